This is an optimization exercise on Yosys and OpenROAD, whose aim is small area, not a production implementation. RTL that was checked went through simulation tests only; none was proved equivalent to the original. The runs stand in the order in which they began. Some may have run side by side, so a run need not build on the results above it, and the first need not be the original design. The series may have gaps, and a smaller design here may also do less where the tests do not look. Function not checked in runs 6, 7 and 18: the RTL went through the layout flow alone. No driver is modelled on the clock port, so clocking that relies on it looks cheaper here than on a real chip.

### flow/config.mk
export PLATFORM = sky130hd
export DESIGN_NAME = polar_costas
export DESIGN_NICKNAME = polar_costas
export VERILOG_FILES = /design/flow/design.v
export SDC_FILE = /design/flow/constraint.sdc
export NUM_CORES = 4
export LEC_CHECK = 0
export CAP_MARGIN = 20
export CORE_MARGIN = 2
export CORE_UTILIZATION = 40
export SLEW_MARGIN = 20
### flow/run.sh
#!/bin/bash
# synth_recipe.tcl (not shown) runs the flow's synth.tcl, then flattens the netlist and writes it again
# the make line also repeats each setting of config.mk as NAME=value (left out here)
make -C /OpenROAD-flow-scripts/flow DESIGN_CONFIG=/design/flow/config.mk WORK_HOME=/design/flow/orfs CLKGATE_MAP_FILE= SYNTH_SCRIPT=/design/flow/synth_recipe.tcl finish
### flow/constraint.sdc
create_clock -name core_clock -period 10.0 [get_ports {aclk}]
set_input_delay 2.0000 -clock core_clock [delete_from_list [all_inputs] [get_ports {aclk}]]
set_output_delay 2.0000 -clock core_clock [all_outputs]
set_load 0.01 [all_outputs]
### flow/design.v
module nco_sin_rom (
  input      [7:0]  addr,
  output reg [14:0] data
);
always @(*) begin
  case (addr)
    8'd0: data = 15'd101;
    8'd1: data = 15'd302;
    8'd2: data = 15'd503;
    8'd3: data = 15'd704;
    8'd4: data = 15'd905;
    8'd5: data = 15'd1106;
    8'd6: data = 15'd1307;
    8'd7: data = 15'd1507;
    8'd8: data = 15'd1708;
    8'd9: data = 15'd1909;
    8'd10: data = 15'd2110;
    8'd11: data = 15'd2310;
    8'd12: data = 15'd2511;
    8'd13: data = 15'd2711;
    8'd14: data = 15'd2911;
    8'd15: data = 15'd3112;
    8'd16: data = 15'd3312;
    8'd17: data = 15'd3512;
    8'd18: data = 15'd3712;
    8'd19: data = 15'd3911;
    8'd20: data = 15'd4111;
    8'd21: data = 15'd4310;
    8'd22: data = 15'd4509;
    8'd23: data = 15'd4708;
    8'd24: data = 15'd4907;
    8'd25: data = 15'd5106;
    8'd26: data = 15'd5305;
    8'd27: data = 15'd5503;
    8'd28: data = 15'd5701;
    8'd29: data = 15'd5899;
    8'd30: data = 15'd6096;
    8'd31: data = 15'd6294;
    8'd32: data = 15'd6491;
    8'd33: data = 15'd6688;
    8'd34: data = 15'd6885;
    8'd35: data = 15'd7081;
    8'd36: data = 15'd7277;
    8'd37: data = 15'd7473;
    8'd38: data = 15'd7669;
    8'd39: data = 15'd7864;
    8'd40: data = 15'd8059;
    8'd41: data = 15'd8254;
    8'd42: data = 15'd8448;
    8'd43: data = 15'd8642;
    8'd44: data = 15'd8836;
    8'd45: data = 15'd9030;
    8'd46: data = 15'd9223;
    8'd47: data = 15'd9416;
    8'd48: data = 15'd9608;
    8'd49: data = 15'd9800;
    8'd50: data = 15'd9992;
    8'd51: data = 15'd10183;
    8'd52: data = 15'd10374;
    8'd53: data = 15'd10564;
    8'd54: data = 15'd10754;
    8'd55: data = 15'd10944;
    8'd56: data = 15'd11133;
    8'd57: data = 15'd11322;
    8'd58: data = 15'd11511;
    8'd59: data = 15'd11699;
    8'd60: data = 15'd11886;
    8'd61: data = 15'd12074;
    8'd62: data = 15'd12260;
    8'd63: data = 15'd12446;
    8'd64: data = 15'd12632;
    8'd65: data = 15'd12817;
    8'd66: data = 15'd13002;
    8'd67: data = 15'd13187;
    8'd68: data = 15'd13370;
    8'd69: data = 15'd13554;
    8'd70: data = 15'd13736;
    8'd71: data = 15'd13919;
    8'd72: data = 15'd14101;
    8'd73: data = 15'd14282;
    8'd74: data = 15'd14462;
    8'd75: data = 15'd14643;
    8'd76: data = 15'd14822;
    8'd77: data = 15'd15001;
    8'd78: data = 15'd15180;
    8'd79: data = 15'd15358;
    8'd80: data = 15'd15535;
    8'd81: data = 15'd15712;
    8'd82: data = 15'd15888;
    8'd83: data = 15'd16063;
    8'd84: data = 15'd16238;
    8'd85: data = 15'd16413;
    8'd86: data = 15'd16586;
    8'd87: data = 15'd16759;
    8'd88: data = 15'd16932;
    8'd89: data = 15'd17104;
    8'd90: data = 15'd17275;
    8'd91: data = 15'd17445;
    8'd92: data = 15'd17615;
    8'd93: data = 15'd17784;
    8'd94: data = 15'd17953;
    8'd95: data = 15'd18121;
    8'd96: data = 15'd18288;
    8'd97: data = 15'd18454;
    8'd98: data = 15'd18620;
    8'd99: data = 15'd18785;
    8'd100: data = 15'd18950;
    8'd101: data = 15'd19113;
    8'd102: data = 15'd19276;
    8'd103: data = 15'd19438;
    8'd104: data = 15'd19600;
    8'd105: data = 15'd19761;
    8'd106: data = 15'd19921;
    8'd107: data = 15'd20080;
    8'd108: data = 15'd20238;
    8'd109: data = 15'd20396;
    8'd110: data = 15'd20553;
    8'd111: data = 15'd20709;
    8'd112: data = 15'd20865;
    8'd113: data = 15'd21019;
    8'd114: data = 15'd21173;
    8'd115: data = 15'd21326;
    8'd116: data = 15'd21479;
    8'd117: data = 15'd21630;
    8'd118: data = 15'd21781;
    8'd119: data = 15'd21930;
    8'd120: data = 15'd22079;
    8'd121: data = 15'd22227;
    8'd122: data = 15'd22375;
    8'd123: data = 15'd22521;
    8'd124: data = 15'd22667;
    8'd125: data = 15'd22812;
    8'd126: data = 15'd22956;
    8'd127: data = 15'd23099;
    8'd128: data = 15'd23241;
    8'd129: data = 15'd23382;
    8'd130: data = 15'd23522;
    8'd131: data = 15'd23662;
    8'd132: data = 15'd23801;
    8'd133: data = 15'd23938;
    8'd134: data = 15'd24075;
    8'd135: data = 15'd24211;
    8'd136: data = 15'd24346;
    8'd137: data = 15'd24480;
    8'd138: data = 15'd24613;
    8'd139: data = 15'd24746;
    8'd140: data = 15'd24877;
    8'd141: data = 15'd25007;
    8'd142: data = 15'd25137;
    8'd143: data = 15'd25265;
    8'd144: data = 15'd25393;
    8'd145: data = 15'd25519;
    8'd146: data = 15'd25645;
    8'd147: data = 15'd25770;
    8'd148: data = 15'd25893;
    8'd149: data = 15'd26016;
    8'd150: data = 15'd26138;
    8'd151: data = 15'd26259;
    8'd152: data = 15'd26378;
    8'd153: data = 15'd26497;
    8'd154: data = 15'd26615;
    8'd155: data = 15'd26732;
    8'd156: data = 15'd26848;
    8'd157: data = 15'd26962;
    8'd158: data = 15'd27076;
    8'd159: data = 15'd27189;
    8'd160: data = 15'd27300;
    8'd161: data = 15'd27411;
    8'd162: data = 15'd27521;
    8'd163: data = 15'd27629;
    8'd164: data = 15'd27737;
    8'd165: data = 15'd27843;
    8'd166: data = 15'd27949;
    8'd167: data = 15'd28053;
    8'd168: data = 15'd28157;
    8'd169: data = 15'd28259;
    8'd170: data = 15'd28360;
    8'd171: data = 15'd28460;
    8'd172: data = 15'd28560;
    8'd173: data = 15'd28658;
    8'd174: data = 15'd28755;
    8'd175: data = 15'd28850;
    8'd176: data = 15'd28945;
    8'd177: data = 15'd29039;
    8'd178: data = 15'd29131;
    8'd179: data = 15'd29223;
    8'd180: data = 15'd29313;
    8'd181: data = 15'd29403;
    8'd182: data = 15'd29491;
    8'd183: data = 15'd29578;
    8'd184: data = 15'd29664;
    8'd185: data = 15'd29749;
    8'd186: data = 15'd29832;
    8'd187: data = 15'd29915;
    8'd188: data = 15'd29997;
    8'd189: data = 15'd30077;
    8'd190: data = 15'd30156;
    8'd191: data = 15'd30234;
    8'd192: data = 15'd30311;
    8'd193: data = 15'd30387;
    8'd194: data = 15'd30462;
    8'd195: data = 15'd30535;
    8'd196: data = 15'd30607;
    8'd197: data = 15'd30679;
    8'd198: data = 15'd30749;
    8'd199: data = 15'd30818;
    8'd200: data = 15'd30885;
    8'd201: data = 15'd30952;
    8'd202: data = 15'd31017;
    8'd203: data = 15'd31082;
    8'd204: data = 15'd31145;
    8'd205: data = 15'd31206;
    8'd206: data = 15'd31267;
    8'd207: data = 15'd31327;
    8'd208: data = 15'd31385;
    8'd209: data = 15'd31442;
    8'd210: data = 15'd31498;
    8'd211: data = 15'd31553;
    8'd212: data = 15'd31607;
    8'd213: data = 15'd31659;
    8'd214: data = 15'd31710;
    8'd215: data = 15'd31760;
    8'd216: data = 15'd31809;
    8'd217: data = 15'd31857;
    8'd218: data = 15'd31903;
    8'd219: data = 15'd31949;
    8'd220: data = 15'd31993;
    8'd221: data = 15'd32036;
    8'd222: data = 15'd32077;
    8'd223: data = 15'd32118;
    8'd224: data = 15'd32157;
    8'd225: data = 15'd32195;
    8'd226: data = 15'd32232;
    8'd227: data = 15'd32267;
    8'd228: data = 15'd32302;
    8'd229: data = 15'd32335;
    8'd230: data = 15'd32367;
    8'd231: data = 15'd32397;
    8'd232: data = 15'd32427;
    8'd233: data = 15'd32455;
    8'd234: data = 15'd32482;
    8'd235: data = 15'd32508;
    8'd236: data = 15'd32533;
    8'd237: data = 15'd32556;
    8'd238: data = 15'd32578;
    8'd239: data = 15'd32599;
    8'd240: data = 15'd32619;
    8'd241: data = 15'd32637;
    8'd242: data = 15'd32655;
    8'd243: data = 15'd32671;
    8'd244: data = 15'd32685;
    8'd245: data = 15'd32699;
    8'd246: data = 15'd32711;
    8'd247: data = 15'd32722;
    8'd248: data = 15'd32732;
    8'd249: data = 15'd32741;
    8'd250: data = 15'd32748;
    8'd251: data = 15'd32755;
    8'd252: data = 15'd32759;
    8'd253: data = 15'd32763;
    8'd254: data = 15'd32766;
    8'd255: data = 15'd32767;
    default: data = 15'd0;
  endcase
end
endmodule
module nco (
  input         aclk,
  input         aresetn,
  input         s_axis_phase_tvalid,
  input  [31:0] s_axis_phase_tdata,    
  output        m_axis_data_tvalid,
  output [31:0] m_axis_data_tdata      
);
reg [29:0] acc;
reg [7:0]  vld;
reg [31:0] dly0, dly1, dly2, dly3, dly4, dly5, dly6;
wire [9:0] ang   = acc[29:20];
wire [1:0] quad  = ang[9:8];
wire [7:0] idx   = ang[7:0];
wire [14:0] t_i, t_ni;
nco_sin_rom rom_a (.addr(idx),  .data(t_i));
nco_sin_rom rom_b (.addr(~idx), .data(t_ni));
reg signed [15:0] sin_v, cos_v;
always @(*) begin
  case (quad)
    2'd0: begin sin_v =  {1'b0, t_i};  cos_v =  {1'b0, t_ni}; end
    2'd1: begin sin_v =  {1'b0, t_ni}; cos_v = -{1'b0, t_i};  end
    2'd2: begin sin_v = -{1'b0, t_i};  cos_v = -{1'b0, t_ni}; end
    default: begin sin_v = -{1'b0, t_ni}; cos_v = {1'b0, t_i}; end
  endcase
end
always @(posedge aclk or negedge aresetn) begin
  if (!aresetn) begin
    acc  <= 30'd0;
    vld  <= 8'd0;
    dly0 <= 32'd0;
    dly1 <= 32'd0;
    dly2 <= 32'd0;
    dly3 <= 32'd0;
    dly4 <= 32'd0;
    dly5 <= 32'd0;
    dly6 <= 32'd0;
  end
  else begin
    vld <= {vld[6:0], s_axis_phase_tvalid};
    if (s_axis_phase_tvalid)
      acc <= acc + s_axis_phase_tdata[29:0];
    dly0 <= {sin_v, cos_v};
    dly1 <= dly0;
    dly2 <= dly1;
    dly3 <= dly2;
    dly4 <= dly3;
    dly5 <= dly4;
    dly6 <= dly5;
  end
end
assign m_axis_data_tvalid = vld[7];
assign m_axis_data_tdata  = dly6;
endmodule
module cmpy_0 (
  input         aclk,
  input         aresetn,
  input         s_axis_a_tvalid,
  input  [31:0] s_axis_a_tdata,      
  input         s_axis_b_tvalid,
  input  [31:0] s_axis_b_tdata,      
  output        m_axis_dout_tvalid,
  output [79:0] m_axis_dout_tdata    
);
reg v1, v2, v3, v4;
reg signed [15:0] ar, ai, br, bi;
reg signed [31:0] p_rr, p_ii, p_ri, p_ir;
reg signed [32:0] re_s, im_s;
reg signed [32:0] re_o, im_o;
wire both = s_axis_a_tvalid & s_axis_b_tvalid;
always @(posedge aclk or negedge aresetn) begin
  if (!aresetn) begin
    v1 <= 1'b0; v2 <= 1'b0; v3 <= 1'b0; v4 <= 1'b0;
    ar <= 16'd0; ai <= 16'd0; br <= 16'd0; bi <= 16'd0;
    p_rr <= 32'd0; p_ii <= 32'd0; p_ri <= 32'd0; p_ir <= 32'd0;
    re_s <= 33'd0; im_s <= 33'd0;
    re_o <= 33'd0; im_o <= 33'd0;
  end
  else begin
    v1 <= both;
    v2 <= v1;
    v3 <= v2;
    v4 <= v3;
    if (both) begin
      ar <= s_axis_a_tdata[15:0];
      ai <= s_axis_a_tdata[31:16];
      br <= s_axis_b_tdata[15:0];
      bi <= s_axis_b_tdata[31:16];
    end
    if (v1) begin
      p_rr <= ar * br;
      p_ii <= ai * bi;
      p_ri <= ar * bi;
      p_ir <= ai * br;
    end
    if (v2) begin
      re_s <= {p_rr[31], p_rr} - {p_ii[31], p_ii};
      im_s <= {p_ri[31], p_ri} + {p_ir[31], p_ir};
    end
    if (v3) begin
      re_o <= re_s;
      im_o <= im_s;
    end
  end
end
assign m_axis_dout_tvalid = v4;
assign m_axis_dout_tdata  = {{7{im_o[32]}}, im_o, {7{re_o[32]}}, re_o};
endmodule
module loop_filter
#(
	parameter AVE_DATA_NUM = 64,
	parameter AVE_DATA_BIT = 6
)
(
   input rst_n,
   input clk,
   input signed [33:0] pd,                 
   input               pd_valid,
   output signed [34:0] dout,      
   output reg           dout_valid
);
reg [33:0] data_reg [AVE_DATA_NUM-1:0];
reg [7:0]temp_i;
always @ (posedge clk or negedge rst_n)
if(!rst_n)
	for (temp_i=0; temp_i<AVE_DATA_NUM; temp_i=temp_i+1)
		data_reg[temp_i] <= 'd0;
else
begin
	if (pd_valid)
		data_reg[0] <= pd;
	else
		data_reg[0] <= data_reg[0];
	for (temp_i=0; temp_i<AVE_DATA_NUM-1; temp_i=temp_i+1) begin
		if (pd_valid)
			data_reg[temp_i+1] <= data_reg[temp_i];
		else
			data_reg[temp_i+1] <= data_reg[temp_i+1];
	end
end
reg signed [40:0] sum;    
always @ (posedge clk or negedge rst_n)
if (!rst_n) begin
	sum <= 'd0;
	dout_valid <= 1'b0;
end
else
	if (pd_valid) begin
		sum <= sum + {{7{pd[33]}}, pd} - {{7{data_reg[AVE_DATA_NUM-1][33]}}, data_reg[AVE_DATA_NUM-1]};  
		dout_valid <= 1;
	end
	else begin
		sum <= sum;
		dout_valid <= 0;
	end
assign dout = sum[40:6];  
endmodule
module polar_costas (
  input aclk,
  input aresetn,
  input signed [15:0] s_axis_i_tdata,
  input               s_axis_i_tvalid,
  output              s_axis_i_tready,
  input signed [15:0] s_axis_q_tdata,
  input               s_axis_q_tvalid,
  output              s_axis_q_tready,
  output signed [15:0] m_axis_i_sync_tdata,
  output 		  m_axis_i_sync_tvalid,
  input		  m_axis_i_sync_tready,
  output signed [15:0] m_axis_q_sync_tdata,
  output 		  m_axis_q_sync_tvalid,
  input		  m_axis_q_sync_tready
);
wire [31:0] nco_out_tdata;
wire        nco_out_tvalid;
wire [79:0] mixer_out_tdata; 
wire        mixer_out_tvalid;
wire signed [33:0] phase_detect;
wire [31:0] phase_offset_tdata;
wire        phase_offset_tvalid;
wire [15:0] nco_out_i, nco_out_q;
assign nco_out_q = nco_out_tdata[31:16];
assign nco_out_i = nco_out_tdata[15:0];
nco nco (
  .aclk(aclk),                                 
  .aresetn(aresetn),                           
  .s_axis_phase_tvalid(s_axis_i_tvalid),   
  .s_axis_phase_tdata(phase_offset_tdata),     
  .m_axis_data_tvalid(nco_out_tvalid),     
  .m_axis_data_tdata(nco_out_tdata)       
);
cmpy_0 cmpy (
  .aclk(aclk),                               
  .aresetn(aresetn),                         
  .s_axis_a_tvalid(nco_out_tvalid),         
  .s_axis_a_tdata(nco_out_tdata),           
  .s_axis_b_tvalid(s_axis_i_tvalid && s_axis_q_tvalid),         
  .s_axis_b_tdata({s_axis_q_tdata, s_axis_i_tdata}),           
  .m_axis_dout_tvalid(mixer_out_tvalid),   
  .m_axis_dout_tdata(mixer_out_tdata)      
);
reg signed [32:0] before_LF_plus;
reg signed [32:0] before_LF_minus;
reg               phase_detect_valid;
wire signed [32:0] mixer_out_i;
wire signed [32:0] mixer_out_q;
assign mixer_out_i = mixer_out_tdata[32:0];
assign mixer_out_q = mixer_out_tdata[72:40];
assign m_axis_i_sync_tdata = mixer_out_i[32:17];
assign m_axis_q_sync_tdata = mixer_out_q[32:17];
assign m_axis_i_sync_tvalid = mixer_out_tvalid;
assign m_axis_q_sync_tvalid = mixer_out_tvalid;
always @(posedge aclk or negedge aresetn) begin
  if(!aresetn) begin
    before_LF_plus <= 0;
    before_LF_minus <= 0;
    phase_detect_valid <= 0;
  end
  else begin
    phase_detect_valid <= mixer_out_tvalid;    
    if (mixer_out_i[32]) begin
      before_LF_plus <= -mixer_out_q;
    end
    else begin
      before_LF_plus <= mixer_out_q;
    end
    if (mixer_out_q[32]) begin
      before_LF_minus <= -mixer_out_i;
    end
    else begin
      before_LF_minus <= mixer_out_i;
    end
  end
end
assign phase_detect = {before_LF_plus[32], before_LF_plus} - {before_LF_minus[32], before_LF_minus};   
wire signed [34:0] loop_filter_out;
wire               loop_filter_out_valid;
loop_filter lp
(
   .rst_n(aresetn),
   .clk(aclk),
   .pd(phase_detect),                 
   .pd_valid(phase_detect_valid),
   .dout(loop_filter_out),  
   .dout_valid(loop_filter_out_valid)
);
wire signed [34:0] K_loop_filter;
assign K_loop_filter = { {8{loop_filter_out[34]}}, loop_filter_out[34:8] };   
reg signed [38:0] pacc;    
always @(posedge aclk or negedge aresetn) begin
  if(!aresetn) pacc <= 39'h1;
  else begin
    if(loop_filter_out_valid) pacc <= pacc + {{4{K_loop_filter[34]}}, K_loop_filter};
    else pacc <= pacc;
  end
end
reg signed [38:0] pacc_abs;   
always @(*) begin
  if (pacc[38]) pacc_abs = +pacc;
  else pacc_abs = -pacc;
end
assign phase_offset_tdata = { {2'b0}, pacc_abs[29:0] };   
assign phase_offset_tvalid = loop_filter_out_valid;
assign s_axis_i_tready = 1'b1;
assign s_axis_q_tready = 1'b1;
endmodule
==> results of run 1 <==
[how the worst max path moves through the flow]
stage | start | end | slack [ns] | depth (start not counted)
2_1_floorplan | cmpy.ai[15] | cmpy.p_ii[31] | 3.50 | 23
3_3_place_gp | cmpy.br[9] | cmpy.p_rr[30] | 2.48 | 21
3_5_place_dp | cmpy.br[9] | cmpy.p_rr[30] | 2.53 | 21
4_1_cts | cmpy.br[9] | cmpy.p_rr[30] | 2.45 | 21
5_1_grt | cmpy.br[9] | cmpy.p_rr[30] | 2.12 | 21
6_report | cmpy.br[9] | cmpy.p_rr[30] | 2.29 | 21
[cells in the final DEF (no fill, tap or decap), types with 55 or more instances in the layout]
| cell type | n |
|---|---|
| a211oi_1 | 60 |
| a21o_1 | 148 |
| a21oi_1 | 381 |
| a31oi_1 | 76 |
| and2_1 | 507 |
| buf_4 | 142 |
| clkbuf_16 | 312 |
| clkbuf_8 | 56 |
| clkdlybuf4s50_1 | 67 |
| clkinv_2 | 55 |
| dfrtp_1 | 2884 |
| fa_1 | 1096 |
| ha_1 | 575 |
| inv_1 | 1479 |
| mux2_2 | 2464 |
| mux2i_1 | 68 |
| mux4_2 | 56 |
| nand2_1 | 788 |
| nand2b_1 | 101 |
| nand3_1 | 96 |
| nor2_1 | 413 |
| nor2b_1 | 61 |
| nor3_1 | 112 |
| o21a_1 | 62 |
| o21ai_0 | 307 |
| xnor2_1 | 300 |
| xor2_1 | 119 |
[routing by layer]
metal | global-route usage | vias up
met5 | 0 | -
met1 | 0.240 | 50300
li1 | - | 45100
met3 | 0.0210 | 633
met2 | 0.274 | 2049
met4 | 0.0662 | 4
[area by class of cell]
| class | instances | share of cell area |
|---|---|---|
| Clock inverter | 136 | 0.00971 |
| Sequential cell | 2914 | 0.402 |
| Clock buffer | 420 | 0.0483 |
| Timing Repair Buffer | 235 | 0.0123 |
| Inverter | 1482 | 0.0306 |
| Tap cell | 5451 | 0.0375 |
| Antenna cell | 10 | 0.000138 |
| Multi-Input combinational cell | 8465 | 0.460 |
[per-stage QoR]
step                worst slack [ns]  cell area (um^2)
floorplan                       3.50            165000
global placement                2.48            171000
detailed placement              2.53            171000
CTS                             2.45            182000
global route                    2.12            182000
finish                          2.29            182000
[cells in the mapped netlist (32+ instances only)]
| cell | count |
|---|---|
| o31ai_1 | 53 |
| o21bai_1 | 49 |
| o21ai_0 | 309 |
| a211oi_1 | 60 |
| a21oi_1 | 381 |
| fa_1 | 1096 |
| clkbuf_1 | 582 |
| nand2_1 | 788 |
| or2_2 | 32 |
| mux2_2 | 2464 |
| o21a_1 | 62 |
| dfrtp_1 | 2913 |
| o211ai_1 | 53 |
| xnor2_1 | 300 |
| and3_1 | 34 |
| a31oi_1 | 76 |
| buf_1 | 43 |
| nand2b_1 | 101 |
| or3_1 | 35 |
| inv_1 | 1480 |
| mux2i_1 | 68 |
| ha_1 | 576 |
| buf_2 | 63 |
| a21o_1 | 148 |
| nand3_1 | 96 |
| nor2_1 | 413 |
| mux4_2 | 56 |
| nor3_1 | 112 |
| xor2_1 | 119 |
| and2_1 | 507 |
| nor2b_1 | 61 |
| buf_4 | 38 |
[cells by family after synthesis]
logic type	after synthesis	share of synthesized area
DFF	2914	0.442
and+or+nand+nor	2298	0.0683
AOI/OAI and AO/OA	1483	0.0588
buffers and inverters	2214	0.0520
adders and majority gates	1672	0.177
xor gates and xnor gates	420	0.0224
other	1	0.0000227
muxes	2590	0.180
==> summary.md, run 1 <==
| Metric | Value |
|---|---|
| Status | `no timing/DRC/antenna violations` |
| Wire per inst | `18.4 um` |
| Pre-antenna DRT Iters | `6` |
| Top-area cell type share of the netlist area | `0.442` |
| Hold Violations, Final | `0` |
| GRT overflow | `0` |
| Multi-input logic area | `83600 um^2` |
| Post-route ant nets | `0` |
| Area grow syn2layout | `10.1%` |
| Initial DRC count | `7044` |
| DR vias | `98000` |
| Worst path top cell family by delay | `adder cells` |
| Reg2reg end | `cmpy.p_rr[30]` |
| Async SR Flop Fraction | `1.00` |
| Nets | `15100` |
| Yosys warns | `6` |
| Setup violators final | `0` |
| CTS root buffer | `clkbuf_16` |
| Crit share post-route | `0.771` |
| R2R depth | `21` |
| Hold EP | `nco.dly1[15]` |
| Hold crit path type | `reg2reg` |
| Reg clk slew, reported paths | `0.07 ns` |
| Total GRT Usage | `0.172` |
| Post-synth EDFFs | `0` |
| Cells on Worst Hold Path | `0` |
| CP Cell Sequence | `buf_4 -> nand2_1 -> fa_1 -> inv_1 -> fa_1 -> inv_1 -> fa_1 -> inv_1 -> fa_1 -> fa_1 -> fa_1 -> ha_1 -> a2111o_1 -> nor3b_1 -> o211ai_1 -> nand2_1 -> o21ai_0 -> o41ai_1 -> o21ai_0 -> xor2_1 -> mux2_2` |
| Syn_area_per_cell | `12.1 um^2` |
| Worst slew margin | `0.259` |
| CTS tree | `built` |
| Top layer in use | `met5` |
| Share of cells above drive strength 1 | `0.242` |
| Critical path's most frequent cell | `fa_1` |
| Rows | `235` |
| Layout Utilization | `0.443` |
| WL final | `352000 um` |
| Initial antenna violation count | `13` |
| Final hold slack | `0.320 ns` |
| RSZ-0062 raised after global routing | `false` |
| MaxCap Viol Count | `0` |
| Placed Instances | `18500` |
| Synth area leaders | `dfrtp_1, mux2_2, fa_1, ha_1, inv_1` |
| Cell count after synthesis | `13600` |
| Clock Sinks | `2914` |
| Top_reg_cell synth | `dfrtp_1` |
| Starting Density | `0.402` |
| Count of different cell masters after synthesis | `102` |
| Sequential cell area | `73000 um^2` |
| DPL Wire Length | `244000 um` |
| Max reg flops | `2176` |
| CP Launch Type | `flip-flop` |
| Hold path startpoint | `nco.dly0[15]` |
| Mapped cell area | `165000 um^2` |
| Slew @ Worst Pin | `1.10 ns` |
| Die Area | `418000 um^2` |
| Die width | `646 um` |
| Final Slew Violations | `0` |
| Number of global-route vias before repair | `101000` |
| CTS Buf Count | `310` |
| Worst path buffer plus inverter count | `4` |
| CTS H-tree depth | `5` |
| First-pass GRT wire length | `578000 um` |
| Reg2reg setup slack | `2.29 ns` |
| Largest net degree at the start of global routing | `190` |
| CP max-delay cell | `dfrtp_1` |
| Met2 WL | `161000 um` |
| Max clock buf depth | `4` |
| Fill cells | `37700` |
| Critical path required time | `10.78 ns` |
| Clock Skew | `0.0696 ns` |
| Post_cts resized | `0` |
| # IOs | `74` |
| Post-CTS Setup Bufs | `0` |
| Total Negative Setup Slacks | `0 ns` |
| Critical Path AT | `8.49 ns` |
| M1 wire length | `159000 um` |
| Max Freq | `0.130 GHz` |
| Hold bufs inserted after CTS | `0` |
| Crit Reg-Reg Startpoint | `cmpy.br[9]` |
| CP endpoint kind | `flip-flop` |
| Final Critical Period | `7.71 ns` |
| Fin cells | `19100` |
| Die height | `646 um` |
| #FFs+latches synth | `2914` |
| Clk latency of the worst-skew pair | `0.92 ns` |
| CP peak stage delay | `0.97 ns` |
| Worst setup path category | `reg2reg` |
| Metal3 WL | `16200 um` |
| Sequential fraction of the synthesis area | `0.442` |
| PortBufs | `69` |
| Critical Path Fanout Max | `20` |
| DRC errors left | `0` |
| Vias per cell | `5.13` |
| Total core area | `410000 um^2` |
| GP Congestion | `0.939` |
| Largest area contributor in the netlist | `dfrtp_1` |
Power of run 1 is not shown: default switching activity piles up to over one toggle a cycle in this logic, so the estimate is an artifact.
==> run 2: changes to the inputs <==
==> flow/design.v (replaced) <==
module nco_sin_rom (
  input      [6:0]  addr,
  output reg [29:0] data
);
always @(*) begin
  case (addr)
    7'd0: data = {15'd32767, 15'd101};
    7'd1: data = {15'd32766, 15'd302};
    7'd2: data = {15'd32763, 15'd503};
    7'd3: data = {15'd32759, 15'd704};
    7'd4: data = {15'd32755, 15'd905};
    7'd5: data = {15'd32748, 15'd1106};
    7'd6: data = {15'd32741, 15'd1307};
    7'd7: data = {15'd32732, 15'd1507};
    7'd8: data = {15'd32722, 15'd1708};
    7'd9: data = {15'd32711, 15'd1909};
    7'd10: data = {15'd32699, 15'd2110};
    7'd11: data = {15'd32685, 15'd2310};
    7'd12: data = {15'd32671, 15'd2511};
    7'd13: data = {15'd32655, 15'd2711};
    7'd14: data = {15'd32637, 15'd2911};
    7'd15: data = {15'd32619, 15'd3112};
    7'd16: data = {15'd32599, 15'd3312};
    7'd17: data = {15'd32578, 15'd3512};
    7'd18: data = {15'd32556, 15'd3712};
    7'd19: data = {15'd32533, 15'd3911};
    7'd20: data = {15'd32508, 15'd4111};
    7'd21: data = {15'd32482, 15'd4310};
    7'd22: data = {15'd32455, 15'd4509};
    7'd23: data = {15'd32427, 15'd4708};
    7'd24: data = {15'd32397, 15'd4907};
    7'd25: data = {15'd32367, 15'd5106};
    7'd26: data = {15'd32335, 15'd5305};
    7'd27: data = {15'd32302, 15'd5503};
    7'd28: data = {15'd32267, 15'd5701};
    7'd29: data = {15'd32232, 15'd5899};
    7'd30: data = {15'd32195, 15'd6096};
    7'd31: data = {15'd32157, 15'd6294};
    7'd32: data = {15'd32118, 15'd6491};
    7'd33: data = {15'd32077, 15'd6688};
    7'd34: data = {15'd32036, 15'd6885};
    7'd35: data = {15'd31993, 15'd7081};
    7'd36: data = {15'd31949, 15'd7277};
    7'd37: data = {15'd31903, 15'd7473};
    7'd38: data = {15'd31857, 15'd7669};
    7'd39: data = {15'd31809, 15'd7864};
    7'd40: data = {15'd31760, 15'd8059};
    7'd41: data = {15'd31710, 15'd8254};
    7'd42: data = {15'd31659, 15'd8448};
    7'd43: data = {15'd31607, 15'd8642};
    7'd44: data = {15'd31553, 15'd8836};
    7'd45: data = {15'd31498, 15'd9030};
    7'd46: data = {15'd31442, 15'd9223};
    7'd47: data = {15'd31385, 15'd9416};
    7'd48: data = {15'd31327, 15'd9608};
    7'd49: data = {15'd31267, 15'd9800};
    7'd50: data = {15'd31206, 15'd9992};
    7'd51: data = {15'd31145, 15'd10183};
    7'd52: data = {15'd31082, 15'd10374};
    7'd53: data = {15'd31017, 15'd10564};
    7'd54: data = {15'd30952, 15'd10754};
    7'd55: data = {15'd30885, 15'd10944};
    7'd56: data = {15'd30818, 15'd11133};
    7'd57: data = {15'd30749, 15'd11322};
    7'd58: data = {15'd30679, 15'd11511};
    7'd59: data = {15'd30607, 15'd11699};
    7'd60: data = {15'd30535, 15'd11886};
    7'd61: data = {15'd30462, 15'd12074};
    7'd62: data = {15'd30387, 15'd12260};
    7'd63: data = {15'd30311, 15'd12446};
    7'd64: data = {15'd30234, 15'd12632};
    7'd65: data = {15'd30156, 15'd12817};
    7'd66: data = {15'd30077, 15'd13002};
    7'd67: data = {15'd29997, 15'd13187};
    7'd68: data = {15'd29915, 15'd13370};
    7'd69: data = {15'd29832, 15'd13554};
    7'd70: data = {15'd29749, 15'd13736};
    7'd71: data = {15'd29664, 15'd13919};
    7'd72: data = {15'd29578, 15'd14101};
    7'd73: data = {15'd29491, 15'd14282};
    7'd74: data = {15'd29403, 15'd14462};
    7'd75: data = {15'd29313, 15'd14643};
    7'd76: data = {15'd29223, 15'd14822};
    7'd77: data = {15'd29131, 15'd15001};
    7'd78: data = {15'd29039, 15'd15180};
    7'd79: data = {15'd28945, 15'd15358};
    7'd80: data = {15'd28850, 15'd15535};
    7'd81: data = {15'd28755, 15'd15712};
    7'd82: data = {15'd28658, 15'd15888};
    7'd83: data = {15'd28560, 15'd16063};
    7'd84: data = {15'd28460, 15'd16238};
    7'd85: data = {15'd28360, 15'd16413};
    7'd86: data = {15'd28259, 15'd16586};
    7'd87: data = {15'd28157, 15'd16759};
    7'd88: data = {15'd28053, 15'd16932};
    7'd89: data = {15'd27949, 15'd17104};
    7'd90: data = {15'd27843, 15'd17275};
    7'd91: data = {15'd27737, 15'd17445};
    7'd92: data = {15'd27629, 15'd17615};
    7'd93: data = {15'd27521, 15'd17784};
    7'd94: data = {15'd27411, 15'd17953};
    7'd95: data = {15'd27300, 15'd18121};
    7'd96: data = {15'd27189, 15'd18288};
    7'd97: data = {15'd27076, 15'd18454};
    7'd98: data = {15'd26962, 15'd18620};
    7'd99: data = {15'd26848, 15'd18785};
    7'd100: data = {15'd26732, 15'd18950};
    7'd101: data = {15'd26615, 15'd19113};
    7'd102: data = {15'd26497, 15'd19276};
    7'd103: data = {15'd26378, 15'd19438};
    7'd104: data = {15'd26259, 15'd19600};
    7'd105: data = {15'd26138, 15'd19761};
    7'd106: data = {15'd26016, 15'd19921};
    7'd107: data = {15'd25893, 15'd20080};
    7'd108: data = {15'd25770, 15'd20238};
    7'd109: data = {15'd25645, 15'd20396};
    7'd110: data = {15'd25519, 15'd20553};
    7'd111: data = {15'd25393, 15'd20709};
    7'd112: data = {15'd25265, 15'd20865};
    7'd113: data = {15'd25137, 15'd21019};
    7'd114: data = {15'd25007, 15'd21173};
    7'd115: data = {15'd24877, 15'd21326};
    7'd116: data = {15'd24746, 15'd21479};
    7'd117: data = {15'd24613, 15'd21630};
    7'd118: data = {15'd24480, 15'd21781};
    7'd119: data = {15'd24346, 15'd21930};
    7'd120: data = {15'd24211, 15'd22079};
    7'd121: data = {15'd24075, 15'd22227};
    7'd122: data = {15'd23938, 15'd22375};
    7'd123: data = {15'd23801, 15'd22521};
    7'd124: data = {15'd23662, 15'd22667};
    7'd125: data = {15'd23522, 15'd22812};
    7'd126: data = {15'd23382, 15'd22956};
    7'd127: data = {15'd23241, 15'd23099};
    default: data = 30'd0;
  endcase
end
endmodule
module nco (
  input         aclk,
  input         aresetn,
  input         s_axis_phase_tvalid,
  input  [38:0] pacc,
  output [9:0]  phase,                  
  output        m_axis_data_tvalid      
);
reg [29:0] acc;
reg [7:0]  vld;
reg [69:0] phd;
wire        inv  = ~pacc[38];
wire [29:0] incx = (pacc[29:0] ^ {30{inv}}) & {30{s_axis_phase_tvalid}};
wire        cin  = inv & s_axis_phase_tvalid;
wire [30:0] accs = {acc, 1'b1} + {incx, cin};
always @(posedge aclk or negedge aresetn) begin
  if (!aresetn) begin
    acc <= 30'd0;
    vld <= 8'd0;
  end
  else begin
    acc <= accs[30:1];
    vld <= {vld[6:0], s_axis_phase_tvalid};
  end
end
always @(posedge aclk)
  phd <= {phd[59:0], acc[29:20]};
assign phase = phd[69:60];
assign m_axis_data_tvalid = vld[7];
endmodule
module cmpy_0 (
  input         aclk,
  input  [9:0]  phase,
  input  [31:0] s_axis_b_tdata,      
  output reg signed [31:0] re_o,
  output reg signed [31:0] im_o
);
reg [41:0] s1, s2, s3;
always @(posedge aclk) begin
  s1 <= {s_axis_b_tdata, phase};
  s2 <= s1;
  s3 <= s2;
end
wire [1:0] quad = s3[9:8];
wire [7:0] idx  = s3[7:0];
wire signed [15:0] br = s3[25:10];
wire signed [15:0] bi = s3[41:26];
wire [29:0] tp;
nco_sin_rom rom (.addr(idx[7] ? ~idx[6:0] : idx[6:0]), .data(tp));
wire [14:0] tb_ = idx[7] ? tp[29:15] : tp[14:0];
wire [14:0] ta_ = idx[7] ? tp[14:0] : tp[29:15];
reg signed [15:0] sin_v, cos_v;
always @(*) begin
  case (quad)
    2'd0: begin sin_v =  {1'b0, tb_}; cos_v =  {1'b0, ta_}; end
    2'd1: begin sin_v =  {1'b0, ta_}; cos_v = -{1'b0, tb_}; end
    2'd2: begin sin_v = -{1'b0, tb_}; cos_v = -{1'b0, ta_}; end
    default: begin sin_v = -{1'b0, ta_}; cos_v = {1'b0, tb_}; end
  endcase
end
always @(posedge aclk) begin
  re_o <= cos_v * br - sin_v * bi;
  im_o <= cos_v * bi + sin_v * br;
end
endmodule
module loop_filter (
  input               rst_n,
  input               clk,
  input signed [31:0] pd,
  input               pd_valid,
  output reg signed [37:0] sum,
  output reg          dout_valid
);
reg [2047:0] dl;
reg [6:0]    cnt;
wire         full = cnt[6];
wire signed [31:0] old = full ? dl[2047:2016] : 32'd0;
always @(posedge clk)
  if (pd_valid) dl <= {dl[2015:0], pd};
always @(posedge clk or negedge rst_n)
  if (!rst_n) begin
    cnt <= 7'd0;
    sum <= 38'd0;
    dout_valid <= 1'b0;
  end
  else begin
    dout_valid <= pd_valid;
    if (pd_valid) begin
      if (!full) cnt <= cnt + 7'd1;
      sum <= sum + pd - old;
    end
  end
endmodule
module polar_costas (
  input aclk,
  input aresetn,
  input signed [15:0] s_axis_i_tdata,
  input               s_axis_i_tvalid,
  output              s_axis_i_tready,
  input signed [15:0] s_axis_q_tdata,
  input               s_axis_q_tvalid,
  output              s_axis_q_tready,
  output signed [15:0] m_axis_i_sync_tdata,
  output               m_axis_i_sync_tvalid,
  input                m_axis_i_sync_tready,
  output signed [15:0] m_axis_q_sync_tdata,
  output               m_axis_q_sync_tvalid,
  input                m_axis_q_sync_tready
);
reg signed [38:0] pacc;
wire [9:0] phase;
wire       nco_valid;
nco nco (
  .aclk(aclk),
  .aresetn(aresetn),
  .s_axis_phase_tvalid(s_axis_i_tvalid),
  .pacc(pacc),
  .phase(phase),
  .m_axis_data_tvalid(nco_valid)
);
reg v1, v2, v3, v4, pd_valid;
wire both = nco_valid & s_axis_i_tvalid & s_axis_q_tvalid;
always @(posedge aclk or negedge aresetn)
  if (!aresetn) begin
    v1 <= 1'b0; v2 <= 1'b0; v3 <= 1'b0; v4 <= 1'b0; pd_valid <= 1'b0;
  end
  else begin
    v1 <= both; v2 <= v1; v3 <= v2; v4 <= v3; pd_valid <= v4;
  end
wire signed [31:0] re, im;
cmpy_0 cmpy (
  .aclk(aclk),
  .phase(phase),
  .s_axis_b_tdata({s_axis_q_tdata, s_axis_i_tdata}),
  .re_o(re),
  .im_o(im)
);
assign m_axis_i_sync_tdata = {re[31], re[31:17]};
assign m_axis_q_sync_tdata = {im[31], im[31:17]};
assign m_axis_i_sync_tvalid = v4;
assign m_axis_q_sync_tvalid = v4;
reg signed [31:0] pd;
wire signed [31:0] pd_plus  = re[31] ? -im : im;
wire signed [31:0] pd_minus = im[31] ? -re : re;
always @(posedge aclk)
  pd <= pd_plus - pd_minus;
wire signed [37:0] sum;
wire               lf_valid;
loop_filter lp (
  .rst_n(aresetn),
  .clk(aclk),
  .pd(pd),
  .pd_valid(pd_valid),
  .sum(sum),
  .dout_valid(lf_valid)
);
always @(posedge aclk or negedge aresetn)
  if (!aresetn) pacc <= 39'h1;
  else if (lf_valid) pacc <= pacc + {{15{sum[37]}}, sum[37:14]};
assign s_axis_i_tready = 1'b1;
assign s_axis_q_tready = 1'b1;
endmodule
--- a/flow/config.mk
+++ b/flow/config.mk
@@ -6,4 +6,5 @@
 export NUM_CORES = 4
 export LEC_CHECK = 0
+export ABC_AREA = 1
 export CAP_MARGIN = 20
 export CORE_MARGIN = 2
==> summary.md, run 2 <==
| Metric | Value |
|---|---|
| Status | `no timing/DRC/antenna violations` |
| Total core area | `314000 um^2` |
| Count of different cell masters after synthesis | `59` |
| Max reg flops | `2048` |
| Top_reg_cell synth | `edfxtp_1` |
| Clock Sinks | `2468` |
| Hold Violations, Final | `0` |
| CTS Buf Count | `240` |
| # IOs | `74` |
| Total Negative Setup Slacks | `0 ns` |
| DRC errors left | `0` |
| Final Critical Period | `9.66 ns` |
| CTS H-tree depth | `4` |
| Hold EP | `nco.phd[59]` |
| Async SR Flop Fraction | `0.0519` |
| CP Launch Type | `flip-flop` |
| Die Area | `320000 um^2` |
| Most common cell after layout, fill and taps aside | `edfxtp_1` |
| CP endpoint kind | `flip-flop` |
| Worst setup path category | `reg2reg` |
| CTS tree | `built` |
| CP peak stage delay | `0.64 ns` |
| Final hold slack | `0.280 ns` |
| Setup violators final | `0` |
| Number of global-route vias before repair | `78400` |
| Die width | `566 um` |
| Placed Instances | `14600` |
| Max Freq | `0.104 GHz` |
| Critical Path AT | `10.40 ns` |
| Largest net degree at the start of global routing | `201` |
| Final worst slack | `0.341 ns` |
| Hold bufs inserted after CTS | `0` |
| Reg clk slew, reported paths | `0.06 ns` |
| Starting Density | `0.402` |
| Share of cells above drive strength 1 | `0.129` |
| Syn_area_per_cell | `12.7 um^2` |
| PortBufs | `69` |
| Critical path required time | `10.74 ns` |
| M1 wire length | `138000 um` |
| R2R depth | `47` |
| Critical Path Fanout Max | `10` |
| Top-area cell type share of the netlist area | `0.487` |
| Initial DRC count | `6004` |
| Reg2reg setup slack | `0.34 ns` |
| #FFs+latches synth | `2468` |
| Vias per cell | `4.89` |
| Cell count after synthesis | `9958` |
| Final Slew Violations | `0` |
| Worst slew margin | `0.250` |
| DR vias | `73900` |
| Hold path startpoint | `nco.phd[49]` |
| Synth area leaders | `edfxtp_1, fa_1, inv_1, dfxtp_1, ha_1` |
| Rows | `206` |
| Reg2reg end | `cmpy.im_o[31]` |
| Sequential fraction of the synthesis area | `0.559` |
| GRT overflow | `0` |
| Nets | `12400` |
| Yosys warns | `5` |
| Hold crit path type | `reg2reg` |
| Fin cells | `15100` |
| Largest area contributor in the netlist | `edfxtp_1` |
| Metal3 WL | `17000 um` |
| Die height | `566 um` |
| Post-synth EDFFs | `2048` |
| Area grow syn2layout | `15.3%` |
| Top-count cell post-synth | `edfxtp_1` |
| Wire per inst | `21.3 um` |
| Initial antenna violation count | `7` |
| Cells on Worst Hold Path | `0` |
| Max clock buf depth | `4` |
| Clk latency of the worst-skew pair | `0.91 ns` |
| First-pass GRT wire length | `486000 um` |
| Met2 WL | `150000 um` |
| Top cells by count, synth | `edfxtp_1, inv_1, nand2_1` |
| Commonest non-fill, non-tap cells in the layout | `edfxtp_1, inv_1, nand2_1, fa_1, nor2_1` |
| CP max-delay cell | `fa_2` |
| DPL Wire Length | `241000 um` |
| GP Congestion | `0.952` |
| Total GRT Usage | `0.202` |
| Top layer in use | `met5` |
| Clock Skew | `0.0975 ns` |
| Pre-CTS setup slack | `-0.187 ns` |
| MaxCap Viol Count | `0` |
| CTS root buffer | `clkbuf_16` |
| Crit share post-route | `0.966` |
| Mapped cell area | `126000 um^2` |
| Crit Reg-Reg Startpoint | `cmpy.s3[7]` |
| Pre-antenna DRT Iters | `6` |
| Post-route ant nets | `0` |
| Slew @ Worst Pin | `1.12 ns` |
| WL final | `322000 um` |
## run 2: cell type report
cell class                      instances  area [um^2]
Multi-Input combinational cell       5364        48000
Clock buffer                          329         6560
Tap cell                             4160         5200
Timing Repair Buffer                  843         7150
Fill cell                           28100       169000
Inverter                             1832         6900
Sequential cell                      2468        70600
Clock inverter                        120         1180
Antenna cell                            9         22.5
## run 2: how the worst max path moves through the flow
stage / startpoint / end / slack [ns] / depth (start not counted)
after floorplan: pd_valid / lp.dout_valid / -5.05 / 0
after global placement: cmpy.s3[7] / cmpy.im_o[31] / -0.19 / 51
after detailed placement: cmpy.s3[7] / cmpy.im_o[31] / -0.19 / 50
after CTS: cmpy.s3[7] / cmpy.im_o[31] / 0.0008 / 51
after global routing: cmpy.s3[1] / cmpy.re_o[30] / -0.03 / 46
final: cmpy.s3[7] / cmpy.im_o[31] / 0.34 / 47
## run 2: metal layers
| metal | vias to the layer above | GRT usage |
|---|---|---|
| li1 | 33700 | - |
| met1 | 37500 | 0.270 |
| met3 | 653 | 0.0292 |
| met2 | 2060 | 0.327 |
| met5 | - | 0 |
| met4 | 2 | 0.0891 |
## run 2: timing repair
action / in CTS / in global routing
buffers inserted: 0 / 32
setup endpoints to repair: 10 / 35
pin swaps: 0 / 51
cloned: 0 / 7
endpoints found under the hold margin: 0 / 0
resized for setup: 11 / 194
## run 2: logic make-up (layout without fill, tap and decap cells)
logic type,count (synthesis),count (layout),share of synthesized area
DFF,2468,2468,0.559
buffers and inverters,2130,3124,0.0664
AOI/OAI and AO/OA,697,697,0.0311
xor gates and xnor gates,293,293,0.0204
adders and majority gates,1646,1646,0.234
other,1,11,0.0000297
and+or+nand+nor,2723,2726,0.0897
## run 2: stage by stage
stage	area, um^2	util
after global placement	137000	0.435
after floorplan	126000	-
after global routing	146000	0.463
after CTS	144000	0.459
final	146000	0.463
after detailed placement	137000	0.435
## run 2: critical path: cells and delay by family (launching register included)
kind	cells	cell delay, ns
simple gates	20	2.34
compound gates	4	0.79
buf+inv	13	1.40
xor+xnor	1	0.18
flops	1	0.39
fa+ha+maj	9	4.43
Power of run 2 is left out for the same reason.
==> run 3: too many edits to list; what changed since run 2 <==
flow/design.v: 300 -> 2359 lines; modules unchanged: 4
  cmpy_0: edited, 35 -> 15 lines
  cmpy_mix: new, 2079 lines, shown in part
==> module cmpy_0 as of run 3 <==
module cmpy_0 (
  input         aclk,
  input  [9:0]  phase,
  input  [31:0] s_axis_b_tdata,      
  output signed [31:0] re_o,
  output signed [31:0] im_o
);
reg [41:0] s1, s2, s3;
always @(posedge aclk) begin
  s1 <= {s_axis_b_tdata, phase};
  s2 <= s1;
  s3 <= s2;
end
cmpy_mix mix (.clk(aclk), .ph(s3[9:0]), .br(s3[25:10]), .bi(s3[41:26]), .re(re_o), .im(im_o));
endmodule
==> module cmpy_mix as of run 3, first 41 of 2079 lines <==
module cmpy_mix(input clk, input [9:0] ph, input signed [15:0] br, bi, output reg signed [31:0] re, im);
wire [1:0] quad = ph[9:8]; wire [7:0] idx = ph[7:0];
wire [29:0] tp;
nco_sin_rom rom (.addr(idx[7] ? ~idx[6:0] : idx[6:0]), .data(tp));
wire swp = idx[7] ^ quad[0];
wire [14:0] cm = swp ? tp[14:0] : tp[29:15];    
wire [14:0] sm = swp ? tp[29:15] : tp[14:0];    
wire nc = quad[1] ^ quad[0];                      
wire ns = quad[1];                                
wire cm_one0 = cm[0] ^ 1'b0;
wire cm_two0 = (cm[1] & ~cm[0] & ~1'b0) | (~cm[1] & cm[0] & 1'b0);
wire cm_neg0 = cm[1];
wire cm_one1 = cm[2] ^ cm[1];
wire cm_two1 = (cm[3] & ~cm[2] & ~cm[1]) | (~cm[3] & cm[2] & cm[1]);
wire cm_neg1 = cm[3];
wire cm_one2 = cm[4] ^ cm[3];
wire cm_two2 = (cm[5] & ~cm[4] & ~cm[3]) | (~cm[5] & cm[4] & cm[3]);
wire cm_neg2 = cm[5];
wire cm_one3 = cm[6] ^ cm[5];
wire cm_two3 = (cm[7] & ~cm[6] & ~cm[5]) | (~cm[7] & cm[6] & cm[5]);
wire cm_neg3 = cm[7];
wire cm_one4 = cm[8] ^ cm[7];
wire cm_two4 = (cm[9] & ~cm[8] & ~cm[7]) | (~cm[9] & cm[8] & cm[7]);
wire cm_neg4 = cm[9];
wire cm_one5 = cm[10] ^ cm[9];
wire cm_two5 = (cm[11] & ~cm[10] & ~cm[9]) | (~cm[11] & cm[10] & cm[9]);
wire cm_neg5 = cm[11];
wire cm_one6 = cm[12] ^ cm[11];
wire cm_two6 = (cm[13] & ~cm[12] & ~cm[11]) | (~cm[13] & cm[12] & cm[11]);
wire cm_neg6 = cm[13];
wire cm_one7 = cm[14] ^ cm[13];
wire cm_two7 = (1'b0 & ~cm[14] & ~cm[13]) | (~1'b0 & cm[14] & cm[13]);
wire cm_neg7 = 1'b0;
wire sm_one0 = sm[0] ^ 1'b0;
wire sm_two0 = (sm[1] & ~sm[0] & ~1'b0) | (~sm[1] & sm[0] & 1'b0);
wire sm_neg0 = sm[1];
wire sm_one1 = sm[2] ^ sm[1];
wire sm_two1 = (sm[3] & ~sm[2] & ~sm[1]) | (~sm[3] & sm[2] & sm[1]);
wire sm_neg1 = sm[3];
wire sm_one2 = sm[4] ^ sm[3];
wire sm_two2 = (sm[5] & ~sm[4] & ~sm[3]) | (~sm[5] & sm[4] & sm[3]);
==> summary.md, run 3 <==
| Metric | Value |
|---|---|
| Fill cells | `24900` |
| Critical path required time | `10.78 ns` |
| Max clock buf depth | `4` |
| Critical path's most frequent cell | `nand2_1` |
| Post-route ant nets | `0` |
| Slew @ Worst Pin | `1.20 ns` |
| Final Slew Violations | `0` |
| CTS H-tree depth | `4` |
| Total GRT Usage | `0.215` |
| Top cells by count, synth | `edfxtp_1, nand2_1, inv_1` |
| Max reg flops | `2048` |
| Worst slew margin | `0.195` |
| # IOs | `74` |
| Max Freq | `0.105 GHz` |
| Vias per cell | `5.12` |
| Initial DRC count | `6716` |
| GP Congestion | `1.01` |
| CP peak stage delay | `0.59 ns` |
| Die height | `534 um` |
| Most common cell after layout, fill and taps aside | `edfxtp_1` |
| CP endpoint kind | `flip-flop` |
| Wire per inst | `22.6 um` |
| Share of cells above drive strength 1 | `0.127` |
| Hold Violations, Final | `0` |
| Final Critical Period | `9.51 ns` |
| Total core area | `279000 um^2` |
| Critical Path Fanout Max | `5` |
| CTS tree | `built` |
| Mapped cell area | `112000 um^2` |
| Top_reg_cell synth | `edfxtp_1` |
| Placed standard-cell area | `122000 um^2` |
| GRT overflow | `0` |
| Count of different cell masters after synthesis | `57` |
| Post-synth EDFFs | `2048` |
| Setup violators final | `0` |
| Area grow syn2layout | `16.2%` |
| Yosys warns | `6` |
| Nets | `10500` |
| CTS root buffer | `clkbuf_16` |
| Synth area leaders | `edfxtp_1, fa_1, nand2_1, dfxtp_1, xor2_1` |
| Hold crit path type | `reg2reg` |
| Clock Sinks | `2468` |
| Die Area | `285000 um^2` |
| Pre-antenna DRT Iters | `6` |
| CP max-delay cell | `fa_1` |
| CP Launch Type | `flip-flop` |
| RSZ-0062 raised after global routing | `false` |
| Hold bufs inserted after CTS | `0` |
| Number of global-route vias before repair | `70600` |
| Largest net degree at the start of global routing | `205` |
| Commonest non-fill, non-tap cells in the layout | `edfxtp_1, nand2_1, inv_1` |
| Clk latency of the worst-skew pair | `0.90 ns` |
| Clock Skew | `0.100 ns` |
| Starting Density | `0.402` |
| Syn_area_per_cell | `12.4 um^2` |
| Worst setup path category | `reg2reg` |
| Top-count cell post-synth | `edfxtp_1` |
| Crit share post-route | `0.951` |
| CTS Buf Count | `238` |
| Die width | `534 um` |
| Reg clk slew, reported paths | `0.06 ns` |
| Status | `no timing/DRC/antenna violations` |
| First-pass GRT wire length | `456000 um` |
| Post_cts resized | `0` |
| #FFs+latches synth | `2468` |
| Critical Path AT | `10.29 ns` |
| DPL Wire Length | `222000 um` |
| DRC errors left | `0` |
| DR vias | `69900` |
| Initial antenna violation count | `7` |
| Reg2reg setup slack | `0.49 ns` |
| Async SR Flop Fraction | `0.0519` |
| Largest area contributor in the netlist | `edfxtp_1` |
| Post-CTS Setup Bufs | `0` |
| PortBufs | `69` |
| WL final | `309000 um` |
| Total Negative Setup Slacks | `0 ns` |
| Sequential fraction of the synthesis area | `0.629` |
| Rows | `194` |
| Top-area cell type share of the netlist area | `0.548` |
| Cell count after synthesis | `9032` |
| Final instance area | `130000 um^2` |
| MaxCap Viol Count | `0` |
-- run 3: worst max-delay path: cells and delay by family, from the launching register on --
family | cells | cell delay [ns]
adder cells (fa/ha/maj) | 9 | 3.97
AND/OR/NAND/NOR | 23 | 2.73
buffers and inverters | 10 | 1.24
AO/OA/AOI/OAI | 4 | 0.82
XOR/XNOR | 2 | 0.35
flip-flops | 1 | 0.33
-- run 3: stage by stage --
step           utilization  std cells  hold slack (ns)  setup slack (ns)
2_1_floorplan            -       9033            0.310             -5.36
3_3_place_gp         0.438      13200            0.310             0.224
3_5_place_dp         0.438      13200            0.312             0.240
4_1_cts              0.467      13600            0.267             0.192
5_1_grt              0.467      13600            0.293            0.0199
6_report             0.467      13700            0.274             0.493
-- run 3: layout make-up --
cell class | count | area, um^2 | share of cell area
antenna | 1 | 2.50 | 0.0000192
clock buffer | 327 | 6730 | 0.0517
clock inverter | 108 | 1200 | 0.00921
inverter | 932 | 3500 | 0.0269
multi-input combinational | 5235 | 36400 | 0.279
sequential | 2468 | 70600 | 0.541
tap | 3724 | 4660 | 0.0357
timing repair buffer | 855 | 7340 | 0.0563
-- run 3: cell families after synthesis --
family | share of synthesized area
AND/OR/NAND/NOR | 0.107
flip-flops | 0.629
adder cells (fa/ha/maj) | 0.121
AO/OA/AOI/OAI | 0.0532
XOR/XNOR | 0.0425
other | 0.0000334
buffers and inverters | 0.0481
-- run 3: path summary, 6_finish.rpt --
check                           start               to  cells after the start
setup / recovery           cmpy.s3[1]  cmpy.mix.re[31]                     48
hold / removal             nco.phd[0]      nco.phd[10]                      0
setup reg to reg           cmpy.s3[1]  cmpy.mix.re[31]                     48
max in group asynchronous     aresetn         pacc[32]                      2
min in group asynchronous     aresetn               v3                      1
hold reg to reg            nco.phd[0]      nco.phd[10]                      0
-- run 3: routing by layer --
metal / vias to the layer above / share of wire / GRT usage
met2: 2456 / 0.47 / 0.347
li1: 32100 / - / -
met1: 34600 / 0.43 / 0.290
met4: 4 / 0.049 / 0.0949
met5: - / 0.000074 / 0
met3: 720 / 0.060 / 0.0301
Power of run 3 is left out for the same reason.
==> run 4: changes to the inputs <==
--- a/flow/config.mk
+++ b/flow/config.mk
@@ -9,4 +9,6 @@
 export CAP_MARGIN = 20
 export CORE_MARGIN = 2
-export CORE_UTILIZATION = 40
+export CORE_UTILIZATION = 60
+export CTS_BUF_LIST = sky130_fd_sc_hd__clkbuf_4 sky130_fd_sc_hd__clkbuf_8
+export GPL_TIMING_DRIVEN = 0
 export SLEW_MARGIN = 20
==> summary.md, run 4 <==
| Metric | Value |
|---|---|
| DPL Wire Length | `341000 um` |
| Mapped cell area | `112000 um^2` |
| GP Congestion | `1.09` |
| CTS H-tree depth | `5` |
| Async SR Flop Fraction | `0.0519` |
| Placed Instances | `11600` |
| Syn_area_per_cell | `12.4 um^2` |
| Rows | `158` |
| Hold bufs inserted after CTS | `0` |
| Yosys warns | `6` |
| Stopped at | `global routing` |
| Count of different cell masters after synthesis | `57` |
| # IOs | `74` |
| Die height | `436 um` |
| Max clock buf depth | `4` |
| Largest area contributor in the netlist | `edfxtp_1` |
| CTS root buffer | `clkbuf_8` |
| Top-count cell post-synth | `edfxtp_1` |
| Die width | `436 um` |
| PortBufs | `69` |
| #FFs+latches synth | `2468` |
| Sequential fraction of the synthesis area | `0.629` |
| Cell count after synthesis | `9032` |
| Post-synth EDFFs | `2048` |
| Log Error | `[ERROR GRT-0116] Global routing finished with congestion. Check the congestion regions in the DRC Viewer.` |
| Largest net degree at the start of global routing | `90` |
| Top-area cell type share of the netlist area | `0.548` |
| CTS Buf Count | `372` |
| Top cells by count, synth | `edfxtp_1, nand2_1, inv_1` |
| Clock Sinks | `2468` |
| Starting Density | `0.604` |
| Status | `did not finish` |
| Top_reg_cell synth | `edfxtp_1` |
| Synth area leaders | `edfxtp_1, fa_1, nand2_1, dfxtp_1, xor2_1` |
[run 4: how the worst max path moves through the flow]
stage,startpoint,to,cells past startpoint
floorplan,pd_valid,lp.cnt[5],7
global placement,pd_valid,lp.cnt[5],7
CTS,cmpy.s3[2],cmpy.mix.im[31],40
detailed placement,cmpy.s3[7],cmpy.mix.re[31],40
[run 4: logic make-up after synthesis]
family                   after synthesis  share of synthesized area
AND/OR/NAND/NOR                     2887                      0.107
flip-flops                          2468                      0.629
buffers and inverters               1330                     0.0481
AO/OA/AOI/OAI                       1040                     0.0532
adder cells (fa/ha/maj)              780                      0.121
XOR/XNOR                             526                     0.0425
other                                  1                  0.0000334
[run 4: through the flow]
step / worst slack (ns) / utilization / hold slack, ns / setup TNS (ns) / instance area [um^2]
2_1_floorplan: -5.36 / - / 0.310 / -9537.04 / 112000
3_3_place_gp: -8.95 / 0.625 / 0.312 / - / 116000
3_5_place_dp: -1.78 / 0.631 / 0.312 / -42.69 / 117000
4_1_cts: 0.00720 / 0.673 / 0.301 / 0 / 125000
[run 4: what timing repair did]
item	4_1_cts
pin swaps	6
endpoints found under the setup margin	42
buffers inserted	9
gates resized for setup	94
gates cloned	0
==> run 5: changes to the inputs <==
--- a/flow/design.v
+++ b/flow/design.v
@@ -174,21 +174,26 @@
   output signed [31:0] im_o
 );
-reg [41:0] s1, s2, s3;
+reg [41:0] s1, s2;
+reg [31:0] s3;
+reg [14:0] cm3, sm3;
+reg        nc3, ns3;
+wire [1:0]  quad = s2[9:8];
+wire [7:0]  idx  = s2[7:0];
+wire [29:0] tp;
+nco_sin_rom rom (.addr(idx[7] ? ~idx[6:0] : idx[6:0]), .data(tp));
+wire        swp = idx[7] ^ quad[0];
 always @(posedge aclk) begin
-  s1 <= {s_axis_b_tdata, phase};
-  s2 <= s1;
-  s3 <= s2;
+  s1  <= {s_axis_b_tdata, phase};
+  s2  <= s1;
+  s3  <= s2[41:10];
+  cm3 <= swp ? tp[14:0] : tp[29:15];    
+  sm3 <= swp ? tp[29:15] : tp[14:0];    
+  nc3 <= quad[1] ^ quad[0];             
+  ns3 <= quad[1];                       
 end
-cmpy_mix mix (.clk(aclk), .ph(s3[9:0]), .br(s3[25:10]), .bi(s3[41:26]), .re(re_o), .im(im_o));
+cmpy_mix mix (.clk(aclk), .cm(cm3), .sm(sm3), .nc(nc3), .ns(ns3),
+              .br(s3[15:0]), .bi(s3[31:16]), .re(re_o), .im(im_o));
 endmodule
-module cmpy_mix(input clk, input [9:0] ph, input signed [15:0] br, bi, output reg signed [31:0] re, im);
-wire [1:0] quad = ph[9:8]; wire [7:0] idx = ph[7:0];
-wire [29:0] tp;
-nco_sin_rom rom (.addr(idx[7] ? ~idx[6:0] : idx[6:0]), .data(tp));
-wire swp = idx[7] ^ quad[0];
-wire [14:0] cm = swp ? tp[14:0] : tp[29:15];    
-wire [14:0] sm = swp ? tp[29:15] : tp[14:0];    
-wire nc = quad[1] ^ quad[0];                      
-wire ns = quad[1];                                
+module cmpy_mix(input clk, input [14:0] cm, input [14:0] sm, input nc, input ns, input signed [15:0] br, bi, output reg signed [31:0] re, im);
 wire cm_one0 = cm[0] ^ 1'b0;
 wire cm_two0 = (cm[1] & ~cm[0] & ~1'b0) | (~cm[1] & cm[0] & 1'b0);
--- a/flow/config.mk
+++ b/flow/config.mk
@@ -9,6 +9,4 @@
 export CAP_MARGIN = 20
 export CORE_MARGIN = 2
-export CORE_UTILIZATION = 60
-export CTS_BUF_LIST = sky130_fd_sc_hd__clkbuf_4 sky130_fd_sc_hd__clkbuf_8
-export GPL_TIMING_DRIVEN = 0
+export CORE_UTILIZATION = 40
 export SLEW_MARGIN = 20
==> summary.md, run 5 <==
| Metric | Value |
|---|---|
| Status | `no timing/DRC/antenna violations` |
| Share of cells above drive strength 1 | `0.0711` |
| DPL Wire Length | `182000 um` |
| CTS H-tree depth | `4` |
| Syn_area_per_cell | `13.0 um^2` |
| Pre-CTS setup slack | `2.83 ns` |
| Clock Sinks | `2490` |
| Initial antenna violation count | `6` |
| Clock Skew | `0.0950 ns` |
| RSZ-0062 raised after global routing | `false` |
| Crit Reg-Reg Startpoint | `cmpy.nc3` |
| Die width | `533 um` |
| Sequential fraction of the synthesis area | `0.635` |
| PortBufs | `69` |
| Top-count cell post-synth | `edfxtp_1` |
| Cell count after synthesis | `8568` |
| CTS Buf Count | `246` |
| Critical Path AT | `8.01 ns` |
| Top-area cell type share of the netlist area | `0.550` |
| Fin cells | `12600` |
| # IOs | `74` |
| Commonest non-fill, non-tap cells in the layout | `edfxtp_1, nand2_1, inv_1` |
| Multi-input logic area | `35700 um^2` |
| CP Launch Type | `flip-flop` |
| WL final | `277000 um` |
| Final worst slack | `2.76 ns` |
| CP Launch Point | `cmpy.nc3` |
| Count of different cell masters after synthesis | `61` |
| Mapped cell area | `112000 um^2` |
| Nets | `9461` |
| Hold Violations, Final | `0` |
| #FFs+latches synth | `2490` |
| Area grow syn2layout | `11.8%` |
| Worst setup path category | `reg2reg` |
| Sequential cell area | `71000 um^2` |
| Max Freq | `0.138 GHz` |
| Max clock buf depth | `4` |
| Die Area | `284000 um^2` |
| Post-CTS Setup Bufs | `0` |
| Post-route ant nets | `0` |
| DR vias | `65000` |
| Fill cells | `25100` |
| Yosys warns | `6` |
| Starting Density | `0.401` |
| MaxCap Viol Count | `0` |
| Worst slew margin | `0.173` |
| Largest net degree at the start of global routing | `207` |
| Post-synth EDFFs | `2048` |
| Hold path startpoint | `nco.phd[0]` |
| GRT overflow | `0` |
| Critical Path Fanout Max | `22` |
| Synth area leaders | `edfxtp_1, fa_1, dfxtp_1, xor2_1, nand2_1` |
| GP Congestion | `0.892` |
| Vias per cell | `5.17` |
| Slew @ Worst Pin | `1.24 ns` |
| Critical path required time | `10.77 ns` |
| Layout Utilization | `0.448` |
| Top_reg_cell synth | `edfxtp_1` |
| Most common cell after layout, fill and taps aside | `edfxtp_1` |
| CTS root buffer | `clkbuf_16` |
| Setup violators final | `0` |
| Final Slew Violations | `0` |
| Top cells by count, synth | `edfxtp_1, nand2_1, inv_1` |
| Initial DRC count | `5890` |
| Die height | `533 um` |
| Number of global-route vias before repair | `67200` |
| Largest area contributor in the netlist | `edfxtp_1` |
| Max reg flops | `2048` |
| Pre-antenna DRT Iters | `8` |
| Final Critical Period | `7.24 ns` |
| Placed Instances | `12100` |
| Total Negative Setup Slacks | `0 ns` |
| Wire per inst | `22.1 um` |
| Total GRT Usage | `0.193` |
| Diodes inserted | `0` |
| Hold bufs inserted after CTS | `0` |
| DRC errors left | `0` |
| Async SR Flop Fraction | `0.0514` |
| First-pass GRT wire length | `419000 um` |
| CP endpoint kind | `flip-flop` |
| Post_cts resized | `0` |
| Total core area | `279000 um^2` |
| Rows | `194` |
| Hold crit path type | `reg2reg` |
| CTS tree | `built` |
| Crit share post-route | `0.724` |
| Clk latency of the worst-skew pair | `0.91 ns` |
| Reg clk slew, reported paths | `0.06 ns` |
[run 5: path summary, 6_finish.rpt]
kind | end | cells after the start | slack, ns
min | nco.phd[10] | 0 | 0.28
max | cmpy.mix.re[31] | 25 | 2.76
min reg2reg | nco.phd[10] | 0 | 0.28
max in group asynchronous | nco.acc[9] | 3 | 7.10
max reg2reg | cmpy.mix.re[31] | 25 | 2.76
min in group asynchronous | v3 | 1 | 1.00
[run 5: layout make-up]
type / instances / share of cell area
repair buffers: 189 / 0.0137
well taps: 3724 / 0.0373
multi-input cells: 4764 / 0.286
clock buffers: 302 / 0.0523
clock inverters: 146 / 0.0139
flip-flops and latches: 2490 / 0.568
inverters: 954 / 0.0287
[run 5: kinds of logic after synthesis]
logic type	count (synthesis)	share of synthesized area
flops	2490	0.635
simple gates	2156	0.0800
buf+inv	1315	0.0477
compound gates	1080	0.0557
fa+ha+maj	778	0.121
xor+xnor	746	0.0601
mux	2	0.000179
other cells	1	0.0000336
[run 5: worst max-delay path, stage by stage, from the launching register on]
cell and delay (ns):
dfxtp_2 0.49, buf_4 0.52, xor2_4 0.12, buf_4 0.25, inv_2 0.20, buf_4 0.52
xor2_1 0.25, fa_1 0.47, fa_1 0.51, fa_1 0.43, fa_1 0.40, fa_1 0.49
fa_1 0.51, inv_1 0.06, ha_1 0.32, a21oi_1 0.13, o21ai_0 0.13, a21oi_1 0.15
nand2_1 0.11, nand2_1 0.08, nand2_1 0.11, nand2_1 0.10, nand2_1 0.07, fa_1 0.38
xnor2_1 0.17, xor2_1 0.18
[run 5: metal layers]
| layer | vias to the layer above | global-route usage | wire [um] |
|---|---|---|---|
| li1 | 29400 | - | - |
| met1 | 32400 | 0.260 | 118000 |
| met2 | 2438 | 0.307 | 128000 |
| met3 | 736 | 0.0343 | 18300 |
| met4 | 4 | 0.0872 | 13000 |
| met5 | - | 0 | 21 |
[run 5: stage by stage]
step                      area (um^2)  hold slack, ns
final                          125000           0.279
after CTS                      125000           0.278
after global routing           125000           0.277
after global placement         117000           0.315
after detailed placement       117000           0.312
after floorplan                112000           0.310
Power of run 5 is left out for the same reason.
==> run 6: changes to the inputs <==
--- a/flow/design.v
+++ b/flow/design.v
@@ -2271,11 +2271,10 @@
   input signed [31:0] pd,
   input               pd_valid,
-  output reg signed [37:0] sum,
-  output reg          dout_valid
+  output reg signed [37:0] sum
 );
 reg [2047:0] dl;
 reg [6:0]    cnt;
 wire         full = cnt[6];
-wire signed [31:0] old = full ? dl[2047:2016] : 32'd0;
+wire signed [31:0] old = (full & pd_valid) ? dl[2047:2016] : 32'd0;
 always @(posedge clk)
   if (pd_valid) dl <= {dl[2015:0], pd};
@@ -2284,12 +2283,8 @@
     cnt <= 7'd0;
     sum <= 38'd0;
-    dout_valid <= 1'b0;
   end
   else begin
-    dout_valid <= pd_valid;
-    if (pd_valid) begin
-      if (!full) cnt <= cnt + 7'd1;
-      sum <= sum + pd - old;
-    end
+    if (pd_valid & ~full) cnt <= cnt + 7'd1;
+    sum <= sum + pd - old;
   end
 endmodule
@@ -2342,22 +2337,26 @@
 assign m_axis_i_sync_tvalid = v4;
 assign m_axis_q_sync_tvalid = v4;
-reg signed [31:0] pd;
-wire signed [31:0] pd_plus  = re[31] ? -im : im;
-wire signed [31:0] pd_minus = im[31] ? -re : re;
-always @(posedge aclk)
-  pd <= pd_plus - pd_minus;
+wire        pr = re[31];
+wire        pm = im[31];
+wire [31:0] pd = (im ^ {32{pr}}) + (re ^ {32{~pm}}) + {31'd0, pr} + {31'd0, ~pm};
+wire [31:0] pd_in = pd & {32{v4}};
 wire signed [37:0] sum;
-wire               lf_valid;
 loop_filter lp (
   .rst_n(aresetn),
   .clk(aclk),
-  .pd(pd),
-  .pd_valid(pd_valid),
-  .sum(sum),
-  .dout_valid(lf_valid)
+  .pd(pd_in),
+  .pd_valid(v4),
+  .sum(sum)
 );
+reg signed [23:0] k_d;
 always @(posedge aclk or negedge aresetn)
-  if (!aresetn) pacc <= 39'h1;
-  else if (lf_valid) pacc <= pacc + {{15{sum[37]}}, sum[37:14]};
+  if (!aresetn) begin
+    k_d  <= 24'd0;
+    pacc <= 39'h1;
+  end
+  else begin
+    k_d  <= pd_valid ? sum[37:14] : 24'd0;
+    pacc <= pacc + {{15{k_d[23]}}, k_d};
+  end
 assign s_axis_i_tready = 1'b1;
 assign s_axis_q_tready = 1'b1;
--- a/flow/config.mk
+++ b/flow/config.mk
@@ -10,3 +10,4 @@
 export CORE_MARGIN = 2
 export CORE_UTILIZATION = 40
+export CTS_BUF_LIST = sky130_fd_sc_hd__clkbuf_4 sky130_fd_sc_hd__clkbuf_8
 export SLEW_MARGIN = 20
==> summary.md, run 6 <==
| Metric | Value |
|---|---|
| Area grow syn2layout | `11.4%` |
| Hold Violations, Final | `0` |
| Initial antenna violation count | `7` |
| Max clock buf depth | `4` |
| DPL Wire Length | `165000 um` |
| Placed Instances | `11400` |
| Critical path required time | `10.82 ns` |
| CTS H-tree depth | `5` |
| Max Freq | `0.136 GHz` |
| Hold path startpoint | `cmpy.s2[35]` |
| Largest net degree at the start of global routing | `187` |
| Total GRT Usage | `0.182` |
| Die height | `528 um` |
| Fin cells | `12100` |
| WL final | `256000 um` |
| Number of global-route vias before repair | `63900` |
| Reg clk slew, reported paths | `0.06 ns` |
| Worst setup path category | `reg2reg` |
| Final worst slack | `2.66 ns` |
| Share of cells above drive strength 1 | `0.100` |
| Initial DRC count | `5939` |
| Fill cells | `24300` |
| Sequential cell area | `70900 um^2` |
| #FFs+latches synth | `2481` |
| Synth area leaders | `edfxtp_1, fa_1, xor2_1, dfxtp_1, dfrtp_1` |
| Slew @ Worst Pin | `1.10 ns` |
| R2R depth | `25` |
| Sequential fraction of the synthesis area | `0.646` |
| Crit Reg-Reg Startpoint | `cmpy.sm3[7]` |
| Clk latency of the worst-skew pair | `0.94 ns` |
| Setup violators final | `0` |
| CTS root buffer | `clkbuf_8` |
| Cells on Worst Hold Path | `0` |
| MaxCap Viol Count | `0` |
| Post_cts resized | `0` |
| Total core area | `273000 um^2` |
| Vias per cell | `5.14` |
| RSZ-0062 raised after global routing | `false` |
| Count of different cell masters after synthesis | `61` |
| Pre-antenna DRT Iters | `6` |
| Hold crit path type | `reg2reg` |
| Commonest non-fill, non-tap cells in the layout | `edfxtp_1, nand2_1, inv_1` |
| Wire per inst | `21.2 um` |
| Post-route ant nets | `0` |
| Pre-CTS setup slack | `2.68 ns` |
| PortBufs | `69` |
| CTS Buf Count | `375` |
| Crit share post-route | `0.734` |
| GRT overflow | `0` |
| CP Launch Type | `flip-flop` |
| Hold bufs inserted after CTS | `0` |
| Multi-input logic area | `34300 um^2` |
| Status | `no timing/DRC/antenna violations` |
| Async SR Flop Fraction | `0.0609` |
| Top cells by count, synth | `edfxtp_1, nand2_1, inv_1` |
| DRC errors left | `0` |
| Layout Utilization | `0.447` |
| Nets | `9042` |
| Die width | `528 um` |
| Most common cell after layout, fill and taps aside | `edfxtp_1` |
| Post-synth EDFFs | `2048` |
| Worst slew margin | `0.262` |
| Hold EP | `cmpy.s3[25]` |
| GP Congestion | `0.895` |
| Reg2reg setup slack | `2.66 ns` |
| CTS tree | `built` |
| # IOs | `74` |
| Cell count after synthesis | `7961` |
| DR vias | `62100` |
| Critical Path AT | `8.16 ns` |
| Yosys warns | `6` |
| Die Area | `279000 um^2` |
| CP endpoint kind | `flip-flop` |
| Max reg flops | `2048` |
| Post-CTS Setup Bufs | `0` |
| Final Slew Violations | `0` |
| First-pass GRT wire length | `389000 um` |
| Top-count cell post-synth | `edfxtp_1` |
| Final Critical Period | `7.34 ns` |
| Reg2reg end | `cmpy.mix.im[31]` |
| Rows | `192` |
| Starting Density | `0.402` |
| Critical Path Fanout Max | `34` |
| Clock Sinks | `2481` |
| Clock Skew | `0.0839 ns` |
| Mapped cell area | `110000 um^2` |
| Largest area contributor in the netlist | `edfxtp_1` |
| Top-area cell type share of the netlist area | `0.560` |
| Top_reg_cell synth | `edfxtp_1` |
| Syn_area_per_cell | `13.8 um^2` |
run 6: cell types whose count changed after synthesis, sizes merged, moves of 15 or more:
cell / delta
a21oi: +33
dfrtp: +23
dfxtp: -32
ha: +27
inv: -109
nand2: -464
nand3: -130
nor2: +25
o211ai: +22
o21bai: +15
xnor2: +27
xor2: -18
run 6: layer usage:
metal	part of all wire	routed length, um	vias up	track usage
li1	-	-	28100	-
met1	0.45	115000	30900	0.259
met2	0.43	110000	2373	0.267
met3	0.076	19400	688	0.0417
met4	0.043	11100	2	0.0776
met5	0.000051	13	-	0
run 6: final cells by class:
| class | count | area share |
|---|---|---|
| Inverter | 842 | 0.0259 |
| Timing Repair Buffer | 202 | 0.0144 |
| Antenna cell | 3 | 0.0000614 |
| Tap cell | 3589 | 0.0367 |
| Clock inverter | 143 | 0.00857 |
| Clock buffer | 537 | 0.0535 |
| Sequential cell | 2481 | 0.580 |
| Multi-Input combinational cell | 4297 | 0.281 |
run 6: worst max-delay path: stages (launching register included):
cell and delay, ns:
dfxtp_1 0.48, nor2_1 0.14, inv_1 0.09, nand2_2 0.59, o22ai_1 0.47, xor2_1 0.23
fa_1 0.47, fa_1 0.60, fa_1 0.45, fa_1 0.41, fa_1 0.49, fa_1 0.57
inv_1 0.06, ha_1 0.35, a21oi_1 0.16, nand2_1 0.07, a21oi_1 0.11, nand2_1 0.28
nand2_1 0.14, nand2_1 0.12, nand2_1 0.10, nand2_1 0.15, nand2_1 0.10, nand2_1 0.07
fa_1 0.37, xor2_1 0.17
run 6: through the flow:
stage | hold WS, ns | area, um^2 | setup TNS, ns
6_report | 0.291 | 122000 | 0
5_1_grt | 0.288 | 122000 | 0
4_1_cts | 0.269 | 122000 | 0
3_5_place_dp | 0.312 | 115000 | 0
3_3_place_gp | 0.310 | 115000 | 0
2_1_floorplan | 0.310 | 110000 | -9845.41
run 6: worst max path at each step:
| stage | from | to | slack (ns) | cells past startpoint |
|---|---|---|---|---|
| after CTS | cmpy.cm3[9] | cmpy.mix.re[31] | 2.71 | 26 |
| final | cmpy.sm3[7] | cmpy.mix.im[31] | 2.66 | 25 |
| after global placement | cmpy.nc3 | cmpy.mix.im[31] | 2.66 | 24 |
| after floorplan | v4 | lp.sum[37] | -8.28 | 13 |
| after detailed placement | cmpy.nc3 | cmpy.mix.im[31] | 2.68 | 24 |
| after global routing | cmpy.cm3[9] | cmpy.mix.re[31] | 2.35 | 26 |
run 6: logic make-up (layout without fill, tap and decap cells):
kind of cell | after synthesis | count (layout) | synth area share
adders and majority gates | 805 | 805 | 0.126
other | 1 | 5 | 0.0000342
muxes | 5 | 5 | 0.000468
and+or+nand+nor | 1552 | 1552 | 0.0581
AOI/OAI and AO/OA | 1178 | 1178 | 0.0629
buffers and inverters | 1184 | 1724 | 0.0435
xor gates and xnor gates | 755 | 755 | 0.0622
DFF | 2481 | 2481 | 0.646
Power of run 6 is left out for the same reason.
==> run 7: changes to the inputs <==
--- a/flow/design.v
+++ b/flow/design.v
@@ -151,5 +151,6 @@
 wire [29:0] incx = (pacc[29:0] ^ {30{inv}}) & {30{s_axis_phase_tvalid}};
 wire        cin  = inv & s_axis_phase_tvalid;
-wire [30:0] accs = {acc, 1'b1} + {incx, cin};
+wire [29:0] accs;
+acc_add acc_adder (.a(acc), .b(incx), .ci(cin), .s(accs));
 always @(posedge aclk or negedge aresetn) begin
   if (!aresetn) begin
@@ -158,5 +159,5 @@
   end
   else begin
-    acc <= accs[30:1];
+    acc <= accs;
     vld <= {vld[6:0], s_axis_phase_tvalid};
   end
@@ -2266,4 +2267,1155 @@
 always @(posedge clk) begin re <= re_w; im <= im_w; end
 endmodule
+module acc_add(input [29:0] a, input [29:0] b, input ci, output [29:0] s);
+wire x_g0 = a[0] & b[0];
+wire x_p0 = a[0] ^ b[0];
+wire x_g1 = a[1] & b[1];
+wire x_p1 = a[1] ^ b[1];
+wire x_g2 = a[2] & b[2];
+wire x_p2 = a[2] ^ b[2];
+wire x_g3 = a[3] & b[3];
+wire x_p3 = a[3] ^ b[3];
+wire x_g4 = a[4] & b[4];
+wire x_p4 = a[4] ^ b[4];
+wire x_g5 = a[5] & b[5];
+wire x_p5 = a[5] ^ b[5];
+wire x_g6 = a[6] & b[6];
+wire x_p6 = a[6] ^ b[6];
+wire x_g7 = a[7] & b[7];
+wire x_p7 = a[7] ^ b[7];
+wire x_g8 = a[8] & b[8];
+wire x_p8 = a[8] ^ b[8];
+wire x_g9 = a[9] & b[9];
+wire x_p9 = a[9] ^ b[9];
+wire x_g10 = a[10] & b[10];
+wire x_p10 = a[10] ^ b[10];
+wire x_g11 = a[11] & b[11];
+wire x_p11 = a[11] ^ b[11];
+wire x_g12 = a[12] & b[12];
+wire x_p12 = a[12] ^ b[12];
+wire x_g13 = a[13] & b[13];
+wire x_p13 = a[13] ^ b[13];
+wire x_g14 = a[14] & b[14];
+wire x_p14 = a[14] ^ b[14];
+wire x_g15 = a[15] & b[15];
+wire x_p15 = a[15] ^ b[15];
+wire x_g16 = a[16] & b[16];
+wire x_p16 = a[16] ^ b[16];
+wire x_g17 = a[17] & b[17];
+wire x_p17 = a[17] ^ b[17];
+wire x_g18 = a[18] & b[18];
+wire x_p18 = a[18] ^ b[18];
+wire x_g19 = a[19] & b[19];
+wire x_p19 = a[19] ^ b[19];
+wire x_g20 = a[20] & b[20];
+wire x_p20 = a[20] ^ b[20];
+wire x_g21 = a[21] & b[21];
+wire x_p21 = a[21] ^ b[21];
+wire x_g22 = a[22] & b[22];
+wire x_p22 = a[22] ^ b[22];
+wire x_g23 = a[23] & b[23];
+wire x_p23 = a[23] ^ b[23];
+wire x_g24 = a[24] & b[24];
+wire x_p24 = a[24] ^ b[24];
+wire x_g25 = a[25] & b[25];
+wire x_p25 = a[25] ^ b[25];
+wire x_g26 = a[26] & b[26];
+wire x_p26 = a[26] ^ b[26];
+wire x_g27 = a[27] & b[27];
+wire x_p27 = a[27] ^ b[27];
+wire x_g28 = a[28] & b[28];
+wire x_p28 = a[28] ^ b[28];
+wire x_g29 = a[29] & b[29];
+wire x_p29 = a[29] ^ b[29];
+wire x_g0c = x_g0 | (x_p0 & ci);
+wire x_n1_G = x_g1 | (x_p1 & x_g0c);
+wire x_n1_P = x_p1 & x_p0;
+wire x_n2_G = x_g3 | (x_p3 & x_g2);
+wire x_n2_P = x_p3 & x_p2;
+wire x_n3_G = x_g5 | (x_p5 & x_g4);
+wire x_n3_P = x_p5 & x_p4;
+wire x_n4_G = x_g7 | (x_p7 & x_g6);
+wire x_n4_P = x_p7 & x_p6;
+wire x_n5_G = x_g9 | (x_p9 & x_g8);
+wire x_n5_P = x_p9 & x_p8;
+wire x_n6_G = x_g11 | (x_p11 & x_g10);
+wire x_n6_P = x_p11 & x_p10;
+wire x_n7_G = x_g13 | (x_p13 & x_g12);
+wire x_n7_P = x_p13 & x_p12;
+wire x_n8_G = x_g15 | (x_p15 & x_g14);
+wire x_n8_P = x_p15 & x_p14;
+wire x_n9_G = x_g17 | (x_p17 & x_g16);
+wire x_n9_P = x_p17 & x_p16;
+wire x_n10_G = x_g19 | (x_p19 & x_g18);
+wire x_n10_P = x_p19 & x_p18;
+wire x_n11_G = x_g21 | (x_p21 & x_g20);
+wire x_n11_P = x_p21 & x_p20;
+wire x_n12_G = x_g23 | (x_p23 & x_g22);
+wire x_n12_P = x_p23 & x_p22;
+wire x_n13_G = x_g25 | (x_p25 & x_g24);
+wire x_n13_P = x_p25 & x_p24;
+wire x_n14_G = x_g27 | (x_p27 & x_g26);
+wire x_n14_P = x_p27 & x_p26;
+wire x_n15_G = x_g29 | (x_p29 & x_g28);
+wire x_n15_P = x_p29 & x_p28;
+wire x_n16_G = x_n2_G | (x_n2_P & x_n1_G);
+wire x_n16_P = x_n2_P & x_n1_P;
+wire x_n17_G = x_n4_G | (x_n4_P & x_n3_G);
+wire x_n17_P = x_n4_P & x_n3_P;
+wire x_n18_G = x_n6_G | (x_n6_P & x_n5_G);
+wire x_n18_P = x_n6_P & x_n5_P;
+wire x_n19_G = x_n8_G | (x_n8_P & x_n7_G);
+wire x_n19_P = x_n8_P & x_n7_P;
+wire x_n20_G = x_n10_G | (x_n10_P & x_n9_G);
+wire x_n20_P = x_n10_P & x_n9_P;
+wire x_n21_G = x_n12_G | (x_n12_P & x_n11_G);
+wire x_n21_P = x_n12_P & x_n11_P;
+wire x_n22_G = x_n14_G | (x_n14_P & x_n13_G);
+wire x_n22_P = x_n14_P & x_n13_P;
+wire x_n23_G = x_n17_G | (x_n17_P & x_n16_G);
+wire x_n23_P = x_n17_P & x_n16_P;
+wire x_n24_G = x_n19_G | (x_n19_P & x_n18_G);
+wire x_n24_P = x_n19_P & x_n18_P;
+wire x_n25_G = x_n21_G | (x_n21_P & x_n20_G);
+wire x_n25_P = x_n21_P & x_n20_P;
+wire x_n26_G = x_n24_G | (x_n24_P & x_n23_G);
+wire x_n26_P = x_n24_P & x_n23_P;
+wire x_n27_G = x_n25_G | (x_n25_P & x_n26_G);
+wire x_n27_P = x_n25_P & x_n26_P;
+wire x_n28_G = x_n18_G | (x_n18_P & x_n23_G);
+wire x_n28_P = x_n18_P & x_n23_P;
+wire x_n29_G = x_n20_G | (x_n20_P & x_n26_G);
+wire x_n29_P = x_n20_P & x_n26_P;
+wire x_n30_G = x_n22_G | (x_n22_P & x_n27_G);
+wire x_n30_P = x_n22_P & x_n27_P;
+wire x_n31_G = x_n3_G | (x_n3_P & x_n16_G);
+wire x_n31_P = x_n3_P & x_n16_P;
+wire x_n32_G = x_n5_G | (x_n5_P & x_n23_G);
+wire x_n32_P = x_n5_P & x_n23_P;
+wire x_n33_G = x_n7_G | (x_n7_P & x_n28_G);
+wire x_n33_P = x_n7_P & x_n28_P;
+wire x_n34_G = x_n9_G | (x_n9_P & x_n26_G);
+wire x_n34_P = x_n9_P & x_n26_P;
+wire x_n35_G = x_n11_G | (x_n11_P & x_n29_G);
+wire x_n35_P = x_n11_P & x_n29_P;
+wire x_n36_G = x_n13_G | (x_n13_P & x_n27_G);
+wire x_n36_P = x_n13_P & x_n27_P;
+wire x_n37_G = x_n15_G | (x_n15_P & x_n30_G);
+wire x_n37_P = x_n15_P & x_n30_P;
+wire x_n38_G = x_g2 | (x_p2 & x_n1_G);
+wire x_n38_P = x_p2 & x_n1_P;
+wire x_n39_G = x_g4 | (x_p4 & x_n16_G);
+wire x_n39_P = x_p4 & x_n16_P;
+wire x_n40_G = x_g6 | (x_p6 & x_n31_G);
+wire x_n40_P = x_p6 & x_n31_P;
+wire x_n41_G = x_g8 | (x_p8 & x_n23_G);
+wire x_n41_P = x_p8 & x_n23_P;
+wire x_n42_G = x_g10 | (x_p10 & x_n32_G);
+wire x_n42_P = x_p10 & x_n32_P;
+wire x_n43_G = x_g12 | (x_p12 & x_n28_G);
+wire x_n43_P = x_p12 & x_n28_P;
+wire x_n44_G = x_g14 | (x_p14 & x_n33_G);
+wire x_n44_P = x_p14 & x_n33_P;
+wire x_n45_G = x_g16 | (x_p16 & x_n26_G);
+wire x_n45_P = x_p16 & x_n26_P;
+wire x_n46_G = x_g18 | (x_p18 & x_n34_G);
+wire x_n46_P = x_p18 & x_n34_P;
+wire x_n47_G = x_g20 | (x_p20 & x_n29_G);
+wire x_n47_P = x_p20 & x_n29_P;
+wire x_n48_G = x_g22 | (x_p22 & x_n35_G);
+wire x_n48_P = x_p22 & x_n35_P;
+wire x_n49_G = x_g24 | (x_p24 & x_n27_G);
+wire x_n49_P = x_p24 & x_n27_P;
+wire x_n50_G = x_g26 | (x_p26 & x_n36_G);
+wire x_n50_P = x_p26 & x_n36_P;
+wire x_n51_G = x_g28 | (x_p28 & x_n30_G);
+wire x_n51_P = x_p28 & x_n30_P;
+wire x_s0 = x_p0 ^ ci;
+wire x_s1 = x_p1 ^ x_g0c;
+wire x_s2 = x_p2 ^ x_n1_G;
+wire x_s3 = x_p3 ^ x_n38_G;
+wire x_s4 = x_p4 ^ x_n16_G;
+wire x_s5 = x_p5 ^ x_n39_G;
+wire x_s6 = x_p6 ^ x_n31_G;
+wire x_s7 = x_p7 ^ x_n40_G;
+wire x_s8 = x_p8 ^ x_n23_G;
+wire x_s9 = x_p9 ^ x_n41_G;
+wire x_s10 = x_p10 ^ x_n32_G;
+wire x_s11 = x_p11 ^ x_n42_G;
+wire x_s12 = x_p12 ^ x_n28_G;
+wire x_s13 = x_p13 ^ x_n43_G;
+wire x_s14 = x_p14 ^ x_n33_G;
+wire x_s15 = x_p15 ^ x_n44_G;
+wire x_s16 = x_p16 ^ x_n26_G;
+wire x_s17 = x_p17 ^ x_n45_G;
+wire x_s18 = x_p18 ^ x_n34_G;
+wire x_s19 = x_p19 ^ x_n46_G;
+wire x_s20 = x_p20 ^ x_n29_G;
+wire x_s21 = x_p21 ^ x_n47_G;
+wire x_s22 = x_p22 ^ x_n35_G;
+wire x_s23 = x_p23 ^ x_n48_G;
+wire x_s24 = x_p24 ^ x_n27_G;
+wire x_s25 = x_p25 ^ x_n49_G;
+wire x_s26 = x_p26 ^ x_n36_G;
+wire x_s27 = x_p27 ^ x_n50_G;
+wire x_s28 = x_p28 ^ x_n30_G;
+wire x_s29 = x_p29 ^ x_n51_G;
+assign s = {x_s29,x_s28,x_s27,x_s26,x_s25,x_s24,x_s23,x_s22,x_s21,x_s20,x_s19,x_s18,x_s17,x_s16,x_s15,x_s14,x_s13,x_s12,x_s11,x_s10,x_s9,x_s8,x_s7,x_s6,x_s5,x_s4,x_s3,x_s2,x_s1,x_s0};
+endmodule
+module pacc_add(input [38:0] a, input [23:0] k, output [38:0] s);
+wire h_1 = a[23] ^ ~k[23];
+wire h_2 = a[23] & ~k[23];
+wire h_3 = a[24] ^ 1'b1;
+wire h_4 = a[24] & 1'b1;
+wire h_5 = a[25] ^ 1'b1;
+wire h_6 = a[25] & 1'b1;
+wire h_7 = a[26] ^ 1'b1;
+wire h_8 = a[26] & 1'b1;
+wire h_9 = a[27] ^ 1'b1;
+wire h_10 = a[27] & 1'b1;
+wire h_11 = a[28] ^ 1'b1;
+wire h_12 = a[28] & 1'b1;
+wire h_13 = a[29] ^ 1'b1;
+wire h_14 = a[29] & 1'b1;
+wire h_15 = a[30] ^ 1'b1;
+wire h_16 = a[30] & 1'b1;
+wire h_17 = a[31] ^ 1'b1;
+wire h_18 = a[31] & 1'b1;
+wire h_19 = a[32] ^ 1'b1;
+wire h_20 = a[32] & 1'b1;
+wire h_21 = a[33] ^ 1'b1;
+wire h_22 = a[33] & 1'b1;
+wire h_23 = a[34] ^ 1'b1;
+wire h_24 = a[34] & 1'b1;
+wire h_25 = a[35] ^ 1'b1;
+wire h_26 = a[35] & 1'b1;
+wire h_27 = a[36] ^ 1'b1;
+wire h_28 = a[36] & 1'b1;
+wire h_29 = a[37] ^ 1'b1;
+wire h_30 = a[37] & 1'b1;
+wire h_31 = a[38] ^ 1'b1;
+wire h_32 = a[38] & 1'b1;
+wire x_g0 = a[0] & k[0];
+wire x_p0 = a[0] ^ k[0];
+wire x_g1 = a[1] & k[1];
+wire x_p1 = a[1] ^ k[1];
+wire x_g2 = a[2] & k[2];
+wire x_p2 = a[2] ^ k[2];
+wire x_g3 = a[3] & k[3];
+wire x_p3 = a[3] ^ k[3];
+wire x_g4 = a[4] & k[4];
+wire x_p4 = a[4] ^ k[4];
+wire x_g5 = a[5] & k[5];
+wire x_p5 = a[5] ^ k[5];
+wire x_g6 = a[6] & k[6];
+wire x_p6 = a[6] ^ k[6];
+wire x_g7 = a[7] & k[7];
+wire x_p7 = a[7] ^ k[7];
+wire x_g8 = a[8] & k[8];
+wire x_p8 = a[8] ^ k[8];
+wire x_g9 = a[9] & k[9];
+wire x_p9 = a[9] ^ k[9];
+wire x_g10 = a[10] & k[10];
+wire x_p10 = a[10] ^ k[10];
+wire x_g11 = a[11] & k[11];
+wire x_p11 = a[11] ^ k[11];
+wire x_g12 = a[12] & k[12];
+wire x_p12 = a[12] ^ k[12];
+wire x_g13 = a[13] & k[13];
+wire x_p13 = a[13] ^ k[13];
+wire x_g14 = a[14] & k[14];
+wire x_p14 = a[14] ^ k[14];
+wire x_g15 = a[15] & k[15];
+wire x_p15 = a[15] ^ k[15];
+wire x_g16 = a[16] & k[16];
+wire x_p16 = a[16] ^ k[16];
+wire x_g17 = a[17] & k[17];
+wire x_p17 = a[17] ^ k[17];
+wire x_g18 = a[18] & k[18];
+wire x_p18 = a[18] ^ k[18];
+wire x_g19 = a[19] & k[19];
+wire x_p19 = a[19] ^ k[19];
+wire x_g20 = a[20] & k[20];
+wire x_p20 = a[20] ^ k[20];
+wire x_g21 = a[21] & k[21];
+wire x_p21 = a[21] ^ k[21];
+wire x_g22 = a[22] & k[22];
+wire x_p22 = a[22] ^ k[22];
+wire x_g23 = 1'b1 & h_1;
+wire x_p23 = 1'b1 ^ h_1;
+wire x_g24 = h_2 & h_3;
+wire x_p24 = h_2 ^ h_3;
+wire x_g25 = h_4 & h_5;
+wire x_p25 = h_4 ^ h_5;
+wire x_g26 = h_6 & h_7;
+wire x_p26 = h_6 ^ h_7;
+wire x_g27 = h_8 & h_9;
+wire x_p27 = h_8 ^ h_9;
+wire x_g28 = h_10 & h_11;
+wire x_p28 = h_10 ^ h_11;
+wire x_g29 = h_12 & h_13;
+wire x_p29 = h_12 ^ h_13;
+wire x_g30 = h_14 & h_15;
+wire x_p30 = h_14 ^ h_15;
+wire x_g31 = h_16 & h_17;
+wire x_p31 = h_16 ^ h_17;
+wire x_g32 = h_18 & h_19;
+wire x_p32 = h_18 ^ h_19;
+wire x_g33 = h_20 & h_21;
+wire x_p33 = h_20 ^ h_21;
+wire x_g34 = h_22 & h_23;
+wire x_p34 = h_22 ^ h_23;
+wire x_g35 = h_24 & h_25;
+wire x_p35 = h_24 ^ h_25;
+wire x_g36 = h_26 & h_27;
+wire x_p36 = h_26 ^ h_27;
+wire x_g37 = h_28 & h_29;
+wire x_p37 = h_28 ^ h_29;
+wire x_g38 = h_30 & h_31;
+wire x_p38 = h_30 ^ h_31;
+wire x_n1_G = x_g1 | (x_p1 & x_g0);
+wire x_n1_P = x_p1 & x_p0;
+wire x_n2_G = x_g3 | (x_p3 & x_g2);
+wire x_n2_P = x_p3 & x_p2;
+wire x_n3_G = x_g5 | (x_p5 & x_g4);
+wire x_n3_P = x_p5 & x_p4;
+wire x_n4_G = x_g7 | (x_p7 & x_g6);
+wire x_n4_P = x_p7 & x_p6;
+wire x_n5_G = x_g9 | (x_p9 & x_g8);
+wire x_n5_P = x_p9 & x_p8;
+wire x_n6_G = x_g11 | (x_p11 & x_g10);
+wire x_n6_P = x_p11 & x_p10;
+wire x_n7_G = x_g13 | (x_p13 & x_g12);
+wire x_n7_P = x_p13 & x_p12;
+wire x_n8_G = x_g15 | (x_p15 & x_g14);
+wire x_n8_P = x_p15 & x_p14;
+wire x_n9_G = x_g17 | (x_p17 & x_g16);
+wire x_n9_P = x_p17 & x_p16;
+wire x_n10_G = x_g19 | (x_p19 & x_g18);
+wire x_n10_P = x_p19 & x_p18;
+wire x_n11_G = x_g21 | (x_p21 & x_g20);
+wire x_n11_P = x_p21 & x_p20;
+wire x_n12_G = x_g23 | (x_p23 & x_g22);
+wire x_n12_P = x_p23 & x_p22;
+wire x_n13_G = x_g25 | (x_p25 & x_g24);
+wire x_n13_P = x_p25 & x_p24;
+wire x_n14_G = x_g27 | (x_p27 & x_g26);
+wire x_n14_P = x_p27 & x_p26;
+wire x_n15_G = x_g29 | (x_p29 & x_g28);
+wire x_n15_P = x_p29 & x_p28;
+wire x_n16_G = x_g31 | (x_p31 & x_g30);
+wire x_n16_P = x_p31 & x_p30;
+wire x_n17_G = x_g33 | (x_p33 & x_g32);
+wire x_n17_P = x_p33 & x_p32;
+wire x_n18_G = x_g35 | (x_p35 & x_g34);
+wire x_n18_P = x_p35 & x_p34;
+wire x_n19_G = x_g37 | (x_p37 & x_g36);
+wire x_n19_P = x_p37 & x_p36;
+wire x_n20_G = x_n2_G | (x_n2_P & x_n1_G);
+wire x_n20_P = x_n2_P & x_n1_P;
+wire x_n21_G = x_n4_G | (x_n4_P & x_n3_G);
+wire x_n21_P = x_n4_P & x_n3_P;
+wire x_n22_G = x_n6_G | (x_n6_P & x_n5_G);
+wire x_n22_P = x_n6_P & x_n5_P;
+wire x_n23_G = x_n8_G | (x_n8_P & x_n7_G);
+wire x_n23_P = x_n8_P & x_n7_P;
+wire x_n24_G = x_n10_G | (x_n10_P & x_n9_G);
+wire x_n24_P = x_n10_P & x_n9_P;
+wire x_n25_G = x_n12_G | (x_n12_P & x_n11_G);
+wire x_n25_P = x_n12_P & x_n11_P;
+wire x_n26_G = x_n14_G | (x_n14_P & x_n13_G);
+wire x_n26_P = x_n14_P & x_n13_P;
+wire x_n27_G = x_n16_G | (x_n16_P & x_n15_G);
+wire x_n27_P = x_n16_P & x_n15_P;
+wire x_n28_G = x_n18_G | (x_n18_P & x_n17_G);
+wire x_n28_P = x_n18_P & x_n17_P;
+wire x_n29_G = x_n21_G | (x_n21_P & x_n20_G);
+wire x_n29_P = x_n21_P & x_n20_P;
+wire x_n30_G = x_n23_G | (x_n23_P & x_n22_G);
+wire x_n30_P = x_n23_P & x_n22_P;
+wire x_n31_G = x_n25_G | (x_n25_P & x_n24_G);
+wire x_n31_P = x_n25_P & x_n24_P;
+wire x_n32_G = x_n27_G | (x_n27_P & x_n26_G);
+wire x_n32_P = x_n27_P & x_n26_P;
+wire x_n33_G = x_n30_G | (x_n30_P & x_n29_G);
+wire x_n33_P = x_n30_P & x_n29_P;
+wire x_n34_G = x_n32_G | (x_n32_P & x_n31_G);
+wire x_n34_P = x_n32_P & x_n31_P;
+wire x_n35_G = x_n34_G | (x_n34_P & x_n33_G);
+wire x_n35_P = x_n34_P & x_n33_P;
+wire x_n36_G = x_n31_G | (x_n31_P & x_n33_G);
+wire x_n36_P = x_n31_P & x_n33_P;
+wire x_n37_G = x_n22_G | (x_n22_P & x_n29_G);
+wire x_n37_P = x_n22_P & x_n29_P;
+wire x_n38_G = x_n24_G | (x_n24_P & x_n33_G);
+wire x_n38_P = x_n24_P & x_n33_P;
+wire x_n39_G = x_n26_G | (x_n26_P & x_n36_G);
+wire x_n39_P = x_n26_P & x_n36_P;
+wire x_n40_G = x_n28_G | (x_n28_P & x_n35_G);
+wire x_n40_P = x_n28_P & x_n35_P;
+wire x_n41_G = x_n3_G | (x_n3_P & x_n20_G);
+wire x_n41_P = x_n3_P & x_n20_P;
+wire x_n42_G = x_n5_G | (x_n5_P & x_n29_G);
+wire x_n42_P = x_n5_P & x_n29_P;
+wire x_n43_G = x_n7_G | (x_n7_P & x_n37_G);
+wire x_n43_P = x_n7_P & x_n37_P;
+wire x_n44_G = x_n9_G | (x_n9_P & x_n33_G);
+wire x_n44_P = x_n9_P & x_n33_P;
+wire x_n45_G = x_n11_G | (x_n11_P & x_n38_G);
+wire x_n45_P = x_n11_P & x_n38_P;
+wire x_n46_G = x_n13_G | (x_n13_P & x_n36_G);
+wire x_n46_P = x_n13_P & x_n36_P;
+wire x_n47_G = x_n15_G | (x_n15_P & x_n39_G);
+wire x_n47_P = x_n15_P & x_n39_P;
+wire x_n48_G = x_n17_G | (x_n17_P & x_n35_G);
+wire x_n48_P = x_n17_P & x_n35_P;
+wire x_n49_G = x_n19_G | (x_n19_P & x_n40_G);
+wire x_n49_P = x_n19_P & x_n40_P;
+wire x_n50_G = x_g2 | (x_p2 & x_n1_G);
+wire x_n50_P = x_p2 & x_n1_P;
+wire x_n51_G = x_g4 | (x_p4 & x_n20_G);
+wire x_n51_P = x_p4 & x_n20_P;
+wire x_n52_G = x_g6 | (x_p6 & x_n41_G);
+wire x_n52_P = x_p6 & x_n41_P;
+wire x_n53_G = x_g8 | (x_p8 & x_n29_G);
+wire x_n53_P = x_p8 & x_n29_P;
+wire x_n54_G = x_g10 | (x_p10 & x_n42_G);
+wire x_n54_P = x_p10 & x_n42_P;
+wire x_n55_G = x_g12 | (x_p12 & x_n37_G);
+wire x_n55_P = x_p12 & x_n37_P;
+wire x_n56_G = x_g14 | (x_p14 & x_n43_G);
+wire x_n56_P = x_p14 & x_n43_P;
+wire x_n57_G = x_g16 | (x_p16 & x_n33_G);
+wire x_n57_P = x_p16 & x_n33_P;
+wire x_n58_G = x_g18 | (x_p18 & x_n44_G);
+wire x_n58_P = x_p18 & x_n44_P;
+wire x_n59_G = x_g20 | (x_p20 & x_n38_G);
+wire x_n59_P = x_p20 & x_n38_P;
+wire x_n60_G = x_g22 | (x_p22 & x_n45_G);
+wire x_n60_P = x_p22 & x_n45_P;
+wire x_n61_G = x_g24 | (x_p24 & x_n36_G);
+wire x_n61_P = x_p24 & x_n36_P;
+wire x_n62_G = x_g26 | (x_p26 & x_n46_G);
+wire x_n62_P = x_p26 & x_n46_P;
+wire x_n63_G = x_g28 | (x_p28 & x_n39_G);
+wire x_n63_P = x_p28 & x_n39_P;
+wire x_n64_G = x_g30 | (x_p30 & x_n47_G);
+wire x_n64_P = x_p30 & x_n47_P;
+wire x_n65_G = x_g32 | (x_p32 & x_n35_G);
+wire x_n65_P = x_p32 & x_n35_P;
+wire x_n66_G = x_g34 | (x_p34 & x_n48_G);
+wire x_n66_P = x_p34 & x_n48_P;
+wire x_n67_G = x_g36 | (x_p36 & x_n40_G);
+wire x_n67_P = x_p36 & x_n40_P;
+wire x_n68_G = x_g38 | (x_p38 & x_n49_G);
+wire x_n68_P = x_p38 & x_n49_P;
+wire x_s1 = x_p1 ^ x_g0;
+wire x_s2 = x_p2 ^ x_n1_G;
+wire x_s3 = x_p3 ^ x_n50_G;
+wire x_s4 = x_p4 ^ x_n20_G;
+wire x_s5 = x_p5 ^ x_n51_G;
+wire x_s6 = x_p6 ^ x_n41_G;
+wire x_s7 = x_p7 ^ x_n52_G;
+wire x_s8 = x_p8 ^ x_n29_G;
+wire x_s9 = x_p9 ^ x_n53_G;
+wire x_s10 = x_p10 ^ x_n42_G;
+wire x_s11 = x_p11 ^ x_n54_G;
+wire x_s12 = x_p12 ^ x_n37_G;
+wire x_s13 = x_p13 ^ x_n55_G;
+wire x_s14 = x_p14 ^ x_n43_G;
+wire x_s15 = x_p15 ^ x_n56_G;
+wire x_s16 = x_p16 ^ x_n33_G;
+wire x_s17 = x_p17 ^ x_n57_G;
+wire x_s18 = x_p18 ^ x_n44_G;
+wire x_s19 = x_p19 ^ x_n58_G;
+wire x_s20 = x_p20 ^ x_n38_G;
+wire x_s21 = x_p21 ^ x_n59_G;
+wire x_s22 = x_p22 ^ x_n45_G;
+wire x_s23 = x_p23 ^ x_n60_G;
+wire x_s24 = x_p24 ^ x_n36_G;
+wire x_s25 = x_p25 ^ x_n61_G;
+wire x_s26 = x_p26 ^ x_n46_G;
+wire x_s27 = x_p27 ^ x_n62_G;
+wire x_s28 = x_p28 ^ x_n39_G;
+wire x_s29 = x_p29 ^ x_n63_G;
+wire x_s30 = x_p30 ^ x_n47_G;
+wire x_s31 = x_p31 ^ x_n64_G;
+wire x_s32 = x_p32 ^ x_n35_G;
+wire x_s33 = x_p33 ^ x_n65_G;
+wire x_s34 = x_p34 ^ x_n48_G;
+wire x_s35 = x_p35 ^ x_n66_G;
+wire x_s36 = x_p36 ^ x_n40_G;
+wire x_s37 = x_p37 ^ x_n67_G;
+wire x_s38 = x_p38 ^ x_n49_G;
+assign s = {x_s38,x_s37,x_s36,x_s35,x_s34,x_s33,x_s32,x_s31,x_s30,x_s29,x_s28,x_s27,x_s26,x_s25,x_s24,x_s23,x_s22,x_s21,x_s20,x_s19,x_s18,x_s17,x_s16,x_s15,x_s14,x_s13,x_s12,x_s11,x_s10,x_s9,x_s8,x_s7,x_s6,x_s5,x_s4,x_s3,x_s2,x_s1,x_p0};
+endmodule
+module sum_add(input [37:0] a, input [31:0] p, input [31:0] o, output [37:0] s);
+wire h_1 = a[0] ^ p[0];
+wire h_2 = a[0] & p[0];
+wire h_3 = a[1] ^ p[1];
+wire h_4 = a[1] & p[1];
+wire h_5 = a[2] ^ p[2];
+wire h_6 = a[2] & p[2];
+wire h_7 = a[3] ^ p[3];
+wire h_8 = a[3] & p[3];
+wire h_9 = a[4] ^ p[4];
+wire h_10 = a[4] & p[4];
+wire h_11 = a[5] ^ p[5];
+wire h_12 = a[5] & p[5];
+wire h_13 = a[6] ^ p[6];
+wire h_14 = a[6] & p[6];
+wire h_15 = a[7] ^ p[7];
+wire h_16 = a[7] & p[7];
+wire h_17 = a[8] ^ p[8];
+wire h_18 = a[8] & p[8];
+wire h_19 = a[9] ^ p[9];
+wire h_20 = a[9] & p[9];
+wire h_21 = a[10] ^ p[10];
+wire h_22 = a[10] & p[10];
+wire h_23 = a[11] ^ p[11];
+wire h_24 = a[11] & p[11];
+wire h_25 = a[12] ^ p[12];
+wire h_26 = a[12] & p[12];
+wire h_27 = a[13] ^ p[13];
+wire h_28 = a[13] & p[13];
+wire h_29 = a[14] ^ p[14];
+wire h_30 = a[14] & p[14];
+wire h_31 = a[15] ^ p[15];
+wire h_32 = a[15] & p[15];
+wire h_33 = a[16] ^ p[16];
+wire h_34 = a[16] & p[16];
+wire h_35 = a[17] ^ p[17];
+wire h_36 = a[17] & p[17];
+wire h_37 = a[18] ^ p[18];
+wire h_38 = a[18] & p[18];
+wire h_39 = a[19] ^ p[19];
+wire h_40 = a[19] & p[19];
+wire h_41 = a[20] ^ p[20];
+wire h_42 = a[20] & p[20];
+wire h_43 = a[21] ^ p[21];
+wire h_44 = a[21] & p[21];
+wire h_45 = a[22] ^ p[22];
+wire h_46 = a[22] & p[22];
+wire h_47 = a[23] ^ p[23];
+wire h_48 = a[23] & p[23];
+wire h_49 = a[24] ^ p[24];
+wire h_50 = a[24] & p[24];
+wire h_51 = a[25] ^ p[25];
+wire h_52 = a[25] & p[25];
+wire h_53 = a[26] ^ p[26];
+wire h_54 = a[26] & p[26];
+wire h_55 = a[27] ^ p[27];
+wire h_56 = a[27] & p[27];
+wire h_57 = a[28] ^ p[28];
+wire h_58 = a[28] & p[28];
+wire h_59 = a[29] ^ p[29];
+wire h_60 = a[29] & p[29];
+wire h_61 = a[30] ^ p[30];
+wire h_62 = a[30] & p[30];
+wire h_63 = a[31] ^ ~p[31];
+wire h_64 = a[31] & ~p[31];
+wire h_65 = ~o[0] ^ 1'b1;
+wire h_66 = ~o[0] & 1'b1;
+wire h_67 = ~o[1] ^ h_2 ^ h_3;
+wire h_68 = (~o[1] & h_2) | (h_3 & (~o[1] ^ h_2));
+wire h_69 = ~o[2] ^ h_4 ^ h_5;
+wire h_70 = (~o[2] & h_4) | (h_5 & (~o[2] ^ h_4));
+wire h_71 = ~o[3] ^ h_6 ^ h_7;
+wire h_72 = (~o[3] & h_6) | (h_7 & (~o[3] ^ h_6));
+wire h_73 = ~o[4] ^ h_8 ^ h_9;
+wire h_74 = (~o[4] & h_8) | (h_9 & (~o[4] ^ h_8));
+wire h_75 = ~o[5] ^ h_10 ^ h_11;
+wire h_76 = (~o[5] & h_10) | (h_11 & (~o[5] ^ h_10));
+wire h_77 = ~o[6] ^ h_12 ^ h_13;
+wire h_78 = (~o[6] & h_12) | (h_13 & (~o[6] ^ h_12));
+wire h_79 = ~o[7] ^ h_14 ^ h_15;
+wire h_80 = (~o[7] & h_14) | (h_15 & (~o[7] ^ h_14));
+wire h_81 = ~o[8] ^ h_16 ^ h_17;
+wire h_82 = (~o[8] & h_16) | (h_17 & (~o[8] ^ h_16));
+wire h_83 = ~o[9] ^ h_18 ^ h_19;
+wire h_84 = (~o[9] & h_18) | (h_19 & (~o[9] ^ h_18));
+wire h_85 = ~o[10] ^ h_20 ^ h_21;
+wire h_86 = (~o[10] & h_20) | (h_21 & (~o[10] ^ h_20));
+wire h_87 = ~o[11] ^ h_22 ^ h_23;
+wire h_88 = (~o[11] & h_22) | (h_23 & (~o[11] ^ h_22));
+wire h_89 = ~o[12] ^ h_24 ^ h_25;
+wire h_90 = (~o[12] & h_24) | (h_25 & (~o[12] ^ h_24));
+wire h_91 = ~o[13] ^ h_26 ^ h_27;
+wire h_92 = (~o[13] & h_26) | (h_27 & (~o[13] ^ h_26));
+wire h_93 = ~o[14] ^ h_28 ^ h_29;
+wire h_94 = (~o[14] & h_28) | (h_29 & (~o[14] ^ h_28));
+wire h_95 = ~o[15] ^ h_30 ^ h_31;
+wire h_96 = (~o[15] & h_30) | (h_31 & (~o[15] ^ h_30));
+wire h_97 = ~o[16] ^ h_32 ^ h_33;
+wire h_98 = (~o[16] & h_32) | (h_33 & (~o[16] ^ h_32));
+wire h_99 = ~o[17] ^ h_34 ^ h_35;
+wire h_100 = (~o[17] & h_34) | (h_35 & (~o[17] ^ h_34));
+wire h_101 = ~o[18] ^ h_36 ^ h_37;
+wire h_102 = (~o[18] & h_36) | (h_37 & (~o[18] ^ h_36));
+wire h_103 = ~o[19] ^ h_38 ^ h_39;
+wire h_104 = (~o[19] & h_38) | (h_39 & (~o[19] ^ h_38));
+wire h_105 = ~o[20] ^ h_40 ^ h_41;
+wire h_106 = (~o[20] & h_40) | (h_41 & (~o[20] ^ h_40));
+wire h_107 = ~o[21] ^ h_42 ^ h_43;
+wire h_108 = (~o[21] & h_42) | (h_43 & (~o[21] ^ h_42));
+wire h_109 = ~o[22] ^ h_44 ^ h_45;
+wire h_110 = (~o[22] & h_44) | (h_45 & (~o[22] ^ h_44));
+wire h_111 = ~o[23] ^ h_46 ^ h_47;
+wire h_112 = (~o[23] & h_46) | (h_47 & (~o[23] ^ h_46));
+wire h_113 = ~o[24] ^ h_48 ^ h_49;
+wire h_114 = (~o[24] & h_48) | (h_49 & (~o[24] ^ h_48));
+wire h_115 = ~o[25] ^ h_50 ^ h_51;
+wire h_116 = (~o[25] & h_50) | (h_51 & (~o[25] ^ h_50));
+wire h_117 = ~o[26] ^ h_52 ^ h_53;
+wire h_118 = (~o[26] & h_52) | (h_53 & (~o[26] ^ h_52));
+wire h_119 = ~o[27] ^ h_54 ^ h_55;
+wire h_120 = (~o[27] & h_54) | (h_55 & (~o[27] ^ h_54));
+wire h_121 = ~o[28] ^ h_56 ^ h_57;
+wire h_122 = (~o[28] & h_56) | (h_57 & (~o[28] ^ h_56));
+wire h_123 = ~o[29] ^ h_58 ^ h_59;
+wire h_124 = (~o[29] & h_58) | (h_59 & (~o[29] ^ h_58));
+wire h_125 = ~o[30] ^ h_60 ^ h_61;
+wire h_126 = (~o[30] & h_60) | (h_61 & (~o[30] ^ h_60));
+wire h_127 = o[31] ^ h_62 ^ h_63;
+wire h_128 = (o[31] & h_62) | (h_63 & (o[31] ^ h_62));
+wire h_129 = a[32] ^ 1'b1 ^ h_64;
+wire h_130 = (a[32] & 1'b1) | (h_64 & (a[32] ^ 1'b1));
+wire h_131 = a[33] ^ 1'b1;
+wire h_132 = a[33] & 1'b1;
+wire h_133 = a[34] ^ 1'b1;
+wire h_134 = a[34] & 1'b1;
+wire h_135 = a[35] ^ 1'b1;
+wire h_136 = a[35] & 1'b1;
+wire h_137 = a[36] ^ 1'b1;
+wire h_138 = a[36] & 1'b1;
+wire h_139 = a[37] ^ 1'b1;
+wire h_140 = a[37] & 1'b1;
+wire x_g0 = h_1 & h_65;
+wire x_p0 = h_1 ^ h_65;
+wire x_g1 = h_66 & h_67;
+wire x_p1 = h_66 ^ h_67;
+wire x_g2 = h_68 & h_69;
+wire x_p2 = h_68 ^ h_69;
+wire x_g3 = h_70 & h_71;
+wire x_p3 = h_70 ^ h_71;
+wire x_g4 = h_72 & h_73;
+wire x_p4 = h_72 ^ h_73;
+wire x_g5 = h_74 & h_75;
+wire x_p5 = h_74 ^ h_75;
+wire x_g6 = h_76 & h_77;
+wire x_p6 = h_76 ^ h_77;
+wire x_g7 = h_78 & h_79;
+wire x_p7 = h_78 ^ h_79;
+wire x_g8 = h_80 & h_81;
+wire x_p8 = h_80 ^ h_81;
+wire x_g9 = h_82 & h_83;
+wire x_p9 = h_82 ^ h_83;
+wire x_g10 = h_84 & h_85;
+wire x_p10 = h_84 ^ h_85;
+wire x_g11 = h_86 & h_87;
+wire x_p11 = h_86 ^ h_87;
+wire x_g12 = h_88 & h_89;
+wire x_p12 = h_88 ^ h_89;
+wire x_g13 = h_90 & h_91;
+wire x_p13 = h_90 ^ h_91;
+wire x_g14 = h_92 & h_93;
+wire x_p14 = h_92 ^ h_93;
+wire x_g15 = h_94 & h_95;
+wire x_p15 = h_94 ^ h_95;
+wire x_g16 = h_96 & h_97;
+wire x_p16 = h_96 ^ h_97;
+wire x_g17 = h_98 & h_99;
+wire x_p17 = h_98 ^ h_99;
+wire x_g18 = h_100 & h_101;
+wire x_p18 = h_100 ^ h_101;
+wire x_g19 = h_102 & h_103;
+wire x_p19 = h_102 ^ h_103;
+wire x_g20 = h_104 & h_105;
+wire x_p20 = h_104 ^ h_105;
+wire x_g21 = h_106 & h_107;
+wire x_p21 = h_106 ^ h_107;
+wire x_g22 = h_108 & h_109;
+wire x_p22 = h_108 ^ h_109;
+wire x_g23 = h_110 & h_111;
+wire x_p23 = h_110 ^ h_111;
+wire x_g24 = h_112 & h_113;
+wire x_p24 = h_112 ^ h_113;
+wire x_g25 = h_114 & h_115;
+wire x_p25 = h_114 ^ h_115;
+wire x_g26 = h_116 & h_117;
+wire x_p26 = h_116 ^ h_117;
+wire x_g27 = h_118 & h_119;
+wire x_p27 = h_118 ^ h_119;
+wire x_g28 = h_120 & h_121;
+wire x_p28 = h_120 ^ h_121;
+wire x_g29 = h_122 & h_123;
+wire x_p29 = h_122 ^ h_123;
+wire x_g30 = h_124 & h_125;
+wire x_p30 = h_124 ^ h_125;
+wire x_g31 = h_126 & h_127;
+wire x_p31 = h_126 ^ h_127;
+wire x_g32 = h_128 & h_129;
+wire x_p32 = h_128 ^ h_129;
+wire x_g33 = h_130 & h_131;
+wire x_p33 = h_130 ^ h_131;
+wire x_g34 = h_132 & h_133;
+wire x_p34 = h_132 ^ h_133;
+wire x_g35 = h_134 & h_135;
+wire x_p35 = h_134 ^ h_135;
+wire x_g36 = h_136 & h_137;
+wire x_p36 = h_136 ^ h_137;
+wire x_g37 = h_138 & h_139;
+wire x_p37 = h_138 ^ h_139;
+wire x_n1_G = x_g1 | (x_p1 & x_g0);
+wire x_n1_P = x_p1 & x_p0;
+wire x_n2_G = x_g3 | (x_p3 & x_g2);
+wire x_n2_P = x_p3 & x_p2;
+wire x_n3_G = x_g5 | (x_p5 & x_g4);
+wire x_n3_P = x_p5 & x_p4;
+wire x_n4_G = x_g7 | (x_p7 & x_g6);
+wire x_n4_P = x_p7 & x_p6;
+wire x_n5_G = x_g9 | (x_p9 & x_g8);
+wire x_n5_P = x_p9 & x_p8;
+wire x_n6_G = x_g11 | (x_p11 & x_g10);
+wire x_n6_P = x_p11 & x_p10;
+wire x_n7_G = x_g13 | (x_p13 & x_g12);
+wire x_n7_P = x_p13 & x_p12;
+wire x_n8_G = x_g15 | (x_p15 & x_g14);
+wire x_n8_P = x_p15 & x_p14;
+wire x_n9_G = x_g17 | (x_p17 & x_g16);
+wire x_n9_P = x_p17 & x_p16;
+wire x_n10_G = x_g19 | (x_p19 & x_g18);
+wire x_n10_P = x_p19 & x_p18;
+wire x_n11_G = x_g21 | (x_p21 & x_g20);
+wire x_n11_P = x_p21 & x_p20;
+wire x_n12_G = x_g23 | (x_p23 & x_g22);
+wire x_n12_P = x_p23 & x_p22;
+wire x_n13_G = x_g25 | (x_p25 & x_g24);
+wire x_n13_P = x_p25 & x_p24;
+wire x_n14_G = x_g27 | (x_p27 & x_g26);
+wire x_n14_P = x_p27 & x_p26;
+wire x_n15_G = x_g29 | (x_p29 & x_g28);
+wire x_n15_P = x_p29 & x_p28;
+wire x_n16_G = x_g31 | (x_p31 & x_g30);
+wire x_n16_P = x_p31 & x_p30;
+wire x_n17_G = x_g33 | (x_p33 & x_g32);
+wire x_n17_P = x_p33 & x_p32;
+wire x_n18_G = x_g35 | (x_p35 & x_g34);
+wire x_n18_P = x_p35 & x_p34;
+wire x_n19_G = x_g37 | (x_p37 & x_g36);
+wire x_n19_P = x_p37 & x_p36;
+wire x_n20_G = x_n2_G | (x_n2_P & x_n1_G);
+wire x_n20_P = x_n2_P & x_n1_P;
+wire x_n21_G = x_n4_G | (x_n4_P & x_n3_G);
+wire x_n21_P = x_n4_P & x_n3_P;
+wire x_n22_G = x_n6_G | (x_n6_P & x_n5_G);
+wire x_n22_P = x_n6_P & x_n5_P;
+wire x_n23_G = x_n8_G | (x_n8_P & x_n7_G);
+wire x_n23_P = x_n8_P & x_n7_P;
+wire x_n24_G = x_n10_G | (x_n10_P & x_n9_G);
+wire x_n24_P = x_n10_P & x_n9_P;
+wire x_n25_G = x_n12_G | (x_n12_P & x_n11_G);
+wire x_n25_P = x_n12_P & x_n11_P;
+wire x_n26_G = x_n14_G | (x_n14_P & x_n13_G);
+wire x_n26_P = x_n14_P & x_n13_P;
+wire x_n27_G = x_n16_G | (x_n16_P & x_n15_G);
+wire x_n27_P = x_n16_P & x_n15_P;
+wire x_n28_G = x_n18_G | (x_n18_P & x_n17_G);
+wire x_n28_P = x_n18_P & x_n17_P;
+wire x_n29_G = x_n21_G | (x_n21_P & x_n20_G);
+wire x_n29_P = x_n21_P & x_n20_P;
+wire x_n30_G = x_n23_G | (x_n23_P & x_n22_G);
+wire x_n30_P = x_n23_P & x_n22_P;
+wire x_n31_G = x_n25_G | (x_n25_P & x_n24_G);
+wire x_n31_P = x_n25_P & x_n24_P;
+wire x_n32_G = x_n27_G | (x_n27_P & x_n26_G);
+wire x_n32_P = x_n27_P & x_n26_P;
+wire x_n33_G = x_n30_G | (x_n30_P & x_n29_G);
+wire x_n33_P = x_n30_P & x_n29_P;
+wire x_n34_G = x_n32_G | (x_n32_P & x_n31_G);
+wire x_n34_P = x_n32_P & x_n31_P;
+wire x_n35_G = x_n34_G | (x_n34_P & x_n33_G);
+wire x_n35_P = x_n34_P & x_n33_P;
+wire x_n36_G = x_n31_G | (x_n31_P & x_n33_G);
+wire x_n36_P = x_n31_P & x_n33_P;
+wire x_n37_G = x_n22_G | (x_n22_P & x_n29_G);
+wire x_n37_P = x_n22_P & x_n29_P;
+wire x_n38_G = x_n24_G | (x_n24_P & x_n33_G);
+wire x_n38_P = x_n24_P & x_n33_P;
+wire x_n39_G = x_n26_G | (x_n26_P & x_n36_G);
+wire x_n39_P = x_n26_P & x_n36_P;
+wire x_n40_G = x_n28_G | (x_n28_P & x_n35_G);
+wire x_n40_P = x_n28_P & x_n35_P;
+wire x_n41_G = x_n3_G | (x_n3_P & x_n20_G);
+wire x_n41_P = x_n3_P & x_n20_P;
+wire x_n42_G = x_n5_G | (x_n5_P & x_n29_G);
+wire x_n42_P = x_n5_P & x_n29_P;
+wire x_n43_G = x_n7_G | (x_n7_P & x_n37_G);
+wire x_n43_P = x_n7_P & x_n37_P;
+wire x_n44_G = x_n9_G | (x_n9_P & x_n33_G);
+wire x_n44_P = x_n9_P & x_n33_P;
+wire x_n45_G = x_n11_G | (x_n11_P & x_n38_G);
+wire x_n45_P = x_n11_P & x_n38_P;
+wire x_n46_G = x_n13_G | (x_n13_P & x_n36_G);
+wire x_n46_P = x_n13_P & x_n36_P;
+wire x_n47_G = x_n15_G | (x_n15_P & x_n39_G);
+wire x_n47_P = x_n15_P & x_n39_P;
+wire x_n48_G = x_n17_G | (x_n17_P & x_n35_G);
+wire x_n48_P = x_n17_P & x_n35_P;
+wire x_n49_G = x_n19_G | (x_n19_P & x_n40_G);
+wire x_n49_P = x_n19_P & x_n40_P;
+wire x_n50_G = x_g2 | (x_p2 & x_n1_G);
+wire x_n50_P = x_p2 & x_n1_P;
+wire x_n51_G = x_g4 | (x_p4 & x_n20_G);
+wire x_n51_P = x_p4 & x_n20_P;
+wire x_n52_G = x_g6 | (x_p6 & x_n41_G);
+wire x_n52_P = x_p6 & x_n41_P;
+wire x_n53_G = x_g8 | (x_p8 & x_n29_G);
+wire x_n53_P = x_p8 & x_n29_P;
+wire x_n54_G = x_g10 | (x_p10 & x_n42_G);
+wire x_n54_P = x_p10 & x_n42_P;
+wire x_n55_G = x_g12 | (x_p12 & x_n37_G);
+wire x_n55_P = x_p12 & x_n37_P;
+wire x_n56_G = x_g14 | (x_p14 & x_n43_G);
+wire x_n56_P = x_p14 & x_n43_P;
+wire x_n57_G = x_g16 | (x_p16 & x_n33_G);
+wire x_n57_P = x_p16 & x_n33_P;
+wire x_n58_G = x_g18 | (x_p18 & x_n44_G);
+wire x_n58_P = x_p18 & x_n44_P;
+wire x_n59_G = x_g20 | (x_p20 & x_n38_G);
+wire x_n59_P = x_p20 & x_n38_P;
+wire x_n60_G = x_g22 | (x_p22 & x_n45_G);
+wire x_n60_P = x_p22 & x_n45_P;
+wire x_n61_G = x_g24 | (x_p24 & x_n36_G);
+wire x_n61_P = x_p24 & x_n36_P;
+wire x_n62_G = x_g26 | (x_p26 & x_n46_G);
+wire x_n62_P = x_p26 & x_n46_P;
+wire x_n63_G = x_g28 | (x_p28 & x_n39_G);
+wire x_n63_P = x_p28 & x_n39_P;
+wire x_n64_G = x_g30 | (x_p30 & x_n47_G);
+wire x_n64_P = x_p30 & x_n47_P;
+wire x_n65_G = x_g32 | (x_p32 & x_n35_G);
+wire x_n65_P = x_p32 & x_n35_P;
+wire x_n66_G = x_g34 | (x_p34 & x_n48_G);
+wire x_n66_P = x_p34 & x_n48_P;
+wire x_n67_G = x_g36 | (x_p36 & x_n40_G);
+wire x_n67_P = x_p36 & x_n40_P;
+wire x_s1 = x_p1 ^ x_g0;
+wire x_s2 = x_p2 ^ x_n1_G;
+wire x_s3 = x_p3 ^ x_n50_G;
+wire x_s4 = x_p4 ^ x_n20_G;
+wire x_s5 = x_p5 ^ x_n51_G;
+wire x_s6 = x_p6 ^ x_n41_G;
+wire x_s7 = x_p7 ^ x_n52_G;
+wire x_s8 = x_p8 ^ x_n29_G;
+wire x_s9 = x_p9 ^ x_n53_G;
+wire x_s10 = x_p10 ^ x_n42_G;
+wire x_s11 = x_p11 ^ x_n54_G;
+wire x_s12 = x_p12 ^ x_n37_G;
+wire x_s13 = x_p13 ^ x_n55_G;
+wire x_s14 = x_p14 ^ x_n43_G;
+wire x_s15 = x_p15 ^ x_n56_G;
+wire x_s16 = x_p16 ^ x_n33_G;
+wire x_s17 = x_p17 ^ x_n57_G;
+wire x_s18 = x_p18 ^ x_n44_G;
+wire x_s19 = x_p19 ^ x_n58_G;
+wire x_s20 = x_p20 ^ x_n38_G;
+wire x_s21 = x_p21 ^ x_n59_G;
+wire x_s22 = x_p22 ^ x_n45_G;
+wire x_s23 = x_p23 ^ x_n60_G;
+wire x_s24 = x_p24 ^ x_n36_G;
+wire x_s25 = x_p25 ^ x_n61_G;
+wire x_s26 = x_p26 ^ x_n46_G;
+wire x_s27 = x_p27 ^ x_n62_G;
+wire x_s28 = x_p28 ^ x_n39_G;
+wire x_s29 = x_p29 ^ x_n63_G;
+wire x_s30 = x_p30 ^ x_n47_G;
+wire x_s31 = x_p31 ^ x_n64_G;
+wire x_s32 = x_p32 ^ x_n35_G;
+wire x_s33 = x_p33 ^ x_n65_G;
+wire x_s34 = x_p34 ^ x_n48_G;
+wire x_s35 = x_p35 ^ x_n66_G;
+wire x_s36 = x_p36 ^ x_n40_G;
+wire x_s37 = x_p37 ^ x_n67_G;
+assign s = {x_s37,x_s36,x_s35,x_s34,x_s33,x_s32,x_s31,x_s30,x_s29,x_s28,x_s27,x_s26,x_s25,x_s24,x_s23,x_s22,x_s21,x_s20,x_s19,x_s18,x_s17,x_s16,x_s15,x_s14,x_s13,x_s12,x_s11,x_s10,x_s9,x_s8,x_s7,x_s6,x_s5,x_s4,x_s3,x_s2,x_s1,x_p0};
+endmodule
+module pd_add(input [31:0] x, input [31:0] y, input c0, input c1, output [31:0] s);
+wire h_1 = x[0] ^ y[0];
+wire h_2 = x[0] & y[0];
+wire h_3 = c0 ^ c1;
+wire h_4 = c0 & c1;
+wire h_5 = x[1] ^ y[1] ^ h_2;
+wire h_6 = (x[1] & y[1]) | (h_2 & (x[1] ^ y[1]));
+wire h_7 = x[2] ^ y[2];
+wire h_8 = x[2] & y[2];
+wire h_9 = x[3] ^ y[3];
+wire h_10 = x[3] & y[3];
+wire h_11 = x[4] ^ y[4];
+wire h_12 = x[4] & y[4];
+wire h_13 = x[5] ^ y[5];
+wire h_14 = x[5] & y[5];
+wire h_15 = x[6] ^ y[6];
+wire h_16 = x[6] & y[6];
+wire h_17 = x[7] ^ y[7];
+wire h_18 = x[7] & y[7];
+wire h_19 = x[8] ^ y[8];
+wire h_20 = x[8] & y[8];
+wire h_21 = x[9] ^ y[9];
+wire h_22 = x[9] & y[9];
+wire h_23 = x[10] ^ y[10];
+wire h_24 = x[10] & y[10];
+wire h_25 = x[11] ^ y[11];
+wire h_26 = x[11] & y[11];
+wire h_27 = x[12] ^ y[12];
+wire h_28 = x[12] & y[12];
+wire h_29 = x[13] ^ y[13];
+wire h_30 = x[13] & y[13];
+wire h_31 = x[14] ^ y[14];
+wire h_32 = x[14] & y[14];
+wire h_33 = x[15] ^ y[15];
+wire h_34 = x[15] & y[15];
+wire h_35 = x[16] ^ y[16];
+wire h_36 = x[16] & y[16];
+wire h_37 = x[17] ^ y[17];
+wire h_38 = x[17] & y[17];
+wire h_39 = x[18] ^ y[18];
+wire h_40 = x[18] & y[18];
+wire h_41 = x[19] ^ y[19];
+wire h_42 = x[19] & y[19];
+wire h_43 = x[20] ^ y[20];
+wire h_44 = x[20] & y[20];
+wire h_45 = x[21] ^ y[21];
+wire h_46 = x[21] & y[21];
+wire h_47 = x[22] ^ y[22];
+wire h_48 = x[22] & y[22];
+wire h_49 = x[23] ^ y[23];
+wire h_50 = x[23] & y[23];
+wire h_51 = x[24] ^ y[24];
+wire h_52 = x[24] & y[24];
+wire h_53 = x[25] ^ y[25];
+wire h_54 = x[25] & y[25];
+wire h_55 = x[26] ^ y[26];
+wire h_56 = x[26] & y[26];
+wire h_57 = x[27] ^ y[27];
+wire h_58 = x[27] & y[27];
+wire h_59 = x[28] ^ y[28];
+wire h_60 = x[28] & y[28];
+wire h_61 = x[29] ^ y[29];
+wire h_62 = x[29] & y[29];
+wire h_63 = x[30] ^ y[30];
+wire h_64 = x[30] & y[30];
+wire h_65 = x[31] ^ y[31];
+wire h_66 = x[31] & y[31];
+wire x_g0 = h_1 & h_3;
+wire x_p0 = h_1 ^ h_3;
+wire x_g1 = h_4 & h_5;
+wire x_p1 = h_4 ^ h_5;
+wire x_g2 = h_6 & h_7;
+wire x_p2 = h_6 ^ h_7;
+wire x_g3 = h_8 & h_9;
+wire x_p3 = h_8 ^ h_9;
+wire x_g4 = h_10 & h_11;
+wire x_p4 = h_10 ^ h_11;
+wire x_g5 = h_12 & h_13;
+wire x_p5 = h_12 ^ h_13;
+wire x_g6 = h_14 & h_15;
+wire x_p6 = h_14 ^ h_15;
+wire x_g7 = h_16 & h_17;
+wire x_p7 = h_16 ^ h_17;
+wire x_g8 = h_18 & h_19;
+wire x_p8 = h_18 ^ h_19;
+wire x_g9 = h_20 & h_21;
+wire x_p9 = h_20 ^ h_21;
+wire x_g10 = h_22 & h_23;
+wire x_p10 = h_22 ^ h_23;
+wire x_g11 = h_24 & h_25;
+wire x_p11 = h_24 ^ h_25;
+wire x_g12 = h_26 & h_27;
+wire x_p12 = h_26 ^ h_27;
+wire x_g13 = h_28 & h_29;
+wire x_p13 = h_28 ^ h_29;
+wire x_g14 = h_30 & h_31;
+wire x_p14 = h_30 ^ h_31;
+wire x_g15 = h_32 & h_33;
+wire x_p15 = h_32 ^ h_33;
+wire x_g16 = h_34 & h_35;
+wire x_p16 = h_34 ^ h_35;
+wire x_g17 = h_36 & h_37;
+wire x_p17 = h_36 ^ h_37;
+wire x_g18 = h_38 & h_39;
+wire x_p18 = h_38 ^ h_39;
+wire x_g19 = h_40 & h_41;
+wire x_p19 = h_40 ^ h_41;
+wire x_g20 = h_42 & h_43;
+wire x_p20 = h_42 ^ h_43;
+wire x_g21 = h_44 & h_45;
+wire x_p21 = h_44 ^ h_45;
+wire x_g22 = h_46 & h_47;
+wire x_p22 = h_46 ^ h_47;
+wire x_g23 = h_48 & h_49;
+wire x_p23 = h_48 ^ h_49;
+wire x_g24 = h_50 & h_51;
+wire x_p24 = h_50 ^ h_51;
+wire x_g25 = h_52 & h_53;
+wire x_p25 = h_52 ^ h_53;
+wire x_g26 = h_54 & h_55;
+wire x_p26 = h_54 ^ h_55;
+wire x_g27 = h_56 & h_57;
+wire x_p27 = h_56 ^ h_57;
+wire x_g28 = h_58 & h_59;
+wire x_p28 = h_58 ^ h_59;
+wire x_g29 = h_60 & h_61;
+wire x_p29 = h_60 ^ h_61;
+wire x_g30 = h_62 & h_63;
+wire x_p30 = h_62 ^ h_63;
+wire x_g31 = h_64 & h_65;
+wire x_p31 = h_64 ^ h_65;
+wire x_n1_G = x_g1 | (x_p1 & x_g0);
+wire x_n1_P = x_p1 & x_p0;
+wire x_n2_G = x_g3 | (x_p3 & x_g2);
+wire x_n2_P = x_p3 & x_p2;
+wire x_n3_G = x_g5 | (x_p5 & x_g4);
+wire x_n3_P = x_p5 & x_p4;
+wire x_n4_G = x_g7 | (x_p7 & x_g6);
+wire x_n4_P = x_p7 & x_p6;
+wire x_n5_G = x_g9 | (x_p9 & x_g8);
+wire x_n5_P = x_p9 & x_p8;
+wire x_n6_G = x_g11 | (x_p11 & x_g10);
+wire x_n6_P = x_p11 & x_p10;
+wire x_n7_G = x_g13 | (x_p13 & x_g12);
+wire x_n7_P = x_p13 & x_p12;
+wire x_n8_G = x_g15 | (x_p15 & x_g14);
+wire x_n8_P = x_p15 & x_p14;
+wire x_n9_G = x_g17 | (x_p17 & x_g16);
+wire x_n9_P = x_p17 & x_p16;
+wire x_n10_G = x_g19 | (x_p19 & x_g18);
+wire x_n10_P = x_p19 & x_p18;
+wire x_n11_G = x_g21 | (x_p21 & x_g20);
+wire x_n11_P = x_p21 & x_p20;
+wire x_n12_G = x_g23 | (x_p23 & x_g22);
+wire x_n12_P = x_p23 & x_p22;
+wire x_n13_G = x_g25 | (x_p25 & x_g24);
+wire x_n13_P = x_p25 & x_p24;
+wire x_n14_G = x_g27 | (x_p27 & x_g26);
+wire x_n14_P = x_p27 & x_p26;
+wire x_n15_G = x_g29 | (x_p29 & x_g28);
+wire x_n15_P = x_p29 & x_p28;
+wire x_n16_G = x_g31 | (x_p31 & x_g30);
+wire x_n16_P = x_p31 & x_p30;
+wire x_n17_G = x_n2_G | (x_n2_P & x_n1_G);
+wire x_n17_P = x_n2_P & x_n1_P;
+wire x_n18_G = x_n4_G | (x_n4_P & x_n3_G);
+wire x_n18_P = x_n4_P & x_n3_P;
+wire x_n19_G = x_n6_G | (x_n6_P & x_n5_G);
+wire x_n19_P = x_n6_P & x_n5_P;
+wire x_n20_G = x_n8_G | (x_n8_P & x_n7_G);
+wire x_n20_P = x_n8_P & x_n7_P;
+wire x_n21_G = x_n10_G | (x_n10_P & x_n9_G);
+wire x_n21_P = x_n10_P & x_n9_P;
+wire x_n22_G = x_n12_G | (x_n12_P & x_n11_G);
+wire x_n22_P = x_n12_P & x_n11_P;
+wire x_n23_G = x_n14_G | (x_n14_P & x_n13_G);
+wire x_n23_P = x_n14_P & x_n13_P;
+wire x_n24_G = x_n16_G | (x_n16_P & x_n15_G);
+wire x_n24_P = x_n16_P & x_n15_P;
+wire x_n25_G = x_n18_G | (x_n18_P & x_n17_G);
+wire x_n25_P = x_n18_P & x_n17_P;
+wire x_n26_G = x_n20_G | (x_n20_P & x_n19_G);
+wire x_n26_P = x_n20_P & x_n19_P;
+wire x_n27_G = x_n22_G | (x_n22_P & x_n21_G);
+wire x_n27_P = x_n22_P & x_n21_P;
+wire x_n28_G = x_n24_G | (x_n24_P & x_n23_G);
+wire x_n28_P = x_n24_P & x_n23_P;
+wire x_n29_G = x_n26_G | (x_n26_P & x_n25_G);
+wire x_n29_P = x_n26_P & x_n25_P;
+wire x_n30_G = x_n28_G | (x_n28_P & x_n27_G);
+wire x_n30_P = x_n28_P & x_n27_P;
+wire x_n31_G = x_n30_G | (x_n30_P & x_n29_G);
+wire x_n31_P = x_n30_P & x_n29_P;
+wire x_n32_G = x_n27_G | (x_n27_P & x_n29_G);
+wire x_n32_P = x_n27_P & x_n29_P;
+wire x_n33_G = x_n19_G | (x_n19_P & x_n25_G);
+wire x_n33_P = x_n19_P & x_n25_P;
+wire x_n34_G = x_n21_G | (x_n21_P & x_n29_G);
+wire x_n34_P = x_n21_P & x_n29_P;
+wire x_n35_G = x_n23_G | (x_n23_P & x_n32_G);
+wire x_n35_P = x_n23_P & x_n32_P;
+wire x_n36_G = x_n3_G | (x_n3_P & x_n17_G);
+wire x_n36_P = x_n3_P & x_n17_P;
+wire x_n37_G = x_n5_G | (x_n5_P & x_n25_G);
+wire x_n37_P = x_n5_P & x_n25_P;
+wire x_n38_G = x_n7_G | (x_n7_P & x_n33_G);
+wire x_n38_P = x_n7_P & x_n33_P;
+wire x_n39_G = x_n9_G | (x_n9_P & x_n29_G);
+wire x_n39_P = x_n9_P & x_n29_P;
+wire x_n40_G = x_n11_G | (x_n11_P & x_n34_G);
+wire x_n40_P = x_n11_P & x_n34_P;
+wire x_n41_G = x_n13_G | (x_n13_P & x_n32_G);
+wire x_n41_P = x_n13_P & x_n32_P;
+wire x_n42_G = x_n15_G | (x_n15_P & x_n35_G);
+wire x_n42_P = x_n15_P & x_n35_P;
+wire x_n43_G = x_g2 | (x_p2 & x_n1_G);
+wire x_n43_P = x_p2 & x_n1_P;
+wire x_n44_G = x_g4 | (x_p4 & x_n17_G);
+wire x_n44_P = x_p4 & x_n17_P;
+wire x_n45_G = x_g6 | (x_p6 & x_n36_G);
+wire x_n45_P = x_p6 & x_n36_P;
+wire x_n46_G = x_g8 | (x_p8 & x_n25_G);
+wire x_n46_P = x_p8 & x_n25_P;
+wire x_n47_G = x_g10 | (x_p10 & x_n37_G);
+wire x_n47_P = x_p10 & x_n37_P;
+wire x_n48_G = x_g12 | (x_p12 & x_n33_G);
+wire x_n48_P = x_p12 & x_n33_P;
+wire x_n49_G = x_g14 | (x_p14 & x_n38_G);
+wire x_n49_P = x_p14 & x_n38_P;
+wire x_n50_G = x_g16 | (x_p16 & x_n29_G);
+wire x_n50_P = x_p16 & x_n29_P;
+wire x_n51_G = x_g18 | (x_p18 & x_n39_G);
+wire x_n51_P = x_p18 & x_n39_P;
+wire x_n52_G = x_g20 | (x_p20 & x_n34_G);
+wire x_n52_P = x_p20 & x_n34_P;
+wire x_n53_G = x_g22 | (x_p22 & x_n40_G);
+wire x_n53_P = x_p22 & x_n40_P;
+wire x_n54_G = x_g24 | (x_p24 & x_n32_G);
+wire x_n54_P = x_p24 & x_n32_P;
+wire x_n55_G = x_g26 | (x_p26 & x_n41_G);
+wire x_n55_P = x_p26 & x_n41_P;
+wire x_n56_G = x_g28 | (x_p28 & x_n35_G);
+wire x_n56_P = x_p28 & x_n35_P;
+wire x_n57_G = x_g30 | (x_p30 & x_n42_G);
+wire x_n57_P = x_p30 & x_n42_P;
+wire x_s1 = x_p1 ^ x_g0;
+wire x_s2 = x_p2 ^ x_n1_G;
+wire x_s3 = x_p3 ^ x_n43_G;
+wire x_s4 = x_p4 ^ x_n17_G;
+wire x_s5 = x_p5 ^ x_n44_G;
+wire x_s6 = x_p6 ^ x_n36_G;
+wire x_s7 = x_p7 ^ x_n45_G;
+wire x_s8 = x_p8 ^ x_n25_G;
+wire x_s9 = x_p9 ^ x_n46_G;
+wire x_s10 = x_p10 ^ x_n37_G;
+wire x_s11 = x_p11 ^ x_n47_G;
+wire x_s12 = x_p12 ^ x_n33_G;
+wire x_s13 = x_p13 ^ x_n48_G;
+wire x_s14 = x_p14 ^ x_n38_G;
+wire x_s15 = x_p15 ^ x_n49_G;
+wire x_s16 = x_p16 ^ x_n29_G;
+wire x_s17 = x_p17 ^ x_n50_G;
+wire x_s18 = x_p18 ^ x_n39_G;
+wire x_s19 = x_p19 ^ x_n51_G;
+wire x_s20 = x_p20 ^ x_n34_G;
+wire x_s21 = x_p21 ^ x_n52_G;
+wire x_s22 = x_p22 ^ x_n40_G;
+wire x_s23 = x_p23 ^ x_n53_G;
+wire x_s24 = x_p24 ^ x_n32_G;
+wire x_s25 = x_p25 ^ x_n54_G;
+wire x_s26 = x_p26 ^ x_n41_G;
+wire x_s27 = x_p27 ^ x_n55_G;
+wire x_s28 = x_p28 ^ x_n35_G;
+wire x_s29 = x_p29 ^ x_n56_G;
+wire x_s30 = x_p30 ^ x_n42_G;
+wire x_s31 = x_p31 ^ x_n57_G;
+assign s = {x_s31,x_s30,x_s29,x_s28,x_s27,x_s26,x_s25,x_s24,x_s23,x_s22,x_s21,x_s20,x_s19,x_s18,x_s17,x_s16,x_s15,x_s14,x_s13,x_s12,x_s11,x_s10,x_s9,x_s8,x_s7,x_s6,x_s5,x_s4,x_s3,x_s2,x_s1,x_p0};
+endmodule
 module loop_filter (
   input               rst_n,
@@ -2277,4 +3429,6 @@
 wire         full = cnt[6];
 wire signed [31:0] old = (full & pd_valid) ? dl[2047:2016] : 32'd0;
+wire [37:0] sum_n;
+sum_add sum_adder (.a(sum), .p(pd), .o(old), .s(sum_n));
 always @(posedge clk)
   if (pd_valid) dl <= {dl[2015:0], pd};
@@ -2286,5 +3440,5 @@
   else begin
     if (pd_valid & ~full) cnt <= cnt + 7'd1;
-    sum <= sum + pd - old;
+    sum <= sum_n;
   end
 endmodule
@@ -2339,5 +3493,6 @@
 wire        pr = re[31];
 wire        pm = im[31];
-wire [31:0] pd = (im ^ {32{pr}}) + (re ^ {32{~pm}}) + {31'd0, pr} + {31'd0, ~pm};
+wire [31:0] pd;
+pd_add pd_adder (.x(im ^ {32{pr}}), .y(re ^ {32{~pm}}), .c0(pr), .c1(~pm), .s(pd));
 wire [31:0] pd_in = pd & {32{v4}};
 wire signed [37:0] sum;
@@ -2350,4 +3505,6 @@
 );
 reg signed [23:0] k_d;
+wire [38:0] pacc_n;
+pacc_add pacc_adder (.a(pacc), .k(k_d), .s(pacc_n));
 always @(posedge aclk or negedge aresetn)
   if (!aresetn) begin
@@ -2357,5 +3514,5 @@
   else begin
     k_d  <= pd_valid ? sum[37:14] : 24'd0;
-    pacc <= pacc + {{15{k_d[23]}}, k_d};
+    pacc <= pacc_n;
   end
 assign s_axis_i_tready = 1'b1;
--- a/flow/config.mk
+++ b/flow/config.mk
@@ -10,4 +10,4 @@
 export CORE_MARGIN = 2
 export CORE_UTILIZATION = 40
-export CTS_BUF_LIST = sky130_fd_sc_hd__clkbuf_4 sky130_fd_sc_hd__clkbuf_8
+export GPL_TIMING_DRIVEN = 0
 export SLEW_MARGIN = 20
==> summary.md, run 7 <==
| Metric | Value |
|---|---|
| # IOs | `74` |
| Share of cells above drive strength 1 | `0.0810` |
| Sequential fraction of the synthesis area | `0.666` |
| Rows | `189` |
| DR vias | `57900` |
| Top_reg_cell synth | `edfxtp_1` |
| Total GRT Usage | `0.226` |
| Post_cts resized | `0` |
| Hold crit path type | `reg2reg` |
| Final Critical Period | `8.84 ns` |
| Area grow syn2layout | `14.0%` |
| Syn_area_per_cell | `15.1 um^2` |
| Setup violators final | `0` |
| DRC errors left | `0` |
| Max clock buf depth | `4` |
| Yosys warns | `6` |
| Critical Path AT | `9.55 ns` |
| Most common cell after layout, fill and taps aside | `edfxtp_1` |
| Post-synth EDFFs | `2048` |
| CTS H-tree depth | `4` |
| Max Freq | `0.113 GHz` |
| Post-CTS Setup Bufs | `0` |
| Critical Path Fanout Max | `10` |
| CP Launch Type | `flip-flop` |
| Crit Reg-Reg Startpoint | `cmpy.nc3` |
| Async SR Flop Fraction | `0.0609` |
| Final Slew Violations | `0` |
| GP Congestion | `0.980` |
| Largest area contributor in the netlist | `edfxtp_1` |
| Clock Sinks | `2481` |
| Worst setup path category | `reg2reg` |
| GRT overflow | `0` |
| CTS tree | `built` |
| Status | `no timing/DRC/antenna violations` |
| Fin cells | `11200` |
| PortBufs | `69` |
| Placed Instances | `10700` |
| Cell count after synthesis | `7078` |
| WL final | `307000 um` |
| Initial DRC count | `5237` |
| Reg clk slew, reported paths | `0.07 ns` |
| Crit share post-route | `0.884` |
| Clk latency of the worst-skew pair | `0.90 ns` |
| CTS root buffer | `clkbuf_16` |
| Slew @ Worst Pin | `1.29 ns` |
| Top-count cell post-synth | `edfxtp_1` |
| Starting Density | `0.402` |
| Hold bufs inserted after CTS | `0` |
| #FFs+latches synth | `2481` |
| Nets | `8369` |
| Layout Utilization | `0.458` |
| First-pass GRT wire length | `437000 um` |
| Die height | `520 um` |
| RSZ-0062 raised after global routing | `false` |
| Die Area | `271000 um^2` |
| Max reg flops | `2048` |
| DPL Wire Length | `220000 um` |
| Critical path required time | `10.71 ns` |
| CTS Buf Count | `243` |
| Post-route ant nets | `0` |
| Largest net degree at the start of global routing | `88` |
| Fill cells | `23100` |
| Clock Skew | `0.117 ns` |
| CP Launch Point | `cmpy.nc3` |
| Top cells by count, synth | `edfxtp_1, xor2_1, nand2_1` |
| Count of different cell masters after synthesis | `50` |
| Pre-antenna DRT Iters | `5` |
| Synth area leaders | `edfxtp_1, fa_1, xor2_1, dfxtp_1, ha_1` |
| CP endpoint kind | `flip-flop` |
| Worst slew margin | `0.141` |
| Initial antenna violation count | `7` |
| Total core area | `265000 um^2` |
| Hold Violations, Final | `0` |
| Wire per inst | `27.4 um` |
| Vias per cell | `5.17` |
| Die width | `520 um` |
| Number of global-route vias before repair | `59900` |
| Top-area cell type share of the netlist area | `0.577` |
| Mapped cell area | `107000 um^2` |
| Hold path startpoint | `nco.phd[12]` |
| MaxCap Viol Count | `0` |
| Commonest non-fill, non-tap cells in the layout | `edfxtp_1, xor2_1, nand2_1` |
run 7: cell count changes in the layout (fill, tap and decap cells not counted), sizes merged, moves of 21 or more:
cell and change:
ha +25, clkinv -36, o21ai -103, buf +25
nand2 -201, nor3 -21, bufinv +27, a21oi -147
nor2 -165, nand3 -61, inv -188, fa +62
run 7: layer usage:
layer	track usage	part of all wire
met5	0	0.000094
met4	0.103	0.051
met3	0.0345	0.053
met1	0.326	0.46
met2	0.339	0.44
run 7: path summary, 6_finish.rpt:
kind,endpoint,slack (ns),depth (start not counted)
setup / recovery,cmpy.mix.re[31],1.16,26
hold / removal,nco.phd[22],0.25,0
max in group asynchronous,lp.sum[29],7.99,2
setup reg to reg,cmpy.mix.re[31],1.16,26
min in group asynchronous,nco.acc[26],1.09,1
hold reg to reg,nco.phd[22],0.25,0
run 7: cell families after synthesis:
group / after synthesis / share of synthesized area
AO/OA/AOI/OAI: 871 / 0.0490
XOR/XNOR: 749 / 0.0622
adder cells (fa/ha/maj): 892 / 0.145
buffers and inverters: 1000 / 0.0369
flip-flops: 2481 / 0.666
multiplexers: 4 / 0.000399
other: 1 / 0.0000352
AND/OR/NAND/NOR: 1080 / 0.0412
run 7: area by class of cell:
| cell class | count | area [um^2] | area share |
|---|---|---|---|
| timing repair buffer | 115 | 1800 | 0.0148 |
| multi-input combinational | 3598 | 31800 | 0.262 |
| sequential | 2481 | 70900 | 0.584 |
| antenna | 17 | 42.5 | 0.000350 |
| clock buffer | 307 | 6550 | 0.0539 |
| buffer | 345 | 1540 | 0.0127 |
| tap | 3533 | 4420 | 0.0364 |
| clock inverter | 141 | 1880 | 0.0155 |
| inverter | 655 | 2460 | 0.0203 |
run 7: critical path, cell delays in order (launching register included):
cell	delay, ns
dfxtp_1	0.39
buf_2	0.46
xor2_1	0.69
inv_2	0.27
buf_1	0.54
xor2_1	0.35
fa_1	0.55
fa_1	0.57
fa_1	0.44
fa_1	0.41
fa_1	0.48
fa_1	0.57
inv_1	0.08
ha_1	0.33
a21oi_1	0.14
nand2_1	0.07
nor2_1	0.09
nand2_1	0.21
nand2_1	0.14
nand2_1	0.22
nand2_1	0.13
nand2_1	0.10
nand2_1	0.07
nand2_1	0.06
fa_1	0.39
xnor2_1	0.18
xor2_1	0.75
run 7: metrics by stage:
stage,worst slack (ns),TNS (ns),area (um^2),hold WS [ns]
6_report,1.16,0,121000,0.246
5_1_grt,0.813,0,121000,0.249
4_1_cts,1.11,0,121000,0.240
3_5_place_dp,1.02,0,113000,0.312
3_3_place_gp,-12.91,-,112000,0.310
2_1_floorplan,-7.11,-9788.80,107000,0.310
Power of run 7 is left out for the same reason.
==> run 8: too many edits to list; what changed since run 7 <==
flow/design.v: 3520 -> 3488 lines; modules unchanged: 9
  cmpy_mix: edited, 2071 -> 2039 lines, shown in part
==> module cmpy_mix as of run 8, first 41 of 2039 lines <==
module cmpy_mix(input clk, input [14:0] cm, input [14:0] sm, input nc, input ns, input signed [15:0] br, bi, output reg signed [31:0] re, im);
wire br_one0 = br[0] ^ 1'b0;
wire br_two0 = (br[1] & ~br[0] & ~1'b0) | (~br[1] & br[0] & 1'b0);
wire br_neg0 = br[1];
wire br_one1 = br[2] ^ br[1];
wire br_two1 = (br[3] & ~br[2] & ~br[1]) | (~br[3] & br[2] & br[1]);
wire br_neg1 = br[3];
wire br_one2 = br[4] ^ br[3];
wire br_two2 = (br[5] & ~br[4] & ~br[3]) | (~br[5] & br[4] & br[3]);
wire br_neg2 = br[5];
wire br_one3 = br[6] ^ br[5];
wire br_two3 = (br[7] & ~br[6] & ~br[5]) | (~br[7] & br[6] & br[5]);
wire br_neg3 = br[7];
wire br_one4 = br[8] ^ br[7];
wire br_two4 = (br[9] & ~br[8] & ~br[7]) | (~br[9] & br[8] & br[7]);
wire br_neg4 = br[9];
wire br_one5 = br[10] ^ br[9];
wire br_two5 = (br[11] & ~br[10] & ~br[9]) | (~br[11] & br[10] & br[9]);
wire br_neg5 = br[11];
wire br_one6 = br[12] ^ br[11];
wire br_two6 = (br[13] & ~br[12] & ~br[11]) | (~br[13] & br[12] & br[11]);
wire br_neg6 = br[13];
wire br_one7 = br[14] ^ br[13];
wire br_two7 = (br[15] & ~br[14] & ~br[13]) | (~br[15] & br[14] & br[13]);
wire br_neg7 = br[15];
wire bi_one0 = bi[0] ^ 1'b0;
wire bi_two0 = (bi[1] & ~bi[0] & ~1'b0) | (~bi[1] & bi[0] & 1'b0);
wire bi_neg0 = bi[1];
wire bi_one1 = bi[2] ^ bi[1];
wire bi_two1 = (bi[3] & ~bi[2] & ~bi[1]) | (~bi[3] & bi[2] & bi[1]);
wire bi_neg1 = bi[3];
wire bi_one2 = bi[4] ^ bi[3];
wire bi_two2 = (bi[5] & ~bi[4] & ~bi[3]) | (~bi[5] & bi[4] & bi[3]);
wire bi_neg2 = bi[5];
wire bi_one3 = bi[6] ^ bi[5];
wire bi_two3 = (bi[7] & ~bi[6] & ~bi[5]) | (~bi[7] & bi[6] & bi[5]);
wire bi_neg3 = bi[7];
wire bi_one4 = bi[8] ^ bi[7];
wire bi_two4 = (bi[9] & ~bi[8] & ~bi[7]) | (~bi[9] & bi[8] & bi[7]);
wire bi_neg4 = bi[9];
wire bi_one5 = bi[10] ^ bi[9];
--- a/flow/config.mk
+++ b/flow/config.mk
@@ -10,4 +10,5 @@
 export CORE_MARGIN = 2
 export CORE_UTILIZATION = 40
-export GPL_TIMING_DRIVEN = 0
+export CTS_CLUSTER_DIAMETER = 100
+export CTS_CLUSTER_SIZE = 30
 export SLEW_MARGIN = 20
==> summary.md, run 8 <==
| Metric | Value |
|---|---|
| Die Area | `271000 um^2` |
| Hold crit path type | `reg2reg` |
| Clock Skew | `0.124 ns` |
| Rows | `189` |
| Share of cells above drive strength 1 | `0.0537` |
| Max clock buf depth | `3` |
| Worst path top cell family by delay | `adder cells` |
| Pre-antenna DRT Iters | `48` |
| Die width | `520 um` |
| Critical path required time | `10.71 ns` |
| Initial DRC count | `4951` |
| Max reg flops | `2048` |
| Failed Checks | `DRC` |
| CTS Buf Count | `102` |
| CP max-delay cell | `xor2_1` |
| Wire per inst | `20.8 um` |
| Critical Path AT | `8.44 ns` |
| Total GRT Usage | `0.162` |
| Largest net degree at the start of global routing | `227` |
| Commonest non-fill, non-tap cells in the layout | `edfxtp_1, inv_1, xor2_1` |
| Hold bufs inserted after CTS | `0` |
| Total Negative Setup Slacks | `0 ns` |
| Crit Reg-Reg Startpoint | `cmpy.ns3` |
| Clock Sinks | `2481` |
| Number of global-route vias before repair | `55000` |
| Initial antenna violation count | `3` |
| Yosys warns | `6` |
| CTS tree | `built` |
| Status | `complete, but fails checks` |
| Slew @ Worst Pin | `1.11 ns` |
| Final Critical Period | `7.73 ns` |
| Top-count cell post-synth | `edfxtp_1` |
| DR vias | `53600` |
| Reg2reg setup slack | `2.27 ns` |
| Setup crit end | `cmpy.mix.im[31]` |
| Vias per cell | `5.06` |
| CP Launch Point | `cmpy.ns3` |
| Synth area leaders | `edfxtp_1, fa_1, dfxtp_1, xor2_1, ha_1` |
| Worst setup path category | `reg2reg` |
| GRT overflow | `0` |
| CP endpoint kind | `flip-flop` |
| Setup violators final | `0` |
| Final Slew Violations | `0` |
| MaxCap Viol Count | `0` |
| Top_reg_cell synth | `edfxtp_1` |
| Critical path depth | `24` |
| DRC errors left | `8` |
| Post_cts resized | `0` |
| Post-route ant nets | `0` |
| Critical path's most frequent cell | `nand2_1` |
| Most common cell after layout, fill and taps aside | `edfxtp_1` |
| Syn_area_per_cell | `15.2 um^2` |
| Crit share post-route | `0.773` |
| Final hold slack | `0.300 ns` |
| Worst slew margin | `0.257` |
| Top-area cell type share of the netlist area | `0.577` |
| Worst path buffer plus inverter count | `3` |
| GP Congestion | `0.894` |
| RSZ-0062 raised after global routing | `false` |
| Mapped cell area | `107000 um^2` |
| Clk latency of the worst-skew pair | `0.84 ns` |
| Starting Density | `0.402` |
| # IOs | `74` |
| Nets | `7916` |
| Count of different cell masters after synthesis | `55` |
| First-pass GRT wire length | `339000 um` |
| #FFs+latches synth | `2481` |
| Die height | `520 um` |
| Max Freq | `0.129 GHz` |
| Area grow syn2layout | `7.73%` |
| Post-CTS Setup Bufs | `0` |
| Hold Violations, Final | `0` |
| PortBufs | `69` |
| CTS root buffer | `clkbuf_16` |
| Async SR Flop Fraction | `0.0609` |
| Total core area | `265000 um^2` |
| Top cells by count, synth | `edfxtp_1, inv_1, xor2_1` |
| R2R depth | `24` |
| CTS H-tree depth | `3` |
| Sequential fraction of the synthesis area | `0.666` |
| Reg2reg end | `cmpy.mix.im[31]` |
| WL final | `221000 um` |
| Reg clk slew, reported paths | `0.12 ns` |
| CP Cell Sequence | `buf_4 -> xor2_1 -> inv_1 -> xor2_1 -> fa_1 -> fa_1 -> fa_1 -> fa_1 -> fa_1 -> fa_1 -> inv_1 -> ha_1 -> a21oi_1 -> nand2_1 -> nor2_1 -> nand2_1 -> nand2_1 -> nand2_1 -> nand2_1 -> nand2_1 -> nand2_1 -> nand2_1 -> fa_1 -> xor2_1` |
| Largest area contributor in the netlist | `edfxtp_1` |
| Cell count after synthesis | `7023` |
| CP Launch Type | `flip-flop` |
| CP peak stage delay | `0.92 ns` |
| Post-synth EDFFs | `2048` |
| DPL Wire Length | `145000 um` |
| Critical Path Fanout Max | `17` |
| Layout Utilization | `0.433` |
==> run 8: metal layers <==
metal	global-route usage	wire (um)	share of wire
met1	0.237	101000	0.46
met2	0.242	97000	0.44
met3	0.0237	11700	0.053
met4	0.0714	10700	0.048
met5	0	8	0.000036
==> run 8: worst min path at each step <==
stage	start	endpoint	slack [ns]	cells past startpoint
final	nco.phd[61]	cmpy.s1[1]	0.30	0
after detailed placement	nco.phd[60]	cmpy.s1[0]	0.31	0
after floorplan	nco.phd[60]	cmpy.s1[0]	0.31	0
after CTS	nco.phd[61]	cmpy.s1[1]	0.29	0
after global routing	nco.phd[61]	cmpy.s1[1]	0.30	0
after global placement	cmpy.s1[36]	cmpy.s2[36]	0.31	0
==> run 8: cell families after synthesis <==
kind of cell | count (synthesis) | synth area share
other | 1 | 0.0000352
adder cells (fa/ha/maj) | 890 | 0.145
multiplexers | 6 | 0.000611
AND/OR/NAND/NOR | 1113 | 0.0430
buffers and inverters | 1000 | 0.0383
XOR/XNOR | 733 | 0.0624
flip-flops | 2481 | 0.666
AO/OA/AOI/OAI | 799 | 0.0454
==> run 8: per-stage QoR <==
step,area [um^2],setup slack (ns),std cells
after floorplan,107000,-7.09,7024
after global placement,111000,2.26,10400
after detailed placement,111000,2.32,10400
after CTS,115000,2.33,10600
after global routing,115000,1.89,10600
final,115000,2.27,10600
==> run 8: worst register-to-register path, stage by stage (launching register included) <==
cell and delay, ns:
dfxtp_1 0.34, buf_4 0.44, xor2_1 0.95, inv_1 0.60, xor2_1 0.33, fa_1 0.55, fa_1 0.62, fa_1 0.47
fa_1 0.40, fa_1 0.49, fa_1 0.53, inv_1 0.05, ha_1 0.34, a21oi_1 0.15, nand2_1 0.08, nor2_1 0.11
nand2_1 0.16, nand2_1 0.10, nand2_1 0.12, nand2_1 0.10, nand2_1 0.09, nand2_1 0.07, nand2_1 0.06, fa_1 0.38
xor2_1 0.16
==> run 8: area by class of cell <==
class,instances,area (um^2)
diodes,2,5.00
clock buffers,143,2710
clock inverters,28,572
fillers,23500,150000
inverters,672,2520
multi-input cells,3543,31900
flip-flops and latches,2481,70900
well taps,3533,4420
repair buffers,188,1710
Power of run 8 is left out for the same reason.
==> run 9: changes to the inputs <==
--- a/flow/config.mk
+++ b/flow/config.mk
@@ -10,5 +10,5 @@
 export CORE_MARGIN = 2
 export CORE_UTILIZATION = 40
-export CTS_CLUSTER_DIAMETER = 100
-export CTS_CLUSTER_SIZE = 30
+export CTS_CLUSTER_DIAMETER = 70
+export CTS_CLUSTER_SIZE = 34
 export SLEW_MARGIN = 20
==> summary.md, run 9 <==
| Metric | Value |
|---|---|
| Status | `complete, but fails checks` |
| Failed Checks | `DRC` |
| Crit Reg-Reg Startpoint | `cmpy.ns3` |
| Worst slew margin | `0.232` |
| DRC errors left | `4` |
| CTS root buffer | `clkbuf_16` |
| Top cells by count, synth | `edfxtp_1, inv_1, xor2_1` |
| #FFs+latches synth | `2481` |
| Post_cts resized | `0` |
| Rows | `189` |
| RSZ-0062 raised after global routing | `false` |
| DPL Wire Length | `145000 um` |
| Hold bufs inserted after CTS | `0` |
| Post-route ant nets | `0` |
| PortBufs | `69` |
| Largest area contributor in the netlist | `edfxtp_1` |
| Hold EP | `cmpy.s3[25]` |
| Max reg flops | `2048` |
| Fill cells | `23400` |
| Nets | `7924` |
| Post-CTS Setup Bufs | `0` |
| Area grow syn2layout | `8.45%` |
| Total GRT Usage | `0.162` |
| Initial antenna violation count | `3` |
| Final Critical Period | `7.78 ns` |
| Worst setup path category | `reg2reg` |
| Cell count after synthesis | `7023` |
| Number of global-route vias before repair | `55000` |
| CTS Buf Count | `110` |
| Commonest non-fill, non-tap cells in the layout | `edfxtp_1, inv_1, xor2_1` |
| Hold Violations, Final | `0` |
| Async SR Flop Fraction | `0.0609` |
| Largest net degree at the start of global routing | `227` |
| Pre-CTS setup slack | `2.32 ns` |
| Critical path required time | `10.70 ns` |
| Hold path startpoint | `cmpy.s2[35]` |
| Yosys warns | `6` |
| Die width | `520 um` |
| Setup violators final | `0` |
| Count of different cell masters after synthesis | `55` |
| Die Area | `271000 um^2` |
| Wire per inst | `20.8 um` |
| MaxCap Viol Count | `0` |
| Vias per cell | `5.05` |
| Final worst slack | `2.22 ns` |
| CTS tree | `built` |
| CTS H-tree depth | `3` |
| Clock Skew | `0.0745 ns` |
| Die height | `520 um` |
| Top-count cell post-synth | `edfxtp_1` |
| Pre-antenna DRT Iters | `48` |
| Share of cells above drive strength 1 | `0.0613` |
| Crit share post-route | `0.778` |
| Starting Density | `0.402` |
| First-pass GRT wire length | `339000 um` |
| Syn_area_per_cell | `15.2 um^2` |
| CP endpoint kind | `flip-flop` |
| Max clock buf depth | `3` |
| Max Freq | `0.129 GHz` |
| R2R depth | `24` |
| Reg clk slew, reported paths | `0.12 ns` |
| Total core area | `265000 um^2` |
| Sequential fraction of the synthesis area | `0.666` |
| Most common cell after layout, fill and taps aside | `edfxtp_1` |
| Clk latency of the worst-skew pair | `0.83 ns` |
| Synth area leaders | `edfxtp_1, fa_1, dfxtp_1, xor2_1, ha_1` |
| Slew @ Worst Pin | `1.15 ns` |
| Initial DRC count | `5187` |
| Cells on Worst Hold Path | `0` |
| Top-area cell type share of the netlist area | `0.577` |
| Clock Sinks | `2481` |
| Top_reg_cell synth | `edfxtp_1` |
| Hold crit path type | `reg2reg` |
| Mapped cell area | `107000 um^2` |
| WL final | `220000 um` |
| DR vias | `53600` |
| Post-synth EDFFs | `2048` |
| Critical Path AT | `8.48 ns` |
| Reg2reg end | `cmpy.mix.im[31]` |
| Final Slew Violations | `0` |
| GP Congestion | `0.894` |
| # IOs | `74` |
| CP Launch Type | `flip-flop` |
| GRT overflow | `0` |
| Reg2reg setup slack | `2.22 ns` |
| Critical Path Fanout Max | `17` |
[run 9: cell counts after synthesis]
Identical to the previous run, type by type.
[run 9: metal layers]
layer / share of wire / GRT usage
met1: 0.46 / 0.238
met2: 0.44 / 0.241
met3: 0.053 / 0.0224
met4: 0.051 / 0.0736
met5: 0.000036 / 0
[run 9: final cells by class]
cell class	count	area, um^2	area share
diodes	1	2.50	0.0000217
clock buffers	116	2790	0.0241
clock inverters	76	1290	0.0112
inverters	672	2520	0.0218
multi-input cells	3543	31900	0.276
flip-flops and latches	2481	70900	0.614
well taps	3533	4420	0.0383
repair buffers	188	1700	0.0147
[run 9: logic make-up (layout without fill, tap and decap cells)]
group | count (synthesis) | after routing | synth area share
compound gates | 799 | 799 | 0.0454
other cells | 1 | 3 | 0.0000352
xor+xnor | 733 | 733 | 0.0624
flops | 2481 | 2481 | 0.666
fa+ha+maj | 890 | 890 | 0.145
simple gates | 1113 | 1113 | 0.0430
buf+inv | 1000 | 1052 | 0.0383
mux | 6 | 6 | 0.000611
[run 9: worst max-delay path by stage]
| stage | from | to | cells past startpoint |
|---|---|---|---|
| 3_3_place_gp | cmpy.ns3 | cmpy.mix.im[31] | 24 |
| 6_report | cmpy.ns3 | cmpy.mix.im[31] | 24 |
| 4_1_cts | cmpy.ns3 | cmpy.mix.im[31] | 24 |
| 5_1_grt | cmpy.ns3 | cmpy.mix.im[31] | 24 |
| 3_5_place_dp | cmpy.ns3 | cmpy.mix.im[31] | 24 |
| 2_1_floorplan | v4 | lp.sum[34] | 22 |
[run 9: critical path, stage by stage (launching register included)]
cell and delay (ns):
dfxtp_1 0.34, buf_4 0.44, xor2_1 0.95, inv_1 0.60, xor2_1 0.33, fa_1 0.54, fa_1 0.62, fa_1 0.46
fa_1 0.40, fa_1 0.48, fa_1 0.53, inv_1 0.05, ha_1 0.34, a21oi_1 0.15, nand2_1 0.08, nor2_1 0.11
nand2_1 0.16, nand2_1 0.10, nand2_1 0.12, nand2_1 0.10, nand2_1 0.09, nand2_1 0.07, nand2_1 0.06, fa_1 0.38
xor2_1 0.16
[run 9: through the flow]
step	hold slack [ns]	cells	TNS, ns	utilization	cell area, um^2
final	0.324	10600	0	0.436	116000
after global routing	0.331	10600	0	0.436	116000
after CTS	0.326	10600	0	0.436	115000
after detailed placement	0.312	10400	0	0.420	111000
after global placement	0.314	10400	0	0.420	111000
after floorplan	0.310	7024	-9788.66	-	107000
Power of run 9 is left out for the same reason.
==> run 10: changes to the inputs <==
==> flow/flow/run.sh (new file) <==
#!/bin/bash
# Standard layout, with clock-tree synthesis told not to add dummy loads.
set -e
export CTS_ARGS="-sink_clustering_enable -repair_clock_nets -dont_use_dummy_load -sink_clustering_size 30 -sink_clustering_max_diameter 100"
bash standard.sh > standard.log 2>&1
==> flow/standard.sh (new file) <==
#!/bin/bash
# synth_recipe.tcl (not shown) runs the flow's synth.tcl, then flattens the netlist and writes it again
# the make line also repeats each setting of config.mk as NAME=value (left out here)
make -C /OpenROAD-flow-scripts/flow DESIGN_CONFIG=/design/flow/config.mk WORK_HOME=/design/flow/orfs CLKGATE_MAP_FILE= SYNTH_SCRIPT=/design/flow/synth_recipe.tcl "${@:-finish}"
--- a/flow/config.mk
+++ b/flow/config.mk
@@ -10,5 +10,5 @@
 export CORE_MARGIN = 2
 export CORE_UTILIZATION = 40
-export CTS_CLUSTER_DIAMETER = 70
-export CTS_CLUSTER_SIZE = 34
+export CTS_CLUSTER_DIAMETER = 100
+export CTS_CLUSTER_SIZE = 30
 export SLEW_MARGIN = 20
removed: flow/run.sh
==> summary.md, run 10 <==
| Metric | Value |
|---|---|
| Status | `complete, but fails checks` |
| Failed Checks | `DRC` |
| Placed standard-cell area | `111000 um^2` |
| Sequential fraction of the synthesis area | `0.666` |
| Hold crit path type | `reg2reg` |
| Setup violators final | `0` |
| CTS H-tree depth | `3` |
| R2R depth | `24` |
| Reg clk slew, reported paths | `0.11 ns` |
| Initial DRC count | `5094` |
| Initial antenna violation count | `3` |
| Final Critical Period | `7.72 ns` |
| Pre-antenna DRT Iters | `49` |
| Max Freq | `0.129 GHz` |
| Largest area contributor in the netlist | `edfxtp_1` |
| Reg2reg end | `cmpy.mix.im[31]` |
| Hold path startpoint | `cmpy.s1[3]` |
| Synth area leaders | `edfxtp_1, fa_1, dfxtp_1, xor2_1, ha_1` |
| Die width | `520 um` |
| Rows | `189` |
| Post-route ant nets | `0` |
| Area grow syn2layout | `7.02%` |
| CP Launch Type | `flip-flop` |
| Cell count after synthesis | `7023` |
| Clock Sinks | `2481` |
| Most common cell after layout, fill and taps aside | `edfxtp_1` |
| Clock Skew | `0.154 ns` |
| CTS root buffer | `clkbuf_16` |
| Starting Density | `0.402` |
| Count of different cell masters after synthesis | `55` |
| # IOs | `74` |
| Total GRT Usage | `0.162` |
| Worst slew margin | `0.258` |
| Reg2reg setup slack | `2.28 ns` |
| CTS tree | `built` |
| Post-synth EDFFs | `2048` |
| Clk latency of the worst-skew pair | `0.79 ns` |
| First-pass GRT wire length | `338000 um` |
| Worst setup path category | `reg2reg` |
| Wire per inst | `21.0 um` |
| Commonest non-fill, non-tap cells in the layout | `edfxtp_1, inv_1, xor2_1` |
| Top cells by count, synth | `edfxtp_1, inv_1, xor2_1` |
| Mapped cell area | `107000 um^2` |
| Syn_area_per_cell | `15.2 um^2` |
| Post-CTS Setup Bufs | `0` |
| DRC errors left | `4` |
| Largest net degree at the start of global routing | `227` |
| PortBufs | `69` |
| Share of cells above drive strength 1 | `0.0502` |
| Hold Violations, Final | `0` |
| Nets | `7916` |
| Max reg flops | `2048` |
| DPL Wire Length | `145000 um` |
| Slew @ Worst Pin | `1.11 ns` |
| Post_cts resized | `0` |
| WL final | `221000 um` |
| DR vias | `53500` |
| Die height | `520 um` |
| Critical Path AT | `8.36 ns` |
| Yosys warns | `6` |
| Total core area | `265000 um^2` |
| Async SR Flop Fraction | `0.0609` |
| GRT overflow | `0` |
| Critical Path Fanout Max | `17` |
| CP endpoint kind | `flip-flop` |
| Cells on Worst Hold Path | `0` |
| Top-area cell type share of the netlist area | `0.577` |
| #FFs+latches synth | `2481` |
| Hold EP | `cmpy.s2[3]` |
| GP Congestion | `0.894` |
| Layout Utilization | `0.430` |
| MaxCap Viol Count | `0` |
| Number of global-route vias before repair | `55000` |
| Hold bufs inserted after CTS | `0` |
| Top-count cell post-synth | `edfxtp_1` |
| RSZ-0062 raised after global routing | `false` |
| Final Slew Violations | `0` |
| Max clock buf depth | `3` |
| Crit share post-route | `0.772` |
| Critical path required time | `10.64 ns` |
| Crit Reg-Reg Startpoint | `cmpy.ns3` |
| Die Area | `271000 um^2` |
| Final instance area | `114000 um^2` |
| Vias per cell | `5.08` |
| Top_reg_cell synth | `edfxtp_1` |
| CTS Buf Count | `102` |
-- run 10: cell counts after synthesis --
Identical to the previous run, type by type.
-- run 10: worst max path at each step --
stage / from / slack, ns / cells after the start / to
floorplan: v4 / -7.09 / 22 / lp.sum[34]
CTS: cmpy.ns3 / 2.31 / 24 / cmpy.mix.im[31]
finish: cmpy.ns3 / 2.28 / 24 / cmpy.mix.im[31]
global placement: cmpy.ns3 / 2.26 / 24 / cmpy.mix.im[31]
detailed placement: cmpy.ns3 / 2.32 / 24 / cmpy.mix.im[31]
global route: cmpy.ns3 / 1.87 / 24 / cmpy.mix.im[31]
-- run 10: cell type report --
type | instances | area [um^2]
multi-input cells | 3543 | 31900
diodes | 1 | 2.50
fillers | 23500 | 151000
well taps | 3533 | 4420
clock buffers | 102 | 2550
repair buffers | 188 | 1700
flip-flops and latches | 2481 | 70900
inverters | 672 | 2520
-- run 10: through the flow --
step                      TNS [ns]  worst slack (ns)  std cells  hold slack, ns
after detailed placement         0              2.32      10400           0.312
final                            0              2.28      10500           0.285
after floorplan           -9788.66             -7.09       7024           0.310
after global routing             0              1.87      10500           0.286
after CTS                        0              2.31      10500           0.287
after global placement           0              2.26      10400           0.314
-- run 10: layer usage --
layer | vias to the layer above | routed length, um | global-route usage
met5 | - | 8 | 0
met4 | 2 | 10700 | 0.0710
met3 | 417 | 12100 | 0.0234
met2 | 1600 | 96700 | 0.241
met1 | 27400 | 101000 | 0.238
li1 | 24100 | - | -
-- run 10: kinds of logic (layout without fill, tap and decap cells) --
| kind of cell | after synthesis | in the layout | share of synthesized area |
|---|---|---|---|
| multiplexers | 6 | 6 | 0.000611 |
| adder cells (fa/ha/maj) | 890 | 890 | 0.145 |
| buffers and inverters | 1000 | 962 | 0.0383 |
| XOR/XNOR | 733 | 733 | 0.0624 |
| AND/OR/NAND/NOR | 1113 | 1113 | 0.0430 |
| AO/OA/AOI/OAI | 799 | 799 | 0.0454 |
| other | 1 | 3 | 0.0000352 |
| flip-flops | 2481 | 2481 | 0.666 |
-- run 10: worst max-delay path: stages, from the launching register on --
cell and delay, ns:
dfxtp_1 0.34, buf_4 0.45, xor2_1 0.92, inv_1 0.59, xor2_1 0.32, fa_1 0.55, fa_1 0.62, fa_1 0.46
fa_1 0.40, fa_1 0.49, fa_1 0.53, inv_1 0.05, ha_1 0.34, a21oi_1 0.15, nand2_1 0.08, nor2_1 0.11
nand2_1 0.16, nand2_1 0.10, nand2_1 0.12, nand2_1 0.10, nand2_1 0.09, nand2_1 0.07, nand2_1 0.06, fa_1 0.38
xor2_1 0.16
Power of run 10 is left out for the same reason.
==> run 11: changes to the inputs <==
==> flow/flow/run.sh (replaced) <==
#!/bin/bash
# The standard layout, with clock-tree synthesis given larger sink clusters,
# no dummy loads and no non-default routing rule on the clock nets.
set -e
export CTS_ARGS="-sink_clustering_enable -repair_clock_nets -dont_use_dummy_load -apply_ndr none -sink_clustering_size 30 -sink_clustering_max_diameter 100"
bash standard.sh > standard.log 2>&1
--- a/flow/config.mk
+++ b/flow/config.mk
@@ -10,5 +10,3 @@
 export CORE_MARGIN = 2
 export CORE_UTILIZATION = 40
-export CTS_CLUSTER_DIAMETER = 100
-export CTS_CLUSTER_SIZE = 30
 export SLEW_MARGIN = 20
==> summary.md, run 11 <==
| Metric | Value |
|---|---|
| Largest net degree at the start of global routing | `227` |
| CTS root buffer | `clkbuf_16` |
| Status | `no timing/DRC/antenna violations` |
| CP Launch Type | `flip-flop` |
| Hold bufs inserted after CTS | `0` |
| Commonest non-fill, non-tap cells in the layout | `edfxtp_1, inv_1, xor2_1` |
| Post-synth EDFFs | `2048` |
| Die width | `520 um` |
| CP max-delay cell | `xor2_1` |
| DPL Wire Length | `145000 um` |
| MaxCap Viol Count | `0` |
| Critical path required time | `10.63 ns` |
| DRC errors left | `0` |
| GRT overflow | `0` |
| Post-CTS Setup Bufs | `0` |
| Synth area leaders | `edfxtp_1, fa_1, dfxtp_1, xor2_1, ha_1` |
| Post-synthesis xor/xnor area fraction | `0.0624` |
| Clock Skew | `0.154 ns` |
| Cells on Worst Hold Path | `0` |
| Post_cts resized | `0` |
| Worst slew margin | `0.253` |
| Die Area | `271000 um^2` |
| Rows | `189` |
| Max Freq | `0.129 GHz` |
| PortBufs | `69` |
| Crit share post-route | `0.774` |
| Hold Violations, Final | `0` |
| # IOs | `74` |
| CP Cell Sequence | `buf_4 -> xor2_1 -> inv_1 -> xor2_1 -> fa_1 -> fa_1 -> fa_1 -> fa_1 -> fa_1 -> fa_1 -> inv_1 -> ha_1 -> a21oi_1 -> nand2_1 -> nor2_1 -> nand2_1 -> nand2_1 -> nand2_1 -> nand2_1 -> nand2_1 -> nand2_1 -> nand2_1 -> fa_1 -> xor2_1` |
| Hold EP | `cmpy.s2[3]` |
| First-pass GRT wire length | `338000 um` |
| Top-count cell post-synth | `edfxtp_1` |
| GP Congestion | `0.894` |
| Final Slew Violations | `0` |
| Clock Sinks | `2481` |
| Wire per inst | `21.0 um` |
| Reg2reg end | `cmpy.mix.im[31]` |
| Total core area | `265000 um^2` |
| Starting Density | `0.402` |
| Simple-gate portion of the synthesized area | `0.0430` |
| #FFs+latches synth | `2481` |
| Critical Path AT | `8.37 ns` |
| DR vias | `53500` |
| WL final | `221000 um` |
| Critical path's most frequent cell | `nand2_1` |
| Hold crit path type | `reg2reg` |
| Cell count after synthesis | `7023` |
| Share of cells above drive strength 1 | `0.0502` |
| Final hold slack | `0.285 ns` |
| RSZ-0062 raised after global routing | `false` |
| Syn_area_per_cell | `15.2 um^2` |
| Vias per cell | `5.09` |
| Area grow syn2layout | `7.02%` |
| Total GRT Usage | `0.160` |
| CP endpoint kind | `flip-flop` |
| Post-route ant nets | `0` |
| CTS H-tree depth | `3` |
| Yosys warns | `6` |
| Hold path startpoint | `cmpy.s1[3]` |
| Die height | `520 um` |
| Clk latency of the worst-skew pair | `0.77 ns` |
| Initial DRC count | `5198` |
| Worst setup path category | `reg2reg` |
| Post-synthesis compound-gate area fraction | `0.0454` |
| Async SR Flop Fraction | `0.0609` |
| Nets | `7916` |
| CTS Buf Count | `102` |
| Sequential fraction of the synthesis area | `0.666` |
| Number of global-route vias before repair | `55000` |
| Reg clk slew, reported paths | `0.11 ns` |
| Count of different cell masters after synthesis | `55` |
| Largest family of logic cells by synthesized area | `adder cells` |
| Top_reg_cell synth | `edfxtp_1` |
| CP peak stage delay | `0.93 ns` |
| Max clock buf depth | `3` |
| Max reg flops | `2048` |
| Top cells by count, synth | `edfxtp_1, inv_1, xor2_1` |
| Largest area contributor in the netlist | `edfxtp_1` |
| R2R depth | `24` |
| Initial antenna violation count | `3` |
| Top-area cell type share of the netlist area | `0.577` |
| Reg2reg setup slack | `2.26 ns` |
| Critical Path Fanout Max | `17` |
| Setup violators final | `0` |
| Most common cell after layout, fill and taps aside | `edfxtp_1` |
| Pre-antenna DRT Iters | `7` |
| Mapped cell area | `107000 um^2` |
| CTS tree | `built` |
| Slew @ Worst Pin | `1.12 ns` |
| Fill cells | `23500` |
| Adder-Cell Fraction of Synth Area | `0.145` |
| Post-synthesis mux area share | `0.000611` |
| Final Critical Period | `7.74 ns` |
| Crit Reg-Reg Startpoint | `cmpy.ns3` |
-- run 11: cell counts after synthesis --
No cell type changed its count.
-- run 11: area by class of cell --
| type | count | area, um^2 | area share |
|---|---|---|---|
| flip-flops and latches | 2481 | 70900 | 0.622 |
| multi-input cells | 3543 | 31900 | 0.280 |
| well taps | 3533 | 4420 | 0.0388 |
| clock buffers | 102 | 2550 | 0.0224 |
| inverters | 672 | 2520 | 0.0221 |
| repair buffers | 188 | 1700 | 0.0149 |
| diodes | 1 | 2.50 | 0.0000219 |
-- run 11: logic make-up after synthesis --
| logic type | count (synthesis) |
|---|---|
| XOR/XNOR | 733 |
| other | 1 |
| adder cells (fa/ha/maj) | 890 |
| multiplexers | 6 |
| buffers and inverters | 1000 |
| flip-flops | 2481 |
| AND/OR/NAND/NOR | 1113 |
| AO/OA/AOI/OAI | 799 |
-- run 11: worst max path at each step --
stage	cells after the start	startpoint	endpoint
final	24	cmpy.ns3	cmpy.mix.im[31]
after global routing	24	cmpy.ns3	cmpy.mix.im[31]
after CTS	24	cmpy.ns3	cmpy.mix.im[31]
after detailed placement	24	cmpy.ns3	cmpy.mix.im[31]
after global placement	24	cmpy.ns3	cmpy.mix.im[31]
after floorplan	22	v4	lp.sum[34]
-- run 11: metrics by stage --
step                area (um^2)  setup slack [ns]   TNS, ns   util  instances
CTS                      114000              2.31         0  0.430      10500
floorplan                107000             -7.09  -9788.66      -       7024
global route             114000              1.87         0  0.430      10500
detailed placement       111000              2.32         0  0.420      10400
finish                   114000              2.26         0  0.430      10500
global placement         111000              2.26         0  0.420      10400
-- run 11: worst max-delay path, delay by kind of cell, from the launching register on --
family | cells | cell delay [ns]
adder cells (fa/ha/maj) | 8 | 3.76
AND/OR/NAND/NOR | 9 | 0.89
buffers and inverters | 3 | 1.10
flip-flops | 1 | 0.34
AO/OA/AOI/OAI | 1 | 0.15
XOR/XNOR | 3 | 1.42
-- run 11: per-layer routing --
layer  share of wire  GRT usage  up-vias
met5        0.000036          0        -
met1            0.46      0.238    27500
met2            0.44      0.241     1576
li1                -          -    24100
met3           0.053     0.0186      404
met4           0.048     0.0647        2
Power of run 11 is left out for the same reason.
==> run 12: changes to the inputs <==
==> flow/run.sh (new file) <==
#!/bin/bash
# synth_recipe.tcl (not shown) runs the flow's synth.tcl, then flattens the netlist and writes it again
# the make line also repeats each setting of config.mk as NAME=value (left out here)
make -C /OpenROAD-flow-scripts/flow DESIGN_CONFIG=/design/flow/config.mk WORK_HOME=/design/flow/orfs CLKGATE_MAP_FILE= SYNTH_SCRIPT=/design/flow/synth_recipe.tcl finish
--- a/flow/config.mk
+++ b/flow/config.mk
@@ -10,3 +10,4 @@
 export CORE_MARGIN = 2
 export CORE_UTILIZATION = 40
+export GPL_TIMING_DRIVEN = 0
 export SLEW_MARGIN = 20
removed: flow/flow/run.sh
removed: flow/standard.sh
==> summary.md, run 12 <==
| Metric | Value |
|---|---|
| PortBufs | `69` |
| Area grow syn2layout | `13.8%` |
| GP Congestion | `1.02` |
| Post-route ant nets | `0` |
| Hold bufs inserted after CTS | `0` |
| CTS H-tree depth | `5` |
| #FFs+latches synth | `2481` |
| Total core area | `265000 um^2` |
| MaxCap Viol Count | `0` |
| Most common cell after layout, fill and taps aside | `edfxtp_1` |
| Critical path required time | `10.64 ns` |
| DR vias | `57100` |
| RSZ-0062 raised after global routing | `false` |
| Top_reg_cell synth | `edfxtp_1` |
| Die width | `520 um` |
| CP peak stage delay | `0.79 ns` |
| Number of global-route vias before repair | `58600` |
| Sequential cell area | `70900 um^2` |
| Setup violators final | `0` |
| Max reg flops | `2048` |
| Share of cells above drive strength 1 | `0.0895` |
| Top-count cell post-synth | `edfxtp_1` |
| DRC errors left | `2` |
| Final worst slack | `0.905 ns` |
| CP Launch Type | `flip-flop` |
| Commonest non-fill, non-tap cells in the layout | `edfxtp_1, inv_1, xor2_1` |
| Total Negative Setup Slacks | `0 ns` |
| Final hold slack | `0.288 ns` |
| Worst slew margin | `0.0879` |
| Reg clk slew, reported paths | `0.06 ns` |
| # IOs | `74` |
| Post_cts resized | `0` |
| Final Slew Violations | `0` |
| CTS tree | `built` |
| Hold crit path type | `reg2reg` |
| Vias per cell | `5.12` |
| Initial DRC count | `5464` |
| CP max-delay cell | `nor2_1` |
| Count of different cell masters after synthesis | `55` |
| GRT overflow | `0` |
| Mapped cell area | `107000 um^2` |
| Critical path's most frequent cell | `nand2_1` |
| Final Critical Period | `9.09 ns` |
| Top-area cell type share of the netlist area | `0.577` |
| Failed Checks | `DRC` |
| Critical Path AT | `9.73 ns` |
| First-pass GRT wire length | `415000 um` |
| Sequential fraction of the synthesis area | `0.666` |
| Pre-CTS setup slack | `1.19 ns` |
| Synth area leaders | `edfxtp_1, fa_1, dfxtp_1, xor2_1, ha_1` |
| DPL Wire Length | `206000 um` |
| Post-synth EDFFs | `2048` |
| Top cells by count, synth | `edfxtp_1, inv_1, xor2_1` |
| CTS root buffer | `clkbuf_16` |
| Cell count after synthesis | `7023` |
| Die Area | `271000 um^2` |
| Max clock buf depth | `4` |
| Die height | `520 um` |
| Starting Density | `0.402` |
| Fill cells | `23200` |
| Hold Violations, Final | `0` |
| Post-CTS Setup Bufs | `0` |
| Clock Sinks | `2481` |
| Status | `complete, but fails checks` |
| Pre-antenna DRT Iters | `48` |
| Largest area contributor in the netlist | `edfxtp_1` |
| Largest net degree at the start of global routing | `90` |
| Total GRT Usage | `0.213` |
| Multi-input logic area | `31700 um^2` |
| Slew @ Worst Pin | `1.37 ns` |
| Crit share post-route | `0.909` |
| Max Freq | `0.110 GHz` |
| Clock Skew | `0.0973 ns` |
| Clk latency of the worst-skew pair | `0.85 ns` |
| Worst setup path category | `reg2reg` |
| Rows | `189` |
| CP endpoint kind | `flip-flop` |
| WL final | `289000 um` |
| Critical Path Fanout Max | `10` |
| CTS Buf Count | `266` |
| Yosys warns | `6` |
| Async SR Flop Fraction | `0.0609` |
| Initial antenna violation count | `10` |
| Reg2reg setup slack | `0.91 ns` |
| Wire per inst | `26.0 um` |
| Syn_area_per_cell | `15.2 um^2` |
| Nets | `8331` |
[run 12: cell count changes in the layout (fill, tap and decap cells not counted), sizes merged]
cell,change
clkbuf,+423
diode,+7
clkinvlp,+7
clkinv,+94
bufinv,+10
inv,+18
buf,+64
[run 12: final timing paths]
path                        startpoint               to  cells after the start
setup / recovery            cmpy.s3[7]  cmpy.mix.re[31]                     28
hold / removal             cmpy.s1[40]      cmpy.s2[40]                      0
setup reg to reg            cmpy.s3[7]  cmpy.mix.re[31]                     28
hold reg to reg            cmpy.s1[40]      cmpy.s2[40]                      0
max in group asynchronous      aresetn        lp.cnt[5]                      2
min in group asynchronous      aresetn         pacc[25]                      1
[run 12: layer usage]
metal | routed length, um | part of all wire | global-route usage
met4 | 17600 | 0.061 | 0.113
met2 | 124000 | 0.43 | 0.309
met5 | 41 | 0.00014 | 0.00105
met3 | 16500 | 0.057 | 0.0326
met1 | 131000 | 0.45 | 0.310
[run 12: critical path: cells and delay by family, from the launching register on]
family          cells  cell delay [ns]
flops               1             0.33
fa+ha+maj           8             3.61
xor+xnor            3             1.19
compound gates      2             0.52
buf+inv             4             1.27
simple gates       11             1.95
[run 12: kinds of logic (layout without fill, tap and decap cells)]
logic type | Yosys count | after routing | share of synthesized area
buffers and inverters | 1000 | 1578 | 0.0383
other | 1 | 10 | 0.0000352
multiplexers | 6 | 6 | 0.000611
AND/OR/NAND/NOR | 1113 | 1113 | 0.0430
flip-flops | 2481 | 2481 | 0.666
adder cells (fa/ha/maj) | 890 | 890 | 0.145
XOR/XNOR | 733 | 733 | 0.0624
AO/OA/AOI/OAI | 799 | 799 | 0.0454
[run 12: final cells by class]
class / count / share of cell area
diodes: 8 / 0.000165
plain buffers: 328 / 0.0132
clock buffers: 338 / 0.0596
clock inverters: 129 / 0.00893
inverters: 672 / 0.0208
multi-input cells: 3543 / 0.262
flip-flops and latches: 2481 / 0.585
well taps: 3533 / 0.0365
repair buffers: 111 / 0.0144
[run 12: metrics by stage]
step                      utilization  std cells  area (um^2)
final                           0.457      11100       121000
after global routing            0.457      11100       121000
after CTS                       0.457      11100       121000
after detailed placement        0.426      10700       113000
after global placement          0.422      10600       112000
after floorplan                     -       7024       107000
Power of run 12 is left out for the same reason.
==> run 13: changes to the inputs <==
==> flow/flow/run.sh (new file) <==
#!/bin/bash
# Own flow: the standard ORFS layout (standard.sh) with two changes.
#  1. Synthesis runs synth_recipe.tcl with one more option on yosys synth,
#     -noabc, which drops the quick ABC pass inside synth's fine stage, so that
#     extract_fa sees the design's adder trees as written. Everything else
#     (-nofsm -noshare, the ORFS synthesis script, flattening and renaming) is
#     unchanged.
#  2. Clock-tree synthesis uses larger sink clusters, no dummy loads and no
#     non-default routing rule on the clock nets.
set -euo pipefail
sed 's/yosys synth -nofsm -noshare {\*}\$args/yosys synth -nofsm -noshare -noabc {*}$args/' synth_recipe.tcl > synth_noabc.tcl
grep -q -- '-noabc' synth_noabc.tcl
sed "s#SYNTH_SCRIPT=[^ ]*#SYNTH_SCRIPT=$PWD/synth_noabc.tcl#" standard.sh > standard_noabc.sh
grep -q 'synth_noabc.tcl' standard_noabc.sh
export CTS_ARGS="-sink_clustering_enable -repair_clock_nets -dont_use_dummy_load -apply_ndr none -sink_clustering_size 30 -sink_clustering_max_diameter 100"
bash standard_noabc.sh > standard.log 2>&1
==> flow/standard.sh (new file) <==
#!/bin/bash
# synth_recipe.tcl (not shown) runs the flow's synth.tcl, then flattens the netlist and writes it again
# the make line also repeats each setting of config.mk as NAME=value (left out here)
make -C /OpenROAD-flow-scripts/flow DESIGN_CONFIG=/design/flow/config.mk WORK_HOME=/design/flow/orfs CLKGATE_MAP_FILE= SYNTH_SCRIPT=/design/flow/synth_recipe.tcl "${@:-finish}"
--- a/flow/config.mk
+++ b/flow/config.mk
@@ -10,4 +10,3 @@
 export CORE_MARGIN = 2
 export CORE_UTILIZATION = 40
-export GPL_TIMING_DRIVEN = 0
 export SLEW_MARGIN = 20
removed: flow/run.sh
==> summary.md, run 13 <==
| Metric | Value |
|---|---|
| Share of cells above drive strength 1 | `0.0584` |
| Starting Density | `0.403` |
| CP max-delay cell | `dfxtp_2` |
| Clk latency of the worst-skew pair | `0.78 ns` |
| Top-count cell post-synth | `edfxtp_1` |
| Clock Skew | `0.114 ns` |
| DPL Wire Length | `140000 um` |
| Top cells by count, synth | `edfxtp_1, nand2_1, xor2_1` |
| CP peak stage delay | `0.69 ns` |
| Post-CTS Setup Bufs | `0` |
| Crit share post-route | `0.789` |
| CTS H-tree depth | `3` |
| Cell count after synthesis | `6841` |
| Worst setup path category | `reg2reg` |
| RSZ-0062 raised after global routing | `false` |
| WL final | `219000 um` |
| GRT overflow | `0` |
| Count of different cell masters after synthesis | `56` |
| Post-route ant nets | `0` |
| CTS tree | `built` |
| Slew @ Worst Pin | `1.13 ns` |
| Mapped cell area | `106000 um^2` |
| DR vias | `53000` |
| Total GRT Usage | `0.159` |
| DRC errors left | `0` |
| Hold crit path type | `reg2reg` |
| Worst slew margin | `0.242` |
| Setup violators final | `0` |
| Die width | `519 um` |
| PortBufs | `69` |
| Nets | `7749` |
| Synth area leaders | `edfxtp_1, fa_1, dfxtp_1, xor2_1, ha_1` |
| Reg clk slew, reported paths | `0.10 ns` |
| Sequential fraction of the synthesis area | `0.670` |
| CTS Buf Count | `102` |
| Critical path required time | `10.64 ns` |
| Hold path startpoint | `nco.vld[0]` |
| CP endpoint kind | `flip-flop` |
| Hold Violations, Final | `0` |
| Vias per cell | `5.13` |
| Syn_area_per_cell | `15.5 um^2` |
| Rows | `188` |
| Most common cell after layout, fill and taps aside | `edfxtp_1` |
| GP Congestion | `0.879` |
| Max reg flops | `2048` |
| Status | `no timing/DRC/antenna violations` |
| Top_reg_cell synth | `edfxtp_1` |
| Yosys warns | `6` |
| # IOs | `74` |
| Number of global-route vias before repair | `53600` |
| Commonest non-fill, non-tap cells in the layout | `edfxtp_1, nand2_1, xor2_1` |
| Initial antenna violation count | `8` |
| Area grow syn2layout | `7.25%` |
| Die Area | `269000 um^2` |
| Final Slew Violations | `0` |
| First-pass GRT wire length | `334000 um` |
| Hold bufs inserted after CTS | `0` |
| Die height | `519 um` |
| Clock Sinks | `2481` |
| Async SR Flop Fraction | `0.0609` |
| Critical Path AT | `8.53 ns` |
| Wire per inst | `21.2 um` |
| CP Launch Type | `flip-flop` |
| MaxCap Viol Count | `0` |
| CP Launch Point | `cmpy.mix.im[31]` |
| Post-synth EDFFs | `2048` |
| Post_cts resized | `0` |
| Critical path's most frequent cell | `nand2_1` |
| Max clock buf depth | `3` |
| Largest area contributor in the netlist | `edfxtp_1` |
| Total core area | `263000 um^2` |
| Initial DRC count | `5249` |
| Pre-antenna DRT Iters | `5` |
| CTS root buffer | `clkbuf_16` |
| Crit Reg-Reg Startpoint | `cmpy.mix.im[31]` |
| Top-area cell type share of the netlist area | `0.581` |
| #FFs+latches synth | `2481` |
| Largest net degree at the start of global routing | `194` |
| Final Critical Period | `7.89 ns` |
| Total Negative Setup Slacks | `0 ns` |
| Max Freq | `0.127 GHz` |
| Critical Path Fanout Max | `13` |
run 13: critical path: cells and delay by family (launching register included):
family / cells / cell delay (ns)
fa+ha+maj: 8 / 3.29
simple gates: 18 / 2.80
xor+xnor: 2 / 0.74
flops: 1 / 0.69
buf+inv: 2 / 0.16
compound gates: 1 / 0.08
run 13: layout make-up:
type | instances | area, um^2
fill | 23500 | 149000
sequential | 2481 | 70900
multi-input combinational | 3512 | 32100
tap | 3515 | 4400
clock buffer | 102 | 2550
inverter | 523 | 1960
timing repair buffer | 184 | 1640
antenna | 6 | 15.0
run 13: final timing paths:
check,cells past startpoint,to,slack [ns]
max,31,lp.sum[34],2.11
min,0,nco.vld[1],0.30
max reg2reg,31,lp.sum[34],2.11
min reg2reg,0,nco.vld[1],0.30
max in group asynchronous,3,lp.cnt[2],6.92
min in group asynchronous,1,v1,1.16
run 13: through the flow:
stage	hold WS [ns]	utilization	worst slack, ns	cell area, um^2	std cells
after detailed placement	0.312	0.422	2.11	111000	10200
final	0.295	0.432	2.11	114000	10300
after CTS	0.299	0.432	2.12	114000	10300
after floorplan	0.310	-	-7.03	106000	6842
after global placement	0.310	0.422	2.15	111000	10200
after global routing	0.307	0.432	1.72	114000	10300
run 13: kinds of logic (layout without fill, tap and decap cells):
logic type,after synthesis,after routing,share of synthesized area
adders and majority gates,907,907,0.149
muxes,1,1,0.000106
buffers and inverters,849,809,0.0335
and+or+nand+nor,1115,1115,0.0446
AOI/OAI and AO/OA,780,780,0.0443
DFF,2481,2481,0.670
xor gates and xnor gates,707,707,0.0593
other,1,8,0.0000354
run 13: per-layer routing:
layer  vias up  global-route usage  share of wire
li1      23700                   -              -
met1     27200               0.236           0.46
met4         0              0.0598          0.045
met5         -                   0              0
met2      1617               0.237           0.44
met3       396              0.0227          0.060
Power of run 13 is left out for the same reason.
==> run 14: changes to the inputs <==
==> flow/flow/run.sh (replaced) <==
#!/bin/bash
# Own flow: the standard ORFS layout (standard.sh) with these changes.
#  1. Synthesis runs synth_recipe.tcl with one more option on yosys synth,
#     -noabc, which drops the quick ABC pass inside synth's fine stage, so that
#     extract_fa sees the design's adder trees as written; and the final ABC
#     mapping uses flow/abc_area.script (area-oriented mapping with &nf)
#     in place of ORFS's abc_area.script. Everything else (-nofsm -noshare,
#     the ORFS synthesis script, dfflibmap, flattening and renaming) is
#     unchanged, so the registers are those of the standard synthesis.
#  2. Clock-tree synthesis uses larger sink clusters, no dummy loads and no
#     non-default routing rule on the clock nets.
#  3. Every input and output port still gets its buffer (buffer_ports), of the
#     smallest buffer cell; the resizer sizes it up where timing needs it.
set -euo pipefail
W=$PWD
sed 's/yosys synth -nofsm -noshare {\*}\$args/yosys synth -nofsm -noshare -noabc {*}$args/' synth_recipe.tcl > synth_own.tmp
grep -q -- '-noabc' synth_own.tmp
{
  head -n 1 synth_own.tmp
  cat <<EOF
proc abc {args} {
  set i [lsearch \$args -script]
  if {\$i >= 0} { lset args [expr {\$i + 1}] $W/flow/abc_area.script }
  yosys abc {*}\$args
}
EOF
  tail -n +2 synth_own.tmp
} > synth_own.tcl
sed "s#SYNTH_SCRIPT=[^ ]*#SYNTH_SCRIPT=$W/synth_own.tcl#" standard.sh > standard_own.sh
grep -q 'synth_own.tcl' standard_own.sh
export CTS_ARGS="-sink_clustering_enable -repair_clock_nets -dont_use_dummy_load -apply_ndr none -sink_clustering_size 30 -sink_clustering_max_diameter 100"
export BUFFER_PORTS_ARGS="-buffer_cell sky130_fd_sc_hd__buf_1"
bash standard_own.sh > standard.log 2>&1
==> flow/flow/abc_area.script (new file) <==
strash
&get -n
&fraig -x
&put
scorr
dc2
strash
&get -n
&dch -f
&nf -R 1000
&put
topo
stime -c
--- a/flow/config.mk
+++ b/flow/config.mk
@@ -9,4 +9,4 @@
 export CAP_MARGIN = 20
 export CORE_MARGIN = 2
-export CORE_UTILIZATION = 40
+export CORE_UTILIZATION = 55
 export SLEW_MARGIN = 20
==> summary.md, run 14 <==
| Metric | Value |
|---|---|
| Top cells by count, synth | `edfxtp_1, fa_1, xnor2_1` |
| #FFs+latches synth | `2481` |
| MaxCap Viol Count | `0` |
| CTS Buf Count | `99` |
| Synth area leaders | `edfxtp_1, fa_1, dfxtp_1, xnor2_1, ha_1` |
| Die height | `437 um` |
| Area grow syn2layout | `7.30%` |
| R2R depth | `47` |
| PortBufs | `69` |
| Clock Skew | `0.124 ns` |
| Yosys warns | `6` |
| Final Slew Violations | `0` |
| Pre-antenna DRT Iters | `8` |
| Slew @ Worst Pin | `1.15 ns` |
| Total core area | `186000 um^2` |
| Share of cells above drive strength 1 | `0.0580` |
| Die width | `437 um` |
| Critical Path AT | `9.45 ns` |
| Clk latency of the worst-skew pair | `0.79 ns` |
| CTS tree | `built` |
| Max clock buf depth | `3` |
| Reg2reg setup slack | `1.26 ns` |
| First-pass GRT wire length | `322000 um` |
| Async SR Flop Fraction | `0.0609` |
| DRC errors left | `0` |
| Starting Density | `0.555` |
| Post-synth EDFFs | `2048` |
| Hold EP | `nco.phd[15]` |
| CP max-delay cell | `fa_1` |
| Die Area | `191000 um^2` |
| Hold crit path type | `reg2reg` |
| Reg clk slew, reported paths | `0.11 ns` |
| Commonest non-fill, non-tap cells in the layout | `edfxtp_1, fa_1, xnor2_1` |
| Wire per inst | `24.5 um` |
| Final Critical Period | `8.74 ns` |
| Clock Sinks | `2481` |
| CTS root buffer | `clkbuf_16` |
| Number of global-route vias before repair | `51200` |
| Multi-input logic area | `31600 um^2` |
| GRT overflow | `0` |
| WL final | `213000 um` |
| Critical Path Fanout Max | `2` |
| Top-area cell type share of the netlist area | `0.597` |
| Worst slew margin | `0.233` |
| Rows | `158` |
| Post-CTS Setup Bufs | `0` |
| Largest area contributor in the netlist | `edfxtp_1` |
| RSZ-0062 raised after global routing | `false` |
| Crit share post-route | `0.874` |
| Total Negative Setup Slacks | `0 ns` |
| Vias per cell | `5.75` |
| Mapped cell area | `103000 um^2` |
| Hold bufs inserted after CTS | `0` |
| CP endpoint kind | `flip-flop` |
| Worst setup path category | `reg2reg` |
| Hold path startpoint | `nco.phd[5]` |
| Cells on Worst Hold Path | `0` |
| Sequential cell area | `71000 um^2` |
| Critical path required time | `10.71 ns` |
| Status | `no timing/DRC/antenna violations` |
| Most common cell after layout, fill and taps aside | `edfxtp_1` |
| Post_cts resized | `0` |
| Nets | `7174` |
| Top_reg_cell synth | `edfxtp_1` |
| Fill cells | `14000` |
| Setup violators final | `0` |
| # IOs | `74` |
| Cell count after synthesis | `5948` |
| Largest net degree at the start of global routing | `209` |
| Top-count cell post-synth | `edfxtp_1` |
| GP Congestion | `0.909` |
| CP peak stage delay | `0.51 ns` |
| Max reg flops | `2048` |
| Syn_area_per_cell | `17.3 um^2` |
| CP Launch Type | `flip-flop` |
| Max Freq | `0.114 GHz` |
| Count of different cell masters after synthesis | `50` |
| Hold Violations, Final | `0` |
| Reg2reg end | `lp.sum[36]` |
| Post-route ant nets | `0` |
| Initial antenna violation count | `2` |
| Crit Reg-Reg Startpoint | `cmpy.mix.im[0]` |
| Total GRT Usage | `0.223` |
| DR vias | `50100` |
| CTS H-tree depth | `3` |
| DPL Wire Length | `140000 um` |
| Initial DRC count | `4672` |
| Sequential fraction of the synthesis area | `0.688` |
[run 14: cell count changes after synthesis, sizes merged, moves of 41 or more]
cell,previous run,this run
a21oi,142,192
a22oi,1,451
and2,1,42
buf,142,35
clkbuf,184,0
clkinv,2,285
inv,521,0
nand2,660,267
nand3,196,83
nor2,207,115
o22ai,452,15
xnor2,101,546
xor2,606,155
[run 14: cell type report]
class	count	area share
well taps	2480	0.0281
clock buffers	99	0.0224
flip-flops and latches	2481	0.642
diodes	1	0.0000226
repair buffers	214	0.0129
multi-input cells	3148	0.285
inverters	285	0.00969
[run 14: through the flow]
| stage | cells | hold WS [ns] | setup slack (ns) | cell area [um^2] | util |
|---|---|---|---|---|---|
| after floorplan | 5949 | 0.310 | -10.31 | 103000 | - |
| final | 8708 | 0.278 | 1.26 | 111000 | 0.595 |
| after detailed placement | 8607 | 0.312 | 1.04 | 108000 | 0.582 |
| after global placement | 8606 | 0.312 | 1.11 | 108000 | 0.582 |
| after CTS | 8706 | 0.284 | 1.11 | 111000 | 0.595 |
| after global routing | 8707 | 0.283 | 0.517 | 111000 | 0.595 |
[run 14: metal layers]
metal / wire length, um / track usage / vias up / part of all wire
li1: - / - / 22300 / -
met1: 95300 / 0.331 / 26000 / 0.45
met2: 98800 / 0.349 / 1452 / 0.46
met3: 11200 / 0.0238 / 405 / 0.052
met4: 8020 / 0.0711 / 0 / 0.038
met5: 0 / 0 / - / 0
[run 14: critical path: cells and delay by family, from the launching register on]
family	cells	cell delay, ns
flip-flops	1	0.32
AND/OR/NAND/NOR	24	2.66
AO/OA/AOI/OAI	11	2.18
buffers and inverters	3	0.23
XOR/XNOR	1	0.16
adder cells (fa/ha/maj)	8	3.17
[run 14: logic make-up (layout without fill, tap and decap cells)]
family | count (synthesis) | after routing | synth area share
AOI/OAI and AO/OA | 930 | 930 | 0.0599
xor gates and xnor gates | 701 | 701 | 0.0596
adders and majority gates | 907 | 907 | 0.153
buffers and inverters | 320 | 598 | 0.0129
DFF | 2481 | 2481 | 0.688
muxes | 15 | 15 | 0.00147
other | 1 | 3 | 0.0000364
and+or+nand+nor | 593 | 593 | 0.0255
[run 14: how the worst max path moves through the flow]
stage                     from    endpoint  slack (ns)
6_report        cmpy.mix.im[0]  lp.sum[36]        1.26
5_1_grt        cmpy.mix.re[31]  lp.sum[36]        0.52
4_1_cts        cmpy.mix.re[31]  lp.sum[36]        1.11
3_5_place_dp   cmpy.mix.re[31]  lp.sum[36]        1.04
3_3_place_gp   cmpy.mix.re[31]  lp.sum[36]        1.11
2_1_floorplan               v4  lp.sum[36]      -10.31
Power of run 14 is left out for the same reason.
==> run 15: changes to the inputs <==
--- a/flow/config.mk
+++ b/flow/config.mk
@@ -9,4 +9,4 @@
 export CAP_MARGIN = 20
 export CORE_MARGIN = 2
-export CORE_UTILIZATION = 55
+export CORE_UTILIZATION = 40
 export SLEW_MARGIN = 20
==> summary.md, run 15 <==
| Metric | Value |
|---|---|
| DPL Wire Length | `137000 um` |
| Die height | `512 um` |
| Post-synth EDFFs | `2048` |
| Top layer in use | `met5` |
| Metal3 WL | `12600 um` |
| Final Critical Period | `9.07 ns` |
| Met2 WL | `91400 um` |
| Final Slew Violations | `0` |
| Status | `no timing/DRC/antenna violations` |
| Post_cts resized | `0` |
| Critical path required time | `10.71 ns` |
| Wire per inst | `21.9 um` |
| Most common cell after layout, fill and taps aside | `edfxtp_1` |
| Mapped cell area | `103000 um^2` |
| CTS root buffer | `clkbuf_16` |
| CP Launch Type | `flip-flop` |
| Total core area | `256000 um^2` |
| Max Freq | `0.110 GHz` |
| Number of global-route vias before repair | `51100` |
| Top cells by count, synth | `edfxtp_1, fa_1, xnor2_1` |
| Fill cells | `22400` |
| Clock Skew | `0.116 ns` |
| DR vias | `50100` |
| Crit share post-route | `0.907` |
| CTS Buf Count | `101` |
| Cell count after synthesis | `5948` |
| Yosys warns | `6` |
| GRT overflow | `0` |
| Cells on Worst Hold Path | `0` |
| Worst slew margin | `0.304` |
| Slew @ Worst Pin | `1.04 ns` |
| Clock Sinks | `2481` |
| Nets | `7188` |
| Sequential cell area | `71000 um^2` |
| Critical Path Fanout Max | `14` |
| Reg clk slew, reported paths | `0.11 ns` |
| #FFs+latches synth | `2481` |
| Total Negative Setup Slacks | `0 ns` |
| CP max-delay cell | `dfxtp_2` |
| Starting Density | `0.402` |
| Count of different cell masters after synthesis | `50` |
| Initial DRC count | `4759` |
| Largest net degree at the start of global routing | `225` |
| CP endpoint kind | `flip-flop` |
| Die width | `512 um` |
| Async SR Flop Fraction | `0.0609` |
| Post-CTS Setup Bufs | `0` |
| Top-area cell type share of the netlist area | `0.597` |
| Setup violators final | `0` |
| Commonest non-fill, non-tap cells in the layout | `edfxtp_1, fa_1, xnor2_1` |
| # IOs | `74` |
| Multi-input logic area | `31700 um^2` |
| Share of cells above drive strength 1 | `0.0594` |
| Clk latency of the worst-skew pair | `0.82 ns` |
| Top-count cell post-synth | `edfxtp_1` |
| Worst setup path category | `reg2reg` |
| PortBufs | `69` |
| Synth area leaders | `edfxtp_1, fa_1, dfxtp_1, xnor2_1, ha_1` |
| First-pass GRT wire length | `321000 um` |
| Top_reg_cell synth | `edfxtp_1` |
| Largest area contributor in the netlist | `edfxtp_1` |
| WL final | `211000 um` |
| Rows | `186` |
| R2R depth | `47` |
| Critical Path AT | `9.78 ns` |
| CTS tree | `built` |
| Total GRT Usage | `0.157` |
| Area grow syn2layout | `8.67%` |
| Hold Violations, Final | `0` |
| GP Congestion | `0.880` |
| Syn_area_per_cell | `17.3 um^2` |
| MaxCap Viol Count | `0` |
| Initial antenna violation count | `4` |
| Max clock buf depth | `3` |
| Die Area | `262000 um^2` |
| M1 wire length | `98300 um` |
| Sequential fraction of the synthesis area | `0.688` |
| CP peak stage delay | `0.59 ns` |
| DRC errors left | `0` |
| Hold bufs inserted after CTS | `0` |
| Pre-antenna DRT Iters | `6` |
| CTS H-tree depth | `3` |
| Final hold slack | `0.298 ns` |
| Post-route ant nets | `0` |
| Hold crit path type | `reg2reg` |
| RSZ-0062 raised after global routing | `false` |
| Max reg flops | `2048` |
| Vias per cell | `5.20` |
-- run 15: critical path: cells and delay by family (launching register included) --
kind	cells	cell delay [ns]
XOR/XNOR	1	0.15
flip-flops	1	0.59
buffers and inverters	3	0.23
AND/OR/NAND/NOR	24	2.54
AO/OA/AOI/OAI	11	2.25
adder cells (fa/ha/maj)	8	3.22
-- run 15: routing by layer --
metal,vias to the layer above,GRT usage
met2,1507,0.231
met3,378,0.0218
li1,22300,-
met4,6,0.0523
met1,25900,0.240
met5,-,0
-- run 15: final timing paths --
path / from / to / slack, ns
worst max-delay path: cmpy.mix.im[31] / lp.sum[36] / 0.93
max in group asynchronous: aresetn / lp.sum[30] / 6.90
min in group asynchronous: aresetn / pacc[27] / 1.21
worst min-delay path: cmpy.s2[28] / cmpy.s3[18] / 0.30
worst min register to register: cmpy.s2[28] / cmpy.s3[18] / 0.30
worst max register to register: cmpy.mix.im[31] / lp.sum[36] / 0.93
-- run 15: metrics by stage --
| step | utilization | area (um^2) | setup slack (ns) | instances |
|---|---|---|---|---|
| after detailed placement | 0.427 | 109000 | 0.818 | 9522 |
| final | 0.437 | 112000 | 0.934 | 9628 |
| after floorplan | - | 103000 | -10.31 | 5949 |
| after global placement | 0.427 | 109000 | 0.883 | 9522 |
| after global routing | 0.437 | 112000 | 0.103 | 9625 |
| after CTS | 0.437 | 112000 | 0.778 | 9623 |
-- run 15: cell families (layout without fill, tap and decap cells) --
family	Yosys count	in the layout	share of synthesized area
flops	2481	2481	0.688
compound gates	930	930	0.0599
fa+ha+maj	907	907	0.153
xor+xnor	701	701	0.0596
simple gates	593	593	0.0255
buf+inv	320	612	0.0129
mux	15	15	0.00147
other cells	1	5	0.0000364
-- run 15: final cells by class --
type,instances,area share
flip-flops and latches,2481,0.633
multi-input cells,3148,0.283
well taps,3384,0.0378
clock buffers,101,0.0226
repair buffers,226,0.0138
inverters,285,0.00957
diodes,3,0.0000670
Power of run 15 is left out for the same reason.
==> run 16: changes to the inputs <==
--- a/flow/flow/run.sh
+++ b/flow/flow/run.sh
@@ -29,5 +29,5 @@
 sed "s#SYNTH_SCRIPT=[^ ]*#SYNTH_SCRIPT=$W/synth_own.tcl#" standard.sh > standard_own.sh
 grep -q 'synth_own.tcl' standard_own.sh
-export CTS_ARGS="-sink_clustering_enable -repair_clock_nets -dont_use_dummy_load -apply_ndr none -sink_clustering_size 30 -sink_clustering_max_diameter 100"
+export CTS_ARGS="-sink_clustering_enable -repair_clock_nets -dont_use_dummy_load -apply_ndr none -sink_clustering_size 36 -sink_clustering_max_diameter 60"
 export BUFFER_PORTS_ARGS="-buffer_cell sky130_fd_sc_hd__buf_1"
 bash standard_own.sh > standard.log 2>&1
--- a/flow/config.mk
+++ b/flow/config.mk
@@ -7,6 +7,6 @@
 export LEC_CHECK = 0
 export ABC_AREA = 1
-export CAP_MARGIN = 20
+export CAP_MARGIN = 5
 export CORE_MARGIN = 2
-export CORE_UTILIZATION = 40
-export SLEW_MARGIN = 20
+export CORE_UTILIZATION = 55
+export SLEW_MARGIN = 5
==> summary.md, run 16 <==
| Metric | Value |
|---|---|
| Setup violators final | `0` |
| DPL Wire Length | `140000 um` |
| Post_cts resized | `0` |
| Hold path startpoint | `nco.phd[5]` |
| Total Negative Setup Slacks | `0 ns` |
| Initial DRC count | `4910` |
| Pre-CTS setup slack | `1.05 ns` |
| Placed standard-cell area | `108000 um^2` |
| Worst path buffer plus inverter count | `3` |
| MaxCap Viol Count | `0` |
| Sequential fraction of the synthesis area | `0.688` |
| Post-CTS Setup Bufs | `0` |
| Global routing's busiest layer | `met2` |
| Wire per inst | `24.5 um` |
| GP Congestion | `0.909` |
| Starting Density | `0.555` |
| Hold Violations, Final | `0` |
| Initial antenna violation count | `6` |
| Max reg flops | `2048` |
| Die Area | `191000 um^2` |
| Async SR Flop Fraction | `0.0609` |
| CTS Buf Count | `136` |
| Critical path required time | `10.71 ns` |
| Clock Sinks | `2481` |
| Largest net degree at the start of global routing | `209` |
| Clk latency of the worst-skew pair | `0.82 ns` |
| Total GRT Usage | `0.223` |
| Worst setup path category | `reg2reg` |
| WL final | `214000 um` |
| Post-synthesis xor/xnor area fraction | `0.0596` |
| Nets | `7209` |
| GRT met3 Usage | `0.0276` |
| Post-synth EDFFs | `2048` |
| Adder-Cell Fraction of Synth Area | `0.153` |
| Final Slew Violations | `0` |
| Share of cells above drive strength 1 | `0.0632` |
| Largest area contributor in the netlist | `edfxtp_1` |
| Vias per cell | `5.77` |
| Most common cell after layout, fill and taps aside | `edfxtp_1` |
| CP Launch Point | `cmpy.mix.im[0]` |
| GRT overflow | `0` |
| Met1 GRT Util | `0.332` |
| Post-synthesis compound-gate area fraction | `0.0599` |
| Die height | `437 um` |
| Top_reg_cell synth | `edfxtp_1` |
| Worst path top cell family by delay | `adder cells` |
| Cell count after synthesis | `5948` |
| Crit share post-route | `0.876` |
| Status | `no timing/DRC/antenna violations` |
| Top-count cell post-synth | `edfxtp_1` |
| Critical Path Fanout Max | `2` |
| DR vias | `50400` |
| Met2 track demand over resource | `0.348` |
| Number of global-route vias before repair | `51300` |
| Max clock buf depth | `3` |
| Top cells by count, synth | `edfxtp_1, fa_1, xnor2_1` |
| CTS H-tree depth | `4` |
| Final instance area | `112000 um^2` |
| Post-synthesis mux area share | `0.00147` |
| Commonest non-fill, non-tap cells in the layout | `edfxtp_1, fa_1, xnor2_1` |
| Final worst slack | `1.24 ns` |
| Syn_area_per_cell | `17.3 um^2` |
| Slew @ Worst Pin | `1.16 ns` |
| CP max-delay cell | `fa_1` |
| DRC errors left | `0` |
| CP Launch Type | `flip-flop` |
| First-pass GRT wire length | `324000 um` |
| Total core area | `186000 um^2` |
| Hold bufs inserted after CTS | `0` |
| # IOs | `74` |
| CTS root buffer | `clkbuf_16` |
| CTS tree | `built` |
| Reg clk slew, reported paths | `0.11 ns` |
| Final Critical Period | `8.76 ns` |
| Area grow syn2layout | `8.16%` |
| CP peak stage delay | `0.51 ns` |
| Max Freq | `0.114 GHz` |
| Pre-antenna DRT Iters | `6` |
| Clock Skew | `0.142 ns` |
| PortBufs | `69` |
| #FFs+latches synth | `2481` |
| Post-route ant nets | `0` |
| Top-area cell type share of the netlist area | `0.597` |
| Hold crit path type | `reg2reg` |
| Mapped cell area | `103000 um^2` |
| CP endpoint kind | `flip-flop` |
| Rows | `158` |
| Final hold slack | `0.269 ns` |
| Worst slew margin | `0.229` |
| Die width | `437 um` |
| Crit Reg-Reg Startpoint | `cmpy.mix.im[0]` |
| Synth area leaders | `edfxtp_1, fa_1, dfxtp_1, xnor2_1, ha_1` |
| Simple-gate portion of the synthesized area | `0.0255` |
| Count of different cell masters after synthesis | `50` |
| Largest family of logic cells by synthesized area | `adder cells` |
| Critical Path AT | `9.47 ns` |
| Yosys warns | `6` |
| RSZ-0062 raised after global routing | `false` |
-- run 16: cell counts after synthesis --
No cell type changed its count.
-- run 16: worst register-to-register path, delay by kind of cell, from the launching register on --
family                     cells  cell delay, ns
adders and majority gates      8            3.16
xor gates and xnor gates       1            0.16
buffers and inverters          3            0.23
and+or+nand+nor               24            2.63
DFF                            1            0.32
AOI/OAI and AO/OA             11            2.20
-- run 16: logic make-up (layout without fill, tap and decap cells) --
family	after synthesis	in the layout
other	1	6
muxes	15	15
adders and majority gates	907	907
xor gates and xnor gates	701	701
buffers and inverters	320	633
AOI/OAI and AO/OA	930	930
and+or+nand+nor	593	593
DFF	2481	2481
-- run 16: metal layers --
metal,share of wire,vias to the layer above
li1,-,22300
met1,0.45,26100
met2,0.46,1529
met3,0.055,464
met4,0.038,2
met5,0.000070,-
-- run 16: metrics by stage --
| step | util | cells |
|---|---|---|
| floorplan | - | 5949 |
| global route | 0.600 | 8743 |
| CTS | 0.600 | 8742 |
| global placement | 0.582 | 8606 |
| finish | 0.600 | 8746 |
| detailed placement | 0.582 | 8606 |
-- run 16: final cells by class --
type | instances | area (um^2)
antenna | 4 | 10.0
sequential | 2481 | 71000
clock buffer | 136 | 3400
tap | 2480 | 3100
multi-input combinational | 3148 | 31600
fill | 13900 | 74300
inverter | 285 | 1070
timing repair buffer | 212 | 1390
-- run 16: final timing paths --
kind,to,slack (ns),cells past startpoint
worst max register to register,lp.sum[36],1.24,47
worst min-delay path,nco.phd[15],0.27,0
worst max-delay path,lp.sum[36],1.24,47
worst min register to register,nco.phd[15],0.27,0
max in group asynchronous,lp.sum[21],6.65,3
min in group asynchronous,nco.vld[7],1.30,1
Power of run 16 is left out for the same reason.
==> run 17: changes to the inputs <==
--- a/flow/design.v
+++ b/flow/design.v
@@ -2432,36 +2432,4 @@
 endmodule
 module pacc_add(input [38:0] a, input [23:0] k, output [38:0] s);
-wire h_1 = a[23] ^ ~k[23];
-wire h_2 = a[23] & ~k[23];
-wire h_3 = a[24] ^ 1'b1;
-wire h_4 = a[24] & 1'b1;
-wire h_5 = a[25] ^ 1'b1;
-wire h_6 = a[25] & 1'b1;
-wire h_7 = a[26] ^ 1'b1;
-wire h_8 = a[26] & 1'b1;
-wire h_9 = a[27] ^ 1'b1;
-wire h_10 = a[27] & 1'b1;
-wire h_11 = a[28] ^ 1'b1;
-wire h_12 = a[28] & 1'b1;
-wire h_13 = a[29] ^ 1'b1;
-wire h_14 = a[29] & 1'b1;
-wire h_15 = a[30] ^ 1'b1;
-wire h_16 = a[30] & 1'b1;
-wire h_17 = a[31] ^ 1'b1;
-wire h_18 = a[31] & 1'b1;
-wire h_19 = a[32] ^ 1'b1;
-wire h_20 = a[32] & 1'b1;
-wire h_21 = a[33] ^ 1'b1;
-wire h_22 = a[33] & 1'b1;
-wire h_23 = a[34] ^ 1'b1;
-wire h_24 = a[34] & 1'b1;
-wire h_25 = a[35] ^ 1'b1;
-wire h_26 = a[35] & 1'b1;
-wire h_27 = a[36] ^ 1'b1;
-wire h_28 = a[36] & 1'b1;
-wire h_29 = a[37] ^ 1'b1;
-wire h_30 = a[37] & 1'b1;
-wire h_31 = a[38] ^ 1'b1;
-wire h_32 = a[38] & 1'b1;
 wire x_g0 = a[0] & k[0];
 wire x_p0 = a[0] ^ k[0];
@@ -2510,36 +2478,36 @@
 wire x_g22 = a[22] & k[22];
 wire x_p22 = a[22] ^ k[22];
-wire x_g23 = 1'b1 & h_1;
-wire x_p23 = 1'b1 ^ h_1;
-wire x_g24 = h_2 & h_3;
-wire x_p24 = h_2 ^ h_3;
-wire x_g25 = h_4 & h_5;
-wire x_p25 = h_4 ^ h_5;
-wire x_g26 = h_6 & h_7;
-wire x_p26 = h_6 ^ h_7;
-wire x_g27 = h_8 & h_9;
-wire x_p27 = h_8 ^ h_9;
-wire x_g28 = h_10 & h_11;
-wire x_p28 = h_10 ^ h_11;
-wire x_g29 = h_12 & h_13;
-wire x_p29 = h_12 ^ h_13;
-wire x_g30 = h_14 & h_15;
-wire x_p30 = h_14 ^ h_15;
-wire x_g31 = h_16 & h_17;
-wire x_p31 = h_16 ^ h_17;
-wire x_g32 = h_18 & h_19;
-wire x_p32 = h_18 ^ h_19;
-wire x_g33 = h_20 & h_21;
-wire x_p33 = h_20 ^ h_21;
-wire x_g34 = h_22 & h_23;
-wire x_p34 = h_22 ^ h_23;
-wire x_g35 = h_24 & h_25;
-wire x_p35 = h_24 ^ h_25;
-wire x_g36 = h_26 & h_27;
-wire x_p36 = h_26 ^ h_27;
-wire x_g37 = h_28 & h_29;
-wire x_p37 = h_28 ^ h_29;
-wire x_g38 = h_30 & h_31;
-wire x_p38 = h_30 ^ h_31;
+wire x_g23 = a[23] & k[23];
+wire x_p23 = a[23] ^ k[23];
+wire x_g24 = a[24] & k[23];
+wire x_p24 = a[24] ^ k[23];
+wire x_g25 = a[25] & k[23];
+wire x_p25 = a[25] ^ k[23];
+wire x_g26 = a[26] & k[23];
+wire x_p26 = a[26] ^ k[23];
+wire x_g27 = a[27] & k[23];
+wire x_p27 = a[27] ^ k[23];
+wire x_g28 = a[28] & k[23];
+wire x_p28 = a[28] ^ k[23];
+wire x_g29 = a[29] & k[23];
+wire x_p29 = a[29] ^ k[23];
+wire x_g30 = a[30] & k[23];
+wire x_p30 = a[30] ^ k[23];
+wire x_g31 = a[31] & k[23];
+wire x_p31 = a[31] ^ k[23];
+wire x_g32 = a[32] & k[23];
+wire x_p32 = a[32] ^ k[23];
+wire x_g33 = a[33] & k[23];
+wire x_p33 = a[33] ^ k[23];
+wire x_g34 = a[34] & k[23];
+wire x_p34 = a[34] ^ k[23];
+wire x_g35 = a[35] & k[23];
+wire x_p35 = a[35] ^ k[23];
+wire x_g36 = a[36] & k[23];
+wire x_p36 = a[36] ^ k[23];
+wire x_g37 = a[37] & k[23];
+wire x_p37 = a[37] ^ k[23];
+wire x_g38 = a[38] & k[23];
+wire x_p38 = a[38] ^ k[23];
 wire x_n1_G = x_g1 | (x_p1 & x_g0);
 wire x_n1_P = x_p1 & x_p0;
@@ -2721,219 +2689,156 @@
 wire h_1 = a[0] ^ p[0];
 wire h_2 = a[0] & p[0];
-wire h_3 = a[1] ^ p[1];
-wire h_4 = a[1] & p[1];
-wire h_5 = a[2] ^ p[2];
-wire h_6 = a[2] & p[2];
-wire h_7 = a[3] ^ p[3];
-wire h_8 = a[3] & p[3];
-wire h_9 = a[4] ^ p[4];
-wire h_10 = a[4] & p[4];
-wire h_11 = a[5] ^ p[5];
-wire h_12 = a[5] & p[5];
-wire h_13 = a[6] ^ p[6];
-wire h_14 = a[6] & p[6];
-wire h_15 = a[7] ^ p[7];
-wire h_16 = a[7] & p[7];
-wire h_17 = a[8] ^ p[8];
-wire h_18 = a[8] & p[8];
-wire h_19 = a[9] ^ p[9];
-wire h_20 = a[9] & p[9];
-wire h_21 = a[10] ^ p[10];
-wire h_22 = a[10] & p[10];
-wire h_23 = a[11] ^ p[11];
-wire h_24 = a[11] & p[11];
-wire h_25 = a[12] ^ p[12];
-wire h_26 = a[12] & p[12];
-wire h_27 = a[13] ^ p[13];
-wire h_28 = a[13] & p[13];
-wire h_29 = a[14] ^ p[14];
-wire h_30 = a[14] & p[14];
-wire h_31 = a[15] ^ p[15];
-wire h_32 = a[15] & p[15];
-wire h_33 = a[16] ^ p[16];
-wire h_34 = a[16] & p[16];
-wire h_35 = a[17] ^ p[17];
-wire h_36 = a[17] & p[17];
-wire h_37 = a[18] ^ p[18];
-wire h_38 = a[18] & p[18];
-wire h_39 = a[19] ^ p[19];
-wire h_40 = a[19] & p[19];
-wire h_41 = a[20] ^ p[20];
-wire h_42 = a[20] & p[20];
-wire h_43 = a[21] ^ p[21];
-wire h_44 = a[21] & p[21];
-wire h_45 = a[22] ^ p[22];
-wire h_46 = a[22] & p[22];
-wire h_47 = a[23] ^ p[23];
-wire h_48 = a[23] & p[23];
-wire h_49 = a[24] ^ p[24];
-wire h_50 = a[24] & p[24];
-wire h_51 = a[25] ^ p[25];
-wire h_52 = a[25] & p[25];
-wire h_53 = a[26] ^ p[26];
-wire h_54 = a[26] & p[26];
-wire h_55 = a[27] ^ p[27];
-wire h_56 = a[27] & p[27];
-wire h_57 = a[28] ^ p[28];
-wire h_58 = a[28] & p[28];
-wire h_59 = a[29] ^ p[29];
-wire h_60 = a[29] & p[29];
-wire h_61 = a[30] ^ p[30];
-wire h_62 = a[30] & p[30];
-wire h_63 = a[31] ^ ~p[31];
-wire h_64 = a[31] & ~p[31];
-wire h_65 = ~o[0] ^ 1'b1;
-wire h_66 = ~o[0] & 1'b1;
-wire h_67 = ~o[1] ^ h_2 ^ h_3;
-wire h_68 = (~o[1] & h_2) | (h_3 & (~o[1] ^ h_2));
-wire h_69 = ~o[2] ^ h_4 ^ h_5;
-wire h_70 = (~o[2] & h_4) | (h_5 & (~o[2] ^ h_4));
-wire h_71 = ~o[3] ^ h_6 ^ h_7;
-wire h_72 = (~o[3] & h_6) | (h_7 & (~o[3] ^ h_6));
-wire h_73 = ~o[4] ^ h_8 ^ h_9;
-wire h_74 = (~o[4] & h_8) | (h_9 & (~o[4] ^ h_8));
-wire h_75 = ~o[5] ^ h_10 ^ h_11;
-wire h_76 = (~o[5] & h_10) | (h_11 & (~o[5] ^ h_10));
-wire h_77 = ~o[6] ^ h_12 ^ h_13;
-wire h_78 = (~o[6] & h_12) | (h_13 & (~o[6] ^ h_12));
-wire h_79 = ~o[7] ^ h_14 ^ h_15;
-wire h_80 = (~o[7] & h_14) | (h_15 & (~o[7] ^ h_14));
-wire h_81 = ~o[8] ^ h_16 ^ h_17;
-wire h_82 = (~o[8] & h_16) | (h_17 & (~o[8] ^ h_16));
-wire h_83 = ~o[9] ^ h_18 ^ h_19;
-wire h_84 = (~o[9] & h_18) | (h_19 & (~o[9] ^ h_18));
-wire h_85 = ~o[10] ^ h_20 ^ h_21;
-wire h_86 = (~o[10] & h_20) | (h_21 & (~o[10] ^ h_20));
-wire h_87 = ~o[11] ^ h_22 ^ h_23;
-wire h_88 = (~o[11] & h_22) | (h_23 & (~o[11] ^ h_22));
-wire h_89 = ~o[12] ^ h_24 ^ h_25;
-wire h_90 = (~o[12] & h_24) | (h_25 & (~o[12] ^ h_24));
-wire h_91 = ~o[13] ^ h_26 ^ h_27;
-wire h_92 = (~o[13] & h_26) | (h_27 & (~o[13] ^ h_26));
-wire h_93 = ~o[14] ^ h_28 ^ h_29;
-wire h_94 = (~o[14] & h_28) | (h_29 & (~o[14] ^ h_28));
-wire h_95 = ~o[15] ^ h_30 ^ h_31;
-wire h_96 = (~o[15] & h_30) | (h_31 & (~o[15] ^ h_30));
-wire h_97 = ~o[16] ^ h_32 ^ h_33;
-wire h_98 = (~o[16] & h_32) | (h_33 & (~o[16] ^ h_32));
-wire h_99 = ~o[17] ^ h_34 ^ h_35;
-wire h_100 = (~o[17] & h_34) | (h_35 & (~o[17] ^ h_34));
-wire h_101 = ~o[18] ^ h_36 ^ h_37;
-wire h_102 = (~o[18] & h_36) | (h_37 & (~o[18] ^ h_36));
-wire h_103 = ~o[19] ^ h_38 ^ h_39;
-wire h_104 = (~o[19] & h_38) | (h_39 & (~o[19] ^ h_38));
-wire h_105 = ~o[20] ^ h_40 ^ h_41;
-wire h_106 = (~o[20] & h_40) | (h_41 & (~o[20] ^ h_40));
-wire h_107 = ~o[21] ^ h_42 ^ h_43;
-wire h_108 = (~o[21] & h_42) | (h_43 & (~o[21] ^ h_42));
-wire h_109 = ~o[22] ^ h_44 ^ h_45;
-wire h_110 = (~o[22] & h_44) | (h_45 & (~o[22] ^ h_44));
-wire h_111 = ~o[23] ^ h_46 ^ h_47;
-wire h_112 = (~o[23] & h_46) | (h_47 & (~o[23] ^ h_46));
-wire h_113 = ~o[24] ^ h_48 ^ h_49;
-wire h_114 = (~o[24] & h_48) | (h_49 & (~o[24] ^ h_48));
-wire h_115 = ~o[25] ^ h_50 ^ h_51;
-wire h_116 = (~o[25] & h_50) | (h_51 & (~o[25] ^ h_50));
-wire h_117 = ~o[26] ^ h_52 ^ h_53;
-wire h_118 = (~o[26] & h_52) | (h_53 & (~o[26] ^ h_52));
-wire h_119 = ~o[27] ^ h_54 ^ h_55;
-wire h_120 = (~o[27] & h_54) | (h_55 & (~o[27] ^ h_54));
-wire h_121 = ~o[28] ^ h_56 ^ h_57;
-wire h_122 = (~o[28] & h_56) | (h_57 & (~o[28] ^ h_56));
-wire h_123 = ~o[29] ^ h_58 ^ h_59;
-wire h_124 = (~o[29] & h_58) | (h_59 & (~o[29] ^ h_58));
-wire h_125 = ~o[30] ^ h_60 ^ h_61;
-wire h_126 = (~o[30] & h_60) | (h_61 & (~o[30] ^ h_60));
-wire h_127 = o[31] ^ h_62 ^ h_63;
-wire h_128 = (o[31] & h_62) | (h_63 & (o[31] ^ h_62));
-wire h_129 = a[32] ^ 1'b1 ^ h_64;
-wire h_130 = (a[32] & 1'b1) | (h_64 & (a[32] ^ 1'b1));
-wire h_131 = a[33] ^ 1'b1;
-wire h_132 = a[33] & 1'b1;
-wire h_133 = a[34] ^ 1'b1;
-wire h_134 = a[34] & 1'b1;
-wire h_135 = a[35] ^ 1'b1;
-wire h_136 = a[35] & 1'b1;
-wire h_137 = a[36] ^ 1'b1;
-wire h_138 = a[36] & 1'b1;
-wire h_139 = a[37] ^ 1'b1;
-wire h_140 = a[37] & 1'b1;
-wire x_g0 = h_1 & h_65;
-wire x_p0 = h_1 ^ h_65;
-wire x_g1 = h_66 & h_67;
-wire x_p1 = h_66 ^ h_67;
-wire x_g2 = h_68 & h_69;
-wire x_p2 = h_68 ^ h_69;
-wire x_g3 = h_70 & h_71;
-wire x_p3 = h_70 ^ h_71;
-wire x_g4 = h_72 & h_73;
-wire x_p4 = h_72 ^ h_73;
-wire x_g5 = h_74 & h_75;
-wire x_p5 = h_74 ^ h_75;
-wire x_g6 = h_76 & h_77;
-wire x_p6 = h_76 ^ h_77;
-wire x_g7 = h_78 & h_79;
-wire x_p7 = h_78 ^ h_79;
-wire x_g8 = h_80 & h_81;
-wire x_p8 = h_80 ^ h_81;
-wire x_g9 = h_82 & h_83;
-wire x_p9 = h_82 ^ h_83;
-wire x_g10 = h_84 & h_85;
-wire x_p10 = h_84 ^ h_85;
-wire x_g11 = h_86 & h_87;
-wire x_p11 = h_86 ^ h_87;
-wire x_g12 = h_88 & h_89;
-wire x_p12 = h_88 ^ h_89;
-wire x_g13 = h_90 & h_91;
-wire x_p13 = h_90 ^ h_91;
-wire x_g14 = h_92 & h_93;
-wire x_p14 = h_92 ^ h_93;
-wire x_g15 = h_94 & h_95;
-wire x_p15 = h_94 ^ h_95;
-wire x_g16 = h_96 & h_97;
-wire x_p16 = h_96 ^ h_97;
-wire x_g17 = h_98 & h_99;
-wire x_p17 = h_98 ^ h_99;
-wire x_g18 = h_100 & h_101;
-wire x_p18 = h_100 ^ h_101;
-wire x_g19 = h_102 & h_103;
-wire x_p19 = h_102 ^ h_103;
-wire x_g20 = h_104 & h_105;
-wire x_p20 = h_104 ^ h_105;
-wire x_g21 = h_106 & h_107;
-wire x_p21 = h_106 ^ h_107;
-wire x_g22 = h_108 & h_109;
-wire x_p22 = h_108 ^ h_109;
-wire x_g23 = h_110 & h_111;
-wire x_p23 = h_110 ^ h_111;
-wire x_g24 = h_112 & h_113;
-wire x_p24 = h_112 ^ h_113;
-wire x_g25 = h_114 & h_115;
-wire x_p25 = h_114 ^ h_115;
-wire x_g26 = h_116 & h_117;
-wire x_p26 = h_116 ^ h_117;
-wire x_g27 = h_118 & h_119;
-wire x_p27 = h_118 ^ h_119;
-wire x_g28 = h_120 & h_121;
-wire x_p28 = h_120 ^ h_121;
-wire x_g29 = h_122 & h_123;
-wire x_p29 = h_122 ^ h_123;
-wire x_g30 = h_124 & h_125;
-wire x_p30 = h_124 ^ h_125;
-wire x_g31 = h_126 & h_127;
-wire x_p31 = h_126 ^ h_127;
-wire x_g32 = h_128 & h_129;
-wire x_p32 = h_128 ^ h_129;
-wire x_g33 = h_130 & h_131;
-wire x_p33 = h_130 ^ h_131;
-wire x_g34 = h_132 & h_133;
-wire x_p34 = h_132 ^ h_133;
-wire x_g35 = h_134 & h_135;
-wire x_p35 = h_134 ^ h_135;
-wire x_g36 = h_136 & h_137;
-wire x_p36 = h_136 ^ h_137;
-wire x_g37 = h_138 & h_139;
-wire x_p37 = h_138 ^ h_139;
-wire x_n1_G = x_g1 | (x_p1 & x_g0);
+wire h_3 = a[1] ^ p[1] ^ ~o[1];
+wire h_4 = (a[1] & p[1]) | (~o[1] & (a[1] ^ p[1]));
+wire h_5 = a[2] ^ p[2] ^ ~o[2];
+wire h_6 = (a[2] & p[2]) | (~o[2] & (a[2] ^ p[2]));
+wire h_7 = a[3] ^ p[3] ^ ~o[3];
+wire h_8 = (a[3] & p[3]) | (~o[3] & (a[3] ^ p[3]));
+wire h_9 = a[4] ^ p[4] ^ ~o[4];
+wire h_10 = (a[4] & p[4]) | (~o[4] & (a[4] ^ p[4]));
+wire h_11 = a[5] ^ p[5] ^ ~o[5];
+wire h_12 = (a[5] & p[5]) | (~o[5] & (a[5] ^ p[5]));
+wire h_13 = a[6] ^ p[6] ^ ~o[6];
+wire h_14 = (a[6] & p[6]) | (~o[6] & (a[6] ^ p[6]));
+wire h_15 = a[7] ^ p[7] ^ ~o[7];
+wire h_16 = (a[7] & p[7]) | (~o[7] & (a[7] ^ p[7]));
+wire h_17 = a[8] ^ p[8] ^ ~o[8];
+wire h_18 = (a[8] & p[8]) | (~o[8] & (a[8] ^ p[8]));
+wire h_19 = a[9] ^ p[9] ^ ~o[9];
+wire h_20 = (a[9] & p[9]) | (~o[9] & (a[9] ^ p[9]));
+wire h_21 = a[10] ^ p[10] ^ ~o[10];
+wire h_22 = (a[10] & p[10]) | (~o[10] & (a[10] ^ p[10]));
+wire h_23 = a[11] ^ p[11] ^ ~o[11];
+wire h_24 = (a[11] & p[11]) | (~o[11] & (a[11] ^ p[11]));
+wire h_25 = a[12] ^ p[12] ^ ~o[12];
+wire h_26 = (a[12] & p[12]) | (~o[12] & (a[12] ^ p[12]));
+wire h_27 = a[13] ^ p[13] ^ ~o[13];
+wire h_28 = (a[13] & p[13]) | (~o[13] & (a[13] ^ p[13]));
+wire h_29 = a[14] ^ p[14] ^ ~o[14];
+wire h_30 = (a[14] & p[14]) | (~o[14] & (a[14] ^ p[14]));
+wire h_31 = a[15] ^ p[15] ^ ~o[15];
+wire h_32 = (a[15] & p[15]) | (~o[15] & (a[15] ^ p[15]));
+wire h_33 = a[16] ^ p[16] ^ ~o[16];
+wire h_34 = (a[16] & p[16]) | (~o[16] & (a[16] ^ p[16]));
+wire h_35 = a[17] ^ p[17] ^ ~o[17];
+wire h_36 = (a[17] & p[17]) | (~o[17] & (a[17] ^ p[17]));
+wire h_37 = a[18] ^ p[18] ^ ~o[18];
+wire h_38 = (a[18] & p[18]) | (~o[18] & (a[18] ^ p[18]));
+wire h_39 = a[19] ^ p[19] ^ ~o[19];
+wire h_40 = (a[19] & p[19]) | (~o[19] & (a[19] ^ p[19]));
+wire h_41 = a[20] ^ p[20] ^ ~o[20];
+wire h_42 = (a[20] & p[20]) | (~o[20] & (a[20] ^ p[20]));
+wire h_43 = a[21] ^ p[21] ^ ~o[21];
+wire h_44 = (a[21] & p[21]) | (~o[21] & (a[21] ^ p[21]));
+wire h_45 = a[22] ^ p[22] ^ ~o[22];
+wire h_46 = (a[22] & p[22]) | (~o[22] & (a[22] ^ p[22]));
+wire h_47 = a[23] ^ p[23] ^ ~o[23];
+wire h_48 = (a[23] & p[23]) | (~o[23] & (a[23] ^ p[23]));
+wire h_49 = a[24] ^ p[24] ^ ~o[24];
+wire h_50 = (a[24] & p[24]) | (~o[24] & (a[24] ^ p[24]));
+wire h_51 = a[25] ^ p[25] ^ ~o[25];
+wire h_52 = (a[25] & p[25]) | (~o[25] & (a[25] ^ p[25]));
+wire h_53 = a[26] ^ p[26] ^ ~o[26];
+wire h_54 = (a[26] & p[26]) | (~o[26] & (a[26] ^ p[26]));
+wire h_55 = a[27] ^ p[27] ^ ~o[27];
+wire h_56 = (a[27] & p[27]) | (~o[27] & (a[27] ^ p[27]));
+wire h_57 = a[28] ^ p[28] ^ ~o[28];
+wire h_58 = (a[28] & p[28]) | (~o[28] & (a[28] ^ p[28]));
+wire h_59 = a[29] ^ p[29] ^ ~o[29];
+wire h_60 = (a[29] & p[29]) | (~o[29] & (a[29] ^ p[29]));
+wire h_61 = a[30] ^ p[30] ^ ~o[30];
+wire h_62 = (a[30] & p[30]) | (~o[30] & (a[30] ^ p[30]));
+wire h_63 = a[31] ^ p[31] ^ ~o[31];
+wire h_64 = (a[31] & p[31]) | (~o[31] & (a[31] ^ p[31]));
+wire h_65 = a[32] ^ p[31] ^ ~o[31];
+wire h_66 = (a[32] & p[31]) | (~o[31] & (a[32] ^ p[31]));
+wire h_67 = a[33] ^ p[31] ^ ~o[31];
+wire h_68 = (a[33] & p[31]) | (~o[31] & (a[33] ^ p[31]));
+wire h_69 = a[34] ^ p[31] ^ ~o[31];
+wire h_70 = (a[34] & p[31]) | (~o[31] & (a[34] ^ p[31]));
+wire h_71 = a[35] ^ p[31] ^ ~o[31];
+wire h_72 = (a[35] & p[31]) | (~o[31] & (a[35] ^ p[31]));
+wire h_73 = a[36] ^ p[31] ^ ~o[31];
+wire h_74 = (a[36] & p[31]) | (~o[31] & (a[36] ^ p[31]));
+wire h_75 = a[37] ^ p[31] ^ ~o[31];
+wire h_76 = (a[37] & p[31]) | (~o[31] & (a[37] ^ p[31]));
+wire x_g0 = ~o[0] & h_1;
+wire x_p0 = ~o[0] ^ h_1;
+wire x_g1 = h_2 & h_3;
+wire x_p1 = h_2 ^ h_3;
+wire x_g2 = h_4 & h_5;
+wire x_p2 = h_4 ^ h_5;
+wire x_g3 = h_6 & h_7;
+wire x_p3 = h_6 ^ h_7;
+wire x_g4 = h_8 & h_9;
+wire x_p4 = h_8 ^ h_9;
+wire x_g5 = h_10 & h_11;
+wire x_p5 = h_10 ^ h_11;
+wire x_g6 = h_12 & h_13;
+wire x_p6 = h_12 ^ h_13;
+wire x_g7 = h_14 & h_15;
+wire x_p7 = h_14 ^ h_15;
+wire x_g8 = h_16 & h_17;
+wire x_p8 = h_16 ^ h_17;
+wire x_g9 = h_18 & h_19;
+wire x_p9 = h_18 ^ h_19;
+wire x_g10 = h_20 & h_21;
+wire x_p10 = h_20 ^ h_21;
+wire x_g11 = h_22 & h_23;
+wire x_p11 = h_22 ^ h_23;
+wire x_g12 = h_24 & h_25;
+wire x_p12 = h_24 ^ h_25;
+wire x_g13 = h_26 & h_27;
+wire x_p13 = h_26 ^ h_27;
+wire x_g14 = h_28 & h_29;
+wire x_p14 = h_28 ^ h_29;
+wire x_g15 = h_30 & h_31;
+wire x_p15 = h_30 ^ h_31;
+wire x_g16 = h_32 & h_33;
+wire x_p16 = h_32 ^ h_33;
+wire x_g17 = h_34 & h_35;
+wire x_p17 = h_34 ^ h_35;
+wire x_g18 = h_36 & h_37;
+wire x_p18 = h_36 ^ h_37;
+wire x_g19 = h_38 & h_39;
+wire x_p19 = h_38 ^ h_39;
+wire x_g20 = h_40 & h_41;
+wire x_p20 = h_40 ^ h_41;
+wire x_g21 = h_42 & h_43;
+wire x_p21 = h_42 ^ h_43;
+wire x_g22 = h_44 & h_45;
+wire x_p22 = h_44 ^ h_45;
+wire x_g23 = h_46 & h_47;
+wire x_p23 = h_46 ^ h_47;
+wire x_g24 = h_48 & h_49;
+wire x_p24 = h_48 ^ h_49;
+wire x_g25 = h_50 & h_51;
+wire x_p25 = h_50 ^ h_51;
+wire x_g26 = h_52 & h_53;
+wire x_p26 = h_52 ^ h_53;
+wire x_g27 = h_54 & h_55;
+wire x_p27 = h_54 ^ h_55;
+wire x_g28 = h_56 & h_57;
+wire x_p28 = h_56 ^ h_57;
+wire x_g29 = h_58 & h_59;
+wire x_p29 = h_58 ^ h_59;
+wire x_g30 = h_60 & h_61;
+wire x_p30 = h_60 ^ h_61;
+wire x_g31 = h_62 & h_63;
+wire x_p31 = h_62 ^ h_63;
+wire x_g32 = h_64 & h_65;
+wire x_p32 = h_64 ^ h_65;
+wire x_g33 = h_66 & h_67;
+wire x_p33 = h_66 ^ h_67;
+wire x_g34 = h_68 & h_69;
+wire x_p34 = h_68 ^ h_69;
+wire x_g35 = h_70 & h_71;
+wire x_p35 = h_70 ^ h_71;
+wire x_g36 = h_72 & h_73;
+wire x_p36 = h_72 ^ h_73;
+wire x_g37 = h_74 & h_75;
+wire x_p37 = h_74 ^ h_75;
+wire x_g0c = x_g0 | (x_p0 & 1'b1);
+wire x_n1_G = x_g1 | (x_p1 & x_g0c);
 wire x_n1_P = x_p1 & x_p0;
 wire x_n2_G = x_g3 | (x_p3 & x_g2);
@@ -3069,5 +2974,6 @@
 wire x_n67_G = x_g36 | (x_p36 & x_n40_G);
 wire x_n67_P = x_p36 & x_n40_P;
-wire x_s1 = x_p1 ^ x_g0;
+wire x_s0 = x_p0 ^ 1'b1;
+wire x_s1 = x_p1 ^ x_g0c;
 wire x_s2 = x_p2 ^ x_n1_G;
 wire x_s3 = x_p3 ^ x_n50_G;
@@ -3106,5 +3012,5 @@
 wire x_s36 = x_p36 ^ x_n40_G;
 wire x_s37 = x_p37 ^ x_n67_G;
-assign s = {x_s37,x_s36,x_s35,x_s34,x_s33,x_s32,x_s31,x_s30,x_s29,x_s28,x_s27,x_s26,x_s25,x_s24,x_s23,x_s22,x_s21,x_s20,x_s19,x_s18,x_s17,x_s16,x_s15,x_s14,x_s13,x_s12,x_s11,x_s10,x_s9,x_s8,x_s7,x_s6,x_s5,x_s4,x_s3,x_s2,x_s1,x_p0};
+assign s = {x_s37,x_s36,x_s35,x_s34,x_s33,x_s32,x_s31,x_s30,x_s29,x_s28,x_s27,x_s26,x_s25,x_s24,x_s23,x_s22,x_s21,x_s20,x_s19,x_s18,x_s17,x_s16,x_s15,x_s14,x_s13,x_s12,x_s11,x_s10,x_s9,x_s8,x_s7,x_s6,x_s5,x_s4,x_s3,x_s2,x_s1,x_s0};
 endmodule
 module pd_add(input [31:0] x, input [31:0] y, input c0, input c1, output [31:0] s);
--- a/flow/flow/run.sh
+++ b/flow/flow/run.sh
@@ -29,5 +29,5 @@
 sed "s#SYNTH_SCRIPT=[^ ]*#SYNTH_SCRIPT=$W/synth_own.tcl#" standard.sh > standard_own.sh
 grep -q 'synth_own.tcl' standard_own.sh
-export CTS_ARGS="-sink_clustering_enable -repair_clock_nets -dont_use_dummy_load -apply_ndr none -sink_clustering_size 36 -sink_clustering_max_diameter 60"
+export CTS_ARGS="-sink_clustering_enable -repair_clock_nets -dont_use_dummy_load -apply_ndr none -sink_clustering_size 30 -sink_clustering_max_diameter 100"
 export BUFFER_PORTS_ARGS="-buffer_cell sky130_fd_sc_hd__buf_1"
 bash standard_own.sh > standard.log 2>&1
--- a/flow/config.mk
+++ b/flow/config.mk
@@ -7,6 +7,6 @@
 export LEC_CHECK = 0
 export ABC_AREA = 1
-export CAP_MARGIN = 5
+export CAP_MARGIN = 20
 export CORE_MARGIN = 2
 export CORE_UTILIZATION = 55
-export SLEW_MARGIN = 5
+export SLEW_MARGIN = 20
==> summary.md, run 17 <==
| Metric | Value |
|---|---|
| Clk latency of the worst-skew pair | `0.80 ns` |
| Crit Reg-Reg Startpoint | `cmpy.mix.im[31]` |
| MaxCap Viol Count | `0` |
| Clock Sinks | `2481` |
| #FFs+latches synth | `2481` |
| Rows | `158` |
| Top-count cell post-synth | `edfxtp_1` |
| Reg clk slew, reported paths | `0.11 ns` |
| Initial DRC count | `4696` |
| Multi-input logic area | `31400 um^2` |
| Nets | `7112` |
| Post-CTS Setup Bufs | `0` |
| R2R depth | `52` |
| CTS tree | `built` |
| Post-synth EDFFs | `2048` |
| Critical Path AT | `9.63 ns` |
| Pre-antenna DRT Iters | `6` |
| CP endpoint kind | `flip-flop` |
| Hold EP | `cmpy.s3[30]` |
| Count of different cell masters after synthesis | `47` |
| Total Negative Setup Slacks | `0 ns` |
| Syn_area_per_cell | `17.4 um^2` |
| Clock Skew | `0.0981 ns` |
| CP max-delay cell | `fa_1` |
| Cells on Worst Hold Path | `0` |
| RSZ-0062 raised after global routing | `false` |
| PortBufs | `69` |
| Critical Path Fanout Max | `7` |
| DRC errors left | `0` |
| Most common cell after layout, fill and taps aside | `edfxtp_1` |
| Die width | `436 um` |
| Initial antenna violation count | `5` |
| Area grow syn2layout | `7.47%` |
| Reg2reg end | `lp.sum[37]` |
| Mapped cell area | `103000 um^2` |
| Worst path buffer plus inverter count | `3` |
| Largest area contributor in the netlist | `edfxtp_1` |
| CP Launch Type | `flip-flop` |
| Max reg flops | `2048` |
| Vias per cell | `5.76` |
| CP peak stage delay | `0.51 ns` |
| Die Area | `190000 um^2` |
| GP Congestion | `0.903` |
| CTS H-tree depth | `3` |
| Reg2reg setup slack | `1.01 ns` |
| # IOs | `74` |
| Setup violators final | `0` |
| Yosys warns | `6` |
| Critical path required time | `10.64 ns` |
| CTS root buffer | `clkbuf_16` |
| WL final | `210000 um` |
| First-pass GRT wire length | `320000 um` |
| Commonest non-fill, non-tap cells in the layout | `edfxtp_1, fa_1, xnor2_1` |
| Pre-CTS setup slack | `0.617 ns` |
| Starting Density | `0.554` |
| Total GRT Usage | `0.220` |
| Slew @ Worst Pin | `1.19 ns` |
| Cell count after synthesis | `5907` |
| Hold crit path type | `reg2reg` |
| Worst slew margin | `0.206` |
| Final Critical Period | `8.99 ns` |
| CTS Buf Count | `98` |
| GRT overflow | `0` |
| Critical path's most frequent cell | `nand3_1` |
| Top_reg_cell synth | `edfxtp_1` |
| DPL Wire Length | `137000 um` |
| Max Freq | `0.111 GHz` |
| Die height | `436 um` |
| Sequential cell area | `71000 um^2` |
| Wire per inst | `24.2 um` |
| Status | `no timing/DRC/antenna violations` |
| Final Slew Violations | `0` |
| Sequential fraction of the synthesis area | `0.690` |
| Crit share post-route | `0.899` |
| Top-area cell type share of the netlist area | `0.599` |
| Largest net degree at the start of global routing | `204` |
| Hold path startpoint | `cmpy.s2[40]` |
| Hold Violations, Final | `0` |
| Synth area leaders | `edfxtp_1, fa_1, dfxtp_1, xnor2_1, dfrtp_1` |
| Async SR Flop Fraction | `0.0609` |
| Post-route ant nets | `0` |
| DR vias | `50000` |
| Total core area | `185000 um^2` |
| Worst path top cell family by delay | `adder cells` |
| Max clock buf depth | `3` |
| Final worst slack | `1.01 ns` |
| Worst setup path category | `reg2reg` |
| Number of global-route vias before repair | `51100` |
| Hold bufs inserted after CTS | `0` |
| Top cells by count, synth | `edfxtp_1, fa_1, xnor2_1` |
| Share of cells above drive strength 1 | `0.0594` |
| Fill cells | `14000` |
run 17: cell count changes after synthesis, sizes merged, moves of 10 or more:
cell / previous run / this run
nand2: 267 / 289
clkinv: 285 / 271
xor2: 155 / 177
o21ai: 138 / 148
a21oi: 192 / 163
and2: 42 / 27
ha: 323 / 291
run 17: routing by layer:
metal / part of all wire / vias up / routed length, um / GRT usage
li1: - / 22100 / - / -
met1: 0.45 / 25900 / 95500 / 0.336
met2: 0.45 / 1583 / 94400 / 0.330
met3: 0.058 / 412 / 12200 / 0.0295
met4: 0.038 / 8 / 8090 / 0.0752
met5: 0.00026 / - / 55 / 0
run 17: cell type report:
type	instances	share of cell area
diodes	2	0.0000453
clock buffers	98	0.0222
inverters	271	0.00922
multi-input cells	3121	0.284
flip-flops and latches	2481	0.643
well taps	2480	0.0281
repair buffers	221	0.0134
run 17: worst max-delay path by stage:
stage	slack (ns)	end	depth (start not counted)	from
6_report	1.01	lp.sum[37]	52	cmpy.mix.im[31]
5_1_grt	0.06	lp.sum[37]	52	cmpy.mix.im[31]
4_1_cts	0.63	lp.sum[37]	52	cmpy.mix.im[31]
3_5_place_dp	0.62	lp.sum[37]	52	cmpy.mix.re[31]
3_3_place_gp	0.69	lp.sum[37]	52	cmpy.mix.re[31]
2_1_floorplan	-11.21	lp.sum[37]	41	v4
run 17: repair_timing:
item,4_1_cts,5_1_grt
resized for setup,0,3
setup endpoints to repair,0,1
endpoints found under the hold margin,0,0
run 17: kinds of logic after synthesis:
group,Yosys count,share of synthesized area
multiplexers,11,0.00108
buffers and inverters,306,0.0125
AO/OA/AOI/OAI,917,0.0596
other,1,0.0000365
AND/OR/NAND/NOR,594,0.0251
adder cells (fa/ha/maj),880,0.150
XOR/XNOR,717,0.0611
flip-flops,2481,0.690
run 17: per-stage QoR:
stage,instances,cell area (um^2),utilization,hold WS [ns]
global route,8672,110000,0.595,0.277
CTS,8671,110000,0.595,0.280
floorplan,5908,103000,-,0.310
detailed placement,8573,108000,0.582,0.312
global placement,8573,108000,0.582,0.310
finish,8674,110000,0.595,0.280
Power of run 17 is left out for the same reason.
==> run 18: changes to the inputs <==
--- a/flow/design.v
+++ b/flow/design.v
@@ -175,10 +175,7 @@
   output signed [31:0] im_o
 );
-reg [41:0] s1, s2;
-reg [31:0] s3;
-reg [14:0] cm3, sm3;
-reg        nc3, ns3;
-wire [1:0]  quad = s2[9:8];
-wire [7:0]  idx  = s2[7:0];
+reg [41:0] s1, s2, s3;
+wire [1:0]  quad = s3[9:8];
+wire [7:0]  idx  = s3[7:0];
 wire [29:0] tp;
 nco_sin_rom rom (.addr(idx[7] ? ~idx[6:0] : idx[6:0]), .data(tp));
@@ -187,12 +184,12 @@
   s1  <= {s_axis_b_tdata, phase};
   s2  <= s1;
-  s3  <= s2[41:10];
-  cm3 <= swp ? tp[14:0] : tp[29:15];    
-  sm3 <= swp ? tp[29:15] : tp[14:0];    
-  nc3 <= quad[1] ^ quad[0];             
-  ns3 <= quad[1];                       
+  s3  <= s2;
 end
+wire [14:0] cm3 = swp ? tp[14:0] : tp[29:15];    
+wire [14:0] sm3 = swp ? tp[29:15] : tp[14:0];    
+wire        nc3 = quad[1] ^ quad[0];             
+wire        ns3 = quad[1];                       
 cmpy_mix mix (.clk(aclk), .cm(cm3), .sm(sm3), .nc(nc3), .ns(ns3),
-              .br(s3[15:0]), .bi(s3[31:16]), .re(re_o), .im(im_o));
+              .br(s3[25:10]), .bi(s3[41:26]), .re(re_o), .im(im_o));
 endmodule
 module cmpy_mix(input clk, input [14:0] cm, input [14:0] sm, input nc, input ns, input signed [15:0] br, bi, output reg signed [31:0] re, im);
==> summary.md, run 18 <==
| Metric | Value |
|---|---|
| Area grow syn2layout | `11.2%` |
| WL final | `212000 um` |
| Final worst slack | `0.605 ns` |
| Max reg flops | `2048` |
| Sequential fraction of the synthesis area | `0.692` |
| Crit Reg-Reg Startpoint | `cmpy.s3[0]` |
| Critical Path AT | `10.04 ns` |
| Number of global-route vias before repair | `51500` |
| DR vias | `51100` |
| CTS Buf Count | `98` |
| Largest area contributor in the netlist | `edfxtp_1` |
| DRC errors left | `0` |
| Critical path's most frequent cell | `nand2_1` |
| # IOs | `74` |
| Setup violators final | `0` |
| Top-area cell type share of the netlist area | `0.604` |
| DPL Wire Length | `146000 um` |
| Count of different cell masters after synthesis | `46` |
| Critical path depth | `47` |
| Post-synth EDFFs | `2048` |
| Initial DRC count | `4720` |
| Die width | `434 um` |
| Setup crit end | `cmpy.mix.im[31]` |
| CP max-delay cell | `fa_1` |
| Total Negative Setup Slacks | `0 ns` |
| Pre-CTS setup slack | `0.227 ns` |
| CTS root buffer | `clkbuf_16` |
| Pre-antenna DRT Iters | `5` |
| Hold bufs inserted after CTS | `0` |
| Top-count cell post-synth | `edfxtp_1` |
| Die height | `434 um` |
| Mapped cell area | `102000 um^2` |
| Critical path required time | `10.65 ns` |
| Worst slew margin | `0.226` |
| Worst path buffer plus inverter count | `7` |
| Post-route ant nets | `0` |
| Largest net degree at the start of global routing | `164` |
| Total core area | `183000 um^2` |
| Max Freq | `0.106 GHz` |
| PortBufs | `69` |
| Slew @ Worst Pin | `1.16 ns` |
| Cell count after synthesis | `5912` |
| CP endpoint kind | `flip-flop` |
| Worst path top cell family by delay | `adder cells` |
| Rows | `157` |
| Starting Density | `0.555` |
| Vias per cell | `5.60` |
| Crit share post-route | `0.940` |
| Critical Path Fanout Max | `9` |
| Reg clk slew, reported paths | `0.11 ns` |
| CP peak stage delay | `0.57 ns` |
| MaxCap Viol Count | `0` |
| Hold crit path type | `reg2reg` |
| GRT overflow | `0` |
| #FFs+latches synth | `2459` |
| Max clock buf depth | `3` |
| Clk latency of the worst-skew pair | `0.79 ns` |
| Share of cells above drive strength 1 | `0.124` |
| Worst setup path category | `reg2reg` |
| Total GRT Usage | `0.225` |
| First-pass GRT wire length | `320000 um` |
| CTS tree | `built` |
| Final Critical Period | `9.40 ns` |
| Async SR Flop Fraction | `0.0614` |
| Commonest non-fill, non-tap cells in the layout | `edfxtp_1, fa_1, buf_4` |
| CP Launch Type | `flip-flop` |
| Syn_area_per_cell | `17.2 um^2` |
| Top_reg_cell synth | `edfxtp_1` |
| Final Slew Violations | `0` |
| CP Launch Point | `cmpy.s3[0]` |
| Synth area leaders | `edfxtp_1, fa_1, dfxtp_1, xnor2_1, dfrtp_1` |
| Status | `no timing/DRC/antenna violations` |
| Wire per inst | `23.2 um` |
| Reg2reg end | `cmpy.mix.im[31]` |
| Die Area | `189000 um^2` |
| Hold Violations, Final | `0` |
| Reg2reg setup slack | `0.60 ns` |
| Nets | `7581` |
| Clock Sinks | `2459` |
| CTS H-tree depth | `3` |
| Yosys warns | `6` |
| R2R depth | `47` |
| Most common cell after layout, fill and taps aside | `edfxtp_1` |
| Top cells by count, synth | `edfxtp_1, fa_1, xnor2_1` |
| Initial antenna violation count | `5` |
| Clock Skew | `0.121 ns` |
| GP Congestion | `0.912` |
## run 18: cell count changes after synthesis, moves of 18 or more
cell      previous run  this run
dfxtp_1            282       260
o22ai_1             10       456
nand2_1            289       209
nor2_1             110       180
nand2b_1             0        22
o21ai_0            148       120
clkinv_1           271       289
a21oi_1            163       212
a22oi_1            452         7
## run 18: worst min-delay path by stage
stage	startpoint	cells past startpoint	end	slack, ns
2_1_floorplan	nco.phd[60]	0	cmpy.s1[0]	0.31
3_3_place_gp	nco.phd[1]	0	nco.phd[11]	0.31
3_5_place_dp	nco.phd[67]	0	cmpy.s1[7]	0.31
4_1_cts	nco.phd[6]	0	nco.phd[16]	0.29
5_1_grt	nco.phd[6]	0	nco.phd[16]	0.29
6_report	nco.phd[6]	0	nco.phd[16]	0.29
## run 18: layer usage
layer / GRT usage / share of wire
met3: 0.0310 / 0.057
met5: 0 / 0.000057
met4: 0.0644 / 0.035
met2: 0.334 / 0.44
met1: 0.349 / 0.47
## run 18: area by class of cell
type | count | area (um^2)
antenna | 1 | 2.50
clock buffer | 98 | 2450
fill | 13700 | 70200
inverter | 289 | 1090
multi-input combinational | 3130 | 30800
sequential | 2459 | 70500
tap | 2464 | 3080
timing repair buffer | 685 | 5320
## run 18: cells by family after synthesis
family	count (synthesis)	share of synthesized area
AO/OA/AOI/OAI	938	0.0557
XOR/XNOR	718	0.0618
adder cells (fa/ha/maj)	880	0.152
buffers and inverters	324	0.0132
flip-flops	2459	0.692
multiplexers	1	0.000111
other	1	0.0000368
AND/OR/NAND/NOR	591	0.0254
## run 18: timing repair
action                                  CTS  global route
setup buffers                             0             1
endpoints found under the setup margin    0             9
gates resized for setup                   0            18
## run 18: through the flow
step           cells  area, um^2   util  hold slack (ns)
2_1_floorplan   5913      102000      -            0.310
3_3_place_gp    9025      111000  0.603            0.311
3_5_place_dp    9025      111000  0.603            0.312
4_1_cts         9123      113000  0.616            0.294
5_1_grt         9125      113000  0.617            0.294
6_report        9126      113000  0.617            0.293
Power of run 18 is left out for the same reason.
--- run 19: outline of the changes from run 18 ---
flow/design.v: 3391 -> 3394 lines; modules unchanged: 8
  cmpy_0: edited, 25 -> 28 lines
  cmpy_mix: edited, 2039 -> 2039 lines, shown in part
==> module cmpy_0 as of run 19 <==
module cmpy_0 (
  input         aclk,
  input  [9:0]  phase,
  input  [31:0] s_axis_b_tdata,      
  output signed [31:0] re_o,
  output signed [31:0] im_o
);
reg [41:0] s1, s2;
reg [31:0] s3;
reg [14:0] ncm3, nsm3;    
reg        nc3, ns3;
wire [1:0]  quad = s2[9:8];
wire [7:0]  idx  = s2[7:0];
wire [29:0] tp;
nco_sin_rom rom (.addr(idx[7] ? ~idx[6:0] : idx[6:0]), .data(tp));
wire        swp = idx[7] ^ quad[0];
always @(posedge aclk) begin
  s1  <= {s_axis_b_tdata, phase};
  s2  <= s1;
  s3  <= s2[41:10];
  ncm3 <= ~(swp ? tp[14:0] : tp[29:15]);    
  nsm3 <= ~(swp ? tp[29:15] : tp[14:0]);    
  nc3 <= quad[1] ^ quad[0];             
  ns3 <= quad[1];                       
end
cmpy_mix mix (.clk(aclk), .ncm(ncm3), .nsm(nsm3), .nc(nc3), .ns(ns3),
              .br(s3[15:0]), .bi(s3[31:16]), .re(re_o), .im(im_o));
endmodule
==> module cmpy_mix, changes in run 19, first 27 of 1069 lines <==
@@ -1,3 +1,3 @@
-module cmpy_mix(input clk, input [14:0] cm, input [14:0] sm, input nc, input ns, input signed [15:0] br, bi, output reg signed [31:0] re, im);
+module cmpy_mix(input clk, input [14:0] ncm, input [14:0] nsm, input nc, input ns, input signed [15:0] br, bi, output reg signed [31:0] re, im);
 wire br_one0 = br[0] ^ 1'b0;
 wire br_two0 = (br[1] & ~br[0] & ~1'b0) | (~br[1] & br[0] & 1'b0);
@@ -49,275 +49,275 @@
 wire bi_neg7 = bi[15];
 wire re0_n0 = br_neg0 ^ nc;
-wire re0_p0_0 = ((br_one0 & cm[0]) | (br_two0 & 1'b0)) ^ re0_n0;
-wire re0_p0_1 = ((br_one0 & cm[1]) | (br_two0 & cm[0])) ^ re0_n0;
-wire re0_p0_2 = ((br_one0 & cm[2]) | (br_two0 & cm[1])) ^ re0_n0;
-wire re0_p0_3 = ((br_one0 & cm[3]) | (br_two0 & cm[2])) ^ re0_n0;
-wire re0_p0_4 = ((br_one0 & cm[4]) | (br_two0 & cm[3])) ^ re0_n0;
-wire re0_p0_5 = ((br_one0 & cm[5]) | (br_two0 & cm[4])) ^ re0_n0;
-wire re0_p0_6 = ((br_one0 & cm[6]) | (br_two0 & cm[5])) ^ re0_n0;
-wire re0_p0_7 = ((br_one0 & cm[7]) | (br_two0 & cm[6])) ^ re0_n0;
-wire re0_p0_8 = ((br_one0 & cm[8]) | (br_two0 & cm[7])) ^ re0_n0;
-wire re0_p0_9 = ((br_one0 & cm[9]) | (br_two0 & cm[8])) ^ re0_n0;
-wire re0_p0_10 = ((br_one0 & cm[10]) | (br_two0 & cm[9])) ^ re0_n0;
-wire re0_p0_11 = ((br_one0 & cm[11]) | (br_two0 & cm[10])) ^ re0_n0;
-wire re0_p0_12 = ((br_one0 & cm[12]) | (br_two0 & cm[11])) ^ re0_n0;
-wire re0_p0_13 = ((br_one0 & cm[13]) | (br_two0 & cm[12])) ^ re0_n0;
-wire re0_p0_14 = ((br_one0 & cm[14]) | (br_two0 & cm[13])) ^ re0_n0;
-wire re0_p0_15 = ((br_one0 & 1'b0) | (br_two0 & cm[14])) ^ re0_n0;
+wire re0_p0_0 = ((br_one0 & ~ncm[0]) | (br_two0 & 1'b0)) ^ re0_n0;
+wire re0_p0_1 = ((br_one0 & ~ncm[1]) | (br_two0 & ~ncm[0])) ^ re0_n0;
+wire re0_p0_2 = ((br_one0 & ~ncm[2]) | (br_two0 & ~ncm[1])) ^ re0_n0;
==> summary.md, run 19 <==
| Metric | Value |
|---|---|
| Top-count cell post-synth | `edfxtp_1` |
| Max reg flops | `2048` |
| Die height | `435 um` |
| Largest area contributor in the netlist | `edfxtp_1` |
| Yosys warns | `6` |
| Mapped cell area | `102000 um^2` |
| Sequential cell area | `71000 um^2` |
| Number of global-route vias before repair | `50300` |
| WL final | `203000 um` |
| Total core area | `185000 um^2` |
| Post-synth EDFFs | `2048` |
| DR vias | `49600` |
| Top_reg_cell synth | `edfxtp_1` |
| CP peak stage delay | `0.53 ns` |
| Worst slew margin | `0.274` |
| CTS tree | `built` |
| Final hold slack | `0.245 ns` |
| DPL Wire Length | `135000 um` |
| Met2 WL | `87800 um` |
| Multi-input logic area | `30600 um^2` |
| Hold crit path type | `reg2reg` |
| Crit share post-route | `0.915` |
| Pre-antenna DRT Iters | `5` |
| Hold Violations, Final | `0` |
| #FFs+latches synth | `2481` |
| Final Critical Period | `9.15 ns` |
| Setup violators final | `0` |
| Clk latency of the worst-skew pair | `0.80 ns` |
| Post-CTS Setup Bufs | `0` |
| Metal3 WL | `12900 um` |
| Worst setup path category | `reg2reg` |
| MaxCap Viol Count | `0` |
| CTS H-tree depth | `3` |
| CP endpoint kind | `flip-flop` |
| Share of cells above drive strength 1 | `0.0589` |
| Initial antenna violation count | `3` |
| GRT overflow | `0` |
| Vias per cell | `5.71` |
| Total Negative Setup Slacks | `0 ns` |
| CTS Buf Count | `100` |
| Die width | `435 um` |
| Most common cell after layout, fill and taps aside | `edfxtp_1` |
| Top cells by count, synth | `edfxtp_1, fa_1, xnor2_1` |
| Top layer in use | `met5` |
| Critical Path AT | `9.72 ns` |
| Reg clk slew, reported paths | `0.10 ns` |
| # IOs | `74` |
| Clock Sinks | `2481` |
| Clock Skew | `0.134 ns` |
| Initial DRC count | `4863` |
| PortBufs | `69` |
| Syn_area_per_cell | `17.3 um^2` |
| Rows | `158` |
| Final worst slack | `0.851 ns` |
| Nets | `7129` |
| CP max-delay cell | `fa_1` |
| Synth area leaders | `edfxtp_1, fa_1, dfxtp_1, xnor2_1, dfrtp_1` |
| Fill cells | `14000` |
| Total GRT Usage | `0.214` |
| CTS root buffer | `clkbuf_16` |
| RSZ-0062 raised after global routing | `false` |
| Commonest non-fill, non-tap cells in the layout | `edfxtp_1, fa_1, xnor2_1` |
| Post_cts resized | `0` |
| Status | `no timing/DRC/antenna violations` |
| Critical Path Fanout Max | `11` |
| Critical path required time | `10.57 ns` |
| Max Freq | `0.109 GHz` |
| Post-route ant nets | `0` |
| M1 wire length | `93400 um` |
| Hold bufs inserted after CTS | `0` |
| Async SR Flop Fraction | `0.0609` |
| Placed Instances | `8589` |
| First-pass GRT wire length | `313000 um` |
| Sequential fraction of the synthesis area | `0.693` |
| Max clock buf depth | `3` |
| DRC errors left | `0` |
| Largest net degree at the start of global routing | `208` |
| Count of different cell masters after synthesis | `51` |
| GP Congestion | `0.914` |
| Area grow syn2layout | `7.30%` |
| Die Area | `189000 um^2` |
| Final Slew Violations | `0` |
| Fin cells | `8691` |
| Pre-CTS setup slack | `0.429 ns` |
| Wire per inst | `23.4 um` |
| Starting Density | `0.553` |
| CP Launch Type | `flip-flop` |
| Slew @ Worst Pin | `1.09 ns` |
| Top-area cell type share of the netlist area | `0.601` |
| Cell count after synthesis | `5919` |
[run 19: final timing paths]
check,start,endpoint,slack [ns],cells past startpoint
max reg2reg,cmpy.mix.re[31],lp.sum[37],0.85,51
min reg2reg,nco.phd[31],nco.phd[41],0.25,0
min,nco.phd[31],nco.phd[41],0.25,0
max in group asynchronous,aresetn,k_d[23],7.33,2
max,cmpy.mix.re[31],lp.sum[37],0.85,51
min in group asynchronous,aresetn,lp.cnt[2],1.32,1
[run 19: per-layer routing]
layer / track usage / up-vias
met5: 0 / -
met4: 0.0786 / 4
met3: 0.0302 / 391
met2: 0.310 / 1582
met1: 0.334 / 25400
li1: - / 22200
[run 19: layout make-up]
| cell class | count | share of cell area |
|---|---|---|
| tap | 2480 | 0.0283 |
| antenna | 2 | 0.0000456 |
| timing repair buffer | 224 | 0.0136 |
| inverter | 286 | 0.00979 |
| multi-input combinational | 3118 | 0.279 |
| clock buffer | 100 | 0.0228 |
| sequential | 2481 | 0.647 |
[run 19: cell families after synthesis]
family | count (synthesis) | share of synthesized area
xor gates and xnor gates | 717 | 0.0614
and+or+nand+nor | 594 | 0.0256
adders and majority gates | 880 | 0.151
other | 1 | 0.0000367
DFF | 2481 | 0.693
AOI/OAI and AO/OA | 909 | 0.0539
muxes | 16 | 0.00161
buffers and inverters | 321 | 0.0131
[run 19: critical path, delay by kind of cell (launching register included)]
| family | cells | cell delay (ns) |
|---|---|---|
| AO/OA/AOI/OAI | 10 | 2.00 |
| XOR/XNOR | 6 | 0.98 |
| adder cells (fa/ha/maj) | 6 | 2.58 |
| buffers and inverters | 3 | 0.57 |
| flip-flops | 1 | 0.46 |
| AND/OR/NAND/NOR | 26 | 2.38 |
[run 19: through the flow]
step,area (um^2),util
finish,110000,0.593
global route,110000,0.593
CTS,110000,0.593
detailed placement,107000,0.579
global placement,107000,0.579
floorplan,102000,-
Power of run 19 is left out for the same reason.
==> run 20: changes to the inputs <==
--- a/flow/design.v
+++ b/flow/design.v
@@ -3303,6 +3303,7 @@
 wire         full = cnt[6];
 wire signed [31:0] old = (full & pd_valid) ? dl[2047:2016] : 32'd0;
+wire signed [31:0] pd_m = pd_valid ? pd : 32'd0;
 wire [37:0] sum_n;
-sum_add sum_adder (.a(sum), .p(pd), .o(old), .s(sum_n));
+sum_add sum_adder (.a(sum), .p(pd_m), .o(old), .s(sum_n));
 always @(posedge clk)
   if (pd_valid) dl <= {dl[2015:0], pd};
@@ -3369,10 +3370,9 @@
 wire [31:0] pd;
 pd_add pd_adder (.x(im ^ {32{pr}}), .y(re ^ {32{~pm}}), .c0(pr), .c1(~pm), .s(pd));
-wire [31:0] pd_in = pd & {32{v4}};
 wire signed [37:0] sum;
 loop_filter lp (
   .rst_n(aresetn),
   .clk(aclk),
-  .pd(pd_in),
+  .pd(pd),
   .pd_valid(v4),
   .sum(sum)
==> summary.md, run 20 <==
| Metric | Value |
|---|---|
| MaxCap Viol Count | `0` |
| Die height | `435 um` |
| Simple-gate portion of the synthesized area | `0.0254` |
| # IOs | `74` |
| Cells on Worst Hold Path | `0` |
| Total Negative Setup Slacks | `0 ns` |
| Nets | `7084` |
| Hold bufs inserted after CTS | `0` |
| Pre-antenna DRT Iters | `6` |
| Most common cell after layout, fill and taps aside | `edfxtp_1` |
| Wire per inst | `24.3 um` |
| Max Freq | `0.114 GHz` |
| Count of different cell masters after synthesis | `46` |
| Top-count cell post-synth | `edfxtp_1` |
| Die Area | `189000 um^2` |
| Post-synth EDFFs | `2048` |
| Largest area contributor in the netlist | `edfxtp_1` |
| Clock Sinks | `2481` |
| Post-CTS Setup Bufs | `0` |
| Top_reg_cell synth | `edfxtp_1` |
| Max reg flops | `2048` |
| Final Critical Period | `8.78 ns` |
| Share of cells above drive strength 1 | `0.0592` |
| Fill cells | `14000` |
| Top-area cell type share of the netlist area | `0.602` |
| Hold crit path type | `reg2reg` |
| #FFs+latches synth | `2481` |
| Total GRT Usage | `0.220` |
| Die width | `435 um` |
| Final Slew Violations | `0` |
| Initial DRC count | `4837` |
| Rows | `158` |
| CP peak stage delay | `0.65 ns` |
| Total core area | `185000 um^2` |
| Critical path required time | `10.63 ns` |
| Max clock buf depth | `3` |
| CTS Buf Count | `99` |
| Top cells by count, synth | `edfxtp_1, fa_1, xnor2_1` |
| CP endpoint kind | `flip-flop` |
| Setup violators final | `0` |
| Largest family of logic cells by synthesized area | `adder cells` |
| WL final | `210000 um` |
| Critical Path Fanout Max | `33` |
| Yosys warns | `6` |
| RSZ-0062 raised after global routing | `false` |
| Slew @ Worst Pin | `1.14 ns` |
| Clock Skew | `0.125 ns` |
| CP Launch Point | `cmpy.mix.re[31]` |
| Fin cells | `8645` |
| DRC errors left | `0` |
| Placed Instances | `8542` |
| Mapped cell area | `102000 um^2` |
| Hold path startpoint | `nco.phd[64]` |
| Crit share post-route | `0.878` |
| CP max-delay cell | `fa_1` |
| Post-synthesis xor/xnor area fraction | `0.0616` |
| CP Launch Type | `flip-flop` |
| Status | `no timing/DRC/antenna violations` |
| CTS tree | `built` |
| Synth area leaders | `edfxtp_1, fa_1, dfxtp_1, xnor2_1, dfrtp_1` |
| Sequential fraction of the synthesis area | `0.694` |
| GP Congestion | `0.891` |
| Worst slew margin | `0.243` |
| Reg clk slew, reported paths | `0.11 ns` |
| Clk latency of the worst-skew pair | `0.76 ns` |
| Adder-Cell Fraction of Synth Area | `0.151` |
| Initial antenna violation count | `8` |
| Crit Reg-Reg Startpoint | `cmpy.mix.re[31]` |
| Area grow syn2layout | `7.38%` |
| Post-route ant nets | `0` |
| CTS H-tree depth | `3` |
| Post-synthesis compound-gate area fraction | `0.0542` |
| DR vias | `50100` |
| GRT overflow | `0` |
| Syn_area_per_cell | `17.3 um^2` |
| Cell count after synthesis | `5892` |
| PortBufs | `69` |
| First-pass GRT wire length | `318000 um` |
| Vias per cell | `5.80` |
| CTS root buffer | `clkbuf_16` |
| Post_cts resized | `0` |
| Commonest non-fill, non-tap cells in the layout | `edfxtp_1, fa_1, xnor2_1` |
| Starting Density | `0.552` |
| Async SR Flop Fraction | `0.0609` |
| Worst setup path category | `reg2reg` |
| Largest net degree at the start of global routing | `210` |
| Hold Violations, Final | `0` |
| Critical Path AT | `9.41 ns` |
| Post-synthesis mux area share | `0.00162` |
| DPL Wire Length | `135000 um` |
| Number of global-route vias before repair | `50600` |
| R2R depth | `49` |
[run 20: per-layer routing]
| metal | vias up | global-route usage | part of all wire |
|---|---|---|---|
| li1 | 22100 | - | - |
| met1 | 25800 | 0.338 | 0.45 |
| met2 | 1707 | 0.328 | 0.44 |
| met3 | 458 | 0.0307 | 0.065 |
| met4 | 0 | 0.0719 | 0.039 |
| met5 | - | 0 | 0 |
[run 20: cell families (layout without fill, tap and decap cells)]
group / after synthesis / count (layout)
buf+inv: 290 / 561
flops: 2481 / 2481
mux: 16 / 16
xor+xnor: 718 / 718
other cells: 1 / 3
fa+ha+maj: 880 / 880
compound gates: 915 / 915
simple gates: 591 / 591
[run 20: path summary, 6_finish.rpt]
kind                               to  slack (ns)
setup reg to reg           lp.sum[37]        1.22
max in group asynchronous   lp.sum[5]        7.31
setup / recovery           lp.sum[37]        1.22
hold / removal             cmpy.s1[4]        0.22
min in group asynchronous    pacc[38]        1.08
hold reg to reg            cmpy.s1[4]        0.22
[run 20: critical path, delay by kind of cell, from the launching register on]
kind,cells,cell delay (ns)
compound gates,8,1.43
xor+xnor,5,0.77
fa+ha+maj,7,2.74
buf+inv,2,0.53
flops,1,0.37
simple gates,27,2.83
[run 20: layout make-up]
class / instances / area (um^2) / share of cell area
antenna: 1 / 2.50 / 0.0000228
clock buffer: 99 / 2480 / 0.0226
timing repair buffer: 207 / 1430 / 0.0130
inverter: 255 / 960 / 0.00875
sequential: 2481 / 71000 / 0.647
tap: 2480 / 3100 / 0.0283
multi-input combinational: 3122 / 30800 / 0.280
[run 20: metrics by stage]
stage	util	hold WS (ns)	setup slack (ns)	instance area (um^2)
detailed placement	0.579	0.312	1.04	107000
floorplan	-	0.310	-11.12	102000
CTS	0.592	0.217	1.01	110000
global route	0.593	0.220	0.413	110000
finish	0.593	0.217	1.22	110000
global placement	0.579	0.310	1.16	107000
Power of run 20 is left out for the same reason.
==> run 21: changes to the inputs <==
--- a/flow/flow/run.sh
+++ b/flow/flow/run.sh
@@ -29,5 +29,5 @@
 sed "s#SYNTH_SCRIPT=[^ ]*#SYNTH_SCRIPT=$W/synth_own.tcl#" standard.sh > standard_own.sh
 grep -q 'synth_own.tcl' standard_own.sh
-export CTS_ARGS="-sink_clustering_enable -repair_clock_nets -dont_use_dummy_load -apply_ndr none -sink_clustering_size 30 -sink_clustering_max_diameter 100"
+export CTS_ARGS="-sink_clustering_enable -repair_clock_nets -dont_use_dummy_load -apply_ndr none -sink_clustering_size 33 -sink_clustering_max_diameter 100"
 export BUFFER_PORTS_ARGS="-buffer_cell sky130_fd_sc_hd__buf_1"
 bash standard_own.sh > standard.log 2>&1
==> summary.md, run 21 <==
| Metric | Value |
|---|---|
| Status | `no timing/DRC/antenna violations` |
| Total Negative Setup Slacks | `0 ns` |
| Post-route ant nets | `0` |
| Wire per inst | `24.3 um` |
| Fill cells | `14000` |
| Hold bufs inserted after CTS | `0` |
| Post-synth EDFFs | `2048` |
| DRC errors left | `0` |
| Total GRT Usage | `0.220` |
| Most common cell after layout, fill and taps aside | `edfxtp_1` |
| Post-CTS Setup Bufs | `0` |
| Sequential fraction of the synthesis area | `0.694` |
| Synth area leaders | `edfxtp_1, fa_1, dfxtp_1, xnor2_1, dfrtp_1` |
| Async SR Flop Fraction | `0.0609` |
| Final worst slack | `1.16 ns` |
| CTS root buffer | `clkbuf_16` |
| Die Area | `189000 um^2` |
| Worst setup path category | `reg2reg` |
| Initial DRC count | `4842` |
| CTS tree | `built` |
| Count of different cell masters after synthesis | `46` |
| Hold path startpoint | `nco.phd[64]` |
| Max Freq | `0.113 GHz` |
| Final hold slack | `0.212 ns` |
| #FFs+latches synth | `2481` |
| CP Launch Type | `flip-flop` |
| Number of global-route vias before repair | `50500` |
| Largest area contributor in the netlist | `edfxtp_1` |
| Hold Violations, Final | `0` |
| Clock Skew | `0.128 ns` |
| CTS H-tree depth | `3` |
| Top-count cell post-synth | `edfxtp_1` |
| Final Slew Violations | `0` |
| Clk latency of the worst-skew pair | `0.76 ns` |
| Critical path's most frequent cell | `nand2_1` |
| Max reg flops | `2048` |
| Yosys warns | `6` |
| Syn_area_per_cell | `17.3 um^2` |
| Sequential cell area | `71000 um^2` |
| Commonest non-fill, non-tap cells in the layout | `edfxtp_1, fa_1, xnor2_1` |
| Area grow syn2layout | `7.23%` |
| RSZ-0062 raised after global routing | `false` |
| Worst path buffer plus inverter count | `1` |
| Crit share post-route | `0.884` |
| CP max-delay cell | `xnor2_1` |
| Vias per cell | `5.79` |
| CP peak stage delay | `0.98 ns` |
| Cell count after synthesis | `5892` |
| Setup violators final | `0` |
| Rows | `158` |
| Mapped cell area | `102000 um^2` |
| Top cells by count, synth | `edfxtp_1, fa_1, xnor2_1` |
| First-pass GRT wire length | `318000 um` |
| # IOs | `74` |
| DPL Wire Length | `135000 um` |
| Layout Utilization | `0.592` |
| Nets | `7077` |
| Top_reg_cell synth | `edfxtp_1` |
| Post_cts resized | `0` |
| Clock Sinks | `2481` |
| Worst path top cell family by delay | `adder cells` |
| WL final | `210000 um` |
| GP Congestion | `0.891` |
| Critical Path Fanout Max | `16` |
| Starting Density | `0.552` |
| Reg clk slew, reported paths | `0.11 ns` |
| GRT overflow | `0` |
| CTS Buf Count | `92` |
| Hold crit path type | `reg2reg` |
| Die width | `435 um` |
| DR vias | `50000` |
| Share of cells above drive strength 1 | `0.0581` |
| Largest net degree at the start of global routing | `210` |
| MaxCap Viol Count | `0` |
| Top-area cell type share of the netlist area | `0.602` |
| Slew @ Worst Pin | `1.27 ns` |
| Initial antenna violation count | `6` |
| Multi-input logic area | `30800 um^2` |
| CP Launch Point | `cmpy.s3[11]` |
| Max clock buf depth | `3` |
| Pre-CTS setup slack | `1.04 ns` |
| Die height | `435 um` |
| Critical path required time | `10.52 ns` |
| Pre-antenna DRT Iters | `5` |
| Final Critical Period | `8.84 ns` |
| CP endpoint kind | `flip-flop` |
| Critical Path AT | `9.36 ns` |
| Total core area | `185000 um^2` |
| Worst slew margin | `0.145` |
| Crit Reg-Reg Startpoint | `cmpy.s3[11]` |
| PortBufs | `69` |
## run 21: routing by layer
metal  vias up  wire length, um  global-route usage
met5         -                0                   0
met4         0             8260              0.0717
met3       433            13500              0.0299
met2      1711            92400               0.328
met1     25800            96200               0.338
li1      22100                -                   -
## run 21: metrics by stage
stage | cell area, um^2 | std cells
final | 110000 | 8644
after detailed placement | 107000 | 8542
after CTS | 109000 | 8634
after global placement | 107000 | 8542
after floorplan | 102000 | 5893
after global routing | 110000 | 8642
## run 21: worst reg2reg max path: cells and delay by family, from the launching register on
kind,cells,cell delay (ns)
compound gates,3,0.91
xor+xnor,3,1.34
fa+ha+maj,8,3.58
buf+inv,1,0.39
flops,1,0.81
simple gates,16,1.61
## run 21: logic make-up (layout without fill, tap and decap cells)
group,count (synthesis),in the layout,synth area share
xor+xnor,718,718,0.0616
fa+ha+maj,880,880,0.151
other cells,1,9,0.0000367
simple gates,591,591,0.0254
mux,16,16,0.00162
buf+inv,290,554,0.0119
flops,2481,2481,0.694
compound gates,915,915,0.0542
## run 21: final cells by class
type,count,share of cell area
inverters,255,0.00876
clock buffers,92,0.0210
diodes,7,0.000160
flip-flops and latches,2481,0.648
multi-input cells,3122,0.281
well taps,2480,0.0283
repair buffers,207,0.0130
## run 21: final timing paths
kind                            slack, ns  depth (start not counted)              end
worst max-delay path                 1.16                         31  cmpy.mix.im[31]
min in group asynchronous            1.08                          1         pacc[36]
max in group asynchronous            7.29                          3        lp.sum[8]
worst max register to register       1.16                         31  cmpy.mix.im[31]
worst min-delay path                 0.21                          0       cmpy.s1[4]
worst min register to register       0.21                          0       cmpy.s1[4]
Power of run 21 is left out for the same reason.

==> port drivers added, routing unchanged <==
In the flow no input, the clock included, has a driving cell. The finished layouts below were timed again as built, in two steps. Step 1, drivers: a clkbuf_16 drives aclk and a buf_2 each remaining input, both assumed. Step 2 moves the port delays by t, midway between the first and last clock arrival at a register: inputs arrive t later, outputs are due t later. That takes back most of the time a late clock gives input paths. Three values: ideal ports, drivers, drivers and shift; two values: the first two.
run	shift t [ns]	slack for setup (ns)	worst register clock-pin slew, ns
run 1	0.992	2.288 / 2.288 / 2.288	0.08 / 0.08
run 2	0.970	0.341 / 0.341 / 0.341	0.08 / 0.08
run 3	0.943	0.493 / 0.493 / 0.493	0.07 / 0.07
run 5	0.963	2.764 / 2.764 / 2.764	0.09 / 0.09
run 6	0.995	2.658 / 2.658 / 2.658	0.07 / 0.07
run 7	0.949	1.156 / 1.156 / 1.156	0.07 / 0.07
run 8	0.858	2.270 / 2.270 / 2.270	0.12 / 0.12
run 9	0.872	2.220 / 2.220 / 2.220	0.12 / 0.12
run 10	0.801	2.278 / 2.278 / 2.278	0.12 / 0.12
run 11	0.797	2.258 / 2.258 / 2.258	0.12 / 0.12
run 12	0.883	0.905 / 0.905 / 0.905	0.07 / 0.07
run 13	0.823	2.110 / 2.110 / 2.110	0.11 / 0.11
run 14	0.811	1.265 / 1.265 / 1.265	0.12 / 0.12
run 15	0.851	0.934 / 0.934 / 0.934	0.11 / 0.11
run 16	0.832	1.242 / 1.242 / 1.242	0.12 / 0.12
run 17	0.832	1.010 / 1.010 / 1.010	0.11 / 0.11
run 18	0.828	0.605 / 0.605 / 0.605	0.12 / 0.12
run 19	0.825	0.851 / 0.851 / 0.851	0.11 / 0.11
run 20	0.803	1.222 / 1.222 / 1.222	0.12 / 0.12
run 21	0.798	1.159 / 1.159 / 1.159	0.12 / 0.12
